Source: an optimization exercise on an open RTL-to-GDS flow (aim: small area and a short achievable clock period). Production flows keep margins and buffers that such runs may drop. Function was checked by simulation only, so behaviour that the tests miss may differ from the original. The runs stand in the order in which they began. Some may have run side by side, so a run need not build on the results above it, and the first need not be the original design. The series may have gaps, and a smaller design here may also do less where the tests do not look. Power and IR drop assume default switching activity.

--- flow/run.sh ---
#!/bin/bash
# synth_recipe.tcl (not shown) runs the flow's synth.tcl, then flattens the netlist and writes it again
# the make line also repeats each setting of config.mk as NAME=value (left out here)
make -C /OpenROAD-flow-scripts/flow DESIGN_CONFIG=/design/flow/config.mk WORK_HOME=/design/flow/orfs CLKGATE_MAP_FILE= SYNTH_SCRIPT=/design/flow/synth_recipe.tcl finish
--- flow/constraint.sdc ---
create_clock -name core_clock -period 6.0 [get_ports {clk}]
set_input_delay 1.2000 -clock core_clock [delete_from_list [all_inputs] [get_ports {clk}]]
set_output_delay 1.2000 -clock core_clock [all_outputs]
set_load 0.01 [all_outputs]
--- flow/config.mk ---
export PLATFORM = sky130hd
export DESIGN_NAME = ARM
export DESIGN_NICKNAME = ARM
export VERILOG_FILES = /design/flow/design.v
export SDC_FILE = /design/flow/constraint.sdc
export NUM_CORES = 4
export LEC_CHECK = 0
export CAP_MARGIN = 20
export CORE_MARGIN = 2
export CORE_UTILIZATION = 40
export SLEW_MARGIN = 20
--- flow/design.v ---
`timescale 1ns / 1ps
module mux64bit2(
	input [63:0]input0, input1,
	input control,
	output [63:0]out
    );
	 assign out = control ? input1 : input0;
endmodule
`timescale 1ns / 1ps
module fetch(
	input clock,
	input reset,
	input [63:0] branch_target,
	input pc_source,
	input hit,
	output [63:0] address,
	output [63:0] next_pc
    );
	 wire [63:0] next_address;
	 wire [63:0] nextPc;
	 reg  [63:0] pc_q;
	 assign address = pc_q;
	 assign next_pc = nextPc;
	 assign nextPc = address + 4;
	 mux64bit2 mux (
    .input0(nextPc), 
    .input1(branch_target), 
    .control(pc_source), 
    .out(next_address)
    );
	 always @(posedge clock) begin
		if (reset)
			pc_q <= 64'd0;
		else if (hit)
			pc_q <= next_address;
	 end
endmodule
`timescale 1ns / 1ps
module IFID(
  input clk,
  input rst,
  input[63:0] pc,
  input[31:0] inst,
  input hit,
  output reg[63:0] pcOut,
  output reg[31:0] instOut,
  output reg hitOut
    );
   always @ (posedge clk) begin
    if (rst) begin
      pcOut <= 64'd0;
      instOut <= 32'd0;
      hitOut <= 1'b0;
    end
    else if (hit) begin
      pcOut <= pc;
      instOut <= inst;
      hitOut <= hit;
    end
   end
endmodule
`timescale 1ns / 1ps
module Register_file(
	input clk,
	input rst,
	input write_signal,
	input [4:0] read_register_num_one,
	input [4:0] read_register_num_two,
	input [4:0] write_reg,
	input [63:0] write_data,
	output [63:0] read_data_num_one,
	output [63:0] read_data_num_two
    );
	reg [63:0] regs [0:30];
	integer i;
	always @(posedge clk) begin
		if (rst) begin
			for (i = 0; i < 31; i = i + 1)
				regs[i] <= 64'd0;
		end
		else if (write_signal && write_reg != 5'd31)
			regs[write_reg] <= write_data;
	end
	reg [63:0] rd1, rd2;
	always @(*) begin
		if (read_register_num_one == 5'd31)
			rd1 = 64'd0;
		else if (write_signal && write_reg == read_register_num_one)
			rd1 = write_data;
		else
			rd1 = regs[read_register_num_one];
	end
	always @(*) begin
		if (read_register_num_two == 5'd31)
			rd2 = 64'd0;
		else if (write_signal && write_reg == read_register_num_two)
			rd2 = write_data;
		else
			rd2 = regs[read_register_num_two];
	end
	assign read_data_num_one = rd1;
	assign read_data_num_two = rd2;
endmodule
`timescale 1ns / 1ps
module sign_extend(
	input [31:0] val,
	output [63:0] sign_extended_val
    );
	assign sign_extended_val = (val[31:24] == 8'b10110100) ?
		{{45{val[23]}}, val[23:5]} :
		{{55{val[20]}}, val[20:12]};
endmodule
`timescale 1ns / 1ps
module decode(
	input clk,
	input rst,
	input [31:0] instruction,
	input reg_write,
	input [4:0] write_reg,
	input [63:0] write_data,
	output reg[10:0] op_code,
	output [63:0] read_data_num_one,
	output [63:0] read_data_num_two,
	output [63:0] sign_extended_imm,
	output reg[4:0] dest_reg
    );
	reg [4:0] read_register_two;
	always @(*) begin 
		if(instruction[28] == 1)
			read_register_two = instruction[4:0];
		else 
			read_register_two = instruction[20:16];
	end
	Register_file reg_file(
    .clk(clk), 
    .rst(rst),
    .write_signal(reg_write), 
    .read_register_num_one(instruction[9:5]), 
    .read_register_num_two(read_register_two), 
    .write_reg(write_reg), 
    .write_data(write_data), 
    .read_data_num_one(read_data_num_one), 
    .read_data_num_two(read_data_num_two)
    );
	 sign_extend SE (
    .val(instruction), 
    .sign_extended_val(sign_extended_imm)
    );
	 always@(*)begin
	  op_code = instruction[31:21];
	  dest_reg = instruction[4:0];
	end
endmodule
`timescale 1ns / 1ps
module ControlUnit(
  input[10:0] opCode,
  output reg ALUSrc,
  output reg MemToReg,
  output reg RegWrite,
  output reg MemRead,
  output reg MemWrite,
  output reg Branch, 
  output reg[1:0] ALUOp
    );
   always @ (*) begin
    casez (opCode)
      11'b11111000010: begin
        ALUSrc = 1;
        MemToReg = 1;
        RegWrite = 1;
        MemRead = 1;
        MemWrite = 0;
        Branch = 0;
        ALUOp = 2'b00;
      end
      11'b11111000000: begin
        ALUSrc = 1;
        MemToReg = 1;
        RegWrite = 0;
        MemRead = 0;
        MemWrite = 1;
        Branch = 0;
        ALUOp = 2'b00;
      end
      11'b10110100???: begin
        ALUSrc = 0;
        MemToReg = 0;
        RegWrite = 0;
        MemRead = 0;
        MemWrite = 0;
        Branch = 1;
        ALUOp = 2'b01;
      end
      default: begin
        ALUSrc = 0;
        MemToReg = 0;
        RegWrite = 1;
        MemRead = 0;
        MemWrite = 0;
        Branch = 0;
        ALUOp = 2'b10;
      end
    endcase
  end
endmodule
`timescale 1ns / 1ps
module IDEX(
input clk,
input rst,
input hit,
input [63:0] ReadData1,
input [63:0] ReadData2,
input [63:0] SignExtendImmediate,
input ALUSrc,
input MemtoReg,
input RegWrite,
input MemRead,
input MemWrite,
input Branch,
input [1:0] ALUOp,
input [4:0] WriteReg,
input [10:0] Opcode,
input [63:0] PC,
output hitOut,
output reg [63:0] ReadData1Out,
output reg [63:0] ReadData2Out,
output reg [63:0] SignExtendImmediateOut,
output reg ALUSrcOut,
output reg MemtoRegOut,
output reg RegWriteOut,
output reg MemReadOut,
output reg MemWriteOut,
output reg BranchOut,
output reg [1:0] ALUOpOut,
output reg [4:0] WriteRegOut,
output reg [10:0] OpcodeOut,
output reg [63:0] PCOut
    );
assign hitOut = hit;
always @ (posedge clk) begin
	if (rst) begin
		ReadData1Out <= 64'd0;
		ReadData2Out <= 64'd0;
		SignExtendImmediateOut <= 64'd0;
		ALUSrcOut <= 1'b0;
		MemtoRegOut <= 1'b0;
		RegWriteOut <= 1'b0;
		MemReadOut <= 1'b0;
		MemWriteOut <= 1'b0;
		BranchOut <= 1'b0;
		ALUOpOut <= 2'b00;
		WriteRegOut <= 5'd0;
		OpcodeOut <= 11'd0;
		PCOut <= 64'd0;
	end
	else if(hit == 1)begin
		ReadData1Out <= ReadData1;
		ReadData2Out <= ReadData2;
		SignExtendImmediateOut <= SignExtendImmediate;
		ALUSrcOut <= ALUSrc;
		MemtoRegOut <= MemtoReg;
		RegWriteOut <= RegWrite;
		MemReadOut <= MemRead;
		MemWriteOut <= MemWrite;
		BranchOut <= Branch;
		ALUOpOut <= ALUOp;
		WriteRegOut <= WriteReg;
		OpcodeOut <= Opcode;
		PCOut <= PC;
	end	
end
endmodule
`timescale 1ns / 1ps
module ALUControl(
  input[10:0] opCode,
  input[1:0] ALUOp,
  output reg[3:0] ALUCnt
    );
   always @ (*) begin
    case (ALUOp)
      2'b00:
        ALUCnt = 4'b0010;
      2'b01:
        ALUCnt = 4'b0111;
      2'b10:
        case (opCode)
          11'b10001011000:
            ALUCnt = 4'b0010;
          11'b11001011000:
            ALUCnt = 4'b0110;
          11'b10001010000:
            ALUCnt = 4'b0000;
          11'b10101010000:
            ALUCnt = 4'b0001;
          default:
            ALUCnt = 4'b0000;
        endcase
      default:
        ALUCnt = 4'd0;
    endcase
   end
endmodule
`timescale 1ns / 1ps
module ALU(
input [63:0] input_1,
input [63:0] input_2, 
input [3:0] ALUCnt,
output zero,
output [63:0] ALU_result
    );
assign ALU_result = ALUCnt == 4'b0010 ? (input_1 + input_2):
						  ALUCnt == 4'b0110 ? (input_1 - input_2):
						  ALUCnt == 4'b0000 ? (input_1 & input_2):
						  ALUCnt == 4'b0001 ? (input_1 | input_2):
						  ALUCnt == 4'b0111 ?  input_2 : 64'd0;
assign zero = ALU_result == 0 ? 1'b1 : 1'b0;
endmodule
`timescale 1ns / 1ps
module execute(
input [63:0] ALUReadData1,
input [63:0] ALUReadData2,
input [63:0] PC,
input [63:0] Immediate,
input [10:0] Opcode,
input ALUSrc,
input [1:0]ALUOp,
output zero,
output [63:0] ALUResult,
output [63:0] AddResult
    );
wire [63:0] alu_input2;
wire [3:0] ALUCnt;
assign alu_input2 = ALUSrc == 1 ? Immediate:ALUReadData2;
assign AddResult = PC + (Immediate << 2);
ALUControl instance_name (
    .opCode(Opcode), 
    .ALUOp(ALUOp), 
    .ALUCnt(ALUCnt)
    );
ALU instance_name1 (
    .input_1(ALUReadData1), 
    .input_2(alu_input2), 
    .ALUCnt(ALUCnt), 
    .zero(zero), 
    .ALU_result(ALUResult)
    );
endmodule
`timescale 1ns / 1ps
module EXMEM(clk, rst, hit, branchTarget, zeroFlag, ALUResult, readData2, writeReg, MemRead,
							  MemWrite, Branch, RegWrite, MemToReg , branchTargetOut, zeroFlagOut, ALUResultOut, 
							  readData2Out, writeRegOut, MemReadOut, MemWriteOut, BranchOut, RegWriteOut,
							  MemToRegOut, hitOut);
	input clk;
	input rst;
	input hit;
	input zeroFlag;
	input MemRead;
	input MemWrite;
	input Branch;
	input RegWrite;
	input MemToReg;
	input [63:0] branchTarget;
	input [63:0] ALUResult;
	input [63:0] readData2;
	input [4:0]  writeReg;
	output reg zeroFlagOut;
	output reg MemReadOut;
	output reg MemWriteOut;
	output reg BranchOut;
	output reg RegWriteOut;
	output reg MemToRegOut;
	output reg [63:0] branchTargetOut;
	output reg [63:0] ALUResultOut;
	output reg [63:0] readData2Out;
	output reg [4:0] writeRegOut;
	output hitOut;
	assign hitOut = hit;
	always @(posedge clk) 
		begin 
		if (rst) begin
				  writeRegOut    <= 5'd0;
				  branchTargetOut<= 64'd0;
				  ALUResultOut   <= 64'd0;
				  readData2Out   <= 64'd0;
				  zeroFlagOut    <= 1'b0;
				  MemReadOut     <= 1'b0;
				  MemWriteOut    <= 1'b0;
				  BranchOut      <= 1'b0;
				  RegWriteOut    <= 1'b0;
				  MemToRegOut    <= 1'b0;
		end
		else if(hit == 1)begin
				  writeRegOut    <= writeReg;
				  branchTargetOut<= branchTarget;
				  ALUResultOut   <= ALUResult;
				  readData2Out <= readData2;
				  zeroFlagOut    <= zeroFlag;
				  MemReadOut     <= MemRead;
				  MemWriteOut    <= MemWrite;
				  BranchOut      <= Branch;
				  RegWriteOut    <= RegWrite;
				  MemToRegOut    <= MemToReg;
		end
		end
endmodule
`timescale 1ns / 1ps
module MEMWB(
input clk,
input rst,
input hit,
input [63:0]readData,
input [63:0]ALUResult,
input [4:0]writeReg,
input RegWrite,
input MemtoReg,
output hitOut,
output reg [63:0]readDataOut,
output reg [63:0]ALUResultOut,
output reg [4:0]writeRegOut,
output reg RegWriteOut,
output reg MemtoRegOut
    );
assign hitOut = hit;
always @ (posedge clk) begin
	if (rst) begin
		readDataOut <= 64'd0;
		ALUResultOut <= 64'd0;
		writeRegOut <= 5'd0;
		RegWriteOut <= 1'b0;
		MemtoRegOut <= 1'b0;
	end
	else if(hit == 1)begin
		readDataOut <= readData;
		ALUResultOut <= ALUResult;
		writeRegOut <= writeReg;
		RegWriteOut <= RegWrite;
		MemtoRegOut <= MemtoReg;
	end
end
endmodule
`timescale 1ns / 1ps
module WriteBack(
input MemtoReg,
input [63:0] readData,
input [63:0] ALUResult,
output [63:0] writeData
    );
assign writeData = MemtoReg ? readData : ALUResult;
endmodule
`timescale 1ns / 1ps
module ARM(
    input             clk,
    input             rst,
    output [63:0]     imem_addr,
    input  [31:0]     imem_data,
    input             imem_ready,
    output [63:0]     dmem_addr,
    output [63:0]     dmem_wdata,
    output            dmem_we,
    output            dmem_re,
    input  [63:0]     dmem_rdata,
    output            wb_we,
    output [4:0]      wb_reg,
    output [63:0]     wb_data
);
wire [63:0] Pc; 
wire [31:0] Instruction; 
wire [63:0] branchTargetOut; 
wire [4:0] writeRegOut2; 
wire hit;
wire pcSource;
assign hit = imem_ready;
assign Instruction = imem_data;
fetch instance_name (
    .clock(clk), 
    .reset(rst),
    .branch_target(branchTargetOut),  
    .pc_source(pcSource), 
    .hit(hit),
    .address(imem_addr),
    .next_pc(Pc)  
    );
wire [31:0] Instruction_out; 
wire [63:0] Pc_out; 
wire hit_out;
IFID instance_name1 (
    .clk(clk), 
    .rst(rst),
    .pc(Pc),  
    .inst(Instruction),  
    .hit(hit), 
    .instOut(Instruction_out),  
    .pcOut(Pc_out),  
    .hitOut(hit_out) 
    );
wire [63:0] WriteData; 
wire [10:0] OpCode; 
wire [63:0] ReadData1; 
wire [63:0] ReadData2; 
wire [63:0] SignExtendedImmediate; 
wire [4:0] DestReg; 
wire RegWriteOut2;
decode decode (
    .clk(clk), 
    .rst(rst),
    .instruction(Instruction_out),  
    .reg_write(RegWriteOut2),
    .write_reg(writeRegOut2),  
    .write_data(WriteData),  
    .op_code(OpCode),  
    .read_data_num_one(ReadData1),  
    .read_data_num_two(ReadData2),  
    .sign_extended_imm(SignExtendedImmediate),  
    .dest_reg(DestReg) 
    );
wire [1:0] aluOpcode; 
wire aluSource, memToReg, RegWrite, memRead, memWrite, branch;
ControlUnit controlUnit (
    .opCode(OpCode),  
    .ALUSrc(aluSource), 
    .MemToReg(memToReg), 
    .RegWrite(RegWrite), 
    .MemRead(memRead), 
    .MemWrite(memWrite), 
    .Branch(branch), 
    .ALUOp(aluOpcode) 
    );
wire [63:0] ReadData1Out; 
wire [63:0] ReadData2Out; 
wire [63:0] SignExtendImmediateOut; 
wire [1:0] ALUOpOut; 
wire [4:0] WriteRegOut; 
wire [10:0] OpcodeOut; 
wire [63:0] PCOut1; 
wire hitOut1, ALUSrcOut, MemtoRegOut, RegWriteOut, MemReadOut, MemWriteOut, BranchOut;
IDEX idex (
    .clk(clk), 
    .rst(rst),
    .hit(hit),  
    .ReadData1(ReadData1),  
    .ReadData2(ReadData2),  
    .SignExtendImmediate(SignExtendedImmediate),  
    .ALUSrc(aluSource), 
    .MemtoReg(memToReg), 
    .RegWrite(RegWrite), 
    .MemRead(memRead), 
    .MemWrite(memWrite), 
    .Branch(branch), 
    .ALUOp(aluOpcode),  
    .WriteReg(DestReg),  
    .Opcode(OpCode),  
    .PC(Pc_out), 
    .hitOut(hitOut1),  
    .ReadData1Out(ReadData1Out),  
    .ReadData2Out(ReadData2Out),  
    .SignExtendImmediateOut(SignExtendImmediateOut),  
    .ALUSrcOut(ALUSrcOut), 
    .MemtoRegOut(MemtoRegOut), 
    .RegWriteOut(RegWriteOut), 
    .MemReadOut(MemReadOut), 
    .MemWriteOut(MemWriteOut), 
    .BranchOut(BranchOut), 
    .ALUOpOut(ALUOpOut),  
    .WriteRegOut(WriteRegOut),  
    .OpcodeOut(OpcodeOut),  
    .PCOut(PCOut1) 
    );
wire [63:0] ALUResult; 
wire [63:0] AddResult; 
wire zero;
execute executee (
    .ALUReadData1(ReadData1Out),  
    .ALUReadData2(ReadData2Out),  
    .PC(PCOut1),  
    .Immediate(SignExtendImmediateOut),  
    .Opcode(OpcodeOut),  
    .ALUSrc(ALUSrcOut), 
    .ALUOp(ALUOpOut),  
    .zero(zero), 
    .ALUResult(ALUResult),  
    .AddResult(AddResult) 
    );
wire [63:0] ALUResultOut; 
wire [63:0] ReadData2Out1; 
wire [4:0] writeRegOut1; 
wire zeroFlagOut1, MemReadOut1, MemWriteOut1, BranchOut1, RegWriteOut1, MemToRegOut1, hitOut2;
EXMEM eXMeM (
    .clk(clk), 
    .rst(rst),
    .hit(hit),  
    .branchTarget(AddResult),  
    .zeroFlag(zero), 
    .ALUResult(ALUResult),  
    .readData2(ReadData2Out),  
    .writeReg(WriteRegOut),  
    .MemRead(MemReadOut), 
    .MemWrite(MemWriteOut), 
    .Branch(BranchOut), 
    .RegWrite(RegWriteOut), 
    .MemToReg(MemtoRegOut), 
    .branchTargetOut(branchTargetOut),  
    .zeroFlagOut(zeroFlagOut1), 
    .ALUResultOut(ALUResultOut),  
    .readData2Out(ReadData2Out1),  
    .writeRegOut(writeRegOut1),  
    .MemReadOut(MemReadOut1), 
    .MemWriteOut(MemWriteOut1), 
    .BranchOut(BranchOut1), 
    .RegWriteOut(RegWriteOut1), 
    .MemToRegOut(MemToRegOut1), 
    .hitOut(hitOut2) 
    );
assign pcSource = BranchOut1 & zeroFlagOut1;
assign dmem_addr  = ALUResultOut;
assign dmem_wdata = ReadData2Out1;
assign dmem_we    = MemWriteOut1;
assign dmem_re    = MemReadOut1;
wire [63:0]readDataOut; 
wire [63:0]ALUResultOut1; 
wire hitOut3, MemtoRegOut2;
MEMWB mEmWB (
    .clk(clk), 
    .rst(rst),
    .hit(hit),  
    .readData(dmem_rdata),  
    .ALUResult(ALUResultOut),  
    .writeReg(writeRegOut1),  
    .RegWrite(RegWriteOut1),
    .MemtoReg(MemToRegOut1), 
    .hitOut(hitOut3),  
    .readDataOut(readDataOut),  
    .ALUResultOut(ALUResultOut1),  
    .writeRegOut(writeRegOut2),  
    .RegWriteOut(RegWriteOut2), 
    .MemtoRegOut(MemtoRegOut2)
    );
WriteBack writeback (
    .MemtoReg(MemtoRegOut2), 
    .readData(readDataOut),  
    .ALUResult(ALUResultOut1),  
    .writeData(WriteData) 
    );
assign wb_we   = RegWriteOut2;
assign wb_reg  = writeRegOut2;
assign wb_data = WriteData;
endmodule
==> report_table.html, run 1 <==
<table>
<tr><th>Metric</th><th>Value</th></tr>
<tr><th colspan="2">CTS</th></tr>
<tr><td>Buffers from clock root to sink, at most</td><td>4</td></tr>
<tr><td>Total CTS buffers</td><td>roughly 300</td></tr>
<tr><td>Library cell used as clock root buffer</td><td>sky130_fd_sc_hd__clkbuf_16</td></tr>
<tr><td>Worst-Skew Late Latency</td><td>0.97 ns</td></tr>
<tr><td>Clock slew at reported path FFs</td><td>0.06 ns</td></tr>
<tr><td>Level count of the clock H-tree</td><td>5</td></tr>
<tr><td>Clock tree from TritonCTS</td><td>done</td></tr>
<tr><td>Buffers inserted during post-CTS setup optimization</td><td>0</td></tr>
<tr><td>Sink Count</td><td>~2,800</td></tr>
<tr><th colspan="2">Routing</th></tr>
<tr><td>Routed wire length</td><td>approximately 640,000 µm</td></tr>
<tr><td>Number of detailed-routing iterations run before antenna repair</td><td>6</td></tr>
<tr><td>Antenna-violating nets left</td><td>0</td></tr>
<tr><td>Routed via count</td><td>128,000</td></tr>
<tr><td>Average detailed-routed wire length per instance</td><td>about 32 µm</td></tr>
<tr><td>Number of DRC markers after the initial detailed-route iteration</td><td>19,200</td></tr>
<tr><td>Residual DRC</td><td>0</td></tr>
<tr><td>Vias per cell</td><td>6.32</td></tr>
<tr><th colspan="2">Yosys</th></tr>
<tr><td>Number of library cell types mapped by synthesis</td><td>100</td></tr>
<tr><td>Number of storage elements in the synthesis netlist</td><td>2,784</td></tr>
<tr><td>Number of synthesis warnings</td><td>9</td></tr>
<tr><td>Number of instances in the synthesized netlist</td><td>between 15,000 and 20,000</td></tr>
<tr><td>Async set or reset register ratio after synthesis</td><td>0%</td></tr>
<tr><td>Cells taking the most area after synthesis</td><td>sky130_fd_sc_hd__edfxtp_1 (41%), sky130_fd_sc_hd__dfxtp_1 (9.7%), sky130_fd_sc_hd__mux4_2 (9.4%)</td></tr>
<tr><td>Area of the mapped netlist</td><td>about 0.15 mm²</td></tr>
<tr><td>Share of the yosys chip area belonging to registers</td><td>around 50%</td></tr>
<tr><td>Number of enable flip-flop cells after synthesis</td><td>2,048</td></tr>
<tr><td>Post-synth top area cell</td><td>sky130_fd_sc_hd__edfxtp_1</td></tr>
<tr><td>Area share of the leading cell type in the synthesized netlist</td><td>just over 40%</td></tr>
<tr><td>Main synth FF type</td><td>sky130_fd_sc_hd__edfxtp_1</td></tr>
<tr><td>Synthesized area per cell</td><td>9.97 µm²</td></tr>
<tr><th colspan="2">Power</th></tr>
<tr><td>Ratio of total power to cell area</td><td>289 mW/mm²</td></tr>
<tr><td>Worst vdd ir</td><td>around 230 µV</td></tr>
<tr><td>PnR Total Power</td><td>approximately 50 mW</td></tr>
<tr><td>Lkg Pwr</td><td>approximately 62 nW</td></tr>
<tr><th colspan="2">STA</th></tr>
<tr><td>Final worst hold slack</td><td>between 0.4 and 0.5 ns</td></tr>
<tr><td>Max-slew violations</td><td>0</td></tr>
<tr><td>RSZ-0062 raised after global routing</td><td>no</td></tr>
<tr><td>Worst Clk Skew</td><td>0.0462 ns</td></tr>
<tr><td>Final number of setup-violating endpoints</td><td>0</td></tr>
<tr><td>Worst max-slew margin expressed relative to the limit</td><td>roughly a fifth</td></tr>
<tr><td>Share of the clock period used by the worst path</td><td>a little over nine tenths</td></tr>
<tr><td>Least-Margin Pin Slew</td><td>between 1 and 1.5 ns</td></tr>
<tr><td>Setup Total Neg Slack</td><td>0 ns</td></tr>
<tr><td>Final hold violation count</td><td>0</td></tr>
<tr><td>Peak clock frequency supported by timing</td><td>about 0.17 GHz</td></tr>
<tr><td>Final Critical Period</td><td>5.91 ns</td></tr>
<tr><td>Worst setup margin</td><td>0.0916 ns</td></tr>
<tr><th colspan="2">Critical path</th></tr>
<tr><td>Depth of the worst register-to-register path</td><td>19</td></tr>
<tr><td>Startpoint type of the worst setup path</td><td>flip-flop</td></tr>
<tr><td>Capturing element type of the critical path</td><td>flip-flop</td></tr>
<tr><td>Critical path fanouts, max</td><td>16</td></tr>
<tr><td>Kind of critical path</td><td>reg2reg</td></tr>
<tr><td>Required arrival time at the worst endpoint</td><td>between 6 and 7 ns</td></tr>
<tr><td>Arrival time reported for the critical path endpoint</td><td>6.80 ns</td></tr>
<tr><th colspan="2">GRT</th></tr>
<tr><td>Via count of the first global-routing pass</td><td>between 100k and 150k</td></tr>
<tr><td>Remaining global-route overflow</td><td>0</td></tr>
<tr><td>Pin count of the biggest net entering global routing</td><td>approximately 170</td></tr>
<tr><td>Wire length of the first global-routing pass</td><td>901,000 µm</td></tr>
<tr><td>Initial antenna violation count</td><td>52</td></tr>
<tr><td>Combined global-route utilization of all metal layers</td><td>32.6%</td></tr>
<tr><th colspan="2">Finish</th></tr>
<tr><td>Layout cell share with drive strength beyond 1</td><td>between 10% and 20%</td></tr>
<tr><td>Leading cell types in the layout, fill and taps excluded</td><td>sky130_fd_sc_hd__nor2_1 (3,101), sky130_fd_sc_hd__nand2_1 (2,282), sky130_fd_sc_hd__edfxtp_1 (2,048)</td></tr>
<tr><td>Growth of design area from synthesis to finish</td><td>14.2%</td></tr>
<tr><td>Commonest non-fill, non-tap cell in the layout</td><td>sky130_fd_sc_hd__nor2_1</td></tr>
<tr><td>Net total in the final layout</td><td>roughly 15,000</td></tr>
<tr><td>Area of the multi-input gates</td><td>between 0.07 and 0.08 mm²</td></tr>
<tr><td>Count of fill cells added during filler insertion</td><td>34,800</td></tr>
<tr><td>Footprint of the flip-flops and latches</td><td>0.0763 mm²</td></tr>
<tr><th colspan="2">Place</th></tr>
<tr><td>Routability congestion estimate from global placement</td><td>~0.98</td></tr>
<tr><td>HPWL reported at the end of detailed placement</td><td>around 400,000 µm</td></tr>
<tr><td>Pre-CTS WS</td><td>a little under 0.1 ns</td></tr>
<tr><td>PortBufs</td><td>~360</td></tr>
<tr><th colspan="2">Floorplanning</th></tr>
<tr><td>Row count</td><td>roughly 230</td></tr>
<tr><td>Initial core utilization</td><td>between 40 and 50%</td></tr>
<tr><td>Vertical die dimension</td><td>~620 µm</td></tr>
<tr><td>DIE WIDTH</td><td>around 620 µm</td></tr>
<tr><td>Placeable core region</td><td>approximately 0.38 mm²</td></tr>
<tr><td>Total die area</td><td>roughly 0.38 mm²</td></tr>
<tr><td>Top-level port count</td><td>roughly 360</td></tr>
<tr><th colspan="2">Min path</th></tr>
<tr><td>Type of the most critical hold path</td><td>reg2reg</td></tr>
<tr><td>Hold Path Stages</td><td>2</td></tr>
<tr><th colspan="2">Status</th></tr>
<tr><td>Outcome</td><td>finished clean</td></tr>
<tr><th colspan="2">Flow run</th></tr>
<tr><td>Max Cap Violations</td><td>0</td></tr>
</table>
-- cell type report --
class	count	share of cell area, %
sequential	2784	44.2
multi-input combinational	10800	40.7
timing repair buffer	873	5.15
clock buffer	406	4.91
tap	4994	3.62
clock inverter	155	0.832
inverter	289	0.634
antenna	20	0.0290
-- critical path, cell delays in order, from the launching register on --
cell                       delay (ns)
sky130_fd_sc_hd__dfxtp_1         0.35
sky130_fd_sc_hd__buf_4           0.33
sky130_fd_sc_hd__mux2_2          0.43
sky130_fd_sc_hd__inv_1           0.09
sky130_fd_sc_hd__ha_1            0.36
sky130_fd_sc_hd__a21oi_1         0.21
sky130_fd_sc_hd__a21boi_0        0.18
sky130_fd_sc_hd__o21bai_1        0.74
sky130_fd_sc_hd__nand2_1         0.41
sky130_fd_sc_hd__a221oi_1        0.41
sky130_fd_sc_hd__o22ai_1         0.11
sky130_fd_sc_hd__buf_4           0.15
sky130_fd_sc_hd__a21oi_1         0.33
sky130_fd_sc_hd__nand4_1         0.21
sky130_fd_sc_hd__nor4_1          0.71
sky130_fd_sc_hd__buf_4           0.24
sky130_fd_sc_hd__nand4_1         0.11
sky130_fd_sc_hd__nor4_1          0.20
sky130_fd_sc_hd__nand4_1         0.13
sky130_fd_sc_hd__o21ai_1         0.14
-- synthesized netlist by cell type, drive strengths merged, types with 51 or more instances --
master and count:
nor2 3101, nand2 2345, edfxtp 2048, clkbuf 1246
dfxtp 736, mux4 632, a21oi 626, nand3 611
mux2i 573, a311oi 395, and3 307, inv 289
ha 253, a211oi 224, o21ai 203, a22oi 167
buf 165, a31oi 162, xnor2 102, a21o 97
nor3 85, nor2b 51
-- per-stage QoR --
step / instance area (µm²) / utilization (%) / cells
after floorplan: 151000 / - / 15200
after global placement: 163000 / 43.3 / 19700
after detailed placement: 163000 / 43.3 / 19700
after CTS: 173000 / 45.9 / 20300
after global routing: 173000 / 45.9 / 20300
final: 173000 / 46.0 / 20300
-- layer usage --
metal  vias to the layer above  global-route usage, %  part of all wire [%]
li1                      54200                      -                     -
met1                     63000                   42.9                    37
met2                      9037                   49.1                    43
met3                      1869                   9.39                    13
met4                        50                   16.5                   6.0
met5                         -                      0                 0.053
-- logic make-up (layout without fill, tap and decap cells) --
logic type,Yosys count,after routing,synth area share [%]
buffers and inverters,1700,1723,4.24
multiplexers,1221,1221,13.3
XOR/XNOR,152,152,0.880
AO/OA/AOI/OAI,2288,2288,10.4
flip-flops,2784,2784,50.4
other,1,84,0.00248
adder cells (fa/ha/maj),256,256,2.13
AND/OR/NAND/NOR,6769,6769,18.6
-- report_power, final --
group | internal [mW] | switching [mW]
clock | 10.9 | 8.38
combinational | 2.88 | 5.70
sequential | 21.4 | 0.653
-- worst paths after layout --
path / slack (ns) / to / from
setup / recovery: 0.09 / eXMeM.zeroFlagOut / idex.ALUSrcOut
hold / removal: 0.46 / eXMeM.branchTargetOut[57] / eXMeM.branchTargetOut[57]
setup reg to reg: 0.09 / eXMeM.zeroFlagOut / idex.ALUSrcOut
hold reg to reg: 0.46 / eXMeM.branchTargetOut[57] / eXMeM.branchTargetOut[57]
-- state kept, by name, summed over array words and instances (netlist names), 64 cells and up, named ones only --
signal and cells:
decode.reg_file.regs 2048, eXMeM.ALUResultOut 64, eXMeM.branchTargetOut 64, eXMeM.readData2Out 64, idex.PCOut 64, idex.ReadData1Out 64
idex.ReadData2Out 64, instance_name.pc_q 64, instance_name1.pcOut 64, mEmWB.ALUResultOut 64, mEmWB.readDataOut 64
-- repair_timing --
| item | 4_1_cts | 5_1_grt |
|---|---|---|
| endpoints found under the setup margin | 0 | 1 |
| resized for setup | 0 | 6 |
| hold buffers | 0 | 0 |
==> run 2, diff against run 1 <==
==> flow/design.v (replaced) <==
`timescale 1ns / 1ps
module ARM(
    input             clk,
    input             rst,
    output [63:0]     imem_addr,
    input  [31:0]     imem_data,
    input             imem_ready,
    output [63:0]     dmem_addr,
    output [63:0]     dmem_wdata,
    output            dmem_we,
    output            dmem_re,
    input  [63:0]     dmem_rdata,
    output            wb_we,
    output [4:0]      wb_reg,
    output [63:0]     wb_data
);
wire hit = imem_ready;
reg  [63:2] pc;
wire [63:2] pc_inc = pc + 62'd1;
assign imem_addr = {pc, 2'b00};
wire [10:0] f_op  = imem_data[31:21];
wire        f_ld  = f_op == 11'b11111000010;
wire        f_st  = f_op == 11'b11111000000;
wire        f_cbz = f_op[10:3] == 8'b10110100;
wire        f_add = f_op == 11'b10001011000;
wire        f_sub = f_op == 11'b11001011000;
wire        f_orr = f_op == 11'b10101010000;
wire [4:0]  f_r2  = imem_data[28] ? imem_data[4:0] : imem_data[20:16];
reg  [63:2] d_pc4;
reg  [13:0] d_hi;                        
reg  [4:0]  d_rn, d_r2, d_rd;
reg         d_ld, d_st, d_cbz, d_add, d_sub, d_orr;   
always @(posedge clk) begin
    if (rst) begin
        d_rn <= 5'd0; d_r2 <= 5'd0; d_rd <= 5'd0;
        d_ld <= 1'b0; d_st <= 1'b0; d_cbz <= 1'b0;
        d_add <= 1'b0; d_sub <= 1'b0; d_orr <= 1'b0;
    end else if (hit) begin
        d_rn <= imem_data[9:5]; d_r2 <= f_r2; d_rd <= imem_data[4:0];
        d_ld <= f_ld; d_st <= f_st; d_cbz <= f_cbz;
        d_add <= f_add; d_sub <= f_sub; d_orr <= f_orr;
    end
end
always @(posedge clk) begin
    if (hit) begin
        d_pc4 <= pc_inc;
        d_hi  <= imem_data[23:10];
    end
end
reg         w_we;
reg  [4:0]  w_rd;
reg  [63:0] w_data;
reg  [30:0] valid;
wire [30:0] wsel;
wire [63:0] rfq [0:30];
genvar gi;
generate
    for (gi = 0; gi < 31; gi = gi + 1) begin : R
        reg [63:0] q;
        assign wsel[gi] = w_we && (w_rd == gi);
        always @(posedge clk)
            if (wsel[gi]) q <= w_data;
        assign rfq[gi] = q;
    end
endgenerate
always @(posedge clk) begin
    if (rst) valid <= 31'd0;
    else     valid <= valid | wsel;
end
wire [30:0] keep = valid & ~wsel;
wire        byp_a = w_we && (w_rd == d_rn) && (d_rn != 5'd31) && !d_cbz;
wire        byp_b = w_we && (w_rd == d_r2) && (d_r2 != 5'd31);
reg [63:0] rd_a, rd_b;
integer i;
always @(*) begin
    rd_a = ({64{d_cbz}} & {d_pc4, 2'b00}) | ({64{byp_a}} & w_data);
    rd_b = {64{byp_b}} & w_data;
    for (i = 0; i < 31; i = i + 1) begin
        rd_a = rd_a | ({64{keep[i] && !d_cbz && d_rn == i}} & rfq[i]);
        rd_b = rd_b | ({64{keep[i] && d_r2 == i}} & rfq[i]);
    end
end
reg  [63:0] e_a, e_b;
reg  [18:0] e_imm;                       
reg  [4:0]  e_rd;
reg         e_re, e_we, e_rw, e_cbz;
reg         e_mem, e_sub, e_and, e_orr;
always @(posedge clk) begin
    if (rst) begin
        e_re <= 1'b0; e_we <= 1'b0; e_rw <= 1'b0; e_cbz <= 1'b0;
    end else if (hit) begin
        e_re  <= d_ld;
        e_we  <= d_st;
        e_rw  <= !(d_st || d_cbz);
        e_cbz <= d_cbz;
    end
end
always @(posedge clk) begin
    if (hit) begin
        e_a   <= rd_a;
        e_b   <= rd_b;
        e_imm <= {d_hi, d_rn};
        e_rd  <= d_rd;
        e_mem <= d_ld || d_st;
        e_sub <= d_sub;
        e_orr <= d_orr;
        e_and <= !(d_ld || d_st || d_cbz || d_add || d_sub || d_orr);
    end
end
wire [63:0] x_off = e_cbz ? {{43{e_imm[18]}}, e_imm, 2'b00}
                          : {{55{e_imm[15]}}, e_imm[15:7]};
wire [63:0] x_y   = (e_mem || e_cbz) ? x_off : (e_b ^ {64{e_sub}});
wire [64:0] x_sum = {e_a, e_sub} + {x_y, e_sub};
wire [63:0] x_res = e_and ? (e_a & e_b) :
                    e_orr ? (e_a | e_b) : x_sum[64:1];
wire        x_taken = e_cbz && (e_b == 64'd0);
reg  [63:0] m_res, m_wd;
reg  [4:0]  m_rd;
reg         m_re, m_we, m_rw, m_taken;
always @(posedge clk) begin
    if (rst) begin
        m_re <= 1'b0; m_we <= 1'b0; m_rw <= 1'b0; m_taken <= 1'b0;
    end else if (hit) begin
        m_re <= e_re; m_we <= e_we; m_rw <= e_rw; m_taken <= x_taken;
    end
end
always @(posedge clk) begin
    if (hit) begin
        m_res <= x_res;
        m_wd  <= e_b;
        m_rd  <= e_rd;
    end
end
assign dmem_addr  = m_res;
assign dmem_wdata = m_wd;
assign dmem_we    = m_we;
assign dmem_re    = m_re;
always @(posedge clk) begin
    if (rst)      pc <= 62'd0;
    else if (hit) pc <= m_taken ? m_res[63:2] : pc_inc;
end
always @(posedge clk) begin
    if (rst)      w_we <= 1'b0;
    else if (hit) w_we <= m_rw;
end
always @(posedge clk) begin
    if (hit) begin
        w_rd   <= m_rd;
        w_data <= m_re ? dmem_rdata : m_res;
    end
end
assign wb_we   = w_we;
assign wb_reg  = w_rd;
assign wb_data = w_data;
endmodule
==> report_table.html, run 2 <==
<table>
<tr><th>Metric</th><th>Value</th></tr>
<tr><th colspan="2">Status</th></tr>
<tr><td>Outcome</td><td>finished clean (unchanged)</td></tr>
<tr><th colspan="2">Finish</th></tr>
<tr><td>Layout cell share with drive strength beyond 1</td><td>11.3% (was 12.2%)</td></tr>
<tr><td>Area of the multi-input gates</td><td>0.0320 mm² (was 0.0703 mm²)</td></tr>
<tr><td>Net total in the final layout</td><td>8,279 (was 15,400)</td></tr>
<tr><td>Footprint of the flip-flops and latches</td><td>0.0751 mm² (was 0.0763 mm²)</td></tr>
<tr><td>Commonest non-fill, non-tap cell in the layout</td><td>sky130_fd_sc_hd__edfxtp_1 (was sky130_fd_sc_hd__nor2_1)</td></tr>
<tr><td>Post-layout instance count excluding filler cells</td><td>12,000 (was 20,300)</td></tr>
<tr><td>Design area</td><td>0.128 mm² (was 0.173 mm²)</td></tr>
<tr><td>Growth of design area from synthesis to finish</td><td>17.7% (was 14.2%)</td></tr>
<tr><td>Count of fill cells added during filler insertion</td><td>23,300 (was 34,800)</td></tr>
<tr><td>Leading cell types in the layout, fill and taps excluded</td><td>sky130_fd_sc_hd__edfxtp_1 (2,418), sky130_fd_sc_hd__a22oi_1 (1,292), sky130_fd_sc_hd__nand4_1 (481) (was sky130_fd_sc_hd__nor2_1 (3,101), sky130_fd_sc_hd__nand2_1 (2,282), sky130_fd_sc_hd__edfxtp_1 (2,048))</td></tr>
<tr><td>Largest reg by FF count</td><td>R.q (was decode.reg_file.regs)</td></tr>
<tr><td>Max reg flops</td><td>1,984 (was 2,048)</td></tr>
<tr><th colspan="2">Yosys</th></tr>
<tr><td>Area share of the leading cell type in the synthesized netlist</td><td>66.7% (was 40.7%)</td></tr>
<tr><td>Number of instances in the synthesized netlist</td><td>7,702 (was 15,200)</td></tr>
<tr><td>Cells taking the most area after synthesis</td><td>sky130_fd_sc_hd__edfxtp_1 (67%), sky130_fd_sc_hd__a22oi_1 (8.9%), sky130_fd_sc_hd__nand4_1 (2.8%) (was sky130_fd_sc_hd__edfxtp_1 (41%), sky130_fd_sc_hd__dfxtp_1 (9.7%), sky130_fd_sc_hd__mux4_2 (9.4%))</td></tr>
<tr><td>Post-synth top area cell</td><td>sky130_fd_sc_hd__edfxtp_1 (unchanged)</td></tr>
<tr><td>Number of library cell types mapped by synthesis</td><td>78 (was 100)</td></tr>
<tr><td>Most numerous cell in the Yosys netlist</td><td>sky130_fd_sc_hd__edfxtp_1 (was sky130_fd_sc_hd__nor2_1)</td></tr>
<tr><td>Number of synthesis warnings</td><td>1 (was 9)</td></tr>
<tr><td>Async set or reset register ratio after synthesis</td><td>0% (unchanged)</td></tr>
<tr><td>Number of enable flip-flop cells after synthesis</td><td>2,418 (was 2,048)</td></tr>
<tr><td>Synthesized area per cell</td><td>14.1 µm² (was 9.97 µm²)</td></tr>
<tr><td>Most frequent cells after synthesis</td><td>sky130_fd_sc_hd__edfxtp_1 (2,418), sky130_fd_sc_hd__a22oi_1 (1,292), sky130_fd_sc_hd__nand4_1 (481) (was sky130_fd_sc_hd__nor2_1 (3,101), sky130_fd_sc_hd__nand2_1 (2,345), sky130_fd_sc_hd__edfxtp_1 (2,048))</td></tr>
<tr><td>Number of storage elements in the synthesis netlist</td><td>2,541 (was 2,784)</td></tr>
<tr><td>Main synth FF type</td><td>sky130_fd_sc_hd__edfxtp_1 (unchanged)</td></tr>
<tr><td>Share of the yosys chip area belonging to registers</td><td>68.9% (was 50.4%)</td></tr>
<tr><td>Area of the mapped netlist</td><td>0.109 mm² (was 0.151 mm²)</td></tr>
<tr><th colspan="2">Floorplanning</th></tr>
<tr><td>Top-level port count</td><td>363 (unchanged)</td></tr>
<tr><td>Row count</td><td>191 (was 225)</td></tr>
<tr><td>Total die area</td><td>0.277 mm² (was 0.383 mm²)</td></tr>
<tr><td>DIE WIDTH</td><td>526 µm (was 619 µm)</td></tr>
<tr><td>Vertical die dimension</td><td>526 µm (was 619 µm)</td></tr>
<tr><td>Placeable core region</td><td>0.271 mm² (was 0.376 mm²)</td></tr>
<tr><td>Initial core utilization</td><td>40.2% (about the same)</td></tr>
<tr><th colspan="2">STA</th></tr>
<tr><td>Max-slew violations</td><td>0 (unchanged)</td></tr>
<tr><td>Peak clock frequency supported by timing</td><td>0.190 GHz (was 0.169 GHz)</td></tr>
<tr><td>Worst max-slew margin expressed relative to the limit</td><td>13.0% (was 19.7%)</td></tr>
<tr><td>RSZ-0062 raised after global routing</td><td>no (unchanged)</td></tr>
<tr><td>Final number of setup-violating endpoints</td><td>0 (unchanged)</td></tr>
<tr><td>Least-Margin Pin Slew</td><td>1.31 ns (was 1.21 ns)</td></tr>
<tr><td>Share of the clock period used by the worst path</td><td>87.8% (was 98.5%)</td></tr>
<tr><td>Setup Total Neg Slack</td><td>0 ns (unchanged)</td></tr>
<tr><td>Final Critical Period</td><td>5.27 ns (was 5.91 ns)</td></tr>
<tr><td>Worst Clk Skew</td><td>0.0592 ns (was 0.0462 ns)</td></tr>
<tr><td>Final hold violation count</td><td>0 (unchanged)</td></tr>
<tr><th colspan="2">GRT</th></tr>
<tr><td>Pin count of the biggest net entering global routing</td><td>137 (was 171)</td></tr>
<tr><td>Combined global-route utilization of all metal layers</td><td>40.7% (was 32.6%)</td></tr>
<tr><td>Wire length of the first global-routing pass</td><td>764,000 µm (was 901,000 µm)</td></tr>
<tr><td>Remaining global-route overflow</td><td>0 (unchanged)</td></tr>
<tr><td>Via count of the first global-routing pass</td><td>84,400 (was 119,000)</td></tr>
<tr><td>Initial antenna violation count</td><td>63 (was 52)</td></tr>
<tr><th colspan="2">Min path</th></tr>
<tr><td>Type of the most critical hold path</td><td>reg2reg (unchanged)</td></tr>
<tr><th colspan="2">Routing</th></tr>
<tr><td>Routed wire length</td><td>584,000 µm (was 645,000 µm)</td></tr>
<tr><td>Met1 Routed Length</td><td>191,000 µm (was 239,000 µm)</td></tr>
<tr><td>Residual DRC</td><td>0 (unchanged)</td></tr>
<tr><td>Vias per cell</td><td>7.76 (was 6.32)</td></tr>
<tr><td>Routed wl met3</td><td>113,000 µm (was 86,700 µm)</td></tr>
<tr><td>Routed via count</td><td>92,700 (was 128,000)</td></tr>
<tr><td>Average detailed-routed wire length per instance</td><td>48.9 µm (was 31.8 µm)</td></tr>
<tr><td>Highest routed layer</td><td>met5 (unchanged)</td></tr>
<tr><td>WL met2</td><td>230,000 µm (was 280,000 µm)</td></tr>
<tr><td>Number of DRC markers after the initial detailed-route iteration</td><td>21,600 (was 19,200)</td></tr>
<tr><td>Number of detailed-routing iterations run before antenna repair</td><td>15 (was 6)</td></tr>
<tr><td>Antenna-violating nets left</td><td>0 (unchanged)</td></tr>
<tr><th colspan="2">Place</th></tr>
<tr><td>Routability congestion estimate from global placement</td><td>0.967 (was 0.979)</td></tr>
<tr><td>Cell area after placement</td><td>0.119 mm² (was 0.163 mm²)</td></tr>
<tr><td>HPWL reported at the end of detailed placement</td><td>326,000 µm (was 402,000 µm)</td></tr>
<tr><td>PortBufs</td><td>360 (was 362)</td></tr>
<tr><td>Placed Cells incl. Taps</td><td>11,400 (was 19,700)</td></tr>
<tr><th colspan="2">Power</th></tr>
<tr><td>Portion of total power attributed to the clock network</td><td>44.5% (was 38.6%)</td></tr>
<tr><td>Relative contribution of sequential cells to total power</td><td>51.6% (was 44.2%)</td></tr>
<tr><td>Part of the total power dissipated in combinational logic</td><td>3.9% (was 17.2%)</td></tr>
<tr><td>Cell-internal power</td><td>29.7 mW (was 35.1 mW)</td></tr>
<tr><td>Switching portion of total power</td><td>22.6% (was 29.5%)</td></tr>
<tr><td>Ratio of total power to cell area</td><td>299 mW/mm² (was 289 mW/mm²)</td></tr>
<tr><td>Net Switching</td><td>8.68 mW (was 14.7 mW)</td></tr>
<tr><td>Worst vdd ir</td><td>212 µV (was 230 µV)</td></tr>
<tr><td>Lkg Pwr</td><td>40.9 nW (was 62.0 nW)</td></tr>
<tr><th colspan="2">Critical path</th></tr>
<tr><td>Critical path fanouts, max</td><td>25 (was 16)</td></tr>
<tr><td>Kind of critical path</td><td>reg2reg (unchanged)</td></tr>
<tr><td>Required arrival time at the worst endpoint</td><td>6.62 ns (was 6.89 ns)</td></tr>
<tr><td>Startpoint type of the worst setup path</td><td>flip-flop (unchanged)</td></tr>
<tr><td>Highest-delay cell along the critical path</td><td>sky130_fd_sc_hd__edfxtp_1 (was sky130_fd_sc_hd__o21bai_1)</td></tr>
<tr><td>Delay of the slowest cell on the worst path</td><td>0.84 ns (was 0.74 ns)</td></tr>
<tr><td>Crit path cell chain</td><td>or2_2 -&gt; buf_4 -&gt; o21ai_0 -&gt; ha_1 -&gt; nand2_1 -&gt; nor3_1 -&gt; nand3_1 -&gt; nor3_1 -&gt; o211ai_1 -&gt; a31oi_1 -&gt; o21ai_1 -&gt; nor4_1 -&gt; nand3_1 -&gt; and3_1 (was buf_4 -&gt; mux2_2 -&gt; inv_1 -&gt; ha_1 -&gt; a21oi_1 -&gt; a21boi_0 -&gt; o21bai_1 -&gt; nand2_1 -&gt; a221oi_1 -&gt; o22ai_1 -&gt; buf_4 -&gt; a21oi_1 -&gt; nand4_1 -&gt; nor4_1 -&gt; buf_4 -&gt; nand4_1 -&gt; nor4_1 -&gt; nand4_1 -&gt; o21ai_1)</td></tr>
<tr><td>Arrival time reported for the critical path endpoint</td><td>5.89 ns (was 6.80 ns)</td></tr>
<tr><td>Capturing element type of the critical path</td><td>flip-flop (unchanged)</td></tr>
<tr><th colspan="2">CTS</th></tr>
<tr><td>Worst-Skew Late Latency</td><td>0.91 ns (was 0.97 ns)</td></tr>
<tr><td>Hold bufs inserted after CTS</td><td>0 (unchanged)</td></tr>
<tr><td>Total CTS buffers</td><td>269 (was 306)</td></tr>
<tr><td>Clock tree from TritonCTS</td><td>done (unchanged)</td></tr>
<tr><td>Sink Count</td><td>2,541 (was 2,784)</td></tr>
<tr><td>Clock slew at reported path FFs</td><td>0.07 ns (was 0.06 ns)</td></tr>
<tr><td>Buffers inserted during post-CTS setup optimization</td><td>0 (unchanged)</td></tr>
<tr><td>Buffers from clock root to sink, at most</td><td>4 (unchanged)</td></tr>
<tr><td>Library cell used as clock root buffer</td><td>sky130_fd_sc_hd__clkbuf_16 (unchanged)</td></tr>
<tr><td># resized after CTS</td><td>0 (unchanged)</td></tr>
<tr><td>Level count of the clock H-tree</td><td>5 (unchanged)</td></tr>
<tr><th colspan="2">Flow run</th></tr>
<tr><td>Max Cap Violations</td><td>0 (unchanged)</td></tr>
</table>
run 2: final timing paths:
check / startpoint / end / slack (ns) / cells past startpoint
min reg2reg: m_rd[4] / w_rd[4] / 0.41 / 0
max reg2reg: e_mem / m_res[61] / 0.73 / 14
min: m_rd[4] / w_rd[4] / 0.41 / 0
max: e_mem / m_res[61] / 0.73 / 14
run 2: logic make-up after synthesis:
logic type | synth area share, %
other cells | 0.00344
simple gates | 7.15
buf+inv | 2.32
fa+ha+maj | 0.754
compound gates | 18.2
flops | 68.9
mux | 1.15
xor+xnor | 1.52
run 2: metrics by stage:
step	power [mW]	setup slack [ns]	utilization (%)	hold slack, ns
finish	38.4	0.729	47.4	0.410
global route	39.0	0.480	47.3	0.421
CTS	38.2	0.792	47.3	0.410
detailed placement	21.6	0.826	44.1	0.407
global placement	21.6	0.839	44.1	0.402
floorplan	20.7	1.65	-	0.400
run 2: worst max-delay path, delay by kind of cell, from the launching register on:
family	cells	cell delay, ns
AOI/OAI and AO/OA	4	0.87
adders and majority gates	1	0.45
buffers and inverters	1	0.41
DFF	1	0.84
and+or+nand+nor	8	2.42
run 2: cell type report:
cell class	instances	share of cell area, %
tap	3570	3.48
multi-input combinational	4511	24.9
clock inverter	137	1.13
timing repair buffer	708	5.90
inverter	84	0.247
clock buffer	337	5.63
sequential	2541	58.6
antenna	62	0.121
run 2: power by group through the flow:
stage                     clock network, mW  registers, mW  logic, mW
after floorplan                           0           20.2      0.554
after global placement                    0           20.2       1.44
after detailed placement                  0           20.2       1.43
after CTS                              17.0           19.8       1.43
after global routing                   17.6           19.8       1.56
final                                  17.1           19.8       1.49
run 2: routing by layer:
| layer | global-route usage [%] | vias up |
|---|---|---|
| li1 | - | 33100 |
| met1 | 49.3 | 45000 |
| met2 | 56.0 | 11400 |
| met3 | 21.6 | 3216 |
| met4 | 25.7 | 42 |
| met5 | 1.73 | - |
==> run 3, diff against run 2 <==
--- a/flow/design.v
+++ b/flow/design.v
@@ -15,6 +15,12 @@
     output [63:0]     wb_data
 );
 wire hit = imem_ready;
+reg  [63:0] m_res, m_wd;
+reg  [4:0]  m_rd;
+reg         m_re, m_we, m_rw, m_taken;
+reg         w_we;
+reg  [4:0]  w_rd;
+reg  [63:0] w_data;
 reg  [63:2] pc;
 wire [63:2] pc_inc = pc + 62'd1;
 assign imem_addr = {pc, 2'b00};
@@ -30,13 +36,17 @@
 reg  [13:0] d_hi;                        
 reg  [4:0]  d_rn, d_r2, d_rd;
 reg         d_ld, d_st, d_cbz, d_add, d_sub, d_orr;   
+reg         d_byp_a, d_byp_b;
 always @(posedge clk) begin
     if (rst) begin
         d_rn <= 5'd0; d_r2 <= 5'd0; d_rd <= 5'd0;
+        d_byp_a <= 1'b0; d_byp_b <= 1'b0;
         d_ld <= 1'b0; d_st <= 1'b0; d_cbz <= 1'b0;
         d_add <= 1'b0; d_sub <= 1'b0; d_orr <= 1'b0;
     end else if (hit) begin
         d_rn <= imem_data[9:5]; d_r2 <= f_r2; d_rd <= imem_data[4:0];
+        d_byp_a <= m_rw && (m_rd == imem_data[9:5]) && (imem_data[9:5] != 5'd31) && !f_cbz;
+        d_byp_b <= m_rw && (m_rd == f_r2) && (f_r2 != 5'd31);
         d_ld <= f_ld; d_st <= f_st; d_cbz <= f_cbz;
         d_add <= f_add; d_sub <= f_sub; d_orr <= f_orr;
     end
@@ -47,9 +57,6 @@
         d_hi  <= imem_data[23:10];
     end
 end
-reg         w_we;
-reg  [4:0]  w_rd;
-reg  [63:0] w_data;
 reg  [30:0] valid;
 wire [30:0] wsel;
 wire [63:0] rfq [0:30];
@@ -68,8 +75,8 @@
     else     valid <= valid | wsel;
 end
 wire [30:0] keep = valid & ~wsel;
-wire        byp_a = w_we && (w_rd == d_rn) && (d_rn != 5'd31) && !d_cbz;
-wire        byp_b = w_we && (w_rd == d_r2) && (d_r2 != 5'd31);
+wire        byp_a = d_byp_a;
+wire        byp_b = d_byp_b;
 reg [63:0] rd_a, rd_b;
 integer i;
 always @(*) begin
@@ -98,7 +105,7 @@
 always @(posedge clk) begin
     if (hit) begin
         e_a   <= rd_a;
-        e_b   <= rd_b;
+        e_b   <= rd_b ^ {64{d_sub}};    
         e_imm <= {d_hi, d_rn};
         e_rd  <= d_rd;
         e_mem <= d_ld || d_st;
@@ -109,14 +116,11 @@
 end
 wire [63:0] x_off = e_cbz ? {{43{e_imm[18]}}, e_imm, 2'b00}
                           : {{55{e_imm[15]}}, e_imm[15:7]};
-wire [63:0] x_y   = (e_mem || e_cbz) ? x_off : (e_b ^ {64{e_sub}});
+wire [63:0] x_y   = (e_mem || e_cbz) ? x_off : e_b;
 wire [64:0] x_sum = {e_a, e_sub} + {x_y, e_sub};
 wire [63:0] x_res = e_and ? (e_a & e_b) :
                     e_orr ? (e_a | e_b) : x_sum[64:1];
 wire        x_taken = e_cbz && (e_b == 64'd0);
-reg  [63:0] m_res, m_wd;
-reg  [4:0]  m_rd;
-reg         m_re, m_we, m_rw, m_taken;
 always @(posedge clk) begin
     if (rst) begin
         m_re <= 1'b0; m_we <= 1'b0; m_rw <= 1'b0; m_taken <= 1'b0;
--- a/flow/config.mk
+++ b/flow/config.mk
@@ -8,4 +8,7 @@
 export CAP_MARGIN = 20
 export CORE_MARGIN = 2
 export CORE_UTILIZATION = 40
+export CTS_CLUSTER_DIAMETER = 90
+export CTS_CLUSTER_SIZE = 25
+export SETUP_SLACK_MARGIN = 2.5
 export SLEW_MARGIN = 20
==> report_table.html, run 3 <==
<table>
<tr><th>Metric</th><th>Value</th></tr>
<tr><th colspan="2">Status</th></tr>
<tr><td>Outcome</td><td>finished clean (unchanged)</td></tr>
<tr><th colspan="2">CTS</th></tr>
<tr><td>Sink Count</td><td>2,543 (was 2,541)</td></tr>
<tr><td>Hold bufs inserted after CTS</td><td>0 (unchanged)</td></tr>
<tr><td>Buffers from clock root to sink, at most</td><td>3 (was 4)</td></tr>
<tr><td>Library cell used as clock root buffer</td><td>sky130_fd_sc_hd__clkbuf_16 (unchanged)</td></tr>
<tr><td>Clock slew at reported path FFs</td><td>0.10 ns (was 0.07 ns)</td></tr>
<tr><td>Total CTS buffers</td><td>114 (was 269)</td></tr>
<tr><td>Worst-Skew Late Latency</td><td>0.89 ns (was 0.91 ns)</td></tr>
<tr><td>Clock tree from TritonCTS</td><td>done (unchanged)</td></tr>
<tr><td>Level count of the clock H-tree</td><td>3 (was 5)</td></tr>
<tr><th colspan="2">GRT</th></tr>
<tr><td>Pin count of the biggest net entering global routing</td><td>145 (was 137)</td></tr>
<tr><td>Remaining global-route overflow</td><td>0 (unchanged)</td></tr>
<tr><td>Via count of the first global-routing pass</td><td>83,900 (was 84,400)</td></tr>
<tr><td>Combined global-route utilization of all metal layers</td><td>39.7% (was 40.7%)</td></tr>
<tr><td>Initial antenna violation count</td><td>31 (was 63)</td></tr>
<tr><td>Wire length of the first global-routing pass</td><td>750,000 µm (was 764,000 µm)</td></tr>
<tr><th colspan="2">Place</th></tr>
<tr><td>Placed Cells incl. Taps</td><td>11,300 (was 11,400)</td></tr>
<tr><td>HPWL reported at the end of detailed placement</td><td>311,000 µm (was 326,000 µm)</td></tr>
<tr><td>Routability congestion estimate from global placement</td><td>0.967 (about the same)</td></tr>
<tr><td>PortBufs</td><td>360 (unchanged)</td></tr>
<tr><th colspan="2">Routing</th></tr>
<tr><td>Residual DRC</td><td>0 (unchanged)</td></tr>
<tr><td>Number of detailed-routing iterations run before antenna repair</td><td>11 (was 15)</td></tr>
<tr><td>Routed wire length</td><td>577,000 µm (was 584,000 µm)</td></tr>
<tr><td>Antenna-violating nets left</td><td>0 (unchanged)</td></tr>
<tr><td>Number of DRC markers after the initial detailed-route iteration</td><td>21,200 (was 21,600)</td></tr>
<tr><td>Routed via count</td><td>92,400 (was 92,700)</td></tr>
<tr><td>Vias per cell</td><td>7.86 (was 7.76)</td></tr>
<tr><td>Average detailed-routed wire length per instance</td><td>49.1 µm (was 48.9 µm)</td></tr>
<tr><th colspan="2">Floorplanning</th></tr>
<tr><td>Total die area</td><td>0.277 mm² (about the same)</td></tr>
<tr><td>DIE WIDTH</td><td>526 µm (about the same)</td></tr>
<tr><td>Initial core utilization</td><td>40.2% (about the same)</td></tr>
<tr><td>Vertical die dimension</td><td>526 µm (about the same)</td></tr>
<tr><td>Row count</td><td>191 (unchanged)</td></tr>
<tr><td>Placeable core region</td><td>0.271 mm² (unchanged)</td></tr>
<tr><td>Top-level port count</td><td>363 (unchanged)</td></tr>
<tr><th colspan="2">Critical path</th></tr>
<tr><td>Crit path cell chain</td><td>buf_12 -&gt; and2_4 -&gt; mux2_4 -&gt; a21o_1 -&gt; ha_4 -&gt; and4_4 -&gt; nand2_4 -&gt; or4_1 -&gt; or3_1 -&gt; a211o_1 -&gt; a211o_1 -&gt; a21oi_2 -&gt; xor2_1 -&gt; nor4b_2 -&gt; a211oi_1 (was or2_2 -&gt; buf_4 -&gt; o21ai_0 -&gt; ha_1 -&gt; nand2_1 -&gt; nor3_1 -&gt; nand3_1 -&gt; nor3_1 -&gt; o211ai_1 -&gt; a31oi_1 -&gt; o21ai_1 -&gt; nor4_1 -&gt; nand3_1 -&gt; and3_1)</td></tr>
<tr><td>Kind of critical path</td><td>reg2reg (unchanged)</td></tr>
<tr><td>Capturing element type of the critical path</td><td>flip-flop (unchanged)</td></tr>
<tr><td>Arrival time reported for the critical path endpoint</td><td>4.81 ns (was 5.89 ns)</td></tr>
<tr><td>Delay of the slowest cell on the worst path</td><td>0.51 ns (was 0.84 ns)</td></tr>
<tr><td>Critical path fanouts, max</td><td>6 (was 25)</td></tr>
<tr><td>Highest-delay cell along the critical path</td><td>sky130_fd_sc_hd__or4_1 (was sky130_fd_sc_hd__edfxtp_1)</td></tr>
<tr><td>Cell with the most instances on the worst path</td><td>sky130_fd_sc_hd__a211o_1</td></tr>
<tr><td>Count of buffering cells on the critical path with inverters included</td><td>1 (unchanged)</td></tr>
<tr><td>Startpoint type of the worst setup path</td><td>flip-flop (unchanged)</td></tr>
<tr><td>FF-to-FF setup slack</td><td>1.81 ns (was 0.73 ns)</td></tr>
<tr><td>Gate family responsible for the most delay along the worst path</td><td>simple AND/OR/NAND/NOR gates (unchanged)</td></tr>
<tr><td>Required arrival time at the worst endpoint</td><td>6.62 ns (about the same)</td></tr>
<tr><th colspan="2">Yosys</th></tr>
<tr><td>Number of library cell types mapped by synthesis</td><td>73 (was 78)</td></tr>
<tr><td>Number of enable flip-flop cells after synthesis</td><td>2,418 (unchanged)</td></tr>
<tr><td>Synthesized area per cell</td><td>14.3 µm² (was 14.1 µm²)</td></tr>
<tr><td>Number of synthesis warnings</td><td>1 (unchanged)</td></tr>
<tr><td>Post-synth top area cell</td><td>sky130_fd_sc_hd__edfxtp_1 (unchanged)</td></tr>
<tr><td>Share of the yosys chip area belonging to registers</td><td>68.9% (about the same)</td></tr>
<tr><td>Number of storage elements in the synthesis netlist</td><td>2,543 (was 2,541)</td></tr>
<tr><td>Most numerous cell in the Yosys netlist</td><td>sky130_fd_sc_hd__edfxtp_1 (unchanged)</td></tr>
<tr><td>Area of the mapped netlist</td><td>0.109 mm² (about the same)</td></tr>
<tr><td>Cells taking the most area after synthesis</td><td>sky130_fd_sc_hd__edfxtp_1 (67%), sky130_fd_sc_hd__a22oi_1 (8.6%), sky130_fd_sc_hd__a221oi_1 (3.1%) (was sky130_fd_sc_hd__edfxtp_1 (67%), sky130_fd_sc_hd__a22oi_1 (8.9%), sky130_fd_sc_hd__nand4_1 (2.8%))</td></tr>
<tr><td>Most frequent cells after synthesis</td><td>sky130_fd_sc_hd__edfxtp_1 (2,418), sky130_fd_sc_hd__a22oi_1 (1,246), sky130_fd_sc_hd__clkbuf_1 (485) (was sky130_fd_sc_hd__edfxtp_1 (2,418), sky130_fd_sc_hd__a22oi_1 (1,292), sky130_fd_sc_hd__nand4_1 (481))</td></tr>
<tr><td>Area share of the leading cell type in the synthesized netlist</td><td>66.6% (was 66.7%)</td></tr>
<tr><td>Main synth FF type</td><td>sky130_fd_sc_hd__edfxtp_1 (unchanged)</td></tr>
<tr><td>Async set or reset register ratio after synthesis</td><td>0% (unchanged)</td></tr>
<tr><td>Number of instances in the synthesized netlist</td><td>7,608 (was 7,702)</td></tr>
<tr><th colspan="2">Finish</th></tr>
<tr><td>Largest reg by FF count</td><td>R.q (unchanged)</td></tr>
<tr><td>Leading cell types in the layout, fill and taps excluded</td><td>sky130_fd_sc_hd__edfxtp_1 (2,418), sky130_fd_sc_hd__a22oi_1 (1,245), sky130_fd_sc_hd__a22o_1 (381) (was sky130_fd_sc_hd__edfxtp_1 (2,418), sky130_fd_sc_hd__a22oi_1 (1,292), sky130_fd_sc_hd__nand4_1 (481))</td></tr>
<tr><td>Net total in the final layout</td><td>8,262 (was 8,279)</td></tr>
<tr><td>Post-layout instance count excluding filler cells</td><td>11,800 (was 12,000)</td></tr>
<tr><td>Layout cell share with drive strength beyond 1</td><td>14.9% (was 11.3%)</td></tr>
<tr><td>Growth of design area from synthesis to finish</td><td>16.7% (was 17.7%)</td></tr>
<tr><td>Commonest non-fill, non-tap cell in the layout</td><td>sky130_fd_sc_hd__edfxtp_1 (unchanged)</td></tr>
<tr><td>Max reg flops</td><td>1,984 (unchanged)</td></tr>
<tr><th colspan="2">STA</th></tr>
<tr><td>Final hold violation count</td><td>0 (unchanged)</td></tr>
<tr><td>Share of the clock period used by the worst path</td><td>69.9% (was 87.8%)</td></tr>
<tr><td>Worst max-slew margin expressed relative to the limit</td><td>10.7% (was 13.0%)</td></tr>
<tr><td>Final Critical Period</td><td>4.19 ns (was 5.27 ns)</td></tr>
<tr><td>Least-Margin Pin Slew</td><td>1.34 ns (was 1.31 ns)</td></tr>
<tr><td>RSZ-0062 raised after global routing</td><td>yes (was no)</td></tr>
<tr><td>Peak clock frequency supported by timing</td><td>0.239 GHz (was 0.190 GHz)</td></tr>
<tr><td>Final number of setup-violating endpoints</td><td>0 (unchanged)</td></tr>
<tr><td>Worst Clk Skew</td><td>0.0529 ns (was 0.0592 ns)</td></tr>
<tr><td>Setup Total Neg Slack</td><td>0 ns (unchanged)</td></tr>
<tr><td>Max-slew violations</td><td>0 (unchanged)</td></tr>
<tr><th colspan="2">Flow run</th></tr>
<tr><td>Max Cap Violations</td><td>0 (unchanged)</td></tr>
<tr><th colspan="2">Power</th></tr>
<tr><td>Worst vdd ir</td><td>276 µV (was 212 µV)</td></tr>
<tr><td>Ratio of total power to cell area</td><td>242 mW/mm² (was 299 mW/mm²)</td></tr>
<tr><td>Lkg Pwr</td><td>40.6 nW (was 40.9 nW)</td></tr>
<tr><th colspan="2">Min path</th></tr>
<tr><td>Type of the most critical hold path</td><td>reg2reg (unchanged)</td></tr>
</table>
==> run 3: cell types whose count changed in the layout (fill, tap and decap cells not counted), moves of 103 or more <==
cell and change:
sky130_fd_sc_hd__nand2_1 -191, sky130_fd_sc_hd__clkbuf_16 -158, sky130_fd_sc_hd__o21ai_0 -135, sky130_fd_sc_hd__nand3_1 +118, sky130_fd_sc_hd__nand4_1 -118, sky130_fd_sc_hd__buf_4 +108
sky130_fd_sc_hd__nor3_1 -103
==> run 3: final cells by class <==
cell class | count | area, µm²
fillers | 23400 | 144000
flip-flops and latches | 2543 | 75100
multi-input cells | 4419 | 34100
repair buffers | 922 | 9720
well taps | 3570 | 4470
clock buffers | 153 | 3060
inverters | 98 | 372
clock inverters | 14 | 165
diodes | 45 | 113
==> run 3: logic make-up (layout without fill, tap and decap cells) <==
family / Yosys count / count (layout) / synth area share, %
AOI/OAI and AO/OA: 2724 / 2724 / 18.9
xor gates and xnor gates: 192 / 192 / 1.54
adders and majority gates: 65 / 65 / 0.753
buffers and inverters: 650 / 1187 / 2.27
DFF: 2543 / 2543 / 68.9
muxes: 120 / 123 / 1.19
other: 1 / 47 / 0.00344
and+or+nand+nor: 1313 / 1313 / 6.38
==> run 3: timing repair <==
action | in CTS | in global routing
hold endpoints to repair | 0 | 0
setup buffers | 134 | 94
pin swaps | 107 | 121
resized for setup | 391 | 235
gates cloned | 4 | 6
endpoints found under the setup margin | 236 | 165
==> run 3: per-layer routing <==
layer	vias to the layer above	share of wire, %	track usage [%]	wire, µm
met5	-	0.089	0.641	514
met4	31	9.1	25.6	52400
met3	3267	20	21.8	113000
met2	11300	39	54.3	224000
met1	45000	32	47.9	187000
li1	32900	-	-	-
==> run 3: final timing paths <==
kind / startpoint / to / cells past startpoint
setup / recovery: e_mem / m_res[63] / 15
hold / removal: e_rd[4] / m_rd[4] / 0
hold reg to reg: e_rd[4] / m_rd[4] / 0
setup reg to reg: e_mem / m_res[63] / 15
==> run 3: through the flow <==
| stage | hold WS [ns] | setup slack [ns] | power (mW) | util [%] | cell area [µm²] |
|---|---|---|---|---|---|
| after CTS | 0.427 | 1.75 | 30.5 | 46.3 | 125000 |
| final | 0.426 | 1.81 | 30.8 | 47.0 | 127000 |
| after floorplan | 0.400 | 1.67 | 20.6 | - | 109000 |
| after detailed placement | 0.405 | 1.06 | 21.4 | 44.1 | 119000 |
| after global placement | 0.402 | 1.00 | 21.4 | 44.0 | 119000 |
| after global routing | 0.433 | 1.70 | 31.3 | 46.9 | 127000 |
==> run 3: where the power goes <==
group | leakage [nW] | switching, mW | internal [mW]
clock | 1.56 | 5.78 | 3.61
combinational | 15.7 | 1.02 | 0.591
sequential | 23.3 | 0.235 | 19.6
==> run 4, diff against run 3 <==
==> flow/flow/run.sh (new file) <==
#!/bin/bash
# The standard layout, except that the port buffers are plain buffers
# (sky130_fd_sc_hd__buf_2) rather than the delay-cell buffers buffer_ports
# picks on its own. make's full output goes to standard.log; ORFS keeps each
# step's log under orfs/logs.
set -euo pipefail
bash standard.sh 'BUFFER_PORTS_ARGS=-buffer_cell sky130_fd_sc_hd__buf_2' finish > standard.log 2>&1
==> flow/standard.sh (new file) <==
#!/bin/bash
# synth_recipe.tcl (not shown) runs the flow's synth.tcl, then flattens the netlist and writes it again
# the make line also repeats each setting of config.mk as NAME=value (left out here)
make -C /OpenROAD-flow-scripts/flow DESIGN_CONFIG=/design/flow/config.mk WORK_HOME=/design/flow/orfs CLKGATE_MAP_FILE= SYNTH_SCRIPT=/design/flow/synth_recipe.tcl "${@:-finish}"
--- a/flow/config.mk
+++ b/flow/config.mk
@@ -8,7 +8,7 @@
 export CAP_MARGIN = 20
 export CORE_MARGIN = 2
 export CORE_UTILIZATION = 40
-export CTS_CLUSTER_DIAMETER = 90
-export CTS_CLUSTER_SIZE = 25
+export CTS_CLUSTER_DIAMETER = 80
+export CTS_CLUSTER_SIZE = 20
 export SETUP_SLACK_MARGIN = 2.5
 export SLEW_MARGIN = 20
removed: flow/run.sh
==> report_table.html, run 4 <==
<table>
<tr><th>Metric</th><th>Value</th></tr>
<tr><th colspan="2">Status</th></tr>
<tr><td>Outcome</td><td>finished clean (unchanged)</td></tr>
<tr><th colspan="2">Yosys</th></tr>
<tr><td>Number of enable flip-flop cells after synthesis</td><td>2,418 (unchanged)</td></tr>
<tr><td>Area fraction in compound gates after synthesis</td><td>18.9% (unchanged)</td></tr>
<tr><td>Most numerous cell in the Yosys netlist</td><td>sky130_fd_sc_hd__edfxtp_1 (unchanged)</td></tr>
<tr><td>Number of library cell types mapped by synthesis</td><td>73 (unchanged)</td></tr>
<tr><td>Number of instances in the synthesized netlist</td><td>7,608 (unchanged)</td></tr>
<tr><td>Area fraction in and, or, nand and nor cells after synthesis</td><td>6.38% (unchanged)</td></tr>
<tr><td>Number of synthesis warnings</td><td>1 (unchanged)</td></tr>
<tr><td>Post-synth top area cell</td><td>sky130_fd_sc_hd__edfxtp_1 (unchanged)</td></tr>
<tr><td>Dominant combinational cell family by area after synthesis</td><td>compound AO/OA/AOI/OAI gates (unchanged)</td></tr>
<tr><td>Main synth FF type</td><td>sky130_fd_sc_hd__edfxtp_1 (unchanged)</td></tr>
<tr><td>Area share of the leading cell type in the synthesized netlist</td><td>66.6% (unchanged)</td></tr>
<tr><td>Share of synthesized cell area in full adder, half adder and majority cells</td><td>0.753% (unchanged)</td></tr>
<tr><td>Share of the yosys chip area belonging to registers</td><td>68.9% (unchanged)</td></tr>
<tr><td>Area of the mapped netlist</td><td>0.109 mm² (unchanged)</td></tr>
<tr><td>Cells taking the most area after synthesis</td><td>sky130_fd_sc_hd__edfxtp_1 (67%), sky130_fd_sc_hd__a22oi_1 (8.6%), sky130_fd_sc_hd__a221oi_1 (3.1%) (unchanged)</td></tr>
<tr><td>Post-Synth XOR/XNOR Area</td><td>1.54% (unchanged)</td></tr>
<tr><td>Most frequent cells after synthesis</td><td>sky130_fd_sc_hd__edfxtp_1 (2,418), sky130_fd_sc_hd__a22oi_1 (1,246), sky130_fd_sc_hd__clkbuf_1 (485) (unchanged)</td></tr>
<tr><td>Number of storage elements in the synthesis netlist</td><td>2,543 (unchanged)</td></tr>
<tr><td>Async set or reset register ratio after synthesis</td><td>0% (unchanged)</td></tr>
<tr><td>Multiplexer share of the synthesized area</td><td>1.19% (unchanged)</td></tr>
<tr><td>Synthesized area per cell</td><td>14.3 µm² (unchanged)</td></tr>
<tr><th colspan="2">Finish</th></tr>
<tr><td>Post-layout instance count excluding filler cells</td><td>11,700 (was 11,800)</td></tr>
<tr><td>Count of fill cells added during filler insertion</td><td>23,600 (was 23,400)</td></tr>
<tr><td>Leading cell types in the layout, fill and taps excluded</td><td>sky130_fd_sc_hd__edfxtp_1 (2,418), sky130_fd_sc_hd__a22oi_1 (1,245), sky130_fd_sc_hd__a22o_1 (381) (unchanged)</td></tr>
<tr><td>Largest reg by FF count</td><td>R.q (unchanged)</td></tr>
<tr><td>Commonest non-fill, non-tap cell in the layout</td><td>sky130_fd_sc_hd__edfxtp_1 (unchanged)</td></tr>
<tr><td>Layout cell share with drive strength beyond 1</td><td>17.9% (was 14.9%)</td></tr>
<tr><td>Net total in the final layout</td><td>8,200 (was 8,262)</td></tr>
<tr><td>Post-layout util</td><td>46.1% (was 47.0%)</td></tr>
<tr><td>Max reg flops</td><td>1,984 (unchanged)</td></tr>
<tr><td>Growth of design area from synthesis to finish</td><td>14.7% (was 16.7%)</td></tr>
<tr><td>Design area</td><td>0.125 mm² (was 0.127 mm²)</td></tr>
<tr><th colspan="2">Power</th></tr>
<tr><td>Switching portion of total power</td><td>22.7% (was 22.8%)</td></tr>
<tr><td>Net Switching</td><td>7.31 mW (was 7.03 mW)</td></tr>
<tr><td>Cell-internal power</td><td>24.8 mW (was 23.8 mW)</td></tr>
<tr><td>PnR Total Power</td><td>32.1 mW (was 30.8 mW)</td></tr>
<tr><td>Part of the total power dissipated in combinational logic</td><td>4.3% (was 5.2%)</td></tr>
<tr><td>Worst vdd ir</td><td>338 µV (was 276 µV)</td></tr>
<tr><td>Ratio of total power to cell area</td><td>257 mW/mm² (was 242 mW/mm²)</td></tr>
<tr><td>Relative contribution of sequential cells to total power</td><td>61.6% (was 64.3%)</td></tr>
<tr><td>Portion of total power attributed to the clock network</td><td>34.1% (was 30.5%)</td></tr>
<tr><td>Lkg Pwr</td><td>40.5 nW (was 40.6 nW)</td></tr>
<tr><th colspan="2">STA</th></tr>
<tr><td>RSZ-0062 raised after global routing</td><td>yes (unchanged)</td></tr>
<tr><td>Setup Total Neg Slack</td><td>0 ns (unchanged)</td></tr>
<tr><td>Least-Margin Pin Slew</td><td>1.35 ns (was 1.34 ns)</td></tr>
<tr><td>Max-slew violations</td><td>0 (unchanged)</td></tr>
<tr><td>Final number of setup-violating endpoints</td><td>0 (unchanged)</td></tr>
<tr><td>Worst setup margin</td><td>1.79 ns (was 1.81 ns)</td></tr>
<tr><td>Share of the clock period used by the worst path</td><td>70.1% (was 69.9%)</td></tr>
<tr><td>Peak clock frequency supported by timing</td><td>0.238 GHz (was 0.239 GHz)</td></tr>
<tr><td>Worst max-slew margin expressed relative to the limit</td><td>9.78% (was 10.7%)</td></tr>
<tr><td>Final Critical Period</td><td>4.21 ns (was 4.19 ns)</td></tr>
<tr><td>Final hold violation count</td><td>0 (unchanged)</td></tr>
<tr><td>Final worst hold slack</td><td>0.426 ns (about the same)</td></tr>
<tr><td>Worst Clk Skew</td><td>0.0474 ns (was 0.0529 ns)</td></tr>
<tr><th colspan="2">Place</th></tr>
<tr><td>Cell area after placement</td><td>0.117 mm² (was 0.119 mm²)</td></tr>
<tr><td>Routability congestion estimate from global placement</td><td>0.961 (was 0.967)</td></tr>
<tr><td>Placed Cells incl. Taps</td><td>11,300 (about the same)</td></tr>
<tr><td>PortBufs</td><td>360 (unchanged)</td></tr>
<tr><td>HPWL reported at the end of detailed placement</td><td>297,000 µm (was 311,000 µm)</td></tr>
<tr><td>Pre-CTS WS</td><td>1.28 ns (was 1.06 ns)</td></tr>
<tr><th colspan="2">Routing</th></tr>
<tr><td>Routed wire length</td><td>575,000 µm (was 577,000 µm)</td></tr>
<tr><td>Residual DRC</td><td>0 (unchanged)</td></tr>
<tr><td>Number of detailed-routing iterations run before antenna repair</td><td>11 (unchanged)</td></tr>
<tr><td>Antenna-violating nets left</td><td>0 (unchanged)</td></tr>
<tr><td>Number of DRC markers after the initial detailed-route iteration</td><td>21,800 (was 21,200)</td></tr>
<tr><td>Routed via count</td><td>92,500 (was 92,400)</td></tr>
<tr><td>Average detailed-routed wire length per instance</td><td>49.1 µm (about the same)</td></tr>
<tr><td>Vias per cell</td><td>7.90 (was 7.86)</td></tr>
<tr><th colspan="2">GRT</th></tr>
<tr><td>Wire length of the first global-routing pass</td><td>745,000 µm (was 750,000 µm)</td></tr>
<tr><td>Pin count of the biggest net entering global routing</td><td>135 (was 145)</td></tr>
<tr><td>Initial antenna violation count</td><td>43 (was 31)</td></tr>
<tr><td>Remaining global-route overflow</td><td>0 (unchanged)</td></tr>
<tr><td>Combined global-route utilization of all metal layers</td><td>39.5% (was 39.7%)</td></tr>
<tr><td>Via count of the first global-routing pass</td><td>84,000 (was 83,900)</td></tr>
<tr><th colspan="2">Floorplanning</th></tr>
<tr><td>Initial core utilization</td><td>40.2% (unchanged)</td></tr>
<tr><td>DIE WIDTH</td><td>526 µm (unchanged)</td></tr>
<tr><td>Vertical die dimension</td><td>526 µm (unchanged)</td></tr>
<tr><td>Row count</td><td>191 (unchanged)</td></tr>
<tr><td>Placeable core region</td><td>0.271 mm² (unchanged)</td></tr>
<tr><td>Total die area</td><td>0.277 mm² (unchanged)</td></tr>
<tr><td>Top-level port count</td><td>363 (unchanged)</td></tr>
<tr><th colspan="2">Critical path</th></tr>
<tr><td>Reg-to-reg critical path startpoint</td><td>e_imm[15] (was e_mem)</td></tr>
<tr><td>Depth of the worst register-to-register path</td><td>14 (was 15)</td></tr>
<tr><td>Required arrival time at the worst endpoint</td><td>6.61 ns (was 6.62 ns)</td></tr>
<tr><td>Arrival time reported for the critical path endpoint</td><td>4.82 ns (was 4.81 ns)</td></tr>
<tr><td>Startpoint type of the worst setup path</td><td>flip-flop (unchanged)</td></tr>
<tr><td>FF-to-FF setup slack</td><td>1.79 ns (was 1.81 ns)</td></tr>
<tr><td>Kind of critical path</td><td>reg2reg (unchanged)</td></tr>
<tr><td>Worst reg2reg endpoint</td><td>m_res[63] (unchanged)</td></tr>
<tr><td>Critical path fanouts, max</td><td>6 (unchanged)</td></tr>
<tr><td>Capturing element type of the critical path</td><td>flip-flop (unchanged)</td></tr>
<tr><th colspan="2">CTS</th></tr>
<tr><td>Buffers from clock root to sink, at most</td><td>3 (unchanged)</td></tr>
<tr><td>Clock tree from TritonCTS</td><td>done (unchanged)</td></tr>
<tr><td>Hold bufs inserted after CTS</td><td>0 (unchanged)</td></tr>
<tr><td>Clock slew at reported path FFs</td><td>0.09 ns (was 0.10 ns)</td></tr>
<tr><td>Library cell used as clock root buffer</td><td>sky130_fd_sc_hd__clkbuf_16 (unchanged)</td></tr>
<tr><td>Worst-Skew Late Latency</td><td>0.88 ns (was 0.89 ns)</td></tr>
<tr><td>Level count of the clock H-tree</td><td>4 (was 3)</td></tr>
<tr><td>Sink Count</td><td>2,543 (unchanged)</td></tr>
<tr><td>Total CTS buffers</td><td>151 (was 114)</td></tr>
<tr><th colspan="2">Min path</th></tr>
<tr><td>Hold Path Stages</td><td>0 (unchanged)</td></tr>
<tr><td>Type of the most critical hold path</td><td>reg2reg (unchanged)</td></tr>
<tr><td>Hold Startpoint</td><td>d_hi[8] (was e_rd[4])</td></tr>
<tr><td>Endpoint of the worst hold path</td><td>e_imm[13] (was m_rd[4])</td></tr>
<tr><th colspan="2">Flow run</th></tr>
<tr><td>Max Cap Violations</td><td>0 (unchanged)</td></tr>
</table>
[run 4: cell types whose count changed in the layout (fill, tap and decap cells not counted), moves of 14 or more]
cell,previous run,this run
sky130_fd_sc_hd__o21ai_0,51,76
sky130_fd_sc_hd__o21ai_2,32,14
sky130_fd_sc_hd__a21oi_1,202,222
sky130_fd_sc_hd__buf_6,87,32
sky130_fd_sc_hd__clkdlybuf4s50_1,332,0
sky130_fd_sc_hd__buf_4,349,309
sky130_fd_sc_hd__xnor2_1,121,138
sky130_fd_sc_hd__dlygate4sd2_1,22,0
sky130_fd_sc_hd__buf_2,0,358
sky130_fd_sc_hd__clkbuf_16,121,164
sky130_fd_sc_hd__clkbuf_1,35,18
sky130_fd_sc_hd__xnor2_2,17,1
sky130_fd_sc_hd__a21oi_2,35,21
[run 4: worst max-delay path by stage]
stage | start | end | slack [ns] | cells after the start
6_report | e_imm[15] | m_res[63] | 1.79 | 14
5_1_grt | e_imm[15] | m_res[63] | 1.69 | 14
4_1_cts | e_mem | m_res[63] | 1.84 | 14
3_5_place_dp | e_cbz | m_res[61] | 1.28 | 13
3_3_place_gp | e_cbz | m_res[57] | 1.28 | 13
2_1_floorplan | w_rd[3] | R[2].q[0] | 1.67 | 4
[run 4: kinds of logic after synthesis]
kind of cell,after synthesis
AOI/OAI and AO/OA,2724
DFF,2543
and+or+nand+nor,1313
buffers and inverters,650
xor gates and xnor gates,192
muxes,120
adders and majority gates,65
other,1
[run 4: area by class of cell]
type                            count  area [µm²]  area share [%]
Antenna cell                       47         118          0.0941
Multi-Input combinational cell   4421       33600            26.9
Clock inverter                     21         231           0.185
Tap cell                         3570        4470            3.58
Clock buffer                      179        4070            3.26
Inverter                           98         372           0.297
Sequential cell                  2543       75200            60.2
Timing Repair Buffer              821        6880            5.51
[run 4: power by group through the flow]
stage	logic, mW	registers (mW)	clock network, mW
6_report	1.39	19.8	11.0
2_1_floorplan	0.463	20.2	0
4_1_cts	1.26	19.8	10.9
5_1_grt	1.44	19.8	11.4
3_3_place_gp	1.17	20.2	0
3_5_place_dp	1.17	20.2	0
[run 4: timing repair]
item	in CTS	in global routing
cloned	7	7
resized for setup	217	196
pin swaps	20	50
endpoints found under the setup margin	194	162
setup buffers	53	79
[run 4: critical path, cell delays in order (launching register included)]
cell and delay [ns]:
sky130_fd_sc_hd__edfxtp_1 0.40, sky130_fd_sc_hd__and2_4 0.24, sky130_fd_sc_hd__mux2_8 0.38, sky130_fd_sc_hd__a21o_1 0.21, sky130_fd_sc_hd__ha_4 0.31, sky130_fd_sc_hd__and4_4 0.24
sky130_fd_sc_hd__nand2_4 0.06, sky130_fd_sc_hd__or4_4 0.53, sky130_fd_sc_hd__or3_4 0.38, sky130_fd_sc_hd__a211o_1 0.26, sky130_fd_sc_hd__a211o_1 0.27, sky130_fd_sc_hd__a21oi_2 0.22
sky130_fd_sc_hd__xor2_2 0.11, sky130_fd_sc_hd__nor4b_2 0.30, sky130_fd_sc_hd__a211oi_2 0.07
[run 4: layer usage]
metal  up-vias  share of wire, %  track usage [%]  wire length, µm
li1      32800                 -                -                -
met1     45100                32             47.9           185000
met2     11200                38             53.4           220000
met3      3357                20             21.7           115000
met4        47               9.2             25.9            52900
met5         -              0.16             1.77              935
==> run 5, diff against run 4 <==
--- a/flow/design.v
+++ b/flow/design.v
@@ -32,31 +32,6 @@
 wire        f_sub = f_op == 11'b11001011000;
 wire        f_orr = f_op == 11'b10101010000;
 wire [4:0]  f_r2  = imem_data[28] ? imem_data[4:0] : imem_data[20:16];
-reg  [63:2] d_pc4;
-reg  [13:0] d_hi;                        
-reg  [4:0]  d_rn, d_r2, d_rd;
-reg         d_ld, d_st, d_cbz, d_add, d_sub, d_orr;   
-reg         d_byp_a, d_byp_b;
-always @(posedge clk) begin
-    if (rst) begin
-        d_rn <= 5'd0; d_r2 <= 5'd0; d_rd <= 5'd0;
-        d_byp_a <= 1'b0; d_byp_b <= 1'b0;
-        d_ld <= 1'b0; d_st <= 1'b0; d_cbz <= 1'b0;
-        d_add <= 1'b0; d_sub <= 1'b0; d_orr <= 1'b0;
-    end else if (hit) begin
-        d_rn <= imem_data[9:5]; d_r2 <= f_r2; d_rd <= imem_data[4:0];
-        d_byp_a <= m_rw && (m_rd == imem_data[9:5]) && (imem_data[9:5] != 5'd31) && !f_cbz;
-        d_byp_b <= m_rw && (m_rd == f_r2) && (f_r2 != 5'd31);
-        d_ld <= f_ld; d_st <= f_st; d_cbz <= f_cbz;
-        d_add <= f_add; d_sub <= f_sub; d_orr <= f_orr;
-    end
-end
-always @(posedge clk) begin
-    if (hit) begin
-        d_pc4 <= pc_inc;
-        d_hi  <= imem_data[23:10];
-    end
-end
 reg  [30:0] valid;
 wire [30:0] wsel;
 wire [63:0] rfq [0:30];
@@ -74,7 +49,45 @@
     if (rst) valid <= 31'd0;
     else     valid <= valid | wsel;
 end
-wire [30:0] keep = valid & ~wsel;
+wire [30:0] f_keep;
+wire [30:0] f_sa, f_sb;
+genvar fi;
+generate
+    for (fi = 0; fi < 31; fi = fi + 1) begin : S
+        assign f_keep[fi] = (valid[fi] || wsel[fi]) && !(m_rw && m_rd == fi);
+        assign f_sa[fi]   = f_keep[fi] && !f_cbz && imem_data[9:5] == fi;
+        assign f_sb[fi]   = f_keep[fi] && f_r2 == fi;
+    end
+endgenerate
+reg  [63:2] d_pc4;
+reg  [13:0] d_hi;                        
+reg  [4:0]  d_rn, d_rd;
+reg  [30:0] d_sa, d_sb;
+reg         d_ld, d_st, d_cbz, d_add, d_sub, d_orr;   
+reg         d_byp_a, d_byp_b;
+always @(posedge clk) begin
+    if (rst) begin
+        d_rn <= 5'd0; d_rd <= 5'd0;
+        d_sa <= 31'd0; d_sb <= 31'd0;
+        d_byp_a <= 1'b0; d_byp_b <= 1'b0;
+        d_ld <= 1'b0; d_st <= 1'b0; d_cbz <= 1'b0;
+        d_add <= 1'b0; d_sub <= 1'b0; d_orr <= 1'b0;
+    end else if (hit) begin
+        d_rn <= imem_data[9:5]; d_rd <= imem_data[4:0];
+        d_sa <= f_sa;
+        d_sb <= f_sb;
+        d_byp_a <= m_rw && (m_rd == imem_data[9:5]) && (imem_data[9:5] != 5'd31) && !f_cbz;
+        d_byp_b <= m_rw && (m_rd == f_r2) && (f_r2 != 5'd31);
+        d_ld <= f_ld; d_st <= f_st; d_cbz <= f_cbz;
+        d_add <= f_add; d_sub <= f_sub; d_orr <= f_orr;
+    end
+end
+always @(posedge clk) begin
+    if (hit) begin
+        d_pc4 <= pc_inc;
+        d_hi  <= imem_data[23:10];
+    end
+end
 wire        byp_a = d_byp_a;
 wire        byp_b = d_byp_b;
 reg [63:0] rd_a, rd_b;
@@ -83,15 +96,17 @@
     rd_a = ({64{d_cbz}} & {d_pc4, 2'b00}) | ({64{byp_a}} & w_data);
     rd_b = {64{byp_b}} & w_data;
     for (i = 0; i < 31; i = i + 1) begin
-        rd_a = rd_a | ({64{keep[i] && !d_cbz && d_rn == i}} & rfq[i]);
-        rd_b = rd_b | ({64{keep[i] && d_r2 == i}} & rfq[i]);
+        rd_a = rd_a | ({64{d_sa[i]}} & rfq[i]);
+        rd_b = rd_b | ({64{d_sb[i]}} & rfq[i]);
     end
 end
-reg  [63:0] e_a, e_b;
-reg  [18:0] e_imm;                       
+wire        d_off_use = d_ld || d_st || d_cbz;
+wire [63:0] d_off     = d_cbz ? {{43{d_hi[13]}}, d_hi, d_rn, 2'b00}
+                              : {{55{d_hi[10]}}, d_hi[10:2]};
+reg  [63:0] e_a, e_b, e_y;
 reg  [4:0]  e_rd;
 reg         e_re, e_we, e_rw, e_cbz;
-reg         e_mem, e_sub, e_and, e_orr;
+reg         e_sub, e_and, e_orr;
 always @(posedge clk) begin
     if (rst) begin
         e_re <= 1'b0; e_we <= 1'b0; e_rw <= 1'b0; e_cbz <= 1'b0;
@@ -104,22 +119,18 @@
 end
 always @(posedge clk) begin
     if (hit) begin
-        e_a   <= rd_a;
-        e_b   <= rd_b ^ {64{d_sub}};    
-        e_imm <= {d_hi, d_rn};
+        e_a   <= rd_a ^ {64{d_sub}};    
+        e_b   <= rd_b;
+        e_y   <= d_off_use ? d_off : rd_b;
         e_rd  <= d_rd;
-        e_mem <= d_ld || d_st;
         e_sub <= d_sub;
         e_orr <= d_orr;
         e_and <= !(d_ld || d_st || d_cbz || d_add || d_sub || d_orr);
     end
 end
-wire [63:0] x_off = e_cbz ? {{43{e_imm[18]}}, e_imm, 2'b00}
-                          : {{55{e_imm[15]}}, e_imm[15:7]};
-wire [63:0] x_y   = (e_mem || e_cbz) ? x_off : e_b;
-wire [64:0] x_sum = {e_a, e_sub} + {x_y, e_sub};
+wire [63:0] x_sum = e_a + e_y;
 wire [63:0] x_res = e_and ? (e_a & e_b) :
-                    e_orr ? (e_a | e_b) : x_sum[64:1];
+                    e_orr ? (e_a | e_b) : (x_sum ^ {64{e_sub}});
 wire        x_taken = e_cbz && (e_b == 64'd0);
 always @(posedge clk) begin
     if (rst) begin
==> flow/run.sh (new file) <==
#!/bin/bash
# synth_recipe.tcl (not shown) runs the flow's synth.tcl, then flattens the netlist and writes it again
# the make line also repeats each setting of config.mk as NAME=value (left out here)
make -C /OpenROAD-flow-scripts/flow DESIGN_CONFIG=/design/flow/config.mk WORK_HOME=/design/flow/orfs CLKGATE_MAP_FILE= SYNTH_SCRIPT=/design/flow/synth_recipe.tcl finish
removed: flow/flow/run.sh
removed: flow/standard.sh
==> report_table.html, run 5 <==
<table>
<tr><th>Metric</th><th>Value</th></tr>
<tr><th colspan="2">Status</th></tr>
<tr><td>Outcome</td><td>finished clean (unchanged)</td></tr>
<tr><th colspan="2">Finish</th></tr>
<tr><td>Net total in the final layout</td><td>8,214 (was 8,200)</td></tr>
<tr><td>Post-layout util</td><td>45.6% (was 46.1%)</td></tr>
<tr><td>Growth of design area from synthesis to finish</td><td>13.3% (was 14.7%)</td></tr>
<tr><td>Layout cell share with drive strength beyond 1</td><td>9.69% (was 17.9%)</td></tr>
<tr><td>Max reg flops</td><td>1,984 (unchanged)</td></tr>
<tr><td>Design area</td><td>0.128 mm² (was 0.125 mm²)</td></tr>
<tr><td>Commonest non-fill, non-tap cell in the layout</td><td>sky130_fd_sc_hd__edfxtp_1 (unchanged)</td></tr>
<tr><td>Largest reg by FF count</td><td>R.q (unchanged)</td></tr>
<tr><td>Leading cell types in the layout, fill and taps excluded</td><td>sky130_fd_sc_hd__edfxtp_1 (2,462), sky130_fd_sc_hd__a22oi_1 (1,118), sky130_fd_sc_hd__a221oi_1 (499) (was sky130_fd_sc_hd__edfxtp_1 (2,418), sky130_fd_sc_hd__a22oi_1 (1,245), sky130_fd_sc_hd__a22o_1 (381))</td></tr>
<tr><th colspan="2">Power</th></tr>
<tr><td>PnR Total Power</td><td>33.3 mW (was 32.1 mW)</td></tr>
<tr><td>Ratio of total power to cell area</td><td>261 mW/mm² (was 257 mW/mm²)</td></tr>
<tr><td>Lkg Pwr</td><td>40.6 nW (was 40.5 nW)</td></tr>
<tr><td>Worst vdd ir</td><td>193 µV (was 338 µV)</td></tr>
<tr><th colspan="2">GRT</th></tr>
<tr><td>Combined global-route utilization of all metal layers</td><td>39.0% (was 39.5%)</td></tr>
<tr><td>Wire length of the first global-routing pass</td><td>761,000 µm (was 745,000 µm)</td></tr>
<tr><td>Initial antenna violation count</td><td>45 (was 43)</td></tr>
<tr><td>Pin count of the biggest net entering global routing</td><td>144 (was 135)</td></tr>
<tr><td>Remaining global-route overflow</td><td>0 (unchanged)</td></tr>
<tr><td>Via count of the first global-routing pass</td><td>84,700 (was 84,000)</td></tr>
<tr><th colspan="2">STA</th></tr>
<tr><td>Setup Total Neg Slack</td><td>0 ns (unchanged)</td></tr>
<tr><td>Worst Clk Skew</td><td>0.0696 ns (was 0.0474 ns)</td></tr>
<tr><td>RSZ-0062 raised after global routing</td><td>yes (unchanged)</td></tr>
<tr><td>Max-slew violations</td><td>0 (unchanged)</td></tr>
<tr><td>Final number of setup-violating endpoints</td><td>0 (unchanged)</td></tr>
<tr><td>Peak clock frequency supported by timing</td><td>0.280 GHz (was 0.238 GHz)</td></tr>
<tr><td>Share of the clock period used by the worst path</td><td>59.6% (was 70.1%)</td></tr>
<tr><td>Worst max-slew margin expressed relative to the limit</td><td>4.65% (was 9.78%)</td></tr>
<tr><td>Least-Margin Pin Slew</td><td>1.43 ns (was 1.35 ns)</td></tr>
<tr><td>Worst setup margin</td><td>2.43 ns (was 1.79 ns)</td></tr>
<tr><td>Final hold violation count</td><td>0 (unchanged)</td></tr>
<tr><td>Final Critical Period</td><td>3.57 ns (was 4.21 ns)</td></tr>
<tr><th colspan="2">Yosys</th></tr>
<tr><td>Number of storage elements in the synthesis netlist</td><td>2,644 (was 2,543)</td></tr>
<tr><td>Main synth FF type</td><td>sky130_fd_sc_hd__edfxtp_1 (unchanged)</td></tr>
<tr><td>Number of synthesis warnings</td><td>1 (unchanged)</td></tr>
<tr><td>Most frequent cells after synthesis</td><td>sky130_fd_sc_hd__edfxtp_1 (2,462), sky130_fd_sc_hd__a22oi_1 (1,118), sky130_fd_sc_hd__a221oi_1 (502) (was sky130_fd_sc_hd__edfxtp_1 (2,418), sky130_fd_sc_hd__a22oi_1 (1,246), sky130_fd_sc_hd__clkbuf_1 (485))</td></tr>
<tr><td>Number of library cell types mapped by synthesis</td><td>80 (was 73)</td></tr>
<tr><td>Most numerous cell in the Yosys netlist</td><td>sky130_fd_sc_hd__edfxtp_1 (unchanged)</td></tr>
<tr><td>Async set or reset register ratio after synthesis</td><td>0% (unchanged)</td></tr>
<tr><td>Cells taking the most area after synthesis</td><td>sky130_fd_sc_hd__edfxtp_1 (66%), sky130_fd_sc_hd__a22oi_1 (7.5%), sky130_fd_sc_hd__a221oi_1 (3.9%) (was sky130_fd_sc_hd__edfxtp_1 (67%), sky130_fd_sc_hd__a22oi_1 (8.6%), sky130_fd_sc_hd__a221oi_1 (3.1%))</td></tr>
<tr><td>Number of enable flip-flop cells after synthesis</td><td>2,462 (was 2,418)</td></tr>
<tr><td>Synthesized area per cell</td><td>14.4 µm² (was 14.3 µm²)</td></tr>
<tr><td>Area share of the leading cell type in the synthesized netlist</td><td>65.7% (was 66.6%)</td></tr>
<tr><td>Number of instances in the synthesized netlist</td><td>7,842 (was 7,608)</td></tr>
<tr><td>Share of the yosys chip area belonging to registers</td><td>68.9% (about the same)</td></tr>
<tr><td>Post-synth top area cell</td><td>sky130_fd_sc_hd__edfxtp_1 (unchanged)</td></tr>
<tr><td>Area of the mapped netlist</td><td>0.113 mm² (was 0.109 mm²)</td></tr>
<tr><th colspan="2">CTS</th></tr>
<tr><td>Total CTS buffers</td><td>163 (was 151)</td></tr>
<tr><td>Level count of the clock H-tree</td><td>4 (unchanged)</td></tr>
<tr><td>Sink Count</td><td>2,644 (was 2,543)</td></tr>
<tr><td>Hold bufs inserted after CTS</td><td>0 (unchanged)</td></tr>
<tr><td>Buffers from clock root to sink, at most</td><td>4 (was 3)</td></tr>
<tr><td>Library cell used as clock root buffer</td><td>sky130_fd_sc_hd__clkbuf_16 (unchanged)</td></tr>
<tr><td>Worst-Skew Late Latency</td><td>0.90 ns (was 0.88 ns)</td></tr>
<tr><td>Clock slew at reported path FFs</td><td>0.09 ns (about the same)</td></tr>
<tr><td>Clock tree from TritonCTS</td><td>done (unchanged)</td></tr>
<tr><th colspan="2">Routing</th></tr>
<tr><td>Number of detailed-routing iterations run before antenna repair</td><td>13 (was 11)</td></tr>
<tr><td>Routed via count</td><td>92,300 (was 92,500)</td></tr>
<tr><td>Routed wire length</td><td>579,000 µm (was 575,000 µm)</td></tr>
<tr><td>Average detailed-routed wire length per instance</td><td>48.8 µm (was 49.1 µm)</td></tr>
<tr><td>Number of DRC markers after the initial detailed-route iteration</td><td>21,200 (was 21,800)</td></tr>
<tr><td>Residual DRC</td><td>0 (unchanged)</td></tr>
<tr><td>Antenna-violating nets left</td><td>0 (unchanged)</td></tr>
<tr><td>Vias per cell</td><td>7.78 (was 7.90)</td></tr>
<tr><th colspan="2">Place</th></tr>
<tr><td>Routability congestion estimate from global placement</td><td>0.962 (was 0.961)</td></tr>
<tr><td>Cell area after placement</td><td>0.122 mm² (was 0.117 mm²)</td></tr>
<tr><td>PortBufs</td><td>360 (unchanged)</td></tr>
<tr><td>HPWL reported at the end of detailed placement</td><td>320,000 µm (was 297,000 µm)</td></tr>
<tr><td>Pre-CTS WS</td><td>1.46 ns (was 1.28 ns)</td></tr>
<tr><th colspan="2">Critical path</th></tr>
<tr><td>Highest-delay cell along the critical path</td><td>sky130_fd_sc_hd__nor3_1 (was sky130_fd_sc_hd__or4_4)</td></tr>
<tr><td>Kind of critical path</td><td>reg2reg (unchanged)</td></tr>
<tr><td>Capturing element type of the critical path</td><td>flip-flop (unchanged)</td></tr>
<tr><td>Arrival time reported for the critical path endpoint</td><td>4.12 ns (was 4.82 ns)</td></tr>
<tr><td>Gate family responsible for the most delay along the worst path</td><td>simple AND/OR/NAND/NOR gates (unchanged)</td></tr>
<tr><td>Delay of the slowest cell on the worst path</td><td>1.05 ns (was 0.53 ns)</td></tr>
<tr><td>Startpoint type of the worst setup path</td><td>flip-flop (unchanged)</td></tr>
<tr><td>FF-to-FF setup slack</td><td>2.43 ns (was 1.79 ns)</td></tr>
<tr><td>Critical path fanouts, max</td><td>35 (was 6)</td></tr>
<tr><td>Required arrival time at the worst endpoint</td><td>6.54 ns (was 6.61 ns)</td></tr>
<tr><td>Count of buffering cells on the critical path with inverters included</td><td>1 (was 0)</td></tr>
<tr><td>Crit path cell chain</td><td>buf_4 -&gt; a22o_1 -&gt; a221oi_1 -&gt; nand4_1 -&gt; nor3_1 -&gt; xnor2_1 (was and2_4 -&gt; mux2_8 -&gt; a21o_1 -&gt; ha_4 -&gt; and4_4 -&gt; nand2_4 -&gt; or4_4 -&gt; or3_4 -&gt; a211o_1 -&gt; a211o_1 -&gt; a21oi_2 -&gt; xor2_2 -&gt; nor4b_2 -&gt; a211oi_2)</td></tr>
<tr><th colspan="2">Floorplanning</th></tr>
<tr><td>Vertical die dimension</td><td>535 µm (was 526 µm)</td></tr>
<tr><td>Initial core utilization</td><td>40.3% (was 40.2%)</td></tr>
<tr><td>Total die area</td><td>0.286 mm² (was 0.277 mm²)</td></tr>
<tr><td>Top-level port count</td><td>363 (unchanged)</td></tr>
<tr><td>DIE WIDTH</td><td>535 µm (was 526 µm)</td></tr>
<tr><td>Placeable core region</td><td>0.280 mm² (was 0.271 mm²)</td></tr>
<tr><td>Row count</td><td>194 (was 191)</td></tr>
<tr><th colspan="2">Min path</th></tr>
<tr><td>Type of the most critical hold path</td><td>reg2reg (unchanged)</td></tr>
<tr><th colspan="2">Flow run</th></tr>
<tr><td>Max Cap Violations</td><td>0 (unchanged)</td></tr>
</table>
[run 5: worst paths after layout]
kind | end | start | cells after the start
max reg2reg | e_a[34] | d_sa[5] | 6
min | m_rd[1] | e_rd[1] | 0
max | e_a[34] | d_sa[5] | 6
min reg2reg | m_rd[1] | e_rd[1] | 0
[run 5: per-stage QoR]
step                hold slack (ns)  cells
floorplan                     0.400   7843
global placement              0.401  11600
detailed placement            0.415  11600
CTS                           0.425  11800
global route                  0.430  11800
finish                        0.420  11900
[run 5: where the power goes]
| group | leakage, nW | internal, mW | switching (mW) |
|---|---|---|---|
| clock network | 2.19 | 5.14 | 6.34 |
| registers | 24.3 | 20.2 | 0.214 |
| logic | 14.1 | 0.439 | 0.897 |
[run 5: kinds of logic (layout without fill, tap and decap cells)]
family	after synthesis	after routing	share of synthesized area (%)
other cells	1	39	0.00333
buf+inv	650	910	2.20
flops	2644	2644	68.9
fa+ha+maj	65	65	0.729
simple gates	1400	1400	6.33
xor+xnor	255	255	1.98
compound gates	2711	2711	18.7
mux	116	116	1.12
[run 5: worst reg2reg max path: stages, from the launching register on]
cell and delay (ns):
sky130_fd_sc_hd__dfxtp_4 0.59, sky130_fd_sc_hd__buf_4 0.65, sky130_fd_sc_hd__a22o_1 0.27, sky130_fd_sc_hd__a221oi_1 0.29, sky130_fd_sc_hd__nand4_1 0.17, sky130_fd_sc_hd__nor3_1 1.05
sky130_fd_sc_hd__xnor2_1 0.21
[run 5: per-layer routing]
layer  vias up  track usage [%]  part of all wire, %
met5         -             2.58                 0.18
met4        49             23.9                  8.5
met3      3204             21.3                   20
met2     10700             54.0                   39
met1     45200             46.9                   32
li1      33200                -                    -
[run 5: final cells by class]
class	instances	area (µm²)
Sequential cell	2644	77800
Multi-Input combinational cell	4549	33600
Fill cell	24500	152000
Timing Repair Buffer	658	6840
Antenna cell	37	92.6
Tap cell	3724	4660
Clock buffer	201	4340
Inverter	34	130
Clock inverter	17	158
[run 5: timing repair]
item	in CTS	in global routing
pin swaps	10	16
gates resized for setup	105	79
setup buffers	23	3
endpoints found under the hold margin	0	0
endpoints found under the setup margin	88	38
==> run 6, diff against run 5 <==
--- a/flow/design.v
+++ b/flow/design.v
@@ -103,7 +103,9 @@
 wire        d_off_use = d_ld || d_st || d_cbz;
 wire [63:0] d_off     = d_cbz ? {{43{d_hi[13]}}, d_hi, d_rn, 2'b00}
                               : {{55{d_hi[10]}}, d_hi[10:2]};
-reg  [63:0] e_a, e_b, e_y;
+wire [63:0] d_opa = rd_a ^ {64{d_sub}};
+wire [63:0] d_opy = d_off_use ? d_off : rd_b;
+reg  [63:0] e_t, e_g, e_b;                  
 reg  [4:0]  e_rd;
 reg         e_re, e_we, e_rw, e_cbz;
 reg         e_sub, e_and, e_orr;
@@ -119,18 +121,37 @@
 end
 always @(posedge clk) begin
     if (hit) begin
-        e_a   <= rd_a ^ {64{d_sub}};    
+        e_t   <= d_opa | d_opy;
+        e_g   <= d_opa & d_opy;
         e_b   <= rd_b;
-        e_y   <= d_off_use ? d_off : rd_b;
         e_rd  <= d_rd;
         e_sub <= d_sub;
         e_orr <= d_orr;
         e_and <= !(d_ld || d_st || d_cbz || d_add || d_sub || d_orr);
     end
 end
-wire [63:0] x_sum = e_a + e_y;
-wire [63:0] x_res = e_and ? (e_a & e_b) :
-                    e_orr ? (e_a | e_b) : (x_sum ^ {64{e_sub}});
+genvar xl;
+generate
+    for (xl = 0; xl < 6; xl = xl + 1) begin : KS
+        wire [63:0] gi, pi, go, po;
+        if (xl == 0) begin : F
+            assign gi = e_g;
+            assign pi = e_t;
+        end else begin : N
+            assign gi = KS[xl-1].go;
+            assign pi = KS[xl-1].po;
+        end
+        assign go = gi | (pi & {gi[63-(1<<xl):0], {(1<<xl){1'b0}}});
+        assign po = pi & {pi[63-(1<<xl):0], {(1<<xl){1'b1}}};
+    end
+endgenerate
+wire [63:0] x_c   = {KS[5].go[62:0], 1'b0};
+wire        x_logic = e_and || e_orr;
+wire [63:0] x_lv    = e_and ? e_g : e_t;
+wire [63:0] x_ps    = (e_t & ~e_g) ^ {64{e_sub}};
+wire [63:0] x_r0    = x_logic ? x_lv : x_ps;
+wire [63:0] x_r1    = x_logic ? x_lv : ~x_ps;
+wire [63:0] x_res   = (x_c & x_r1) | (~x_c & x_r0);
 wire        x_taken = e_cbz && (e_b == 64'd0);
 always @(posedge clk) begin
     if (rst) begin
==> flow/flow/run.sh (new file) <==
#!/bin/bash
# The standard layout, except that the port buffers are plain buffers
# (sky130_fd_sc_hd__buf_2) rather than the delay-cell buffers buffer_ports
# picks on its own. make's full output goes to standard.log; ORFS keeps each
# step's log under orfs/logs.
set -euo pipefail
bash standard.sh 'BUFFER_PORTS_ARGS=-buffer_cell sky130_fd_sc_hd__buf_2' finish > standard.log 2>&1
==> flow/standard.sh (new file) <==
#!/bin/bash
# synth_recipe.tcl (not shown) runs the flow's synth.tcl, then flattens the netlist and writes it again
# the make line also repeats each setting of config.mk as NAME=value (left out here)
make -C /OpenROAD-flow-scripts/flow DESIGN_CONFIG=/design/flow/config.mk WORK_HOME=/design/flow/orfs CLKGATE_MAP_FILE= SYNTH_SCRIPT=/design/flow/synth_recipe.tcl "${@:-finish}"
--- a/flow/config.mk
+++ b/flow/config.mk
@@ -7,8 +7,8 @@
 export LEC_CHECK = 0
 export CAP_MARGIN = 20
 export CORE_MARGIN = 2
-export CORE_UTILIZATION = 40
+export CORE_UTILIZATION = 55
 export CTS_CLUSTER_DIAMETER = 80
 export CTS_CLUSTER_SIZE = 20
-export SETUP_SLACK_MARGIN = 2.5
+export SETUP_SLACK_MARGIN = 3.2
 export SLEW_MARGIN = 20
removed: flow/run.sh
==> report_table.html, run 6 <==
<table>
<tr><th>Metric</th><th>Value</th></tr>
<tr><th colspan="2">GRT</th></tr>
<tr><td>Via count of the first global-routing pass</td><td>88,200 (was 84,700)</td></tr>
<tr><td>Wire length of the first global-routing pass</td><td>795,000 µm (was 761,000 µm)</td></tr>
<tr><td>Pin count of the biggest net entering global routing</td><td>150 (was 144)</td></tr>
<tr><td>Remaining global-route overflow</td><td>0 (unchanged)</td></tr>
<tr><td>Combined global-route utilization of all metal layers</td><td>57.2% (was 39.0%)</td></tr>
<tr><td>Initial antenna violation count</td><td>61 (was 45)</td></tr>
<tr><th colspan="2">Routing</th></tr>
<tr><td>Routed wire length</td><td>630,000 µm (was 579,000 µm)</td></tr>
<tr><td>Antenna-violating nets left</td><td>1 (was 0)</td></tr>
<tr><td>Number of detailed-routing iterations run before antenna repair</td><td>14 (was 13)</td></tr>
<tr><td>Routed via count</td><td>102,000 (was 92,300)</td></tr>
<tr><td>Average detailed-routed wire length per instance</td><td>53.9 µm (was 48.8 µm)</td></tr>
<tr><td>Number of DRC markers after the initial detailed-route iteration</td><td>25,600 (was 21,200)</td></tr>
<tr><td>Vias per cell</td><td>8.75 (was 7.78)</td></tr>
<tr><td>Residual DRC</td><td>0 (unchanged)</td></tr>
<tr><th colspan="2">Yosys</th></tr>
<tr><td>Main synth FF type</td><td>sky130_fd_sc_hd__edfxtp_1 (unchanged)</td></tr>
<tr><td>Number of synthesis warnings</td><td>1 (unchanged)</td></tr>
<tr><td>Number of library cell types mapped by synthesis</td><td>97 (was 80)</td></tr>
<tr><td>Most frequent cells after synthesis</td><td>sky130_fd_sc_hd__edfxtp_1 (2,462), sky130_fd_sc_hd__a22oi_1 (1,105), sky130_fd_sc_hd__a221oi_1 (448) (was sky130_fd_sc_hd__edfxtp_1 (2,462), sky130_fd_sc_hd__a22oi_1 (1,118), sky130_fd_sc_hd__a221oi_1 (502))</td></tr>
<tr><td>Number of storage elements in the synthesis netlist</td><td>2,644 (unchanged)</td></tr>
<tr><td>Share of the yosys chip area belonging to registers</td><td>68.9% (about the same)</td></tr>
<tr><td>Cells taking the most area after synthesis</td><td>sky130_fd_sc_hd__edfxtp_1 (66%), sky130_fd_sc_hd__a22oi_1 (7.4%), sky130_fd_sc_hd__a221oi_1 (3.5%) (was sky130_fd_sc_hd__edfxtp_1 (66%), sky130_fd_sc_hd__a22oi_1 (7.5%), sky130_fd_sc_hd__a221oi_1 (3.9%))</td></tr>
<tr><td>Synthesized area per cell</td><td>14.1 µm² (was 14.4 µm²)</td></tr>
<tr><td>Number of instances in the synthesized netlist</td><td>7,995 (was 7,842)</td></tr>
<tr><td>Area of the mapped netlist</td><td>0.113 mm² (about the same)</td></tr>
<tr><td>Area share of the leading cell type in the synthesized netlist</td><td>65.7% (about the same)</td></tr>
<tr><td>Post-synth top area cell</td><td>sky130_fd_sc_hd__edfxtp_1 (unchanged)</td></tr>
<tr><td>Most numerous cell in the Yosys netlist</td><td>sky130_fd_sc_hd__edfxtp_1 (unchanged)</td></tr>
<tr><td>Async set or reset register ratio after synthesis</td><td>0% (unchanged)</td></tr>
<tr><td>Number of enable flip-flop cells after synthesis</td><td>2,462 (unchanged)</td></tr>
<tr><th colspan="2">Finish</th></tr>
<tr><td>Growth of design area from synthesis to finish</td><td>20.0% (was 13.3%)</td></tr>
<tr><td>Post-layout util</td><td>66.2% (was 45.6%)</td></tr>
<tr><td>Max reg flops</td><td>1,984 (unchanged)</td></tr>
<tr><td>Commonest non-fill, non-tap cell in the layout</td><td>sky130_fd_sc_hd__edfxtp_1 (unchanged)</td></tr>
<tr><td>Leading cell types in the layout, fill and taps excluded</td><td>sky130_fd_sc_hd__edfxtp_1 (2,462), sky130_fd_sc_hd__a22oi_1 (1,104), sky130_fd_sc_hd__buf_4 (569) (was sky130_fd_sc_hd__edfxtp_1 (2,462), sky130_fd_sc_hd__a22oi_1 (1,118), sky130_fd_sc_hd__a221oi_1 (499))</td></tr>
<tr><td>Net total in the final layout</td><td>8,929 (was 8,214)</td></tr>
<tr><td>Layout cell share with drive strength beyond 1</td><td>22.9% (was 9.69%)</td></tr>
<tr><td>Count of fill cells added during filler insertion</td><td>14,500 (was 24,500)</td></tr>
<tr><td>Largest reg by FF count</td><td>R.q (unchanged)</td></tr>
<tr><th colspan="2">Critical path</th></tr>
<tr><td>Capturing element type of the critical path</td><td>flip-flop (unchanged)</td></tr>
<tr><td>Required arrival time at the worst endpoint</td><td>6.60 ns (was 6.54 ns)</td></tr>
<tr><td>Crit path cell chain</td><td>a21oi_1 -&gt; o21ai_2 -&gt; o21ai_2 -&gt; nor2_4 -&gt; nand4b_4 -&gt; a2111oi_4 -&gt; buf_6 -&gt; o31ai_4 -&gt; o311a_4 -&gt; buf_4 -&gt; xnor2_2 -&gt; a21oi_1 -&gt; a2bb2oi_1 -&gt; a21oi_1 (was buf_4 -&gt; a22o_1 -&gt; a221oi_1 -&gt; nand4_1 -&gt; nor3_1 -&gt; xnor2_1)</td></tr>
<tr><td>Count of buffering cells on the critical path with inverters included</td><td>2 (was 1)</td></tr>
<tr><td>Kind of critical path</td><td>reg2reg (unchanged)</td></tr>
<tr><td>Highest-delay cell along the critical path</td><td>sky130_fd_sc_hd__edfxtp_1 (was sky130_fd_sc_hd__nor3_1)</td></tr>
<tr><td>Startpoint type of the worst setup path</td><td>flip-flop (unchanged)</td></tr>
<tr><td>Delay of the slowest cell on the worst path</td><td>0.47 ns (was 1.05 ns)</td></tr>
<tr><td>Cell with the most instances on the worst path</td><td>sky130_fd_sc_hd__a21oi_1</td></tr>
<tr><td>Arrival time reported for the critical path endpoint</td><td>3.85 ns (was 4.12 ns)</td></tr>
<tr><td>Gate family responsible for the most delay along the worst path</td><td>compound AO/OA/AOI/OAI gates (was simple AND/OR/NAND/NOR gates)</td></tr>
<tr><td>Critical path fanouts, max</td><td>5 (was 35)</td></tr>
<tr><th colspan="2">STA</th></tr>
<tr><td>Final Critical Period</td><td>3.25 ns (was 3.57 ns)</td></tr>
<tr><td>Worst Clk Skew</td><td>0.0485 ns (was 0.0696 ns)</td></tr>
<tr><td>Final hold violation count</td><td>0 (unchanged)</td></tr>
<tr><td>Least-Margin Pin Slew</td><td>1.33 ns (was 1.43 ns)</td></tr>
<tr><td>Max-slew violations</td><td>0 (unchanged)</td></tr>
<tr><td>RSZ-0062 raised after global routing</td><td>yes (unchanged)</td></tr>
<tr><td>Final number of setup-violating endpoints</td><td>0 (unchanged)</td></tr>
<tr><td>Peak clock frequency supported by timing</td><td>0.308 GHz (was 0.280 GHz)</td></tr>
<tr><td>Share of the clock period used by the worst path</td><td>54.1% (was 59.6%)</td></tr>
<tr><td>Setup Total Neg Slack</td><td>0 ns (unchanged)</td></tr>
<tr><td>Worst max-slew margin expressed relative to the limit</td><td>10.1% (was 4.65%)</td></tr>
<tr><th colspan="2">Power</th></tr>
<tr><td>Lkg Pwr</td><td>45.8 nW (was 40.6 nW)</td></tr>
<tr><td>Worst vdd ir</td><td>343 µV (was 193 µV)</td></tr>
<tr><td>Ratio of total power to cell area</td><td>250 mW/mm² (was 261 mW/mm²)</td></tr>
<tr><th colspan="2">Floorplanning</th></tr>
<tr><td>Vertical die dimension</td><td>456 µm (was 535 µm)</td></tr>
<tr><td>Initial core utilization</td><td>55.2% (was 40.3%)</td></tr>
<tr><td>Top-level port count</td><td>363 (unchanged)</td></tr>
<tr><td>Placeable core region</td><td>0.204 mm² (was 0.280 mm²)</td></tr>
<tr><td>Total die area</td><td>0.208 mm² (was 0.286 mm²)</td></tr>
<tr><td>DIE WIDTH</td><td>456 µm (was 535 µm)</td></tr>
<tr><td>Row count</td><td>166 (was 194)</td></tr>
<tr><th colspan="2">CTS</th></tr>
<tr><td>Level count of the clock H-tree</td><td>4 (unchanged)</td></tr>
<tr><td>Sink Count</td><td>2,644 (unchanged)</td></tr>
<tr><td>Hold bufs inserted after CTS</td><td>0 (unchanged)</td></tr>
<tr><td>Clock tree from TritonCTS</td><td>done (unchanged)</td></tr>
<tr><td>Total CTS buffers</td><td>156 (was 163)</td></tr>
<tr><td>Worst-Skew Late Latency</td><td>0.91 ns (was 0.90 ns)</td></tr>
<tr><td>Buffers from clock root to sink, at most</td><td>3 (was 4)</td></tr>
<tr><td>Library cell used as clock root buffer</td><td>sky130_fd_sc_hd__clkbuf_16 (unchanged)</td></tr>
<tr><td>Clock slew at reported path FFs</td><td>0.09 ns (about the same)</td></tr>
<tr><th colspan="2">Place</th></tr>
<tr><td>HPWL reported at the end of detailed placement</td><td>312,000 µm (was 320,000 µm)</td></tr>
<tr><td>PortBufs</td><td>360 (unchanged)</td></tr>
<tr><td>Routability congestion estimate from global placement</td><td>1.00 (was 0.962)</td></tr>
<tr><th colspan="2">Status</th></tr>
<tr><td>Violated checks</td><td>antenna rules</td></tr>
<tr><td>Outcome</td><td>complete, but fails checks (was finished clean)</td></tr>
<tr><th colspan="2">Min path</th></tr>
<tr><td>Type of the most critical hold path</td><td>reg2reg (unchanged)</td></tr>
<tr><th colspan="2">Flow run</th></tr>
<tr><td>Max Cap Violations</td><td>0 (unchanged)</td></tr>
</table>
==> run 6: cell types whose count changed in the layout (fill, tap and decap cells not counted), sizes merged, moves of 53 or more <==
cell	before	now
nor2	358	434
clkdlybuf4s50	322	0
xnor2	193	115
o21ai	86	162
diode	37	101
a21o	94	30
bufbuf	0	66
a21oi	206	270
a221oi	503	450
buf	300	1225
ha	64	1
==> run 6: layer usage <==
metal	global-route usage [%]	part of all wire, %	vias to the layer above
li1	-	-	35000
met1	66.8	30	49500
met2	71.5	36	13300
met3	41.0	22	4361
met4	39.0	11	103
met5	14.3	0.84	-
==> run 6: repair_timing <==
action | 4_1_cts | 5_1_grt
resized for setup | 594 | 251
setup endpoints to repair | 960 | 248
buffers inserted | 342 | 238
gates cloned | 66 | 12
pin swaps | 89 | 131
==> run 6: power by group <==
part | switching (mW) | internal [mW] | total (mW)
clock | 6.38 | 5.17 | 11.6
combinational | 0.997 | 0.660 | 1.66
sequential | 0.237 | 20.3 | 20.5
total | 7.61 | 26.1 | 33.7
==> run 6: layout make-up <==
type                            instances  area, µm²  area share (%)
Antenna cell                          101        253           0.187
Sequential cell                      2644      77900            57.7
Clock buffer                          195       4220            3.13
Inverter                               60        228           0.169
Clock inverter                         29        330           0.245
Timing Repair Buffer                 1304      14300            10.6
Tap cell                             2688       3360            2.49
Multi-Input combinational cell       4663      34400            25.5
==> run 6: worst paths after layout <==
| path | start | endpoint | slack (ns) | cells past startpoint |
|---|---|---|---|---|
| min reg2reg | e_rd[3] | m_rd[3] | 0.43 | 0 |
| max reg2reg | e_g[8] | m_res[55] | 2.75 | 14 |
| max | e_g[8] | m_res[55] | 2.75 | 14 |
| min | e_rd[3] | m_rd[3] | 0.43 | 0 |
==> run 6: cells by family after synthesis <==
family	after synthesis	synth area share, %
AND/OR/NAND/NOR	1580	7.15
other	1	0.00333
multiplexers	108	1.04
AO/OA/AOI/OAI	2782	19.0
flip-flops	2644	68.9
buffers and inverters	689	2.35
XOR/XNOR	190	1.48
adder cells (fa/ha/maj)	1	0.0111
==> run 6: worst reg2reg max path, delay by kind of cell (launching register included) <==
family | cells | cell delay (ns)
AOI/OAI and AO/OA | 9 | 1.66
and+or+nand+nor | 2 | 0.37
buffers and inverters | 2 | 0.36
DFF | 1 | 0.47
xor gates and xnor gates | 1 | 0.13
==> run 6: metrics by stage <==
| step | cell area, µm² | hold WS (ns) | setup slack (ns) | cells | power (mW) |
|---|---|---|---|---|---|
| after CTS | 131000 | 0.415 | 2.82 | 11300 | 33.3 |
| after detailed placement | 119000 | 0.407 | 2.26 | 10700 | 21.9 |
| after global routing | 135000 | 0.429 | 2.68 | 11600 | 34.1 |
| after global placement | 119000 | 0.403 | 2.23 | 10700 | 21.9 |
| final | 135000 | 0.429 | 2.75 | 11700 | 33.7 |
| after floorplan | 113000 | 0.400 | 2.76 | 7996 | 21.3 |
==> run 7, diff against run 6 <==
==> flow/run.sh (new file) <==
#!/bin/bash
# synth_recipe.tcl (not shown) runs the flow's synth.tcl, then flattens the netlist and writes it again
# the make line also repeats each setting of config.mk as NAME=value (left out here)
make -C /OpenROAD-flow-scripts/flow DESIGN_CONFIG=/design/flow/config.mk WORK_HOME=/design/flow/orfs CLKGATE_MAP_FILE= SYNTH_SCRIPT=/design/flow/synth_recipe.tcl finish
removed: flow/flow/run.sh
removed: flow/standard.sh
==> report_table.html, run 7 <==
<table>
<tr><th>Metric</th><th>Value</th></tr>
<tr><th colspan="2">Yosys</th></tr>
<tr><td>Area fraction in and, or, nand and nor cells after synthesis</td><td>7.15% (unchanged)</td></tr>
<tr><td>Most frequent cells after synthesis</td><td>sky130_fd_sc_hd__edfxtp_1 (2,462), sky130_fd_sc_hd__a22oi_1 (1,105), sky130_fd_sc_hd__a221oi_1 (448) (unchanged)</td></tr>
<tr><td>Share of the yosys chip area belonging to registers</td><td>68.9% (unchanged)</td></tr>
<tr><td>Dominant combinational cell family by area after synthesis</td><td>compound AO/OA/AOI/OAI gates (unchanged)</td></tr>
<tr><td>Post-Synth XOR/XNOR Area</td><td>1.48% (unchanged)</td></tr>
<tr><td>Area share of the leading cell type in the synthesized netlist</td><td>65.7% (unchanged)</td></tr>
<tr><td>Number of library cell types mapped by synthesis</td><td>97 (unchanged)</td></tr>
<tr><td>Area of the mapped netlist</td><td>0.113 mm² (unchanged)</td></tr>
<tr><td>Multiplexer share of the synthesized area</td><td>1.04% (unchanged)</td></tr>
<tr><td>Main synth FF type</td><td>sky130_fd_sc_hd__edfxtp_1 (unchanged)</td></tr>
<tr><td>Number of enable flip-flop cells after synthesis</td><td>2,462 (unchanged)</td></tr>
<tr><td>Share of synthesized cell area in full adder, half adder and majority cells</td><td>0.0111% (unchanged)</td></tr>
<tr><td>Number of synthesis warnings</td><td>1 (unchanged)</td></tr>
<tr><td>Number of storage elements in the synthesis netlist</td><td>2,644 (unchanged)</td></tr>
<tr><td>Number of instances in the synthesized netlist</td><td>7,995 (unchanged)</td></tr>
<tr><td>Synthesized area per cell</td><td>14.1 µm² (unchanged)</td></tr>
<tr><td>Most numerous cell in the Yosys netlist</td><td>sky130_fd_sc_hd__edfxtp_1 (unchanged)</td></tr>
<tr><td>Area fraction in compound gates after synthesis</td><td>19.0% (unchanged)</td></tr>
<tr><td>Async set or reset register ratio after synthesis</td><td>0% (unchanged)</td></tr>
<tr><td>Post-synth top area cell</td><td>sky130_fd_sc_hd__edfxtp_1 (unchanged)</td></tr>
<tr><td>Cells taking the most area after synthesis</td><td>sky130_fd_sc_hd__edfxtp_1 (66%), sky130_fd_sc_hd__a22oi_1 (7.4%), sky130_fd_sc_hd__a221oi_1 (3.5%) (unchanged)</td></tr>
<tr><th colspan="2">Critical path</th></tr>
<tr><td>Arrival time reported for the critical path endpoint</td><td>3.83 ns (was 3.85 ns)</td></tr>
<tr><td>Kind of critical path</td><td>reg2reg (unchanged)</td></tr>
<tr><td>Count of buffering cells on the critical path with inverters included</td><td>1 (was 2)</td></tr>
<tr><td>Cell with the most instances on the worst path</td><td>sky130_fd_sc_hd__o21ai_1 (was sky130_fd_sc_hd__a21oi_1)</td></tr>
<tr><td>Startpoint type of the worst setup path</td><td>flip-flop (unchanged)</td></tr>
<tr><td>Delay of the slowest cell on the worst path</td><td>0.46 ns (was 0.47 ns)</td></tr>
<tr><td>Critical path fanouts, max</td><td>4 (was 5)</td></tr>
<tr><td>Required arrival time at the worst endpoint</td><td>6.62 ns (was 6.60 ns)</td></tr>
<tr><td>Highest-delay cell along the critical path</td><td>sky130_fd_sc_hd__edfxtp_1 (unchanged)</td></tr>
<tr><td>Gate family responsible for the most delay along the worst path</td><td>compound AO/OA/AOI/OAI gates (unchanged)</td></tr>
<tr><td>Crit path cell chain</td><td>o21ai_1 -&gt; o21ai_1 -&gt; o2111a_1 -&gt; a21oi_2 -&gt; o221a_4 -&gt; a2111oi_4 -&gt; buf_6 -&gt; o31ai_4 -&gt; o311a_4 -&gt; o21ai_2 -&gt; xnor2_1 -&gt; mux2i_1 -&gt; a221o_1 (was a21oi_1 -&gt; o21ai_2 -&gt; o21ai_2 -&gt; nor2_4 -&gt; nand4b_4 -&gt; a2111oi_4 -&gt; buf_6 -&gt; o31ai_4 -&gt; o311a_4 -&gt; buf_4 -&gt; xnor2_2 -&gt; a21oi_1 -&gt; a2bb2oi_1 -&gt; a21oi_1)</td></tr>
<tr><td>Capturing element type of the critical path</td><td>flip-flop (unchanged)</td></tr>
<tr><th colspan="2">Power</th></tr>
<tr><td>Ratio of total power to cell area</td><td>248 mW/mm² (was 250 mW/mm²)</td></tr>
<tr><td>Portion of total power attributed to the clock network</td><td>34.3% (about the same)</td></tr>
<tr><td>Net Switching</td><td>7.66 mW (was 7.61 mW)</td></tr>
<tr><td>Lkg Pwr</td><td>46.0 nW (was 45.8 nW)</td></tr>
<tr><td>Switching portion of total power</td><td>22.7% (was 22.6%)</td></tr>
<tr><td>Cell-internal power</td><td>26.1 mW (about the same)</td></tr>
<tr><td>Worst vdd ir</td><td>342 µV (was 343 µV)</td></tr>
<tr><td>Relative contribution of sequential cells to total power</td><td>60.6% (was 60.8%)</td></tr>
<tr><td>Part of the total power dissipated in combinational logic</td><td>5.1% (was 4.9%)</td></tr>
<tr><th colspan="2">GRT</th></tr>
<tr><td>Initial antenna violation count</td><td>61 (unchanged)</td></tr>
<tr><td>Wire length of the first global-routing pass</td><td>791,000 µm (was 795,000 µm)</td></tr>
<tr><td>Remaining global-route overflow</td><td>0 (unchanged)</td></tr>
<tr><td>Pin count of the biggest net entering global routing</td><td>168 (was 150)</td></tr>
<tr><td>Via count of the first global-routing pass</td><td>88,100 (was 88,200)</td></tr>
<tr><td>Combined global-route utilization of all metal layers</td><td>56.6% (was 57.2%)</td></tr>
<tr><th colspan="2">Finish</th></tr>
<tr><td>Layout cell share with drive strength beyond 1</td><td>20.4% (was 22.9%)</td></tr>
<tr><td>Commonest non-fill, non-tap cell in the layout</td><td>sky130_fd_sc_hd__edfxtp_1 (unchanged)</td></tr>
<tr><td>Footprint of the flip-flops and latches</td><td>0.0780 mm² (was 0.0779 mm²)</td></tr>
<tr><td>Largest reg by FF count</td><td>R.q (unchanged)</td></tr>
<tr><td>Post-layout instance count excluding filler cells</td><td>11,700 (about the same)</td></tr>
<tr><td>Growth of design area from synthesis to finish</td><td>21.2% (was 20.0%)</td></tr>
<tr><td>Area of the multi-input gates</td><td>0.0343 mm² (was 0.0344 mm²)</td></tr>
<tr><td>Count of fill cells added during filler insertion</td><td>14,500 (about the same)</td></tr>
<tr><td>Net total in the final layout</td><td>8,939 (was 8,929)</td></tr>
<tr><td>Leading cell types in the layout, fill and taps excluded</td><td>sky130_fd_sc_hd__edfxtp_1 (2,462), sky130_fd_sc_hd__a22oi_1 (1,105), sky130_fd_sc_hd__buf_4 (591) (was sky130_fd_sc_hd__edfxtp_1 (2,462), sky130_fd_sc_hd__a22oi_1 (1,104), sky130_fd_sc_hd__buf_4 (569))</td></tr>
<tr><td>Max reg flops</td><td>1,984 (unchanged)</td></tr>
<tr><th colspan="2">CTS</th></tr>
<tr><td>Worst-Skew Late Latency</td><td>0.90 ns (was 0.91 ns)</td></tr>
<tr><td>Buffers from clock root to sink, at most</td><td>3 (unchanged)</td></tr>
<tr><td>Total CTS buffers</td><td>156 (unchanged)</td></tr>
<tr><td>Level count of the clock H-tree</td><td>4 (unchanged)</td></tr>
<tr><td>Hold bufs inserted after CTS</td><td>0 (unchanged)</td></tr>
<tr><td>Library cell used as clock root buffer</td><td>sky130_fd_sc_hd__clkbuf_16 (unchanged)</td></tr>
<tr><td>Sink Count</td><td>2,644 (unchanged)</td></tr>
<tr><td>Clock tree from TritonCTS</td><td>done (unchanged)</td></tr>
<tr><td>Clock slew at reported path FFs</td><td>0.08 ns (was 0.09 ns)</td></tr>
<tr><th colspan="2">STA</th></tr>
<tr><td>RSZ-0062 raised after global routing</td><td>yes (unchanged)</td></tr>
<tr><td>Final number of setup-violating endpoints</td><td>0 (unchanged)</td></tr>
<tr><td>Peak clock frequency supported by timing</td><td>0.311 GHz (was 0.308 GHz)</td></tr>
<tr><td>Least-Margin Pin Slew</td><td>1.22 ns (was 1.33 ns)</td></tr>
<tr><td>Final Critical Period</td><td>3.22 ns (was 3.25 ns)</td></tr>
<tr><td>Worst Clk Skew</td><td>0.0460 ns (was 0.0485 ns)</td></tr>
<tr><td>Final worst hold slack</td><td>0.427 ns (was 0.429 ns)</td></tr>
<tr><td>Worst max-slew margin expressed relative to the limit</td><td>18.6% (was 10.1%)</td></tr>
<tr><td>Max-slew violations</td><td>0 (unchanged)</td></tr>
<tr><td>Setup Total Neg Slack</td><td>0 ns (unchanged)</td></tr>
<tr><td>Share of the clock period used by the worst path</td><td>53.6% (was 54.1%)</td></tr>
<tr><td>Final hold violation count</td><td>0 (unchanged)</td></tr>
<tr><th colspan="2">Routing</th></tr>
<tr><td>Routed via count</td><td>102,000 (about the same)</td></tr>
<tr><td>Routed wire length</td><td>628,000 µm (was 630,000 µm)</td></tr>
<tr><td>Number of DRC markers after the initial detailed-route iteration</td><td>24,600 (was 25,600)</td></tr>
<tr><td>Routed wl met3</td><td>136,000 µm (was 139,000 µm)</td></tr>
<tr><td>Number of detailed-routing iterations run before antenna repair</td><td>14 (unchanged)</td></tr>
<tr><td>Residual DRC</td><td>0 (unchanged)</td></tr>
<tr><td>Met1 Routed Length</td><td>195,000 µm (was 192,000 µm)</td></tr>
<tr><td>WL met2</td><td>226,000 µm (was 224,000 µm)</td></tr>
<tr><td>Highest routed layer</td><td>met5 (unchanged)</td></tr>
<tr><td>Average detailed-routed wire length per instance</td><td>53.6 µm (was 53.9 µm)</td></tr>
<tr><td>Antenna-violating nets left</td><td>0 (was 1)</td></tr>
<tr><td>Vias per cell</td><td>8.73 (was 8.75)</td></tr>
<tr><th colspan="2">Place</th></tr>
<tr><td>HPWL reported at the end of detailed placement</td><td>308,000 µm (was 312,000 µm)</td></tr>
<tr><td>Placed Cells incl. Taps</td><td>10,700 (about the same)</td></tr>
<tr><td>Routability congestion estimate from global placement</td><td>0.985 (was 1.00)</td></tr>
<tr><td>PortBufs</td><td>360 (unchanged)</td></tr>
<tr><th colspan="2">Floorplanning</th></tr>
<tr><td>Placeable core region</td><td>0.204 mm² (unchanged)</td></tr>
<tr><td>DIE WIDTH</td><td>456 µm (unchanged)</td></tr>
<tr><td>Initial core utilization</td><td>55.2% (unchanged)</td></tr>
<tr><td>Top-level port count</td><td>363 (unchanged)</td></tr>
<tr><td>Vertical die dimension</td><td>456 µm (unchanged)</td></tr>
<tr><td>Row count</td><td>166 (unchanged)</td></tr>
<tr><td>Total die area</td><td>0.208 mm² (unchanged)</td></tr>
<tr><th colspan="2">Status</th></tr>
<tr><td>Outcome</td><td>finished clean (was complete, but fails checks)</td></tr>
<tr><th colspan="2">Flow run</th></tr>
<tr><td>Max Cap Violations</td><td>0 (unchanged)</td></tr>
<tr><th colspan="2">Min path</th></tr>
<tr><td>Type of the most critical hold path</td><td>reg2reg (unchanged)</td></tr>
</table>
## run 7: cell counts after synthesis
Identical to the previous run, type by type.
## run 7: per-stage QoR
step | utilization [%] | cell area, µm² | setup slack (ns) | total power, mW
2_1_floorplan | - | 113000 | 2.76 | 21.3
3_3_place_gp | 59.1 | 121000 | 2.10 | 22.0
3_5_place_dp | 59.1 | 121000 | 2.10 | 22.0
4_1_cts | 65.1 | 133000 | 2.77 | 33.4
5_1_grt | 66.7 | 136000 | 2.69 | 34.2
6_report | 66.9 | 136000 | 2.78 | 33.8
## run 7: cells by family (layout without fill, tap and decap cells)
family,count (synthesis),count (layout)
flops,2644,2644
mux,108,108
fa+ha+maj,1,1
compound gates,2782,2782
xor+xnor,190,190
buf+inv,689,1599
simple gates,1580,1580
other cells,1,133
## run 7: layout make-up
| type | count | area share (%) |
|---|---|---|
| clock inverter | 29 | 0.221 |
| multi-input combinational | 4663 | 25.2 |
| sequential | 2644 | 57.2 |
| inverter | 60 | 0.169 |
| timing repair buffer | 1314 | 11.4 |
| clock buffer | 196 | 3.13 |
| antenna | 131 | 0.240 |
| tap | 2688 | 2.47 |
## run 7: worst paths after layout
path | end | slack, ns | cells past startpoint | start
max | m_res[56] | 2.78 | 13 | e_g[15]
min | m_rd[2] | 0.43 | 0 | e_rd[2]
max reg2reg | m_res[56] | 2.78 | 13 | e_g[15]
min reg2reg | m_rd[2] | 0.43 | 0 | e_rd[2]
## run 7: power groups by stage
stage / clock network [mW] / registers (mW) / logic, mW
2_1_floorplan: 0 / 21.0 / 0.329
3_3_place_gp: 0 / 20.9 / 1.05
3_5_place_dp: 0 / 20.9 / 1.07
4_1_cts: 11.4 / 20.5 / 1.58
5_1_grt: 12.0 / 20.5 / 1.76
6_report: 11.6 / 20.5 / 1.73
## run 7: worst reg2reg max path, stage by stage, from the launching register on
cell,delay [ns]
sky130_fd_sc_hd__edfxtp_1,0.46
sky130_fd_sc_hd__o21ai_1,0.08
sky130_fd_sc_hd__o21ai_1,0.19
sky130_fd_sc_hd__o2111a_1,0.28
sky130_fd_sc_hd__a21oi_2,0.09
sky130_fd_sc_hd__o221a_4,0.24
sky130_fd_sc_hd__a2111oi_4,0.35
sky130_fd_sc_hd__buf_6,0.20
sky130_fd_sc_hd__o31ai_4,0.09
sky130_fd_sc_hd__o311a_4,0.36
sky130_fd_sc_hd__o21ai_2,0.13
sky130_fd_sc_hd__xnor2_1,0.15
sky130_fd_sc_hd__mux2i_1,0.10
sky130_fd_sc_hd__a221o_1,0.27
## run 7: repair_timing
action                                   CTS  global route
endpoints found under the hold margin      0             0
cloned                                    63            17
endpoints found under the setup margin  1132           437
buffers inserted                         380           226
resized for setup                       1291           208
pin swaps                                 87           128
## run 7: routing by layer
layer  global-route usage [%]  vias to the layer above
met1                     67.0                    49700
met3                     40.1                     4502
met4                     36.5                       96
li1                         -                    35000
met2                     71.9                    13100
met5                     9.02                        -
==> run 8, diff against run 7 <==
==> flow/flow/run.sh (new file) <==
#!/bin/bash
# The standard layout, except that the port buffers are plain buffers
# (sky130_fd_sc_hd__buf_2) rather than the delay-cell buffers buffer_ports
# picks on its own. make's full output goes to standard.log; ORFS keeps each
# step's log under orfs/logs.
set -euo pipefail
bash standard.sh 'BUFFER_PORTS_ARGS=-buffer_cell sky130_fd_sc_hd__buf_2' finish > standard.log 2>&1
==> flow/standard.sh (new file) <==
#!/bin/bash
# synth_recipe.tcl (not shown) runs the flow's synth.tcl, then flattens the netlist and writes it again
# the make line also repeats each setting of config.mk as NAME=value (left out here)
make -C /OpenROAD-flow-scripts/flow DESIGN_CONFIG=/design/flow/config.mk WORK_HOME=/design/flow/orfs CLKGATE_MAP_FILE= SYNTH_SCRIPT=/design/flow/synth_recipe.tcl "${@:-finish}"
--- a/flow/config.mk
+++ b/flow/config.mk
@@ -7,8 +7,8 @@
 export LEC_CHECK = 0
 export CAP_MARGIN = 20
 export CORE_MARGIN = 2
-export CORE_UTILIZATION = 55
+export CORE_UTILIZATION = 40
 export CTS_CLUSTER_DIAMETER = 80
 export CTS_CLUSTER_SIZE = 20
-export SETUP_SLACK_MARGIN = 3.2
+export SETUP_SLACK_MARGIN = 3.1
 export SLEW_MARGIN = 20
removed: flow/run.sh
==> report_table.html, run 8 <==
<table>
<tr><th>Metric</th><th>Value</th></tr>
<tr><th colspan="2">STA</th></tr>
<tr><td>Worst max-slew margin expressed relative to the limit</td><td>9.52% (was 18.6%)</td></tr>
<tr><td>Share of the clock period used by the worst path</td><td>55.4% (was 53.6%)</td></tr>
<tr><td>Final Critical Period</td><td>3.33 ns (was 3.22 ns)</td></tr>
<tr><td>RSZ-0062 raised after global routing</td><td>yes (unchanged)</td></tr>
<tr><td>Peak clock frequency supported by timing</td><td>0.301 GHz (was 0.311 GHz)</td></tr>
<tr><td>Least-Margin Pin Slew</td><td>1.36 ns (was 1.22 ns)</td></tr>
<tr><td>Worst Clk Skew</td><td>0.0645 ns (was 0.0460 ns)</td></tr>
<tr><td>Final number of setup-violating endpoints</td><td>0 (unchanged)</td></tr>
<tr><td>Max-slew violations</td><td>0 (unchanged)</td></tr>
<tr><td>Setup Total Neg Slack</td><td>0 ns (unchanged)</td></tr>
<tr><td>Final hold violation count</td><td>0 (unchanged)</td></tr>
<tr><th colspan="2">Yosys</th></tr>
<tr><td>Number of storage elements in the synthesis netlist</td><td>2,644 (unchanged)</td></tr>
<tr><td>Dominant combinational cell family by area after synthesis</td><td>compound AO/OA/AOI/OAI gates (unchanged)</td></tr>
<tr><td>Synthesized area per cell</td><td>14.1 µm² (unchanged)</td></tr>
<tr><td>Async set or reset register ratio after synthesis</td><td>0% (unchanged)</td></tr>
<tr><td>Most frequent cells after synthesis</td><td>sky130_fd_sc_hd__edfxtp_1 (2,462), sky130_fd_sc_hd__a22oi_1 (1,105), sky130_fd_sc_hd__a221oi_1 (448) (unchanged)</td></tr>
<tr><td>Number of enable flip-flop cells after synthesis</td><td>2,462 (unchanged)</td></tr>
<tr><td>Area fraction in compound gates after synthesis</td><td>19.0% (unchanged)</td></tr>
<tr><td>Area fraction in and, or, nand and nor cells after synthesis</td><td>7.15% (unchanged)</td></tr>
<tr><td>Share of synthesized cell area in full adder, half adder and majority cells</td><td>0.0111% (unchanged)</td></tr>
<tr><td>Cells taking the most area after synthesis</td><td>sky130_fd_sc_hd__edfxtp_1 (66%), sky130_fd_sc_hd__a22oi_1 (7.4%), sky130_fd_sc_hd__a221oi_1 (3.5%) (unchanged)</td></tr>
<tr><td>Main synth FF type</td><td>sky130_fd_sc_hd__edfxtp_1 (unchanged)</td></tr>
<tr><td>Number of instances in the synthesized netlist</td><td>7,995 (unchanged)</td></tr>
<tr><td>Number of library cell types mapped by synthesis</td><td>97 (unchanged)</td></tr>
<tr><td>Multiplexer share of the synthesized area</td><td>1.04% (unchanged)</td></tr>
<tr><td>Most numerous cell in the Yosys netlist</td><td>sky130_fd_sc_hd__edfxtp_1 (unchanged)</td></tr>
<tr><td>Area of the mapped netlist</td><td>0.113 mm² (unchanged)</td></tr>
<tr><td>Post-Synth XOR/XNOR Area</td><td>1.48% (unchanged)</td></tr>
<tr><td>Share of the yosys chip area belonging to registers</td><td>68.9% (unchanged)</td></tr>
<tr><td>Post-synth top area cell</td><td>sky130_fd_sc_hd__edfxtp_1 (unchanged)</td></tr>
<tr><td>Area share of the leading cell type in the synthesized netlist</td><td>65.7% (unchanged)</td></tr>
<tr><td>Number of synthesis warnings</td><td>1 (unchanged)</td></tr>
<tr><th colspan="2">Power</th></tr>
<tr><td>Worst vdd ir</td><td>230 µV (was 342 µV)</td></tr>
<tr><td>Net Switching</td><td>7.49 mW (was 7.66 mW)</td></tr>
<tr><td>Lkg Pwr</td><td>43.5 nW (was 46.0 nW)</td></tr>
<tr><td>Part of the total power dissipated in combinational logic</td><td>4.5% (was 5.1%)</td></tr>
<tr><td>Switching portion of total power</td><td>22.5% (was 22.7%)</td></tr>
<tr><td>Portion of total power attributed to the clock network</td><td>34.1% (was 34.3%)</td></tr>
<tr><td>Ratio of total power to cell area</td><td>253 mW/mm² (was 248 mW/mm²)</td></tr>
<tr><td>Relative contribution of sequential cells to total power</td><td>61.4% (was 60.6%)</td></tr>
<tr><td>Cell-internal power</td><td>25.9 mW (was 26.1 mW)</td></tr>
<tr><th colspan="2">Finish</th></tr>
<tr><td>Commonest non-fill, non-tap cell in the layout</td><td>sky130_fd_sc_hd__edfxtp_1 (unchanged)</td></tr>
<tr><td>Max reg flops</td><td>1,984 (unchanged)</td></tr>
<tr><td>Layout cell share with drive strength beyond 1</td><td>19.4% (was 20.4%)</td></tr>
<tr><td>Leading cell types in the layout, fill and taps excluded</td><td>sky130_fd_sc_hd__edfxtp_1 (2,462), sky130_fd_sc_hd__a22oi_1 (1,105), sky130_fd_sc_hd__a22o_1 (447) (was sky130_fd_sc_hd__edfxtp_1 (2,462), sky130_fd_sc_hd__a22oi_1 (1,105), sky130_fd_sc_hd__buf_4 (591))</td></tr>
<tr><td>Net total in the final layout</td><td>8,668 (was 8,939)</td></tr>
<tr><td>Largest reg by FF count</td><td>R.q (unchanged)</td></tr>
<tr><td>Post-layout instance count excluding filler cells</td><td>12,400 (was 11,700)</td></tr>
<tr><td>Footprint of the flip-flops and latches</td><td>0.0779 mm² (was 0.0780 mm²)</td></tr>
<tr><td>Area of the multi-input gates</td><td>0.0339 mm² (was 0.0343 mm²)</td></tr>
<tr><td>Growth of design area from synthesis to finish</td><td>17.3% (was 21.2%)</td></tr>
<tr><td>Count of fill cells added during filler insertion</td><td>24,100 (was 14,500)</td></tr>
<tr><th colspan="2">Critical path</th></tr>
<tr><td>Required arrival time at the worst endpoint</td><td>6.56 ns (was 6.62 ns)</td></tr>
<tr><td>Depth of the worst register-to-register path</td><td>14 (was 13)</td></tr>
<tr><td>Capturing element type of the critical path</td><td>flip-flop (unchanged)</td></tr>
<tr><td>Startpoint type of the worst setup path</td><td>flip-flop (unchanged)</td></tr>
<tr><td>Kind of critical path</td><td>reg2reg (unchanged)</td></tr>
<tr><td>Critical path fanouts, max</td><td>4 (unchanged)</td></tr>
<tr><td>Arrival time reported for the critical path endpoint</td><td>3.89 ns (was 3.83 ns)</td></tr>
<tr><th colspan="2">Floorplanning</th></tr>
<tr><td>Row count</td><td>194 (was 166)</td></tr>
<tr><td>Vertical die dimension</td><td>534 µm (was 456 µm)</td></tr>
<tr><td>Top-level port count</td><td>363 (unchanged)</td></tr>
<tr><td>DIE WIDTH</td><td>534 µm (was 456 µm)</td></tr>
<tr><td>Total die area</td><td>0.286 mm² (was 0.208 mm²)</td></tr>
<tr><td>Initial core utilization</td><td>40.2% (was 55.2%)</td></tr>
<tr><td>Placeable core region</td><td>0.280 mm² (was 0.204 mm²)</td></tr>
<tr><th colspan="2">Flow run</th></tr>
<tr><td>Max Cap Violations</td><td>0 (unchanged)</td></tr>
<tr><th colspan="2">Routing</th></tr>
<tr><td>Routed via count</td><td>98,700 (was 102,000)</td></tr>
<tr><td>Antenna-violating nets left</td><td>0 (unchanged)</td></tr>
<tr><td>Vias per cell</td><td>7.95 (was 8.73)</td></tr>
<tr><td>Number of detailed-routing iterations run before antenna repair</td><td>12 (was 14)</td></tr>
<tr><td>Number of DRC markers after the initial detailed-route iteration</td><td>23,100 (was 24,600)</td></tr>
<tr><td>Residual DRC</td><td>0 (unchanged)</td></tr>
<tr><td>Average detailed-routed wire length per instance</td><td>48.7 µm (was 53.6 µm)</td></tr>
<tr><td>Routed wire length</td><td>604,000 µm (was 628,000 µm)</td></tr>
<tr><th colspan="2">CTS</th></tr>
<tr><td>Worst-Skew Late Latency</td><td>0.91 ns (was 0.90 ns)</td></tr>
<tr><td>Sink Count</td><td>2,644 (unchanged)</td></tr>
<tr><td>Clock slew at reported path FFs</td><td>0.09 ns (was 0.08 ns)</td></tr>
<tr><td>Clock tree from TritonCTS</td><td>done (unchanged)</td></tr>
<tr><td>Level count of the clock H-tree</td><td>4 (unchanged)</td></tr>
<tr><td>Buffers from clock root to sink, at most</td><td>4 (was 3)</td></tr>
<tr><td>Library cell used as clock root buffer</td><td>sky130_fd_sc_hd__clkbuf_16 (unchanged)</td></tr>
<tr><td>Total CTS buffers</td><td>161 (was 156)</td></tr>
<tr><th colspan="2">GRT</th></tr>
<tr><td>Wire length of the first global-routing pass</td><td>765,000 µm (was 791,000 µm)</td></tr>
<tr><td>Remaining global-route overflow</td><td>0 (unchanged)</td></tr>
<tr><td>Via count of the first global-routing pass</td><td>86,500 (was 88,100)</td></tr>
<tr><td>Combined global-route utilization of all metal layers</td><td>39.3% (was 56.6%)</td></tr>
<tr><td>Pin count of the biggest net entering global routing</td><td>170 (was 168)</td></tr>
<tr><td>Initial antenna violation count</td><td>56 (was 61)</td></tr>
<tr><th colspan="2">Place</th></tr>
<tr><td>Placed Cells incl. Taps</td><td>11,700 (was 10,700)</td></tr>
<tr><td>PortBufs</td><td>360 (unchanged)</td></tr>
<tr><td>Routability congestion estimate from global placement</td><td>0.985 (unchanged)</td></tr>
<tr><td>HPWL reported at the end of detailed placement</td><td>309,000 µm (was 308,000 µm)</td></tr>
<tr><th colspan="2">Min path</th></tr>
<tr><td>Hold Path Stages</td><td>0 (unchanged)</td></tr>
<tr><td>Type of the most critical hold path</td><td>reg2reg (unchanged)</td></tr>
<tr><th colspan="2">Status</th></tr>
<tr><td>Outcome</td><td>finished clean (unchanged)</td></tr>
</table>
-- run 8: cell counts after synthesis --
No cell type changed its count.
-- run 8: power groups by stage --
| stage | logic [mW] | clock network, mW | registers, mW |
|---|---|---|---|
| detailed placement | 0.978 | 0 | 20.9 |
| floorplan | 0.328 | 0 | 20.9 |
| global route | 1.53 | 11.8 | 20.5 |
| finish | 1.50 | 11.4 | 20.5 |
| CTS | 1.34 | 11.2 | 20.5 |
| global placement | 0.963 | 0 | 20.9 |
-- run 8: per-layer routing --
| metal | vias to the layer above | part of all wire, % | wire length [µm] | track usage (%) |
|---|---|---|---|---|
| met4 | 56 | 10 | 60900 | 25.7 |
| met3 | 3954 | 21 | 127000 | 23.6 |
| met5 | - | 0.18 | 1120 | 2.32 |
| li1 | 34400 | - | - | - |
| met2 | 12500 | 38 | 229000 | 53.6 |
| met1 | 47800 | 31 | 186000 | 46.0 |
-- run 8: worst paths after layout --
check,to,slack (ns),startpoint
worst max-delay path,m_res[54],2.67,e_g[13]
worst min register to register,m_rd[1],0.43,e_rd[1]
worst max register to register,m_res[54],2.67,e_g[13]
worst min-delay path,m_rd[1],0.43,e_rd[1]
-- run 8: kinds of logic after synthesis --
family	count (synthesis)
compound gates	2782
mux	108
buf+inv	689
simple gates	1580
flops	2644
other cells	1
xor+xnor	190
fa+ha+maj	1
-- run 8: critical path, cell delays in order, from the launching register on --
cell and delay [ns]:
sky130_fd_sc_hd__edfxtp_1 0.45, sky130_fd_sc_hd__a21oi_1 0.28, sky130_fd_sc_hd__o21ai_2 0.15, sky130_fd_sc_hd__a221oi_2 0.29, sky130_fd_sc_hd__buf_4 0.20, sky130_fd_sc_hd__nand2_8 0.09
sky130_fd_sc_hd__o211a_4 0.29, sky130_fd_sc_hd__o211ai_4 0.31, sky130_fd_sc_hd__buf_6 0.15, sky130_fd_sc_hd__o21ai_2 0.05, sky130_fd_sc_hd__xnor2_1 0.15, sky130_fd_sc_hd__buf_4 0.17
sky130_fd_sc_hd__a221oi_2 0.25, sky130_fd_sc_hd__a41o_1 0.13, sky130_fd_sc_hd__a21oi_1 0.05
-- run 8: metrics by stage --
step | utilization, % | total power, mW | setup slack [ns] | cell area [µm²] | hold WS (ns)
after floorplan | - | 21.3 | 2.76 | 113000 | 0.400
after global placement | 42.9 | 21.9 | 2.20 | 120000 | 0.407
after detailed placement | 42.9 | 21.9 | 2.12 | 120000 | 0.410
after CTS | 46.1 | 33.0 | 2.83 | 129000 | 0.434
after global routing | 47.1 | 33.8 | 2.61 | 132000 | 0.434
final | 47.2 | 33.4 | 2.67 | 132000 | 0.431
-- run 8: area by class of cell --
| type | count | share of cell area [%] |
|---|---|---|
| clock buffer | 192 | 3.21 |
| clock inverter | 16 | 0.112 |
| sequential | 2644 | 59.0 |
| antenna | 79 | 0.150 |
| multi-input combinational | 4663 | 25.7 |
| tap | 3724 | 3.53 |
| inverter | 60 | 0.173 |
| timing repair buffer | 1038 | 8.12 |
-- run 8: timing repair --
item                       in CTS  in global routing
hold buffers                    0                  0
pin swaps                      64                 60
setup endpoints to repair     671                266
cloned                         39                 13
buffers inserted              186                176
gates resized for setup       442                187

-- static timing again, ports no longer ideal --
In the flow no input, the clock included, has a driving cell. The finished layouts below were timed again as built, in two steps. Step 1 assumes that a clkbuf_16 drives the clock port and a buf_2 every other input. Step 2 also shifts input and output timing later by t, the mid clock arrival at the registers, as if the neighbouring blocks saw the same clock. Three values: ideal ports, drivers, drivers and shift; two values: the first two.
run | t (ns) | setup WS [ns] | worst register clock-pin slew, ns | cell pins on the clock port's net
run 1 | 1.065 | 0.092 / 0.092 / 0.092 | 0.07 / 0.07 | 1
run 2 | 0.978 | 0.729 / 0.729 / 0.729 | 0.07 / 0.07 | 1
run 3 | 0.960 | 1.809 / 1.809 / 1.809 | 0.11 / 0.11 | 1
run 4 | 0.968 | 1.791 / 1.791 / 1.791 | 0.10 / 0.10 | 1
run 5 | 0.971 | 2.426 / 2.399 / 1.814 | 0.09 / 0.09 | 1
run 6 | 0.982 | 2.751 / 2.751 / 2.452 | 0.10 / 0.10 | 1
run 7 | 0.975 | 2.783 / 2.783 / 2.345 | 0.09 / 0.09 | 1
run 8 | 0.982 | 2.675 / 2.675 / 2.229 | 0.09 / 0.09 | 1
The setup slack of run 5, which loses most, moves by -0.027 ns with the drivers and by -0.612 ns with both steps.
